Source: an optimization exercise on an open RTL-to-GDS flow (aim: small area, a short achievable clock period and few clock cycles). Production flows keep margins and buffers that such runs may drop. At most, simulation tests tie the RTL to the original design; equivalence was not proved. Runs are listed by start time; runs that overlapped did not see each other's results, and the first one shown may already differ from the original design. Some runs may be left out. An edit can pass the tests and still lose a function that they never use. No functional check of the RTL was part of runs 2, 4, 5, 7, 13 and 14. Power is estimated from default activity; no workload was simulated.

`flow/config.mk`:
```
export PLATFORM = sky130hd
export DESIGN_NAME = ARM
export DESIGN_NICKNAME = ARM
export VERILOG_FILES = /design/flow/design.v
export SDC_FILE = /design/flow/constraint.sdc
export NUM_CORES = 4
export LEC_CHECK = 0
export CAP_MARGIN = 20
export CORE_MARGIN = 2
export CORE_UTILIZATION = 40
export SLEW_MARGIN = 20
```
`flow/constraint.sdc`:
```
create_clock -name core_clock -period 20.0 [get_ports {clk}]
set_input_delay 4.0000 -clock core_clock [delete_from_list [all_inputs] [get_ports {clk}]]
set_output_delay 4.0000 -clock core_clock [all_outputs]
set_load 0.01 [all_outputs]
```
`flow/design.v`:
```
module Adder #(parameter WIDTH = 32)(a, b, res);
    input [WIDTH-1:0] a, b;
    output [WIDTH-1:0] res;
    assign res = a + b;
endmodule
module Mux2To1 # (parameter WIDTH = 32)(out, in1, in2, sel);
    input [WIDTH - 1:0] in1, in2;
    input sel;
    output [WIDTH - 1:0] out;
    assign out = (sel == 1'b0) ? in1 : in2;
endmodule
module Mux3To1  #(parameter WIDTH=32)(in1, in2, in3, sel, out);
    input [WIDTH - 1 : 0] in1;
    input [WIDTH - 1 : 0] in2;
    input [WIDTH - 1 : 0] in3;
    input [1:0] sel;
    output reg [WIDTH - 1 : 0] out;
    always @(*) begin
        out = {WIDTH{1'b0}};
        if (sel == 2'b00)
            out = in1;
        else if (sel == 2'b01)
            out = in2;
        else if (sel == 2'b10)
            out = in3;
    end
endmodule
module ALU ( val1, val2, cin, EX_command, ALU_out, SR);
    input [32-1:0] val1, val2;
    input cin;
    input [3:0] EX_command;
    output reg [32-1:0] ALU_out;
    output [3:0] SR;
    reg V, C;
    wire N, Z;
    always @(*) begin
        {V, C} = 2'd0;
        case (EX_command)
            4'b0001: begin
                ALU_out = val2;
            end
            4'b1001: begin
                ALU_out = ~val2;
            end
            4'b0010: begin
                {C, ALU_out} = val1 + val2;
                V = ((val1[32 - 1] == val2[32 - 1]) & (ALU_out[32 - 1] != val1[32 - 1]));
            end
            4'b0011: begin
                {C, ALU_out} = val1 + val2 + {31'd0, cin};
                V = ((val1[32 - 1] == val2[32 - 1]) & (ALU_out[32 - 1] != val1[32 - 1]));
            end
            4'b0100: begin
               {C, ALU_out} = val1 - val2;
                V = ((val1[32 - 1] != val2[32 - 1]) & (ALU_out[32 - 1] != val1[32 - 1]));
            end
            4'b0101: begin
               {C, ALU_out} = val1 - val2 - {31'd0, ~cin};
                V = ((val1[32 - 1] != val2[32 - 1]) & (ALU_out[32 - 1] != val1[32 - 1]));
            end
            4'b0110: begin
                ALU_out = val1 & val2;
            end
            4'b0111: begin
                ALU_out = val1 | val2;
            end
            4'b1000: begin
                ALU_out = val1 ^ val2;
            end
            default: ALU_out = {32{1'b0}};
        endcase
    end
    assign SR = {Z, C, N, V};
    assign N = ALU_out[32-1];
    assign Z = |ALU_out ? 1'b0:1'b1;
endmodule
module Val2Generator(val_Rm, shift_operand, immediate, is_mem_cmd, val2_out);
    input [32-1:0] val_Rm;
    input [12-1:0] shift_operand;
    input immediate, is_mem_cmd;
    output reg [32-1:0] val2_out;
    reg [2 * (32) - 1 : 0] tmp;
    always @(val_Rm, shift_operand, immediate, is_mem_cmd) begin
        val2_out = 32'b0;
        tmp = 0;
        if (is_mem_cmd == 1'b0) begin
            if (immediate == 1'b1) begin
                tmp = {24'b0, shift_operand[7 : 0], 24'b0, shift_operand[7 : 0]} >> {shift_operand[11:8], 1'b0};
                val2_out = tmp[32-1:0];
            end 
            else if(immediate == 1'b0 && shift_operand[4] == 0) begin
                case(shift_operand[6:5])
                    2'b00 : begin
                        val2_out = val_Rm << shift_operand[11 : 7];
                    end
                    2'b01 : begin
                        val2_out = val_Rm >> shift_operand[11 : 7];
                    end
                    2'b10 : begin
                        val2_out = $signed(val_Rm) >>> shift_operand[11 : 7];
                    end
                    2'b11 : begin
                        tmp = {val_Rm, val_Rm} >> shift_operand[11 : 7];
                        val2_out = tmp[32-1:0];
                    end
                endcase
            end
        end 
        else  
        begin
            val2_out = { {20{shift_operand[11]}} , shift_operand}; 
        end
    end
endmodule
module Status_Register(clk, rst, ld, in, out);
    input clk;
    input rst;
    input ld;
    input [3:0] in;
    output reg [3:0] out;
    always@(negedge clk, posedge rst) 
	begin
		if (rst) 
            out <= 0;
		else 
        if (ld) 
            out <= in;
	end
endmodule
module Condition_Check(cond, status_register, condition);
    input  [3:0] cond, status_register;
    output condition;
    reg   condition_state;
    wire  Z, C, N, V;
    assign {Z, C, N, V} = status_register;
    parameter [3:0] EQ = 4'b0000,
                    NE = 4'b0001,
                    CS_HS = 4'b0010,
                    CC_LO = 4'b0011,
                    MI = 4'b0100,
                    PL = 4'b0101,
                    VS = 4'b0110,
                    VC = 4'b0111,
                    HI = 4'b1000,
                    LS = 4'b1001,
                    GE = 4'b1010,
                    LT = 4'b1011,
                    GT = 4'b1100,
                    LE = 4'b1101,
                    AL = 4'b1110;
    always @(cond, Z, C, N, V)begin
        case(cond)
            EQ:    condition_state = Z;
            NE:    condition_state = ~Z;
            CS_HS: condition_state = C;
            CC_LO: condition_state = ~C;
            MI:    condition_state = N;
            PL:    condition_state = ~N;
            VS:    condition_state = V;
            VC:    condition_state = ~V;
            HI:    condition_state = C & ~Z;
            LS:    condition_state = ~C | Z;
            GE:    condition_state = (N & V) | (~N & ~V);
            LT:    condition_state = N != V;
            GT:    condition_state = ~Z & ((N & V) | (~N & ~V));
            LE:    condition_state = Z | ((N & ~V) | (~N & V));
            AL:    condition_state = 1'b1;
            default: condition_state = 1'b0;
        endcase
    end
    assign condition = condition_state;
endmodule
module Control_Unit(S, mode, op_code, executeCommand, mem_read, mem_write, WB_Enable, B, status_update);
    input S;
    input [1:0] mode;
    input [3:0] op_code;
    output reg [3:0] executeCommand;
    output reg  mem_read, mem_write, WB_Enable, B;
    output status_update;
    always @(*) begin
        {mem_read, mem_write, WB_Enable, B} = 4'd0;
        executeCommand = 4'd0;
        case (mode)
            2'b10: begin
                B = 1'b1;
            end
            2'b01: begin
                case (S)
                    0: begin
                        executeCommand = 4'b0010;
                        mem_write = 1'b1;
                    end
                    1: begin
                        executeCommand = 4'b0010;
                        mem_read = 1'b1;
                        WB_Enable = 1'b1;
                    end
                endcase
            end
            2'b00: begin
                case (op_code)
                    4'b1101: begin
                        executeCommand = 4'b0001;
                        WB_Enable = 1'b1;
                    end
                    4'b1111: begin
                        executeCommand = 4'b1001;
                        WB_Enable = 1'b1;
                    end
                    4'b0100: begin
                        executeCommand = 4'b0010;
                        WB_Enable = 1'b1;
                    end
                    4'b0101: begin
                        executeCommand = 4'b0011;
                        WB_Enable = 1'b1;
                    end
                    4'b0010: begin
                        executeCommand = 4'b0100;
                        WB_Enable = 1'b1;
                    end
                    4'b0110: begin
                        executeCommand = 4'b0101;
                        WB_Enable = 1'b1;
                    end
                    4'b0000: begin
                        executeCommand = 4'b0110;
                        WB_Enable = 1'b1;
                    end
                    4'b1100: begin
                        executeCommand = 4'b0111;
                        WB_Enable = 1'b1;
                    end
                    4'b0001: begin
                        executeCommand = 4'b1000;
                        WB_Enable = 1'b1;
                    end
                    4'b1010: begin
                        executeCommand = 4'b0100;
                        WB_Enable = 1'b0;
                    end
                    4'b1000: begin
                        executeCommand = 4'b0110;
                        WB_Enable = 1'b0;
                    end
                endcase
            end
        endcase
    end
    assign status_update = S & (mode == 2'b00);
endmodule
module Register_File(reg1, reg2, result_WB, src1, src2, dest_wb, writeBackEn, rst, clk);
    input [32-1:0] result_WB;
    input [4-1:0] src1, src2, dest_wb;
    input clk, rst, writeBackEn;
    output [32-1:0] reg1, reg2;
    reg [32-1:0] registerFile [0:16-2];
    integer i;
    always@(negedge clk, posedge rst)begin
        if(rst)
            for(i = 0; i < 16 - 1; i = i + 1) 
                registerFile[i] <= i;
        else if(writeBackEn)
                registerFile[dest_wb] <= result_WB;
    end
    assign reg1 = registerFile[src1];
    assign reg2 = registerFile[src2];
endmodule
module PCRegister # (parameter WIDTH = 32)(out, in, rst, freeze, clk);
    input [WIDTH - 1:0] in;
    input rst, freeze, clk;
    output reg [WIDTH - 1:0] out;
    always@(posedge clk, posedge rst) begin
        if(rst)
            out <= {WIDTH{1'b0}};
        else if(~freeze)
            out <= in;
    end
endmodule
module IF_Stage(clk, rst, freeze, branch_taken, branchAddr, pc, instruction, inst_addr, inst_data);
    input clk, rst, freeze, branch_taken;
    input [31:0] branchAddr;
    output [31:0] pc, instruction;
    output [31:0] inst_addr;
    input [31:0] inst_data;
    wire [31:0] adderOut;
    wire [31:0] PCout;
    wire [31:0] muxIFout;
    Adder adder(.a(PCout), .b(32'd4), .res(adderOut));
    assign inst_addr = PCout;
    assign instruction = inst_data;
    Mux2To1 muxIF(.out(muxIFout),.in1(adderOut), .in2(branchAddr), .sel(branch_taken));
    PCRegister PCReg(.out(PCout), .in(muxIFout), .rst(rst), .freeze(freeze), .clk(clk));
    assign pc = adderOut;
endmodule
module IF_Stage_Reg #(parameter N = 32)(clk, rst, freeze, flush, pcIn, instructionIn, pcOut, instruction);
    input clk, rst, freeze, flush;
    input [N-1:0] pcIn;
    input [N-1:0] instructionIn;
    output reg [N-1:0] pcOut;
    output reg [N-1:0] instruction;
    always @(posedge clk or posedge rst) begin
        if(rst) begin
            pcOut <= 0;
            instruction <= 0;
        end  
        else if(flush) begin
            pcOut <= 0;
            instruction <= 0;
        end
        else if(~freeze) begin
            pcOut <= pcIn;
            instruction <= instructionIn;
        end    
    end
endmodule
module ID_Stage (clk, rst, freeze, reg_file_enable,  pc_in, instruction_in, reg_file_result_WB, reg_file_dest_wb, status_register,
                                    pcOut, val_Rn, val_Rm, signed_immediate, shifter_operand, reg_file_src1,
                                    reg_file_src2, reg_file_dst, execute_cmd_out, mem_read_out, mem_write_out, WB_en_out, Imm_out, B_out, status_update_out);
    input clk, rst, freeze, reg_file_enable;
    input [32-1:0] pc_in, instruction_in, reg_file_result_WB;
    input [3:0] reg_file_dest_wb, status_register;
    output [32-1:0] pcOut, val_Rn, val_Rm;
    output [24-1:0] signed_immediate;
	output [12-1:0] shifter_operand;
    output [4-1:0] reg_file_src1, reg_file_src2, reg_file_dst, execute_cmd_out;
    output mem_read_out, mem_write_out, WB_en_out, Imm_out, B_out, status_update_out;
    wire [8:0] ctrl_unit_mux_in, ctrl_unit_mux_out;
    wire[3:0] executeCommand;
    wire mem_read, mem_write, WB_Enable, B, status_update, condition_state;
	wire ctrl_unit_mux_enable;
    wire [32-1:0] val_Rn_temp, val_Rm_temp;
    Mux2To1 #(4) muxRegFile(.out(reg_file_src2),.in1(instruction_in[3:0]), .in2(instruction_in[15:12]), .sel(mem_write));
    Register_File regFile(.reg1(val_Rn_temp), .reg2(val_Rm_temp), .result_WB(reg_file_result_WB), .src1(reg_file_src1), .src2(reg_file_src2),
                         .dest_wb(reg_file_dest_wb), .writeBackEn(reg_file_enable), .rst(rst), .clk(clk));
    Mux2To1 #(9) muxCtrlUnit(.out(ctrl_unit_mux_out),.in1(ctrl_unit_mux_in), .in2(9'd0), .sel(ctrl_unit_mux_enable));
    Control_Unit ctrlUnit(.S(instruction_in[20]), .mode(instruction_in[27:26]), .op_code(instruction_in[24:21]), .executeCommand(executeCommand),
                          .mem_read(mem_read), .mem_write(mem_write), .WB_Enable(WB_Enable), .B(B), .status_update(status_update));
    Condition_Check condCheck(.cond(instruction_in[31:28]), .status_register(status_register), .condition(condition_state));
    wire isRn15, isRm15;
    assign isRn15 = &reg_file_src1;
    assign isRm15 = &reg_file_src2;
    Mux2To1 #(32) muxRnVal(.out(val_Rn),.in1(val_Rn_temp), .in2(pc_in), .sel(isRn15));
    Mux2To1 #(32) muxRmVal(.out(val_Rm),.in1(val_Rm_temp), .in2(pc_in), .sel(isRm15));
    assign pcOut = pc_in;
    assign ctrl_unit_mux_in = {status_update, B, executeCommand, mem_write, mem_read, WB_Enable};
    assign {status_update_out, B_out, execute_cmd_out, mem_write_out, mem_read_out, WB_en_out} = ctrl_unit_mux_out;
    assign ctrl_unit_mux_enable = (~condition_state) | freeze;
    assign shifter_operand = instruction_in[11:0];
	assign reg_file_dst = instruction_in[15:12];
	assign reg_file_src1 = instruction_in[19:16];
	assign signed_immediate = instruction_in[23:0];
	assign Imm_out = instruction_in[25];
endmodule
module ID_Stage_Reg #(parameter N = 32)(clk, rst, flush, mem_read_in, mem_write_in, WB_Enable_in, Imm_in, B_in, status_update_in, 
                                        reg_file_dst_in, executeCommand_in, status_register_in, reg_file_src1_in, reg_file_src2_in, 
                                        shifter_operand_in, signed_immediate_in, pc_in, val_Rn_in, val_Rm_in, mem_read_out, 
                                        mem_write_out, WB_Enable_out, Imm_out, B_out, status_update_out, reg_file_dst_out, execute_cmd_out,
                                        status_register_out, reg_file_src1_out, reg_file_src2_out, shifter_operand_out, signed_immediate_out,
                                        pc_out, val_Rn_out, val_Rm_out);
    input clk, rst, flush, mem_read_in, mem_write_in, WB_Enable_in, Imm_in, B_in, status_update_in;
    input [3:0] reg_file_dst_in, executeCommand_in, status_register_in, reg_file_src1_in, reg_file_src2_in;
    input [12-1:0] shifter_operand_in;
    input [24-1:0] signed_immediate_in;
    input [32-1:0] pc_in, val_Rn_in, val_Rm_in;
    output reg mem_read_out, mem_write_out, WB_Enable_out, Imm_out, B_out, status_update_out;
    output reg [3:0] reg_file_dst_out, execute_cmd_out, status_register_out, reg_file_src1_out, reg_file_src2_out;
    output reg [12-1:0] shifter_operand_out;
    output reg [24-1:0] signed_immediate_out;
    output reg [32-1:0] pc_out, val_Rn_out, val_Rm_out;
   always @(posedge clk, posedge rst) begin
    if (rst) 
        begin
            pc_out <= 0;
            reg_file_dst_out <= 0;
            val_Rn_out <= 0;
            val_Rm_out <=0;
            signed_immediate_out <= 0;
            shifter_operand_out <= 0;
            execute_cmd_out <= 0;
            status_register_out <= 0;
            mem_read_out <= 0;
            mem_write_out <= 0;
            WB_Enable_out <= 0;
            Imm_out <= 0;
            B_out <= 0;
            status_update_out <= 0;
            reg_file_src1_out <= 0;
            reg_file_src2_out <= 0;
        end
    else if (flush) 
        begin
            pc_out <= 0;
            reg_file_dst_out <= 0;
            val_Rn_out <= 0;
            val_Rm_out <=0;
            signed_immediate_out <= 0;
            shifter_operand_out <= 0;
            execute_cmd_out <= 0;
            status_register_out <= 0;
            mem_read_out <= 0;
            mem_write_out <= 0;
            WB_Enable_out <= 0;
            Imm_out <= 0;
            B_out <= 0;
            status_update_out <= 0;
            reg_file_src1_out <= 0;
            reg_file_src2_out <= 0;
        end
    else 
        begin
            pc_out <= pc_in;
            reg_file_dst_out <= reg_file_dst_in;
            val_Rn_out <= val_Rn_in;
            val_Rm_out <= val_Rm_in;
            signed_immediate_out <= signed_immediate_in;
            shifter_operand_out <= shifter_operand_in;
            execute_cmd_out <= executeCommand_in;
            status_register_out <= status_register_in;
            mem_read_out <= mem_read_in;
            mem_write_out <= mem_write_in;
            WB_Enable_out <= WB_Enable_in;
            Imm_out <= Imm_in;
            B_out <= B_in;
            status_update_out <= status_update_in;
            reg_file_src1_out <= reg_file_src1_in;
            reg_file_src2_out <= reg_file_src2_in;
        end
  end
endmodule
module Exec_Stage(clk, rst, pc_in, mem_read_in, mem_write_in, S, B, WB_en_in, execute_cmd_in, immediate_in, signed_immediate_24_in, shift_operand_in,
				 val_Rn_in, val_Rm_in, SR_in, dst_in, alu_res_in_MEM, wb_value_WB, alu_mux_src_1_sel, alu_mux_src_2_sel, alu_out, branch_address, 
				 status_reg_out, branch_taken_out, WB_en_out, mem_read_out, mem_write_out, dst_out, val_Rm_out);
	input clk, rst;
	input [32-1: 0] pc_in;
	input mem_read_in, mem_write_in, S, B, WB_en_in;
	input [3:0] execute_cmd_in;
	input immediate_in;
	input [24-1:0] signed_immediate_24_in;
	input [12 - 1 : 0] shift_operand_in;
	input [32 - 1: 0] val_Rn_in, val_Rm_in;
	input [3:0] SR_in; 
	input [4-1:0] dst_in;
	input [32 - 1 : 0] alu_res_in_MEM, wb_value_WB;
	input [1:0] alu_mux_src_1_sel;
	input [1:0] alu_mux_src_2_sel;
	output [32 - 1 : 0] alu_out;
	output [32 - 1 : 0] branch_address;
	output [3:0] status_reg_out;
	output branch_taken_out, WB_en_out, mem_read_out, mem_write_out;
	output [4-1:0] dst_out;
	output [32 - 1 : 0] val_Rm_out;
	wire [3:0] status_bits;
	wire [32 - 1 : 0] val2out;
	wire [32 - 1 : 0] alu_mux_Rn_out, alu_mux_Rm_out;
	ALU alu(.val1(alu_mux_Rn_out), .val2(val2out), .cin(SR_in[2]), .EX_command(execute_cmd_in), .ALU_out(alu_out), .SR(status_bits));
	Mux3To1 #(32) alu_mux_src_1(.in1(val_Rn_in), .in2(alu_res_in_MEM), .in3(wb_value_WB), .sel(alu_mux_src_1_sel), .out(alu_mux_Rn_out)); 
	Mux3To1 #(32) alu_mux_src_2(.in1(val_Rm_in), .in2(alu_res_in_MEM), .in3(wb_value_WB), .sel(alu_mux_src_2_sel), .out(alu_mux_Rm_out));
	wire is_mem_cmd;
	assign is_mem_cmd = mem_read_in | mem_write_in;
	assign dst_out = dst_in;
	assign branch_taken_out = B;
	assign mem_read_out = mem_read_in;
	assign mem_write_out = mem_write_in;
	assign WB_en_out = WB_en_in;
	Status_Register status_ref(.clk(clk), .rst(rst), .ld(S), .in(status_bits), .out(status_reg_out));
	assign val_Rm_out = alu_mux_Rm_out; 
    Val2Generator v2g(.val_Rm(alu_mux_Rm_out), .shift_operand(shift_operand_in), .immediate(immediate_in), .is_mem_cmd(is_mem_cmd), .val2_out(val2out));
	wire [32 - 1 : 0] sign_immediate_extended = { {8{signed_immediate_24_in[23]}}, signed_immediate_24_in}; 
    wire [32 - 1 : 0] sign_immediate_extended_xfour = sign_immediate_extended << 2;
    Adder adderPc(.a(pc_in), .b(sign_immediate_extended_xfour), .res(branch_address));
endmodule 
module Exec_Stage_Reg (clk, rst, dst_in, mem_read_in, mem_write_in, WB_en_in, val_Rm_in, ALU_res_in, dst_out, ALU_res_out, val_Rm_out, mem_read_out, mem_write_out, WB_en_out);
    input clk, rst;
    input  [4-1:0] dst_in;
    input  mem_read_in, mem_write_in, WB_en_in;
    input  [32-1:0] val_Rm_in;
    input [32-1:0] ALU_res_in;
    output reg [4-1:0] dst_out;
    output reg [32-1:0] ALU_res_out;
    output reg [32-1:0] val_Rm_out;
    output reg mem_read_out, mem_write_out, WB_en_out;
    always @(posedge clk, posedge rst) begin
        if(rst) begin
        dst_out <= 0;
        ALU_res_out <= 0;
        val_Rm_out <= 0;
        mem_read_out <= 0;
        mem_write_out <= 0;
        WB_en_out <= 0;
        end
        else begin
        dst_out <= dst_in;
        ALU_res_out <= ALU_res_in;
        val_Rm_out <= val_Rm_in;
        mem_read_out <= mem_read_in;
        mem_write_out <= mem_write_in;
        WB_en_out <= WB_en_in;
        end
    end
endmodule
module Mem_Stage (clk, rst, dst, ALU_res, val_Rm, mem_read, mem_write, WB_en, dst_out, ALU_res_out, mem_out, mem_read_out, WB_en_out,
                  data_addr, data_wdata, data_we, data_re, data_rdata);
    input clk, rst;
    input [4-1:0] dst;
    input [32-1:0] ALU_res;
    input [32-1:0] val_Rm;
    input mem_read, mem_write, WB_en;
    output [4-1:0] dst_out;
    output [32-1:0] ALU_res_out;
    output [32-1:0] mem_out;
    output mem_read_out, WB_en_out;
    output [32-1:0] data_addr, data_wdata;
    output data_we, data_re;
    input [32-1:0] data_rdata;
    assign dst_out = dst;
    assign mem_read_out = mem_read;
    assign WB_en_out = WB_en;
    assign ALU_res_out = ALU_res;
    assign data_addr = ALU_res;
    assign data_wdata = val_Rm;
    assign data_we = mem_write;
    assign data_re = mem_read;
    assign mem_out = data_rdata;
endmodule
module Mem_Stage_Reg (clk, rst, dst, ALU_res, mem_data, mem_read, WB_en, dst_out, ALU_res_out, mem_data_out, mem_read_out, WB_en_out);
    input clk, rst;
    input [4-1:0] dst;
    input [32-1:0] ALU_res;
    input [32-1:0] mem_data;
    input mem_read, WB_en;
    output reg [4-1:0] dst_out;
    output reg [32-1:0] ALU_res_out;
    output reg [32-1:0] mem_data_out;
    output reg mem_read_out, WB_en_out;
    always @(posedge clk, posedge rst) begin
        if(rst) begin
            dst_out <= 0;
            ALU_res_out <= 0;
            mem_data_out <= 0;
            mem_read_out <= 0;
            WB_en_out <= 0;
        end
        else begin
            dst_out <= dst;
            ALU_res_out <= ALU_res;
            mem_data_out <= mem_data;
            mem_read_out <= mem_read;
            WB_en_out <= WB_en;
        end
    end
endmodule
module WB_Stage(clk, rst, dst, ALU_res, mem_data, mem_read, WB_en, WB_dst, WB_en_out, WB_value);
    input clk, rst;
    input [4-1:0] dst;
    input [32-1:0] ALU_res;
    input [32-1:0] mem_data;
    input mem_read, WB_en;
    output [4-1:0] WB_dst;
    output WB_en_out;
    output [32-1:0] WB_value;
    assign WB_dst = dst;
    assign WB_en_out = WB_en;
    Mux2To1 #(32) MUX_2_to_1_Reg_File (.out(WB_value), .in1(ALU_res), .in2(mem_data), .sel(mem_read));
endmodule
module Hazard_Detector (src1, src2, exe_wb_dest, mem_wb_dest, two_src,  exe_wb_enable, mem_wb_enable, forward_en, EXE_mem_read_en, hazard);  
    input [4 - 1:0] src1, src2;
    input [4 - 1:0] exe_wb_dest;
    input [4 - 1:0] mem_wb_dest;
    input two_src, exe_wb_enable, mem_wb_enable;
    input forward_en, EXE_mem_read_en;
    output reg hazard;
    always @(*)
    begin
        if (~forward_en) begin
            if ((src1 == exe_wb_dest) && (exe_wb_enable == 1'b1))
                hazard = 1'b1;
            else
            if ((src1 == mem_wb_dest) && (mem_wb_enable == 1'b1))
                hazard = 1'b1;
            else
            if ((src2 == exe_wb_dest) && (exe_wb_enable == 1'b1) && (two_src == 1'b1))
                hazard = 1'b1;            
            else
            if ((src2 == mem_wb_dest) && (mem_wb_enable == 1'b1) && (two_src == 1'b1))
                hazard = 1'b1;    
            else
                hazard = 1'b0;
        end
        else  begin
            if ((src1 == exe_wb_dest) && EXE_mem_read_en)
                hazard = 1'b1;
            else
            if ((src2 == exe_wb_dest) && (two_src == 1'b1) && EXE_mem_read_en)
                hazard = 1'b1;
            else
                hazard = 1'b0;
        end
    end
endmodule
module Forwarding_Unit (forward_en, WB_wb_en, MEM_wb_en, MEM_dst, WB_dst, src1_in, src2_in, sel_src1, sel_src2);
    input forward_en;
	input WB_wb_en, MEM_wb_en;
    input [4 - 1:0] MEM_dst, WB_dst, src1_in, src2_in;
    output reg [1:0] sel_src1, sel_src2;
	always@(*) begin
		{sel_src1, sel_src2} = 4'd0;
        if (forward_en && WB_wb_en) begin
            if (WB_dst == src1_in) begin
                sel_src1 = 2'b10; 
            end
            if (WB_dst == src2_in) begin
                sel_src2 = 2'b10; 
            end
        end
        if (forward_en && MEM_wb_en) begin
            if (MEM_dst == src1_in) begin
                sel_src1 = 2'b01;
            end
            if (MEM_dst == src2_in) begin
                sel_src2 = 2'b01;
            end
        end
	end
endmodule
module ARM(clk, rst, inst_addr, inst_data, data_addr, data_wdata, data_we, data_re, data_rdata);
    input clk, rst;
    output [32-1:0] inst_addr;
    input  [32-1:0] inst_data;
    output [32-1:0] data_addr, data_wdata;
    output data_we, data_re;
    input  [32-1:0] data_rdata;
    wire forward_en = 1'b1;
    wire freeze, branch_taken;
    wire  [32-1:0] branchAddr, IFStagePcOut, IFRegPcOut, IFStageInstructionOut, IFRegInstructionOut;
    wire  [32-1:0] ID_pc_out, ID_val_Rn, ID_val_Rm;
    wire [24-1:0] ID_signed_immediate;
    wire [12-1:0] ID_shifter_operand;
    wire [4-1:0] ID_regFile_src1, ID_regFile_src2, ID_regFile_dst;
    wire [3:0] ID_execute_cmd_out, status_reg_out;
    wire ID_mem_read_out, ID_mem_write_out, ID_WB_en_out, ID_imm_out, ID_B_out, ID_status_update_out;
    wire IDreg_mem_read_out, IDreg_mem_write_out, IDreg_WB_en_out, IDreg_imm_out, IDreg_B_out, IDreg_S_out;
    wire [4-1:0] IDreg_regFile_dst;
    wire [3:0] IDreg_execute_cmd_out, IDreg_status_reg_out;
    wire [4-1:0] IDreg_regFile_src1, IDreg_regFile_src2;
    wire [12-1:0] IDreg_shifter_operand;
    wire [24-1:0] IDreg_signed_immediate;
    wire [32-1:0] IDreg_pc_out, IDreg_val_Rn, IDreg_val_Rm;
    wire EXE_wb_en_out, EXE_mem_read_out, EXE_mem_write_out;
    wire [32-1:0] EXE_alu_out, EXE_val_Rm_out;
    wire [4-1:0] EXE_dst_out;
    wire EXEreg_wb_en_out, EXEreg_mem_read_out, EXEreg_mem_write_out;
    wire [32-1:0] EXEreg_alu_out, EXEreg_val_Rm_out;
    wire [4-1:0] EXEreg_dst_out;
    wire MEM_wb_en_out, MEM_mem_read_out;
    wire [32-1:0] MEM_alu_out;
    wire [4-1:0] MEM_dst_out;
    wire [32-1:0] mem_out;
    wire MEMreg_wb_en_out, MEMreg_mem_read_out;
    wire [32-1:0] MEMreg_alu_out;
    wire [4-1:0] MEMreg_dst_out;
    wire [32-1:0] MEMreg_mem_out;
    wire WB_WB_en_out;
    wire [32-1:0] WB_value;
    wire [4-1:0] WB_dst_out;
    wire two_src;
    wire [1 : 0] FWD_sel_src1, FWD_sel_src2;
    IF_Stage IF_stage(.clk(clk), .rst(rst), .freeze(freeze), .branch_taken(branch_taken), .branchAddr(branchAddr), .pc(IFStagePcOut),
                      .instruction(IFStageInstructionOut), .inst_addr(inst_addr), .inst_data(inst_data));
    IF_Stage_Reg IF_stage_reg(.clk(clk), .rst(rst), .freeze(freeze), .flush(branch_taken), .pcIn(IFStagePcOut), .instructionIn(IFStageInstructionOut),
                              .pcOut(IFRegPcOut), .instruction(IFRegInstructionOut));
    ID_Stage ID_stage(.clk(clk), .rst(rst), .freeze(freeze), .reg_file_enable(WB_WB_en_out),  .pc_in(IFRegPcOut), .instruction_in(IFRegInstructionOut),
                      .reg_file_result_WB(WB_value), .reg_file_dest_wb(WB_dst_out), .status_register(status_reg_out), .pcOut(ID_pc_out),
                      .val_Rn(ID_val_Rn), .val_Rm(ID_val_Rm), .signed_immediate(ID_signed_immediate), .shifter_operand(ID_shifter_operand), 
                      .reg_file_src1(ID_regFile_src1), .reg_file_src2(ID_regFile_src2), .reg_file_dst(ID_regFile_dst),
                      .execute_cmd_out(ID_execute_cmd_out), .mem_read_out(ID_mem_read_out), .mem_write_out(ID_mem_write_out),
                      .WB_en_out(ID_WB_en_out), .Imm_out(ID_imm_out), .B_out(ID_B_out), .status_update_out(ID_status_update_out));
    ID_Stage_Reg ID_stage_reg(.clk(clk), .rst(rst), .flush(branch_taken), .mem_read_in(ID_mem_read_out), .mem_write_in(ID_mem_write_out),
                              .WB_Enable_in(ID_WB_en_out), .Imm_in(ID_imm_out), .B_in(ID_B_out), .status_update_in(ID_status_update_out), 
                              .reg_file_dst_in(ID_regFile_dst), .executeCommand_in(ID_execute_cmd_out), .status_register_in(status_reg_out),
                              .reg_file_src1_in(ID_regFile_src1), .reg_file_src2_in(ID_regFile_src2), .shifter_operand_in(ID_shifter_operand),
                              .signed_immediate_in(ID_signed_immediate), .pc_in(ID_pc_out), .val_Rn_in(ID_val_Rn), .val_Rm_in(ID_val_Rm),
                              .mem_read_out(IDreg_mem_read_out), .mem_write_out(IDreg_mem_write_out), .WB_Enable_out(IDreg_WB_en_out),
                              .Imm_out(IDreg_imm_out), .B_out(IDreg_B_out), .status_update_out(IDreg_S_out),
                              .reg_file_dst_out(IDreg_regFile_dst), .execute_cmd_out(IDreg_execute_cmd_out), .status_register_out(IDreg_status_reg_out),
                              .reg_file_src1_out(IDreg_regFile_src1), .reg_file_src2_out(IDreg_regFile_src2), .shifter_operand_out(IDreg_shifter_operand),
                              .signed_immediate_out(IDreg_signed_immediate), .pc_out(IDreg_pc_out), 
                              .val_Rn_out(IDreg_val_Rn), .val_Rm_out(IDreg_val_Rm));
    Exec_Stage exec_stage(.clk(clk), .rst(rst), .pc_in(IDreg_pc_out), .mem_read_in(IDreg_mem_read_out), .mem_write_in(IDreg_mem_write_out), .S(IDreg_S_out), .B(IDreg_B_out),
                          .WB_en_in(IDreg_WB_en_out), .execute_cmd_in(IDreg_execute_cmd_out), .immediate_in(IDreg_imm_out), .signed_immediate_24_in(IDreg_signed_immediate),
                          .shift_operand_in(IDreg_shifter_operand), .val_Rn_in(IDreg_val_Rn), .val_Rm_in(IDreg_val_Rm), .SR_in(IDreg_status_reg_out), .dst_in(IDreg_regFile_dst),
                          .alu_res_in_MEM(MEM_alu_out), .wb_value_WB(WB_value), .alu_mux_src_1_sel(FWD_sel_src1), .alu_mux_src_2_sel(FWD_sel_src2),
                          .alu_out(EXE_alu_out), .branch_address(branchAddr), .status_reg_out(status_reg_out), .branch_taken_out(branch_taken), .WB_en_out(EXE_wb_en_out), 
                          .mem_read_out(EXE_mem_read_out), .mem_write_out(EXE_mem_write_out), .dst_out(EXE_dst_out), .val_Rm_out(EXE_val_Rm_out));
    Exec_Stage_Reg Exec_stage_reg(.clk(clk), .rst(rst), .dst_in(EXE_dst_out), .mem_read_in(EXE_mem_read_out), .mem_write_in(EXE_mem_write_out), .WB_en_in(EXE_wb_en_out),
                                  .val_Rm_in(EXE_val_Rm_out), .ALU_res_in(EXE_alu_out), .dst_out(EXEreg_dst_out), .ALU_res_out(EXEreg_alu_out), .val_Rm_out(EXEreg_val_Rm_out),
                                  .mem_read_out(EXEreg_mem_read_out), .mem_write_out(EXEreg_mem_write_out), .WB_en_out(EXEreg_wb_en_out));
    Mem_Stage Mem_stage(.clk(clk), .rst(rst), .dst(EXEreg_dst_out), .ALU_res(EXEreg_alu_out), .val_Rm(EXEreg_val_Rm_out), .mem_read(EXEreg_mem_read_out), .mem_write(EXEreg_mem_write_out),
                        .WB_en(EXEreg_wb_en_out), .dst_out(MEM_dst_out), .ALU_res_out(MEM_alu_out), .mem_out(mem_out), .mem_read_out(MEM_mem_read_out), .WB_en_out(MEM_wb_en_out),
                        .data_addr(data_addr), .data_wdata(data_wdata), .data_we(data_we), .data_re(data_re), .data_rdata(data_rdata));
    Mem_Stage_Reg Mem_stage_reg(.clk(clk), .rst(rst), .dst(MEM_dst_out), .ALU_res(MEM_alu_out), .mem_data(mem_out), .mem_read(MEM_mem_read_out), .WB_en(MEM_wb_en_out),
                                .dst_out(MEMreg_dst_out), .ALU_res_out(MEMreg_alu_out), .mem_data_out(MEMreg_mem_out), .mem_read_out(MEMreg_mem_read_out), .WB_en_out(MEMreg_wb_en_out));
    WB_Stage wb_stage(.clk(clk), .rst(rst), .dst(MEMreg_dst_out), .ALU_res(MEMreg_alu_out), .mem_data(MEMreg_mem_out), .mem_read(MEMreg_mem_read_out), .WB_en(MEMreg_wb_en_out),
                      .WB_dst(WB_dst_out), .WB_en_out(WB_WB_en_out), .WB_value(WB_value));
    wire ID_is_store = (IFRegInstructionOut[27:26] == 2'b01) & ~IFRegInstructionOut[20];
    assign two_src = ID_is_store | ~ID_imm_out;
    Hazard_Detector hazard_detector(.src1(ID_regFile_src1), .src2(ID_regFile_src2), .exe_wb_dest(EXE_dst_out), .mem_wb_dest(MEM_dst_out), .two_src(two_src),  .exe_wb_enable(EXE_wb_en_out),
                                    .mem_wb_enable(MEM_wb_en_out), .forward_en(forward_en), .EXE_mem_read_en(IDreg_mem_read_out), .hazard(freeze));  
    Forwarding_Unit forwarding_unit(.forward_en(forward_en), .WB_wb_en(WB_WB_en_out), .MEM_wb_en(MEM_wb_en_out), .MEM_dst(MEM_dst_out), .WB_dst(WB_dst_out), .src1_in(IDreg_regFile_src1), 
                                    .src2_in(IDreg_regFile_src2), .sel_src1(FWD_sel_src1), .sel_src2(FWD_sel_src2));
endmodule
```
`flow/run.sh`:
```
#!/bin/bash
# synth_recipe.tcl (not shown) runs the flow's synth.tcl, then flattens the netlist and writes it again
# the make line also repeats each setting of config.mk as NAME=value (left out here)
make -C /OpenROAD-flow-scripts/flow DESIGN_CONFIG=/design/flow/config.mk WORK_HOME=/design/flow/orfs CLKGATE_MAP_FILE= SYNTH_SCRIPT=/design/flow/synth_recipe.tcl finish
```
==> results.toml, run 1 <==
[run_status]
status = "finished clean"

[setup_path]
startpoint_type = "flip-flop"
crit_path_start = "Mem_stage_reg.dst_out[1]"
crit_type = "flip-flop to flip-flop"
regToRegSetupSlack_ps = 220
cp_slowest_cell = "nor4_1"
required_ps = 10690
worstRegToRegCells = 28
r2r-end = "exec_stage.status_ref.out[3]"
cp.arrival_ps = 10470
critPathMaxStageDelay_ps = 940
cp_max_fo = 20
reg2reg_from = "Mem_stage_reg.dst_out[1]"
crit_path_end_kind = "flip-flop"

[synth]
synth.yosys.seq_area_share = 0.403
ys_warn_count = 15
synth_cell_types = 111
ys_dominant_reg_cell = "dfrtn_1"
avgSynthCellArea_um2 = 8.43
synth.largest_area_cell = "dfrtn_1"
ys_ff_latch = 856
synth_top_area_frac = 0.214
async_flop_share = 1.00
synth_edf_count = 0
syn_area_um2 = 53300
syn_inst = 6323
netlist_top_cells_area = "dfrtn_1 21%, dfrtp_1 17%, a21oi_1 5.8%"

[cells_and_area]
synthToLayoutAreaGrowth_pct = 16.8
most-common-layout-cells = "773 x nor2_1, 629 x nand2_1, 613 x a21oi_1, 456 x dfrtn_1, 439 x o21ai_0"
area.sequential_um2 = 21500
layout_commonest_cell = "nor2_1"
layout.nets = 6700
fillCellCount = 12900
multi_input_area_um2 = 29800
layout-drive-gt1-share = 0.122

[run]
maxCapViolCount = 0

[route]
drcViolationCount = 0
dr_total_vias = 55600
dr.pass1.iters = 8
antenna_left = 0
wl_per_cell_um = 34.0
routed_wl_um = 284000
drt_iter0_drc = 8176
vias_per_cell = 6.66

[clock_tree]
cts_resized = 0
cts_setup_buffers = 0
tritoncts = "built"
cts_sinks = 856
clock_latency_ps = 750
ctsHoldBuffers = 0
clk_pin_slew_ps = 60
cts_buffer_depth = 3
cts-root-buf = "clkbuf_16"
htreeDepth = 3
cts_buffers = 96

[power]
leakagePower_uw = 0.0261
intPower_uw = 5790
power_density_nw_per_um2 = 188
combPwrFrac = 0.585
pwr-share-seq = 0.249
swShare = 0.504
p_sw_uw = 5880
vdd_drop_max_v = 0.0000913
p_clk_frac = 0.166
p_total_uw = 11700

[global_route]
grt_pass1_wl_um = 401000
grt-ovfl-total = 0
antenna_found_initial = 19
grt_max_degree = 155
grt_pass1_vias = 52800
grtUsageTotal = 0.408

[floorplanning]
die_w_um = 369
dieArea_um2 = 136000
ios = 164
fp.dieH_um = 369
row_count = 133
core_um2 = 132000
start_util = 0.404

[timing]
setup_viol = 0
fin_tns_setup_ps = 0
slew_headroom = 0.117
whs_ps = 414
rsz0062_at_grt = "no"
finalHoldViolations = 0
tightest_slew_ps = 1310
final_max_slew_viol_count = 0
clock_skew_ps = 86.4

[worst_hold_path]
holdPathStages = 0
min_to = "Exec_stage_reg.WB_en_out"
worstHoldStart = "ID_stage_reg.WB_Enable_out"
hp-class = "flip-flop to flip-flop"

[placed_design]
place_congestion = 1.08
hpwl_um = 197000
io_buffers = 163
-- flip-flops by register name, summed over array words and instances (netlist names), 4 cells and up --
register	cells
IF_stage_reg.instruction	32
Exec_stage_reg.ALU_res_out	32
Mem_stage_reg.mem_data_out	32
Exec_stage_reg.val_Rm_out	32
ID_stage_reg.val_Rm_out	32
ID_stage_reg.val_Rn_out	32
ID_stage_reg.execute_cmd_out	4
Mem_stage_reg.ALU_res_out	32
exec_stage.status_ref.out	4
IF_stage_reg.pcOut	32
ID_stage.regFile.registerFile	480
ID_stage_reg.pc_out	32
IF_stage.PCReg.out	32
Mem_stage_reg.dst_out	4
ID_stage_reg.reg_file_src2_out	4
Exec_stage_reg.dst_out	4
ID_stage_reg.signed_immediate_out	24
-- layout make-up --
class,count,share of cell area
diodes,6,0.000241
clock buffers,151,0.0481
clock inverters,59,0.00853
inverters,166,0.0101
multi-input cells,4801,0.479
flip-flops and latches,856,0.345
well taps,1755,0.0353
repair buffers,547,0.0742
-- synth_stat cells, types with 39 or more instances --
master,count
nor2_1,811
nand2_1,630
a21oi_1,614
dfrtn_1,456
o21ai_0,448
clkbuf_1,425
dfrtp_1,372
a22oi_1,274
nand3_1,192
inv_1,152
ha_1,135
o22ai_1,122
xnor2_1,109
nor3_1,107
nand4_1,99
mux2i_1,91
nor2b_1,78
a221oi_1,73
xor2_1,66
and3_1,63
a211oi_1,60
a222oi_1,58
a22o_1,50
o211ai_1,50
a31oi_1,39
-- power by group through the flow --
stage          Sequential (µW)  Clock (µW)  Combinational, µW
3_3_place_gp              2900        8.86               6550
6_report                  2910        1930               6830
4_1_cts                   2890        1950               6580
5_1_grt                   2970        2030               7140
3_5_place_dp              2910        8.86               6540
2_1_floorplan             2710        8.86               3810
-- metrics by stage --
step	instances	worst slack [ps]	cell area (µm²)	utilization
floorplan	6323	-5410	53300	-
global placement	8124	653	58600	0.445
detailed placement	8125	562	58700	0.445
CTS	8334	481	62200	0.472
global route	8335	23.9	62200	0.472
finish	8341	217	62200	0.472
-- worst max path at each step --
| stage | cells after the start | end |
|---|---|---|
| 3_5_place_dp | 30 | exec_stage.status_ref.out[3] |
| 6_report | 28 | exec_stage.status_ref.out[3] |
| 5_1_grt | 30 | exec_stage.status_ref.out[3] |
| 3_3_place_gp | 30 | exec_stage.status_ref.out[3] |
| 4_1_cts | 30 | exec_stage.status_ref.out[3] |
| 2_1_floorplan | 1 | ID_stage.regFile.registerFile[0][0] |
-- critical path: cells and delay by family, from the launching register on --
family,cells,cell delay [ps]
simple gates,12,4840
xor+xnor,2,350
flops,1,530
buf+inv,3,670
fa+ha+maj,1,310
compound gates,10,3020
-- cell families (layout without fill, tap and decap cells) --
group | Yosys count | after routing | synth area share
compound gates | 2152 | 2152 | 0.265
buf+inv | 666 | 923 | 0.0486
fa+ha+maj | 138 | 138 | 0.0328
xor+xnor | 176 | 176 | 0.0291
flops | 856 | 856 | 0.403
mux | 141 | 141 | 0.0353
other cells | 0 | 6 | 0
simple gates | 2194 | 2194 | 0.187
-- routing by layer --
metal / vias up / part of all wire / GRT usage
met3: 1139 / 0.11 / 0.119
li1: 23500 / - / -
met4: 26 / 0.089 / 0.291
met2: 3766 / 0.42 / 0.602
met1: 27100 / 0.37 / 0.509
met5: - / 0.00061 / 0
Testbench counts, summed over its fixed seeds: cycles 99,171.
==> run 2: changes to the inputs <==
==> flow/design.v (replaced) <==
module ARM(clk, rst, inst_addr, inst_data, data_addr, data_wdata, data_we, data_re, data_rdata);
    input clk, rst;
    output [31:0] inst_addr;
    input  [31:0] inst_data;
    output [31:0] data_addr, data_wdata;
    output data_we, data_re;
    input  [31:0] data_rdata;
    reg [31:0] pc;
    reg [31:0] ir;
    reg [3:0]  ra2;               
    reg        e_v;
    reg        fZ, fC, fN, fV;
    reg [31:0] m_res, m_wd;
    reg [3:0]  m_dst;
    reg        m_wb, m_ld, m_st;
    wire [31:0] rf_q [0:15];
    wire [31:0] wb_val = m_ld ? data_rdata : m_res;
    genvar gi;
    generate
        for (gi = 0; gi < 15; gi = gi + 1) begin : g_rf
            reg [31:0] r;
            always @(posedge clk or posedge rst)
                if (rst) r <= gi;
                else if (m_wb && m_dst == gi) r <= wb_val;
            assign rf_q[gi] = r;
        end
    endgenerate
    assign rf_q[15] = pc;
    wire [3:0] cond = ir[31:28];
    wire is_dp  = ir[27:26] == 2'b00;
    wire is_mem = ir[27:26] == 2'b01;
    wire is_br  = ir[27:26] == 2'b10;
    wire I      = ir[25];
    wire [3:0] opc = ir[24:21];
    wire S      = ir[20];
    wire [3:0] rn = ir[19:16];
    wire [3:0] rd = ir[15:12];
    wire is_ld  = is_mem & ir[20];
    wire is_st  = is_mem & ~ir[20];
    wire op_and = opc == 4'b0000, op_eor = opc == 4'b0001, op_sub = opc == 4'b0010,
         op_add = opc == 4'b0100, op_adc = opc == 4'b0101, op_sbc = opc == 4'b0110,
         op_tst = opc == 4'b1000, op_cmp = opc == 4'b1010, op_orr = opc == 4'b1100,
         op_mov = opc == 4'b1101, op_mvn = opc == 4'b1111;
    wire dp_wb   = is_dp & (op_and | op_eor | op_sub | op_add | op_adc | op_sbc | op_orr | op_mov | op_mvn);
    wire uses_rn = is_mem | (is_dp & ~op_mov & ~op_mvn);
    wire uses_rm = is_dp & ~I & ~ir[4];
    reg cond_ok;
    always @(*) begin
        case (cond)
            4'd0:  cond_ok = fZ;
            4'd1:  cond_ok = ~fZ;
            4'd2:  cond_ok = fC;
            4'd3:  cond_ok = ~fC;
            4'd4:  cond_ok = fN;
            4'd5:  cond_ok = ~fN;
            4'd6:  cond_ok = fV;
            4'd7:  cond_ok = ~fV;
            4'd8:  cond_ok = fC & ~fZ;
            4'd9:  cond_ok = ~fC | fZ;
            4'd10: cond_ok = fN == fV;
            4'd11: cond_ok = fN != fV;
            4'd12: cond_ok = ~fZ & (fN == fV);
            4'd13: cond_ok = fZ | (fN != fV);
            4'd14: cond_ok = 1'b1;
            default: cond_ok = 1'b0;
        endcase
    end
    wire stall = e_v & m_ld & ((uses_rn & (rn == m_dst)) | (uses_rm & (ra2 == m_dst)));
    wire fwd_a = m_wb & (m_dst == rn);
    wire fwd_b = m_wb & (m_dst == ra2);
    wire [31:0] val_a = fwd_a ? m_res : rf_q[rn];
    wire [31:0] val_b = fwd_b ? m_res : rf_q[ra2];
    wire [31:0] st_data = (m_ld & (m_dst == ra2)) ? data_rdata : val_b;
    wire [4:0] sh   = ir[11:7];
    wire [1:0] styp = ir[6:5];
    wire [4:0] ramt = I ? {ir[11:8], 1'b0} : ((styp == 2'b00) ? (5'd0 - sh) : sh);
    wire [31:0] rin = I ? {24'd0, ir[7:0]} : val_b;
    wire [63:0] rdbl = {rin, rin} >> ramt;
    wire [31:0] rot = rdbl[31:0];
    wire [31:0] ones = 32'hFFFFFFFF;
    wire [31:0] hi_m = ~(ones >> sh);           
    wire [31:0] lo_m = ~(ones << sh);           
    wire [31:0] shifted =
        (I | styp == 2'b11) ? rot :
        (styp == 2'b00) ? (rot & ~lo_m) :
        (styp == 2'b01) ? (rot & ~hi_m) :
                          ((rot & ~hi_m) | (hi_m & {32{val_b[31]}}));
    wire [31:0] op2 = is_mem ? {{20{ir[11]}}, ir[11:0]} :
                      (~I & ir[4]) ? 32'd0 : shifted;
    wire sub  = is_dp & (op_sub | op_sbc | op_cmp);
    wire arith = is_mem | (is_dp & (op_sub | op_sbc | op_cmp | op_add | op_adc));
    wire cin  = (is_dp & (op_adc | op_sbc)) ? fC : sub;
    wire [31:0] bx = op2 ^ {32{sub}};
    wire [32:0] sum = {1'b0, val_a} + {1'b0, bx} + {32'd0, cin};
    reg [31:0] logic_res;
    always @(*) begin
        case (opc)
            4'b0000, 4'b1000: logic_res = val_a & op2;
            4'b0001:          logic_res = val_a ^ op2;
            4'b1100:          logic_res = val_a | op2;
            4'b1101:          logic_res = op2;
            4'b1111:          logic_res = ~op2;
            default:          logic_res = 32'd0;
        endcase
    end
    wire [31:0] res = arith ? sum[31:0] : logic_res;
    wire nC = arith & (sum[32] ^ sub);
    wire nV = arith & (val_a[31] == bx[31]) & (sum[31] != val_a[31]);
    wire nN = res[31];
    wire nZ = ~|res;
    wire exec  = e_v & cond_ok & ~stall;
    wire br_tk = e_v & cond_ok & is_br;
    wire [31:0] br_target = pc + {{6{ir[23]}}, ir[23:0], 2'b00};
    assign inst_addr  = pc;
    assign data_addr  = m_res;
    assign data_wdata = m_wd;
    assign data_we    = m_st;
    assign data_re    = m_ld;
    always @(posedge clk or posedge rst) begin
        if (rst) begin
            pc <= 32'd0;
            e_v <= 1'b0;
            fZ <= 1'b0; fC <= 1'b0; fN <= 1'b0; fV <= 1'b0;
            m_wb <= 1'b0; m_ld <= 1'b0; m_st <= 1'b0;
        end else begin
            if (br_tk) begin
                pc <= br_target;
                e_v <= 1'b0;
            end else if (!stall) begin
                pc <= pc + 32'd4;
                e_v <= 1'b1;
            end
            if (exec & is_dp & S) begin
                fZ <= nZ; fC <= nC; fN <= nN; fV <= nV;
            end
            m_wb <= exec & (dp_wb | is_ld);
            m_ld <= exec & is_ld;
            m_st <= exec & is_st;
        end
    end
    always @(posedge clk) begin
        if (!stall) begin
            ir  <= inst_data;
            ra2 <= (inst_data[27:26] == 2'b01 && !inst_data[20]) ? inst_data[15:12] : inst_data[3:0];
        end
        m_res <= res;
        m_wd  <= st_data;
        m_dst <= rd;
    end
endmodule
==> results.toml, run 2 <==
[timing]
fin_tns_setup_ps = 0
final_max_slew_viol_count = 0
setup_viol = 0
fin_crit_ps = 10300
rsz0062_at_grt = "no"
slew_headroom = 0.173
clock_skew_ps = 37.4
fmax_ghz = 0.0971
finalHoldViolations = 0
tightest_slew_ps = 1240
period_share = 0.515

[clock_tree]
cts_resized = 0
clk_pin_slew_ps = 60
tritoncts = "built"
clock_latency_ps = 680
cts-root-buf = "clkbuf_16"
cts_sinks = 622
ctsHoldBuffers = 0
cts_setup_buffers = 0
htreeDepth = 3
cts_buffers = 74
cts_buffer_depth = 3

[global_route]
antenna_found_initial = 20
grt-ovfl-total = 0
grt_pass1_vias = 39600
grtUsageTotal = 0.406
grt_pass1_wl_um = 304000
grt_max_degree = 125

[synth]
synth.yosys.seq_area_share = 0.377
syn_area_um2 = 41000
syn_inst = 4849
ys_ff_latch = 622
synth_cell_types = 110
yosysMostFrequentCell = "nor2_1"
avgSynthCellArea_um2 = 8.45
synth.largest_area_cell = "dfrtp_1"
ys_warn_count = 1
netlist_top_cells_area = "dfrtp_1 30%, a21oi_1 6.4%, nor2_1 4.9%"
async_flop_share = 0.833
synth_edf_count = 36
synth_top_area_frac = 0.299
ys_dominant_reg_cell = "dfrtp_1"
yosys-top-cells-count = "530 x nor2_1, 527 x a21oi_1, 490 x dfrtp_1"

[cells_and_area]
largest_reg_flops = 480
layout.nets = 5049
most-common-layout-cells = "525 x a21oi_1, 511 x nor2_1, 489 x dfrtp_1, 411 x nand2_1, 346 x o21ai_0"
layout_commonest_cell = "a21oi_1"
largest-register = "g_rf.r"
final_area_um2 = 46700
layout-drive-gt1-share = 0.109
final_core_util = 0.459
fillCellCount = 9949
synthToLayoutAreaGrowth_pct = 14.0

[setup_path]
critPathMaxStageDelay_ps = 1000
required_ps = 20570
crit_path_end_kind = "flip-flop"
crit_top_cell = "o21ai_0"
startpoint_type = "flip-flop"
cp_max_fo = 67
cp_slowest_cell = "nor2b_1"
cp.arrival_ps = 10860
crit_type = "flip-flop to flip-flop"
regToRegSetupSlack_ps = 9700

[route]
drt_iter0_drc = 6503
antenna_left = 0
routed_wl_um = 218000
drcViolationCount = 0
dr_total_vias = 43200
dr.pass1.iters = 9
wl_per_cell_um = 34.6
vias_per_cell = 6.87

[floorplanning]
core_um2 = 102000
dieArea_um2 = 105000
fp.dieH_um = 324
row_count = 117
die_w_um = 324
start_util = 0.403
ios = 164

[run_status]
status = "finished clean"

[run]
maxCapViolCount = 0

[power]
p_total_uw = 5540
vdd_drop_max_v = 0.0000692
power_density_nw_per_um2 = 119
leakagePower_uw = 0.0188

[placed_design]
hpwl_um = 151000
place_congestion = 1.07
io_buffers = 161
place_area_um2 = 44200

[worst_hold_path]
hp-class = "flip-flop to flip-flop"
-- run 2: worst paths after layout --
path,start,endpoint,depth (start not counted)
setup / recovery,ra2[1],fZ,31
hold / removal,ir[15],m_dst[3],0
setup reg to reg,ra2[1],fZ,31
hold reg to reg,ir[15],m_dst[3],0
max in group asynchronous,rst,m_ld,4
min in group asynchronous,rst,g_rf[3].r[6],2
-- run 2: worst max-delay path: cells and delay by family (launching register included) --
| kind | cells | cell delay (ps) |
|---|---|---|
| xor+xnor | 2 | 250 |
| buf+inv | 2 | 1500 |
| fa+ha+maj | 1 | 370 |
| simple gates | 11 | 2660 |
| flops | 1 | 810 |
| mux | 1 | 290 |
| compound gates | 14 | 4240 |
-- run 2: final cells by class --
cell class              count  area, µm²  area share
multi-input cells        3705      23700       0.507
clock buffers             107       2190      0.0469
flip-flops and latches    622      15400       0.331
well taps                1368       1710      0.0366
clock inverters            27        248     0.00530
diodes                      7       17.5    0.000375
inverters                 112        428     0.00916
repair buffers            337       2980      0.0637
-- run 2: routing by layer --
metal,up-vias,share of wire,routed length [µm],GRT usage
li1,17900,-,-,-
met1,21000,0.38,83000,0.529
met2,3371,0.40,86600,0.556
met3,847,0.15,32100,0.170
met4,20,0.072,15800,0.239
met5,-,0.0010,218,0
-- run 2: through the flow --
stage	cells	hold slack (ps)	setup slack [ps]
after floorplan	4850	339	1580
final	6285	372	9700
after detailed placement	6141	360	10160
after global placement	6140	361	10220
after global routing	6279	388	9220
after CTS	6275	374	10140
-- run 2: report_power, final --
| group | internal (µW) | switching (µW) | total [µW] |
|---|---|---|---|
| combinational | 767 | 1260 | 2030 |
| sequential | 1630 | 485 | 2110 |
| clock | 791 | 600 | 1390 |
| total | 3190 | 2350 | 5540 |
-- run 2: kinds of logic after synthesis --
family,after synthesis,share of synthesized area
other,1,0.0000915
adder cells (fa/ha/maj),131,0.0405
multiplexers,175,0.0470
buffers and inverters,523,0.0544
XOR/XNOR,94,0.0201
AND/OR/NAND/NOR,1531,0.177
flip-flops,622,0.377
AO/OA/AOI/OAI,1772,0.284
==> run 3: changes to the inputs <==
==> flow/design.v (replaced) <==
module ARM(clk, rst, inst_addr, inst_data, data_addr, data_wdata, data_we, data_re, data_rdata);
    input clk, rst;
    output [31:0] inst_addr;
    input  [31:0] inst_data;
    output [31:0] data_addr, data_wdata;
    output data_we, data_re;
    input  [31:0] data_rdata;
    reg [31:0] pc, alt_pc;
    reg [31:0] ir;
    reg        e_v, e_pred;
    reg [3:0]  ra2;               
    reg [14:0] sa_rf, sb_rf;      
    reg        sa_pc, sb_pc;      
    reg        sa_fw, sb_fw;      
    reg        sa_k, sb_k;        
    reg [4:0]  ramt;              
    reg        fZr, zsel, fC, fN, fV;
    reg [31:0] m_res, m_wd;
    reg [3:0]  m_dst;
    reg        m_wb, m_ld, m_st;
    reg [14:0] rv;                
    wire [31:0] wb_val = m_ld ? data_rdata : m_res;
    wire [14:0] we;
    wire [31:0] rf_q [0:14];
    genvar gi;
    generate
        for (gi = 0; gi < 15; gi = gi + 1) begin : g_rf
            reg [31:0] r;
            assign we[gi] = m_wb & (m_dst == gi);
            always @(posedge clk)
                if (we[gi]) r <= wb_val;
            assign rf_q[gi] = r;
        end
    endgenerate
    function [31:0] rd_port;
        input [14:0] s;
        input spc, sfw, sk;
        input [3:0] idx;
        input [31:0] pcv, fwv;
        integer k;
        begin
            rd_port = ({32{spc}} & pcv) | ({32{sfw}} & fwv) | {28'd0, {4{sk}} & idx};
            for (k = 0; k < 15; k = k + 1)
                rd_port = rd_port | ({32{s[k]}} & rf_q[k]);
        end
    endfunction
    wire [3:0] cond = ir[31:28];
    wire is_dp  = ir[27:26] == 2'b00;
    wire is_mem = ir[27:26] == 2'b01;
    wire is_br  = ir[27:26] == 2'b10;
    wire I      = ir[25];
    wire [3:0] opc = ir[24:21];
    wire S      = ir[20];
    wire [3:0] rn = ir[19:16];
    wire [3:0] rd = ir[15:12];
    wire is_ld  = is_mem & ir[20];
    wire is_st  = is_mem & ~ir[20];
    wire op_and = opc == 4'b0000, op_eor = opc == 4'b0001, op_sub = opc == 4'b0010,
         op_add = opc == 4'b0100, op_adc = opc == 4'b0101, op_sbc = opc == 4'b0110,
         op_tst = opc == 4'b1000, op_cmp = opc == 4'b1010, op_orr = opc == 4'b1100,
         op_mov = opc == 4'b1101, op_mvn = opc == 4'b1111;
    wire dp_wb   = is_dp & (op_and | op_eor | op_sub | op_add | op_adc | op_sbc | op_orr | op_mov | op_mvn);
    wire uses_rn = is_mem | (is_dp & ~op_mov & ~op_mvn);
    wire uses_rm = is_dp & ~I & ~ir[4];
    wire fZ = zsel ? ~|m_res : fZr;
    function cond_pass;
        input [3:0] c;
        input z, cy, n, v;
        begin
            case (c)
                4'd0:  cond_pass = z;
                4'd1:  cond_pass = ~z;
                4'd2:  cond_pass = cy;
                4'd3:  cond_pass = ~cy;
                4'd4:  cond_pass = n;
                4'd5:  cond_pass = ~n;
                4'd6:  cond_pass = v;
                4'd7:  cond_pass = ~v;
                4'd8:  cond_pass = cy & ~z;
                4'd9:  cond_pass = ~cy | z;
                4'd10: cond_pass = n == v;
                4'd11: cond_pass = n != v;
                4'd12: cond_pass = ~z & (n == v);
                4'd13: cond_pass = z | (n != v);
                4'd14: cond_pass = 1'b1;
                default: cond_pass = 1'b0;
            endcase
        end
    endfunction
    wire cond_ok = cond_pass(cond, fZ, fC, fN, fV);
    wire stall = e_v & m_ld & ((uses_rn & (rn == m_dst)) | (uses_rm & (ra2 == m_dst)));
    wire [31:0] val_a = rd_port(sa_rf, sa_pc, sa_fw, sa_k, rn,  pc, m_res);
    wire [31:0] val_b = rd_port(sb_rf, sb_pc, sb_fw, sb_k, ra2, pc, m_res);
    wire [31:0] st_data = (m_ld & (m_dst == ra2)) ? data_rdata : val_b;
    wire [4:0] sh   = ir[11:7];
    wire [1:0] styp = ir[6:5];
    wire [31:0] rin = I ? {24'd0, ir[7:0]} : val_b;
    wire [63:0] rdbl = {rin, rin} >> ramt;
    wire [31:0] rot = rdbl[31:0];
    wire [31:0] ones = 32'hFFFFFFFF;
    wire [31:0] hi_m = ~(ones >> sh);           
    wire [31:0] lo_m = ~(ones << sh);           
    wire [31:0] keep = (I | styp == 2'b11) ? ones : (styp == 2'b00) ? ~lo_m : ~hi_m;
    wire [31:0] fill = (~I & styp == 2'b10) ? hi_m : 32'd0;
    wire [31:0] shifted = (rot & keep) | (fill & {32{val_b[31]}});
    wire [31:0] op2 = is_mem ? {{20{ir[11]}}, ir[11:0]} :
                      (~I & ir[4]) ? 32'd0 : shifted;
    wire sub  = is_dp & (op_sub | op_sbc | op_cmp);
    wire arith = is_mem | (is_dp & (op_sub | op_sbc | op_cmp | op_add | op_adc));
    wire cin  = (is_dp & (op_adc | op_sbc)) ? fC : sub;
    wire [31:0] bx = op2 ^ {32{sub}};
    wire [32:0] sum = {1'b0, val_a} + {1'b0, bx} + {32'd0, cin};
    reg [31:0] logic_res;
    always @(*) begin
        case (opc)
            4'b0000, 4'b1000: logic_res = val_a & op2;
            4'b0001:          logic_res = val_a ^ op2;
            4'b1100:          logic_res = val_a | op2;
            4'b1101:          logic_res = op2;
            4'b1111:          logic_res = ~op2;
            default:          logic_res = 32'd0;
        endcase
    end
    wire [31:0] res = arith ? sum[31:0] : logic_res;
    wire nC = arith & (sum[32] ^ sub);
    wire nV = arith & (val_a[31] == bx[31]) & (sum[31] != val_a[31]);
    wire nN = res[31];
    wire exec    = e_v & cond_ok & ~stall;
    wire setf    = exec & is_dp & S;
    wire e_wr    = exec & (dp_wb | is_ld);
    wire mispred = e_v & is_br & (cond_ok != e_pred);
    wire [31:0] nx = stall ? ir : inst_data;
    wire nx_st = nx[27:26] == 2'b01 && !nx[20];
    wire [3:0] nx_a = nx[19:16];
    wire [3:0] nx_b = nx_st ? nx[15:12] : nx[3:0];
    wire [14:0] rv_n = rv | we;
    wire [15:0] rv16 = {1'b1, rv_n};
    wire fw_a = e_wr & (rd == nx_a);
    wire fw_b = e_wr & (rd == nx_b);
    wire [4:0] nx_sh = nx[11:7];
    wire [4:0] nx_ramt = nx[25] ? {nx[11:8], 1'b0} : (nx[6:5] == 2'b00) ? (5'd0 - nx_sh) : nx_sh;
    wire f_br = inst_data[27:26] == 2'b10;
    wire [3:0] f_cond = inst_data[31:28];
    wire f_pend = e_v & is_dp & S & cond_ok;
    wire f_static = (f_cond == 4'd14) | ((f_cond != 4'd15) & inst_data[23]);
    wire f_taken = f_br & (f_pend ? f_static : cond_pass(f_cond, fZ, fC, fN, fV));
    wire [31:0] seq = pc + 32'd4;
    wire [29:0] tgt_w = pc[31:2] + {{6{inst_data[23]}}, inst_data[23:0]} + 30'd1;
    wire [31:0] tgt = {tgt_w, 2'b00};
    assign inst_addr  = pc;
    assign data_addr  = m_res;
    assign data_wdata = m_wd;
    assign data_we    = m_st;
    assign data_re    = m_ld;
    integer k;
    always @(posedge clk or posedge rst) begin
        if (rst) begin
            pc <= 32'd0;
            e_v <= 1'b0;
            fZr <= 1'b0; zsel <= 1'b0; fC <= 1'b0; fN <= 1'b0; fV <= 1'b0;
            m_wb <= 1'b0; m_ld <= 1'b0; m_st <= 1'b0;
            rv <= 15'd0;
        end else begin
            if (mispred) begin
                pc <= alt_pc;
                e_v <= 1'b0;
            end else if (!stall) begin
                pc <= f_taken ? tgt : seq;
                e_v <= 1'b1;
            end
            if (setf) begin
                zsel <= 1'b1; fC <= nC; fN <= nN; fV <= nV;
            end else if (zsel) begin
                zsel <= 1'b0; fZr <= ~|m_res;
            end
            m_wb <= e_wr;
            m_ld <= exec & is_ld;
            m_st <= exec & is_st;
            rv <= rv_n;
        end
    end
    always @(posedge clk) begin
        if (!stall) begin
            ir  <= inst_data;
            e_pred <= f_taken;
            alt_pc <= f_taken ? seq : tgt;
        end
        ra2 <= nx_b;
        ramt <= nx_ramt;
        for (k = 0; k < 15; k = k + 1) begin
            sa_rf[k] <= (nx_a == k) & rv_n[k] & ~fw_a;
            sb_rf[k] <= (nx_b == k) & rv_n[k] & ~fw_b;
        end
        sa_pc <= nx_a == 4'd15;
        sb_pc <= nx_b == 4'd15;
        sa_fw <= fw_a & (nx_a != 4'd15);
        sb_fw <= fw_b & (nx_b != 4'd15);
        sa_k  <= ~rv16[nx_a] & ~fw_a;
        sb_k  <= ~rv16[nx_b] & ~fw_b;
        m_res <= res;
        m_wd  <= st_data;
        m_dst <= rd;
    end
endmodule
==> flow/flow/run.sh (new file) <==
#!/bin/bash
set -euo pipefail
MARGIN=$(cat flow/margin.txt)
bash standard.sh SETUP_SLACK_MARGIN=$MARGIN finish > standard_flow.log 2>&1
==> flow/flow/margin.txt (new file) <==
14
==> flow/standard.sh (new file) <==
#!/bin/bash
# synth_recipe.tcl (not shown) runs the flow's synth.tcl, then flattens the netlist and writes it again
# the make line also repeats each setting of config.mk as NAME=value (left out here)
make -C /OpenROAD-flow-scripts/flow DESIGN_CONFIG=/design/flow/config.mk WORK_HOME=/design/flow/orfs CLKGATE_MAP_FILE= SYNTH_SCRIPT=/design/flow/synth_recipe.tcl "${@:-finish}"
removed: flow/run.sh
==> results.toml, run 3 <==
[timing]
fin_crit_ps = 6430
finalHoldViolations = 0
tightest_slew_ps = 1190
slew_headroom = 0.196
fin_tns_setup_ps = 0
fmax_ghz = 0.155
worst_slack_ps = 13570
period_share = 0.322
rsz0062_at_grt = "yes"
setup_viol = 0
final_max_slew_viol_count = 0
clock_skew_ps = 29.0

[floorplanning]
core_um2 = 98400
fp.dieH_um = 319
ios = 164
row_count = 115
die_w_um = 319
dieArea_um2 = 102000
start_util = 0.403

[route]
wl_met2_um = 75300
route.met3.wl_um = 29600
drcViolationCount = 0
dr_total_vias = 37300
wl_per_cell_um = 34.8
vias_per_cell = 6.94
dr.pass1.iters = 10
wl_met1_um = 68800
top_layer_used = "met5"
routed_wl_um = 187000
antenna_left = 0
drt_iter0_drc = 6393

[synth]
yosys-top-cells-count = "522 x edfxtp_1, 296 x nand2_1, 294 x a22oi_1"
synth-compound-area-share = 0.235
synth_cell_types = 86
synthMuxAreaShare = 0.0397
ys_dominant_reg_cell = "edfxtp_1"
syn_area_um2 = 39700
synthAdderAreaFrac = 0.0412
syn_inst = 3763
yosysMostFrequentCell = "edfxtp_1"
netlist_top_cells_area = "edfxtp_1 39%, dfxtp_1 6.9%, a22oi_1 5.6%"
synth-xor-area-share = 0.0313
async_flop_share = 0.0784
ys_ff_latch = 714
ys_warn_count = 1
synth_top_area_frac = 0.395
synth_top_family_by_area = "compound AO/OA/AOI/OAI gates"
yosys.area_share.simple = 0.112
synth.largest_area_cell = "edfxtp_1"
synth.yosys.seq_area_share = 0.499
synth_edf_count = 522
avgSynthCellArea_um2 = 10.6

[power]
p_clk_frac = 0.313
swShare = 0.349
leakagePower_uw = 0.0176
vdd_drop_max_v = 0.0000617
p_sw_uw = 1860
pwr-share-seq = 0.353
intPower_uw = 3470
power_density_nw_per_um2 = 109
combPwrFrac = 0.334

[global_route]
grt_pass1_vias = 35100
grt_pass1_wl_um = 258000
antenna_found_initial = 6
grt-ovfl-total = 0
grt_max_degree = 64
grtUsageTotal = 0.351

[placed_design]
place_ws_ps = 12240
io_buffers = 163
place_congestion = 1.02
hpwl_um = 113000

[run]
maxCapViolCount = 0

[run_status]
status = "finished clean"

[worst_hold_path]
hp-class = "flip-flop to flip-flop"
worstHoldStart = "ir[13]"

[clock_tree]
tritoncts = "built"
clock_latency_ps = 670
ctsHoldBuffers = 0
clk_pin_slew_ps = 60
cts-root-buf = "clkbuf_16"
htreeDepth = 3
cts_sinks = 714
cts_buffers = 80
cts_buffer_depth = 3

[setup_path]
crit_path_end_kind = "flip-flop"
cp_max_fo = 3
required_ps = 20400
crit_type = "input pin to flip-flop"
reg2reg_from = "sb_fw"
crit_path_start = "inst_data[0]"
startpoint_type = "input pin"
cp.arrival_ps = 6830

[cells_and_area]
largest-register = "g_rf.r"
most-common-layout-cells = "522 x edfxtp_1, 294 x a22oi_1, 285 x nand2_1, 211 x a21oi_1"
layout_commonest_cell = "edfxtp_1"
fillCellCount = 8758
largest_reg_flops = 480
synthToLayoutAreaGrowth_pct = 23.3
layout-drive-gt1-share = 0.191
layout.nets = 4203
run 3: cell type report:
| type | count | area, µm² | area share |
|---|---|---|---|
| multi-input cells | 2661 | 20000 | 0.409 |
| flip-flops and latches | 714 | 19900 | 0.406 |
| clock inverters | 55 | 817 | 0.0167 |
| inverters | 134 | 528 | 0.0108 |
| well taps | 1287 | 1610 | 0.0329 |
| clock buffers | 95 | 2150 | 0.0440 |
| repair buffers | 417 | 3950 | 0.0807 |
| diodes | 3 | 7.51 | 0.000153 |
run 3: power groups by stage:
stage	combinational, µW	sequential (µW)	clock, µW
5_1_grt	1880	1890	1730
4_1_cts	1630	1880	1670
3_3_place_gp	1500	1900	0
6_report	1780	1880	1670
3_5_place_dp	1510	1900	0
2_1_floorplan	832	1910	0
run 3: cells by family after synthesis:
group,Yosys count
muxes,142
AOI/OAI and AO/OA,1319
and+or+nand+nor,929
xor gates and xnor gates,142
adders and majority gates,129
DFF,714
buffers and inverters,388
run 3: timing repair:
action                                 CTS  global route
setup endpoints to repair              136            87
setup buffers                           61            41
gates cloned                             4             5
endpoints found under the hold margin    0             0
resized for setup                      291           179
pin swaps                               47            74
run 3: worst max-delay path, stage by stage:
cell and delay (ps):
buf_12 110, inv_12 40, ha_4 120, inv_2 40, fa_2 350, a211oi_2 250
o211ai_1 260, a311oi_2 360, nand2_1 100, a221o_1 370, a221oi_2 320, nand2b_1 110
a21oi_2 130, xor2_1 180, mux2i_1 90
run 3: routing by layer:
| metal | up-vias | global-route usage |
|---|---|---|
| li1 | 15300 | - |
| met1 | 18100 | 0.465 |
| met2 | 3114 | 0.495 |
| met3 | 734 | 0.127 |
| met4 | 6 | 0.193 |
| met5 | - | 0 |
run 3: path summary, 6_finish.rpt:
kind,endpoint,slack (ps),cells past startpoint
worst min register to register,m_dst[1],450,0
min in group asynchronous,rv[7],3920,3
worst min-delay path,m_dst[1],450,0
max in group asynchronous,pc[4],15390,3
worst max register to register,fN,14060,25
worst max-delay path,alt_pc[28],13570,15
run 3: per-stage QoR:
step / area (µm²) / hold slack, ps / total power, µW / util / cells
after global placement: 43100 / 434 / 3400 / 0.438 / 5102
after floorplan: 39800 / 394 / 2740 / - / 3763
after global routing: 48900 / 462 / 5500 / 0.497 / 5363
after detailed placement: 43100 / 441 / 3410 / 0.438 / 5102
after CTS: 47800 / 453 / 5180 / 0.486 / 5317
final: 48900 / 446 / 5330 / 0.497 / 5366
Testbench counts for the RTL of run 3, summed over its fixed seeds: cycles 81,880.
==> run 4: changes to the inputs <==
--- a/flow/design.v
+++ b/flow/design.v
@@ -129,6 +129,17 @@
     wire setf    = exec & is_dp & S;
     wire e_wr    = exec & (dp_wb | is_ld);
     wire mispred = e_v & is_br & (cond_ok != e_pred);
+    wire [31:0] e_tgt = alt_pc + {{6{ir[23]}}, ir[23:0], 2'b00};
+    wire [21:0] pc_hi    = pc[31:10];
+    wire [21:0] pc_hi_p1 = pc_hi + 22'd1;
+    wire [21:0] pc_hi_m1 = pc_hi - 22'd1;
+    wire [8:0]  lo_inc   = {1'b0, pc[9:2]} + 9'd1;
+    wire [31:0] seq      = {lo_inc[8] ? pc_hi_p1 : pc_hi, lo_inc[7:0], 2'b00};
+    wire [8:0]  lo_tgt   = {1'b0, pc[9:2]} + {1'b0, inst_data[7:0]} + 9'd1;
+    wire f_off_pos = ~|inst_data[23:8];
+    wire f_off_neg = &inst_data[23:8];
+    wire [21:0] hi_tgt = f_off_neg ? (lo_tgt[8] ? pc_hi : pc_hi_m1) : (lo_tgt[8] ? pc_hi_p1 : pc_hi);
+    wire [31:0] tgt = {hi_tgt, lo_tgt[7:0], 2'b00};
     wire [31:0] nx = stall ? ir : inst_data;
     wire nx_st = nx[27:26] == 2'b01 && !nx[20];
     wire [3:0] nx_a = nx[19:16];
@@ -143,10 +154,7 @@
     wire [3:0] f_cond = inst_data[31:28];
     wire f_pend = e_v & is_dp & S & cond_ok;
     wire f_static = (f_cond == 4'd14) | ((f_cond != 4'd15) & inst_data[23]);
-    wire f_taken = f_br & (f_pend ? f_static : cond_pass(f_cond, fZ, fC, fN, fV));
-    wire [31:0] seq = pc + 32'd4;
-    wire [29:0] tgt_w = pc[31:2] + {{6{inst_data[23]}}, inst_data[23:0]} + 30'd1;
-    wire [31:0] tgt = {tgt_w, 2'b00};
+    wire f_taken = f_br & (f_off_pos | f_off_neg) & (f_pend ? f_static : cond_pass(f_cond, fZ, fC, fN, fV));
     assign inst_addr  = pc;
     assign data_addr  = m_res;
     assign data_wdata = m_wd;
@@ -162,7 +170,7 @@
             rv <= 15'd0;
         end else begin
             if (mispred) begin
-                pc <= alt_pc;
+                pc <= e_pred ? alt_pc : e_tgt;
                 e_v <= 1'b0;
             end else if (!stall) begin
                 pc <= f_taken ? tgt : seq;
@@ -183,7 +191,7 @@
         if (!stall) begin
             ir  <= inst_data;
             e_pred <= f_taken;
-            alt_pc <= f_taken ? seq : tgt;
+            alt_pc <= seq;
         end
         ra2 <= nx_b;
         ramt <= nx_ramt;
==> flow/flow/run.sh (replaced) <==
#!/bin/bash
set -euo pipefail
KNOBS=$(grep -v '^#' flow/knobs.txt | tr '\n' ' ')
bash standard.sh $KNOBS finish > standard_flow.log 2>&1
==> flow/flow/knobs.txt (new file) <==
SETUP_SLACK_MARGIN=14
removed: flow/flow/margin.txt
==> results.toml, run 4 <==
[run_status]
status = "finished clean"

[power]
p_sw_uw = 1850
p_clk_frac = 0.302
swShare = 0.361
pwr-share-seq = 0.363
intPower_uw = 3280
vdd_drop_max_v = 0.0000600
combPwrFrac = 0.335
power_density_nw_per_um2 = 99.1
leakagePower_uw = 0.0189

[timing]
slew_headroom = 0.241
period_share = 0.311
final_max_slew_viol_count = 0
setup_viol = 0
whs_ps = 512
fmax_ghz = 0.161
finalHoldViolations = 0
rsz0062_at_grt = "yes"
fin_crit_ps = 6220
clock_skew_ps = 57.6
tightest_slew_ps = 1120
fin_tns_setup_ps = 0

[cells_and_area]
fin_cells = 5703
layout_commonest_cell = "edfxtp_1"
multi_input_area_um2 = 21300
largest_reg_flops = 480
most-common-layout-cells = "520 x edfxtp_1, 295 x buf_4, 286 x a22oi_1, 253 x nand2_1, 219 x nor2_1"
fillCellCount = 9065
final_area_um2 = 51800
layout-drive-gt1-share = 0.212
area.sequential_um2 = 19800
largest-register = "g_rf.r"
layout.nets = 4467
synthToLayoutAreaGrowth_pct = 26.2

[setup_path]
path_delay_family = "compound AO/OA/AOI/OAI gates"
crit_type = "input pin to flip-flop"
critPathMaxStageDelay_ps = 450
cp_slowest_cell = "a2111o_1"
startpoint_type = "input pin"
regToRegSetupSlack_ps = 13790
cp_max_fo = 6
cp_num_buf_inv = 4
path_cells = "buf_12 -> inv_12 -> ha_4 -> inv_2 -> fa_2 -> a21o_1 -> a21oi_2 -> o21bai_2 -> a21oi_2 -> o21ai_4 -> xor2_4 -> a2111o_1 -> o21ai_4 -> buf_6 -> a21oi_2 -> o22a_1"
crit_path_end_kind = "flip-flop"
crit_top_cell = "a21oi_2"
required_ps = 20540
cp.arrival_ps = 6760

[floorplanning]
core_um2 = 102000
die_w_um = 324
fp.dieH_um = 324
dieArea_um2 = 105000
start_util = 0.404
ios = 164
row_count = 117

[synth]
syn_area_um2 = 41100
yosysMostFrequentCell = "edfxtp_1"
ys_warn_count = 1
synth_cell_types = 95
avgSynthCellArea_um2 = 10.5
yosys-top-cells-count = "520 x edfxtp_1, 287 x a22oi_1, 269 x nand2_1"
ys_dominant_reg_cell = "edfxtp_1"
ys_ff_latch = 710
synth.yosys.seq_area_share = 0.479
async_flop_share = 0.0761
synth_top_area_frac = 0.380
synth_edf_count = 520
syn_inst = 3904
synth.largest_area_cell = "edfxtp_1"
netlist_top_cells_area = "edfxtp_1 38%, dfxtp_1 6.6%, a22oi_1 5.2%"

[global_route]
grt_max_degree = 65
antenna_found_initial = 6
grtUsageTotal = 0.366
grt-ovfl-total = 0
grt_pass1_vias = 37500
grt_pass1_wl_um = 278000

[clock_tree]
cts-root-buf = "clkbuf_16"
clk_pin_slew_ps = 60
htreeDepth = 3
cts_buffer_depth = 3
cts_buffers = 81
tritoncts = "built"
clock_latency_ps = 700
cts_sinks = 710

[route]
antenna_left = 0
dr_total_vias = 40000
drcViolationCount = 0
drt_iter0_drc = 6675
routed_wl_um = 202000
vias_per_cell = 7.02
wl_per_cell_um = 35.4
dr.pass1.iters = 9

[worst_hold_path]
hp-class = "flip-flop to flip-flop"

[placed_design]
dpl.cell_count = 5316
place_area_um2 = 44600
hpwl_um = 119000
io_buffers = 161
place_congestion = 1.01

[run]
maxCapViolCount = 0
==> run 4: power groups by stage <==
stage,Combinational [µW],Clock [µW],Sequential [µW]
floorplan,833,0,1860
global placement,1470,0,1880
detailed placement,1480,0,1880
CTS,1590,1550,1860
global route,1800,1600,1870
finish,1720,1550,1870
==> run 4: cells by family after synthesis <==
| family | synth area share |
|---|---|
| AOI/OAI and AO/OA | 0.246 |
| xor gates and xnor gates | 0.0296 |
| adders and majority gates | 0.0434 |
| buffers and inverters | 0.0430 |
| DFF | 0.479 |
| muxes | 0.0430 |
| other | 0.0000913 |
| and+or+nand+nor | 0.116 |
==> run 4: through the flow <==
step	util	worst slack [ps]	total power [µW]
2_1_floorplan	-	13480	2700
3_3_place_gp	0.439	11500	3350
3_5_place_dp	0.439	11390	3360
4_1_cts	0.496	13880	5000
5_1_grt	0.509	13690	5270
6_report	0.509	13780	5130
==> run 4: cell type report <==
type                    count  share of cell area
clock inverters            39             0.00862
flip-flops and latches    710               0.382
diodes                      7            0.000338
repair buffers            546               0.109
multi-input cells        2769               0.412
well taps                1368              0.0330
repair inverters            3            0.000386
clock buffers             111              0.0438
inverters                 150              0.0116
==> run 4: what timing repair did <==
action | in CTS | in global routing
gates resized for setup | 353 | 163
setup endpoints to repair | 94 | 72
gates cloned | 21 | 7
endpoints found under the hold margin | 0 | 0
hold buffers | 0 | 0
buffers inserted | 141 | 61
pin swaps | 77 | 95
==> run 4: worst min-delay path, delay by kind of cell, from the launching register on <==
family                 cells  cell delay, ps
DFF                        1             320
buffers and inverters      1              80
and+or+nand+nor            1              80
==> run 4: final timing paths <==
path / from / to / cells past startpoint
max: inst_data[0] / pc[25] / 16
min: rv[4] / rv[4] / 2
max reg2reg: sb_rf[3] / fC / 25
min reg2reg: rv[4] / rv[4] / 2
max in group asynchronous: rst / pc[3] / 3
min in group asynchronous: rst / pc[17] / 3
==> run 4: layer usage <==
metal / vias to the layer above / global-route usage / wire, µm
met4: 0 / 0.253 / 16300
li1: 16200 / - / -
met5: - / 0 / 0
met3: 880 / 0.144 / 30700
met1: 19500 / 0.462 / 73400
met2: 3453 / 0.512 / 81700
==> run 5: changes to the inputs <==
--- a/flow/design.v
+++ b/flow/design.v
@@ -5,7 +5,7 @@
     output [31:0] data_addr, data_wdata;
     output data_we, data_re;
     input  [31:0] data_rdata;
-    reg [31:0] pc, alt_pc;
+    reg [31:0] pc;
     reg [31:0] ir;
     reg        e_v, e_pred;
     reg [3:0]  ra2;               
@@ -13,6 +13,7 @@
     reg        sa_pc, sb_pc;      
     reg        sa_fw, sb_fw;      
     reg        sa_k, sb_k;        
+    reg        sb_im;             
     reg [4:0]  ramt;              
     reg        fZr, zsel, fC, fN, fV;
     reg [31:0] m_res, m_wd;
@@ -90,11 +91,11 @@
     wire cond_ok = cond_pass(cond, fZ, fC, fN, fV);
     wire stall = e_v & m_ld & ((uses_rn & (rn == m_dst)) | (uses_rm & (ra2 == m_dst)));
     wire [31:0] val_a = rd_port(sa_rf, sa_pc, sa_fw, sa_k, rn,  pc, m_res);
-    wire [31:0] val_b = rd_port(sb_rf, sb_pc, sb_fw, sb_k, ra2, pc, m_res);
+    wire [31:0] val_b = rd_port(sb_rf, sb_pc, sb_fw, sb_k, ra2, pc, m_res) | {24'd0, {8{sb_im}} & ir[7:0]};
     wire [31:0] st_data = (m_ld & (m_dst == ra2)) ? data_rdata : val_b;
     wire [4:0] sh   = ir[11:7];
     wire [1:0] styp = ir[6:5];
-    wire [31:0] rin = I ? {24'd0, ir[7:0]} : val_b;
+    wire [31:0] rin = val_b;
     wire [63:0] rdbl = {rin, rin} >> ramt;
     wire [31:0] rot = rdbl[31:0];
     wire [31:0] ones = 32'hFFFFFFFF;
@@ -129,7 +130,8 @@
     wire setf    = exec & is_dp & S;
     wire e_wr    = exec & (dp_wb | is_ld);
     wire mispred = e_v & is_br & (cond_ok != e_pred);
-    wire [31:0] e_tgt = alt_pc + {{6{ir[23]}}, ir[23:0], 2'b00};
+    wire [31:0] e_off = {{6{ir[23]}}, ir[23:0], 2'b00};
+    wire [31:0] e_fix = pc + (e_off ^ {32{e_pred}}) + {31'd0, e_pred};
     wire [21:0] pc_hi    = pc[31:10];
     wire [21:0] pc_hi_p1 = pc_hi + 22'd1;
     wire [21:0] pc_hi_m1 = pc_hi - 22'd1;
@@ -147,7 +149,8 @@
     wire [14:0] rv_n = rv | we;
     wire [15:0] rv16 = {1'b1, rv_n};
     wire fw_a = e_wr & (rd == nx_a);
-    wire fw_b = e_wr & (rd == nx_b);
+    wire nx_imm = nx[27:26] == 2'b00 && nx[25];
+    wire fw_b = e_wr & (rd == nx_b) & ~nx_imm;
     wire [4:0] nx_sh = nx[11:7];
     wire [4:0] nx_ramt = nx[25] ? {nx[11:8], 1'b0} : (nx[6:5] == 2'b00) ? (5'd0 - nx_sh) : nx_sh;
     wire f_br = inst_data[27:26] == 2'b10;
@@ -170,7 +173,7 @@
             rv <= 15'd0;
         end else begin
             if (mispred) begin
-                pc <= e_pred ? alt_pc : e_tgt;
+                pc <= e_fix;
                 e_v <= 1'b0;
             end else if (!stall) begin
                 pc <= f_taken ? tgt : seq;
@@ -191,20 +194,20 @@
         if (!stall) begin
             ir  <= inst_data;
             e_pred <= f_taken;
-            alt_pc <= seq;
         end
         ra2 <= nx_b;
         ramt <= nx_ramt;
         for (k = 0; k < 15; k = k + 1) begin
             sa_rf[k] <= (nx_a == k) & rv_n[k] & ~fw_a;
-            sb_rf[k] <= (nx_b == k) & rv_n[k] & ~fw_b;
+            sb_rf[k] <= (nx_b == k) & rv_n[k] & ~fw_b & ~nx_imm;
         end
         sa_pc <= nx_a == 4'd15;
-        sb_pc <= nx_b == 4'd15;
+        sb_pc <= (nx_b == 4'd15) & ~nx_imm;
+        sb_im <= nx_imm;
         sa_fw <= fw_a & (nx_a != 4'd15);
         sb_fw <= fw_b & (nx_b != 4'd15);
         sa_k  <= ~rv16[nx_a] & ~fw_a;
-        sb_k  <= ~rv16[nx_b] & ~fw_b;
+        sb_k  <= ~rv16[nx_b] & ~fw_b & ~nx_imm;
         m_res <= res;
         m_wd  <= st_data;
         m_dst <= rd;
==> results.toml, run 5 <==
[timing]
finalHoldViolations = 0
period_share = 0.318
tightest_slew_ps = 1110
fin_crit_ps = 6360
rsz0062_at_grt = "yes"
fin_tns_setup_ps = 0
clock_skew_ps = 50.3
setup_viol = 0
final_max_slew_viol_count = 0
slew_headroom = 0.254
fmax_ghz = 0.157
worst_slack_ps = 13640

[worst_hold_path]
min_to = "fZr"
hp-class = "flip-flop to flip-flop"
holdPathStages = 2
worstHoldStart = "fZr"

[cells_and_area]
most-common-layout-cells = "490 x edfxtp_1, 371 x a22oi_1, 207 x nand2_1, 200 x buf_4, 167 x nor2_1"
largest_reg_flops = 480
synthToLayoutAreaGrowth_pct = 22.2
layout.nets = 3990
layout-drive-gt1-share = 0.207
largest-register = "g_rf.r"
fillCellCount = 8515
fin_cells = 5128
layout_commonest_cell = "edfxtp_1"

[synth]
syn_inst = 3536
yosys-top-cells-count = "490 x edfxtp_1, 372 x a22oi_1, 212 x nand2_1"
ys_ff_latch = 683
async_flop_share = 0.0820
yosysMostFrequentCell = "edfxtp_1"
synth_top_area_frac = 0.375
synth.largest_area_cell = "edfxtp_1"
ys_warn_count = 1
netlist_top_cells_area = "edfxtp_1 37%, a22oi_1 7.1%, dfxtp_1 7.0%"
avgSynthCellArea_um2 = 11.1
synth.yosys.seq_area_share = 0.480
synth_edf_count = 490
ys_dominant_reg_cell = "edfxtp_1"
synth_cell_types = 97
syn_area_um2 = 39300

[power]
combPwrFrac = 0.339
power_density_nw_per_um2 = 107
p_clk_frac = 0.312
intPower_uw = 3300
swShare = 0.358
vdd_drop_max_v = 0.0000677
p_sw_uw = 1840
leakagePower_uw = 0.0176
pwr-share-seq = 0.349
p_total_uw = 5140

[setup_path]
r2r-end = "fC"
cp_max_fo = 15
cp.arrival_ps = 6890
reg2reg_from = "sb_rf[1]"
regToRegSetupSlack_ps = 14020
crit_path_end_kind = "flip-flop"
required_ps = 20530
crit_type = "input pin to flip-flop"
worstRegToRegCells = 26
startpoint_type = "input pin"

[placed_design]
place_ws_ps = 11970
dpl.cell_count = 4861
hpwl_um = 108000
place_congestion = 1.04
io_buffers = 163

[clock_tree]
ctsHoldBuffers = 0
tritoncts = "built"
cts_buffers = 79
clk_pin_slew_ps = 60
cts_sinks = 683
htreeDepth = 3
cts_buffer_depth = 3
clock_latency_ps = 680
cts-root-buf = "clkbuf_16"

[floorplanning]
row_count = 114
ios = 164
fp.dieH_um = 317
die_w_um = 317
dieArea_um2 = 101000
core_um2 = 97000
start_util = 0.405

[route]
dr.pass1.iters = 13
routed_wl_um = 179000
antenna_left = 0
wl_per_cell_um = 34.9
drcViolationCount = 0
vias_per_cell = 6.87
dr_total_vias = 35200
wl_met1_um = 63200
drt_iter0_drc = 6194
route.met3.wl_um = 27500
wl_met2_um = 74100
top_layer_used = "met5"

[global_route]
grtUsageTotal = 0.346
grt-ovfl-total = 0
grt_pass1_vias = 33400
grt_max_degree = 58
grt_pass1_wl_um = 247000
antenna_found_initial = 10

[run]
maxCapViolCount = 0

[run_status]
status = "finished clean"
## run 5: area by class of cell
class	instances	area, µm²	area share
diodes	4	10.0	0.000209
multi-input cells	2463	20100	0.418
clock inverters	61	830	0.0173
flip-flops and latches	683	18900	0.394
inverters	142	554	0.0115
well taps	1276	1600	0.0333
clock buffers	87	2040	0.0424
repair buffers	412	3980	0.0830
## run 5: layer usage
layer | vias up | GRT usage
met5 | - | 0
met4 | 2 | 0.227
met3 | 764 | 0.131
met2 | 3092 | 0.500
met1 | 16900 | 0.431
li1 | 14500 | -
## run 5: how the worst max path moves through the flow
stage	start	end	depth (start not counted)
final	inst_data[0]	pc[19]	17
after global routing	inst_data[0]	pc[19]	17
after CTS	inst_data[0]	pc[23]	17
after detailed placement	inst_data[0]	pc[11]	16
after global placement	inst_data[0]	pc[11]	16
after floorplan	inst_data[0]	pc[19]	16
## run 5: what timing repair did
| item | 4_1_cts | 5_1_grt |
|---|---|---|
| endpoints found under the hold margin | 0 | 0 |
| buffers inserted | 79 | 29 |
| gates cloned | 6 | 1 |
| pin swaps | 66 | 58 |
| gates resized for setup | 225 | 101 |
| setup endpoints to repair | 92 | 57 |
## run 5: logic make-up (layout without fill, tap and decap cells)
family          after synthesis  after routing  share of synthesized area
fa+ha+maj                   143            143                     0.0463
xor+xnor                    172            172                     0.0384
buf+inv                     391            702                     0.0401
mux                         240            240                     0.0871
flops                       683            683                      0.480
other cells                   0              4                          0
compound gates             1093           1093                      0.206
simple gates                814            815                      0.102
## run 5: critical path: stages
cell	delay (ps)
buf_12	110
inv_12	40
ha_4	110
inv_2	40
fa_2	360
a21o_1	180
a21oi_2	200
o21ai_2	90
o41ai_2	240
xor2_1	240
nor2_2	70
and4_1	160
a41o_4	280
o31ai_4	260
buf_12	200
o21ba_1	150
o22a_1	150
## run 5: through the flow
stage               hold slack [ps]  utilization  area (µm²)
finish                          498        0.495       48000
CTS                             499        0.487       47300
floorplan                       329            -       39400
global placement                466        0.440       42700
detailed placement              485        0.440       42700
global route                    532        0.495       48000
## run 5: power groups by stage
stage                     Combinational [µW]  Clock (µW)  Sequential (µW)
after global routing                    1820        1660             1790
final                                   1740        1600             1790
after detailed placement                1550           0             1810
after floorplan                          876           0             1790
after global placement                  1540           0             1810
after CTS                               1640        1610             1780
==> run 6: changes to the inputs <==
==> flow/design.v: back to that of run 3 <==
==> flow/flow/run.sh (replaced) <==
#!/bin/bash
set -euo pipefail
KNOBS=()
while IFS= read -r line; do
  [[ -z "$line" || "$line" == \#* ]] && continue
  KNOBS+=("$line")
done < flow/knobs.txt
bash standard.sh "${KNOBS[@]}" finish > standard_flow.log 2>&1
==> results.toml, run 6 <==
[run_status]
status = "finished clean"

[floorplanning]
dieArea_um2 = 102000
die_w_um = 319
start_util = 0.403
ios = 164
fp.dieH_um = 319
row_count = 115
core_um2 = 98400

[timing]
rsz0062_at_grt = "yes"
tightest_slew_ps = 1190
fin_crit_ps = 6430
clock_skew_ps = 29.0
finalHoldViolations = 0
fmax_ghz = 0.155
final_max_slew_viol_count = 0
setup_viol = 0
fin_tns_setup_ps = 0
slew_headroom = 0.196
period_share = 0.322

[cells_and_area]
final_area_um2 = 48900
most-common-layout-cells = "522 x edfxtp_1, 294 x a22oi_1, 285 x nand2_1, 211 x a21oi_1"
synthToLayoutAreaGrowth_pct = 23.3
fillCellCount = 8758
layout-drive-gt1-share = 0.191
largest-register = "g_rf.r"
largest_reg_flops = 480
layout_commonest_cell = "edfxtp_1"
layout.nets = 4203

[route]
wl_per_cell_um = 34.8
drcViolationCount = 0
routed_wl_um = 187000
drt_iter0_drc = 6393
vias_per_cell = 6.94
dr.pass1.iters = 10
antenna_left = 0
dr_total_vias = 37300

[clock_tree]
tritoncts = "built"
cts_sinks = 714
clk_pin_slew_ps = 60
cts-root-buf = "clkbuf_16"
cts_buffer_depth = 3
cts_buffers = 80
htreeDepth = 3
clock_latency_ps = 670

[synth]
syn_inst = 3763
ys_dominant_reg_cell = "edfxtp_1"
yosysMostFrequentCell = "edfxtp_1"
ys_ff_latch = 714
synth_edf_count = 522
ys_warn_count = 1
yosys-top-cells-count = "522 x edfxtp_1, 296 x nand2_1, 294 x a22oi_1"
async_flop_share = 0.0784
avgSynthCellArea_um2 = 10.6
synth.largest_area_cell = "edfxtp_1"
synth_top_area_frac = 0.395
netlist_top_cells_area = "edfxtp_1 39%, dfxtp_1 6.9%, a22oi_1 5.6%"
syn_area_um2 = 39700
synth.yosys.seq_area_share = 0.499
synth_cell_types = 86

[power]
power_density_nw_per_um2 = 109
p_total_uw = 5330
vdd_drop_max_v = 0.0000617
leakagePower_uw = 0.0176

[setup_path]
path_cells = "buf_12 -> inv_12 -> ha_4 -> inv_2 -> fa_2 -> a211oi_2 -> o211ai_1 -> a311oi_2 -> nand2_1 -> a221o_1 -> a221oi_2 -> nand2b_1 -> a21oi_2 -> xor2_1 -> mux2i_1"
crit_type = "input pin to flip-flop"
cp_max_fo = 3
critPathMaxStageDelay_ps = 370
worstRegToRegCells = 25
required_ps = 20400
cp.arrival_ps = 6830
crit_path_end_kind = "flip-flop"
startpoint_type = "input pin"
cp_slowest_cell = "a221o_1"

[global_route]
grt_pass1_vias = 35100
grt_max_degree = 64
grt-ovfl-total = 0
grtUsageTotal = 0.351
antenna_found_initial = 6
grt_pass1_wl_um = 258000

[worst_hold_path]
holdPathStages = 0
hp-class = "flip-flop to flip-flop"

[placed_design]
hpwl_um = 113000
place_congestion = 1.02
place_area_um2 = 43100
io_buffers = 163

[run]
maxCapViolCount = 0
run 6: cell count changes in the layout (fill, tap and decap cells not counted), moves of 29 or more:
cell | before | now
a21oi_1 | 98 | 211
a221oi_1 | 68 | 125
a22o_1 | 63 | 109
a22oi_1 | 371 | 294
a31oi_1 | 16 | 48
edfxtp_1 | 490 | 522
ha_1 | 133 | 101
mux2_2 | 79 | 50
mux4_2 | 70 | 5
nand2_1 | 207 | 285
nor2_1 | 167 | 210
o21ai_0 | 109 | 184
run 6: final timing paths:
path	start	end	slack, ps
setup / recovery	inst_data[0]	alt_pc[28]	13570
hold / removal	ir[13]	m_dst[1]	450
setup reg to reg	sb_fw	fN	14060
hold reg to reg	ir[13]	m_dst[1]	450
max in group asynchronous	rst	pc[4]	15390
min in group asynchronous	rst	rv[7]	3920
run 6: through the flow:
step	util	std cells	hold WS (ps)	setup WS [ps]
2_1_floorplan	-	3763	394	13360
3_3_place_gp	0.438	5102	434	12300
3_5_place_dp	0.438	5102	441	12240
4_1_cts	0.486	5317	453	13650
5_1_grt	0.497	5363	462	13430
6_report	0.497	5366	446	13570
run 6: cell families (layout without fill, tap and decap cells):
kind of cell	Yosys count	after routing	synth area share
AOI/OAI and AO/OA	1319	1319	0.235
muxes	142	142	0.0397
xor gates and xnor gates	142	142	0.0313
and+or+nand+nor	929	929	0.112
DFF	714	714	0.499
other	0	3	0
buffers and inverters	388	701	0.0416
adders and majority gates	129	129	0.0412
run 6: repair_timing:
| item | in CTS | in global routing |
|---|---|---|
| hold buffers | 0 | 0 |
| pin swaps | 47 | 74 |
| endpoints found under the setup margin | 136 | 87 |
| endpoints found under the hold margin | 0 | 0 |
| setup buffers | 61 | 41 |
| cloned | 4 | 5 |
| resized for setup | 291 | 179 |
run 6: routing by layer:
layer  part of all wire  global-route usage  up-vias
li1                   -                   -    15300
met1               0.37               0.465    18100
met2               0.40               0.495     3114
met3               0.16               0.127      734
met4              0.069               0.193        6
met5            0.00051                   0        -
run 6: final cells by class:
type	count	area [µm²]	share of cell area
inverters	134	528	0.0108
multi-input cells	2661	20000	0.409
repair buffers	417	3950	0.0807
clock buffers	95	2150	0.0440
flip-flops and latches	714	19900	0.406
clock inverters	55	817	0.0167
well taps	1287	1610	0.0329
diodes	3	7.51	0.000153
run 6: report_power, final:
part / total [µW] / switching, µW / internal, µW
sequential: 1880 / 111 / 1770
combinational: 1780 / 1100 / 686
clock: 1670 / 654 / 1010
run 6: worst max-delay path, delay by kind of cell:
kind            cells  cell delay (ps)
buf+inv             3              190
fa+ha+maj           2              470
mux                 1               90
simple gates        2              210
xor+xnor            1              180
compound gates      6             1690
Testbench counts for the RTL of run 6, summed over its fixed seeds: cycles 81,880.
==> run 7: changes to the inputs <==
--- a/flow/design.v
+++ b/flow/design.v
@@ -1,3 +1,24 @@
+module add32(a, b, ci, s, co);
+    input  [31:0] a, b;
+    input  ci;
+    output [31:0] s;
+    output co;
+    assign {co, s} = {1'b0, a} + {1'b0, b} + {32'd0, ci};
+endmodule
+module add8p1(a, b, s, co);
+    input  [7:0] a, b;
+    output [7:0] s;
+    output co;
+    assign {co, s} = {1'b0, a} + {1'b0, b} + 9'd1;
+endmodule
+module pick_taken(ok_f, ok_b, cond, back, br, near, taken);
+    input  [15:0] ok_f, ok_b;
+    input  [3:0] cond;
+    input  back, br, near;
+    output taken;
+    wire [15:0] ok = back ? ok_b : ok_f;
+    assign taken = br & near & ok[cond];
+endmodule
 module ARM(clk, rst, inst_addr, inst_data, data_addr, data_wdata, data_we, data_re, data_rdata);
     input clk, rst;
     output [31:0] inst_addr;
@@ -5,7 +26,7 @@
     output [31:0] data_addr, data_wdata;
     output data_we, data_re;
     input  [31:0] data_rdata;
-    reg [31:0] pc, alt_pc;
+    reg [31:0] pc;
     reg [31:0] ir;
     reg        e_v, e_pred;
     reg [3:0]  ra2;               
@@ -13,6 +34,7 @@
     reg        sa_pc, sb_pc;      
     reg        sa_fw, sb_fw;      
     reg        sa_k, sb_k;        
+    reg        sb_im;             
     reg [4:0]  ramt;              
     reg        fZr, zsel, fC, fN, fV;
     reg [31:0] m_res, m_wd;
@@ -90,11 +112,11 @@
     wire cond_ok = cond_pass(cond, fZ, fC, fN, fV);
     wire stall = e_v & m_ld & ((uses_rn & (rn == m_dst)) | (uses_rm & (ra2 == m_dst)));
     wire [31:0] val_a = rd_port(sa_rf, sa_pc, sa_fw, sa_k, rn,  pc, m_res);
-    wire [31:0] val_b = rd_port(sb_rf, sb_pc, sb_fw, sb_k, ra2, pc, m_res);
+    wire [31:0] val_b = rd_port(sb_rf, sb_pc, sb_fw, sb_k, ra2, pc, m_res) | {24'd0, {8{sb_im}} & ir[7:0]};
     wire [31:0] st_data = (m_ld & (m_dst == ra2)) ? data_rdata : val_b;
     wire [4:0] sh   = ir[11:7];
     wire [1:0] styp = ir[6:5];
-    wire [31:0] rin = I ? {24'd0, ir[7:0]} : val_b;
+    wire [31:0] rin = val_b;
     wire [63:0] rdbl = {rin, rin} >> ramt;
     wire [31:0] rot = rdbl[31:0];
     wire [31:0] ones = 32'hFFFFFFFF;
@@ -109,7 +131,8 @@
     wire arith = is_mem | (is_dp & (op_sub | op_sbc | op_cmp | op_add | op_adc));
     wire cin  = (is_dp & (op_adc | op_sbc)) ? fC : sub;
     wire [31:0] bx = op2 ^ {32{sub}};
-    wire [32:0] sum = {1'b0, val_a} + {1'b0, bx} + {32'd0, cin};
+    wire [32:0] sum;
+    add32 alu_add(.a(val_a), .b(bx), .ci(cin), .s(sum[31:0]), .co(sum[32]));
     reg [31:0] logic_res;
     always @(*) begin
         case (opc)
@@ -129,6 +152,19 @@
     wire setf    = exec & is_dp & S;
     wire e_wr    = exec & (dp_wb | is_ld);
     wire mispred = e_v & is_br & (cond_ok != e_pred);
+    wire [31:0] e_off = {{6{ir[23]}}, ir[23:0], 2'b00};
+    wire [31:0] e_fix = pc + (e_off ^ {32{e_pred}}) + {31'd0, e_pred};
+    wire [21:0] pc_hi    = pc[31:10];
+    wire [21:0] pc_hi_p1 = pc_hi + 22'd1;
+    wire [21:0] pc_hi_m1 = pc_hi - 22'd1;
+    wire [8:0]  lo_inc   = {1'b0, pc[9:2]} + 9'd1;
+    wire [31:0] seq      = {lo_inc[8] ? pc_hi_p1 : pc_hi, lo_inc[7:0], 2'b00};
+    wire [8:0]  lo_tgt;
+    add8p1 tgt_add(.a(pc[9:2]), .b(inst_data[7:0]), .s(lo_tgt[7:0]), .co(lo_tgt[8]));
+    wire f_off_pos = ~|inst_data[23:8];
+    wire f_off_neg = &inst_data[23:8];
+    wire [21:0] hi_tgt = f_off_neg ? (lo_tgt[8] ? pc_hi : pc_hi_m1) : (lo_tgt[8] ? pc_hi_p1 : pc_hi);
+    wire [31:0] tgt = {hi_tgt, lo_tgt[7:0], 2'b00};
     wire [31:0] nx = stall ? ir : inst_data;
     wire nx_st = nx[27:26] == 2'b01 && !nx[20];
     wire [3:0] nx_a = nx[19:16];
@@ -136,17 +172,25 @@
     wire [14:0] rv_n = rv | we;
     wire [15:0] rv16 = {1'b1, rv_n};
     wire fw_a = e_wr & (rd == nx_a);
-    wire fw_b = e_wr & (rd == nx_b);
+    wire nx_imm = nx[27:26] == 2'b00 && nx[25];
+    wire fw_b = e_wr & (rd == nx_b) & ~nx_imm;
     wire [4:0] nx_sh = nx[11:7];
     wire [4:0] nx_ramt = nx[25] ? {nx[11:8], 1'b0} : (nx[6:5] == 2'b00) ? (5'd0 - nx_sh) : nx_sh;
     wire f_br = inst_data[27:26] == 2'b10;
     wire [3:0] f_cond = inst_data[31:28];
     wire f_pend = e_v & is_dp & S & cond_ok;
-    wire f_static = (f_cond == 4'd14) | ((f_cond != 4'd15) & inst_data[23]);
-    wire f_taken = f_br & (f_pend ? f_static : cond_pass(f_cond, fZ, fC, fN, fV));
-    wire [31:0] seq = pc + 32'd4;
-    wire [29:0] tgt_w = pc[31:2] + {{6{inst_data[23]}}, inst_data[23:0]} + 30'd1;
-    wire [31:0] tgt = {tgt_w, 2'b00};
+    reg [15:0] ok_f, ok_b;
+    integer c;
+    always @(*)
+        for (c = 0; c < 16; c = c + 1) begin
+            ok_f[c] = f_pend ? (c == 14) : cond_pass(c, fZ, fC, fN, fV);
+            ok_b[c] = f_pend ? (c != 15) : cond_pass(c, fZ, fC, fN, fV);
+        end
+    wire f_taken;
+    pick_taken pt(.ok_f(ok_f), .ok_b(ok_b), .cond(f_cond), .back(inst_data[23]), .br(f_br),
+                  .near(f_off_pos | f_off_neg), .taken(f_taken));
+    wire [31:0] pc_other = mispred ? e_fix : stall ? pc : seq;
+    wire f_follow = f_taken & ~mispred & ~stall;
     assign inst_addr  = pc;
     assign data_addr  = m_res;
     assign data_wdata = m_wd;
@@ -161,13 +205,9 @@
             m_wb <= 1'b0; m_ld <= 1'b0; m_st <= 1'b0;
             rv <= 15'd0;
         end else begin
-            if (mispred) begin
-                pc <= alt_pc;
-                e_v <= 1'b0;
-            end else if (!stall) begin
-                pc <= f_taken ? tgt : seq;
-                e_v <= 1'b1;
-            end
+            pc <= f_follow ? tgt : pc_other;
+            if (mispred) e_v <= 1'b0;
+            else if (!stall) e_v <= 1'b1;
             if (setf) begin
                 zsel <= 1'b1; fC <= nC; fN <= nN; fV <= nV;
             end else if (zsel) begin
@@ -183,20 +223,20 @@
         if (!stall) begin
             ir  <= inst_data;
             e_pred <= f_taken;
-            alt_pc <= f_taken ? seq : tgt;
         end
         ra2 <= nx_b;
         ramt <= nx_ramt;
         for (k = 0; k < 15; k = k + 1) begin
             sa_rf[k] <= (nx_a == k) & rv_n[k] & ~fw_a;
-            sb_rf[k] <= (nx_b == k) & rv_n[k] & ~fw_b;
+            sb_rf[k] <= (nx_b == k) & rv_n[k] & ~fw_b & ~nx_imm;
         end
         sa_pc <= nx_a == 4'd15;
-        sb_pc <= nx_b == 4'd15;
+        sb_pc <= (nx_b == 4'd15) & ~nx_imm;
+        sb_im <= nx_imm;
         sa_fw <= fw_a & (nx_a != 4'd15);
         sb_fw <= fw_b & (nx_b != 4'd15);
         sa_k  <= ~rv16[nx_a] & ~fw_a;
-        sb_k  <= ~rv16[nx_b] & ~fw_b;
+        sb_k  <= ~rv16[nx_b] & ~fw_b & ~nx_imm;
         m_res <= res;
         m_wd  <= st_data;
         m_dst <= rd;
--- a/flow/config.mk
+++ b/flow/config.mk
@@ -9,3 +9,4 @@
 export CORE_MARGIN = 2
 export CORE_UTILIZATION = 40
 export SLEW_MARGIN = 20
+export SYNTH_HIERARCHICAL = 1
==> results.toml, run 7 <==
[route]
vias_per_cell = 6.99
drcViolationCount = 0
antenna_left = 0
routed_wl_um = 194000
drt_iter0_drc = 7049
dr_total_vias = 38400
wl_per_cell_um = 35.4
dr.pass1.iters = 8

[power]
p_clk_frac = 0.301
power_density_nw_per_um2 = 104
pwr-share-seq = 0.347
swShare = 0.372
vdd_drop_max_v = 0.0000698
p_total_uw = 5130
leakagePower_uw = 0.0183
combPwrFrac = 0.352
intPower_uw = 3220
p_sw_uw = 1910

[floorplanning]
die_w_um = 322
start_util = 0.404
ios = 164
row_count = 116
fp.dieH_um = 322
dieArea_um2 = 103000
core_um2 = 100000

[placed_design]
place_congestion = 1.05
io_buffers = 163
dpl.cell_count = 5174
hpwl_um = 119000

[synth]
netlist_top_cells_area = "edfxtp_1 36%, dfxtp_1 6.8%, a22oi_1 6.4%"
syn_area_um2 = 40400
synth_cell_types = 102
async_flop_share = 0.0820
synth.yosys.seq_area_share = 0.467
synth_top_area_frac = 0.364
ys_ff_latch = 683
synth.largest_area_cell = "edfxtp_1"
syn_inst = 3846
yosys-top-cells-count = "490 x edfxtp_1, 342 x a22oi_1, 331 x nand2_1"
avgSynthCellArea_um2 = 10.5
ys_warn_count = 7
ys_dominant_reg_cell = "edfxtp_1"
synth_edf_count = 490
yosysMostFrequentCell = "edfxtp_1"

[timing]
finalHoldViolations = 0
tightest_slew_ps = 1130
fin_tns_setup_ps = 0
clock_skew_ps = 63.9
rsz0062_at_grt = "yes"
fmax_ghz = 0.164
slew_headroom = 0.227
period_share = 0.305
setup_viol = 0
fin_crit_ps = 6090
final_max_slew_viol_count = 0

[global_route]
antenna_found_initial = 7
grt_pass1_wl_um = 260000
grt-ovfl-total = 0
grtUsageTotal = 0.353
grt_max_degree = 65
grt_pass1_vias = 35100

[clock_tree]
clk_pin_slew_ps = 50
cts_buffer_depth = 3
htreeDepth = 3
tritoncts = "built"
cts-root-buf = "clkbuf_16"
cts_sinks = 683
clock_latency_ps = 700
cts_buffers = 80

[cells_and_area]
layout.nets = 4330
fin_cells = 5492
layout_commonest_cell = "edfxtp_1"
largest-register = "g_rf.r"
synthToLayoutAreaGrowth_pct = 22.3
most-common-layout-cells = "490 x edfxtp_1, 340 x a22oi_1, 322 x nand2_1, 222 x buf_4, 221 x nor2_1"
largest_reg_flops = 480
layout-drive-gt1-share = 0.196

[setup_path]
cp_slowest_cell = "or4_4"
path_delay_family = "simple AND/OR/NAND/NOR gates"
cp_max_fo = 6
critPathMaxStageDelay_ps = 560
cp.arrival_ps = 6660
required_ps = 20570
crit_top_cell = "buf_12"
crit_path_end_kind = "flip-flop"
startpoint_type = "input pin"
cp_num_buf_inv = 4
crit_type = "input pin to flip-flop"
path_cells = "buf_12 -> nand4_1 -> or4_4 -> nand2_4 -> o311ai_4 -> a211oi_2 -> buf_6 -> and2_4 -> nand2_8 -> buf_12 -> buf_8 -> nor3_4 -> a41oi_2 -> a211o_1 -> a21oi_2"

[run_status]
status = "finished clean"

[worst_hold_path]
hp-class = "flip-flop to flip-flop"

[run]
maxCapViolCount = 0
[run 7: cell types whose count changed after synthesis, moves of 24 or more]
cell	before	now
a21oi_1	235	178
a221oi_1	145	107
a22oi_1	294	342
and3_1	27	51
clkbuf_1	175	201
edfxtp_1	522	490
mux4_2	5	49
nand2_1	296	331
nand3_1	77	108
o211ai_1	12	37
o21ai_0	212	146
xor2_1	58	84
[run 7: repair_timing]
action | CTS | global route
resized for setup | 240 | 195
buffers inserted | 63 | 81
gates cloned | 5 | 15
pin swaps | 26 | 64
setup endpoints to repair | 96 | 53
hold buffers | 0 | 0
[run 7: final cells by class]
class,instances,area (µm²)
Timing Repair Buffer,458,4610
Fill cell,8834,50600
Tap cell,1298,1620
Clock inverter,50,631
Sequential cell,683,18900
Clock buffer,100,2160
Multi-Input combinational cell,2747,20800
Antenna cell,4,10.0
Inverter,152,571
[run 7: path summary, 6_finish.rpt]
kind / start / end / slack [ps] / cells after the start
setup / recovery: inst_data[23] / pc[26] / 13910 / 15
hold / removal: fZr / fZr / 500 / 1
setup reg to reg: sb_rf[2] / m_res[29] / 14000 / 20
hold reg to reg: fZr / fZr / 500 / 1
max in group asynchronous: rst / m_ld / 15440 / 3
min in group asynchronous: rst / rv[13] / 3910 / 3
[run 7: kinds of logic after synthesis]
logic type,count (synthesis),share of synthesized area
AOI/OAI and AO/OA,1207,0.219
and+or+nand+nor,1060,0.127
DFF,683,0.467
buffers and inverters,422,0.0438
muxes,174,0.0644
xor gates and xnor gates,156,0.0340
adders and majority gates,142,0.0446
other,2,0.000186
[run 7: worst reg2reg max path, stage by stage (launching register included)]
cell	delay, ps
dfxtp_2	480
buf_12	260
a22o_1	180
a221oi_1	50
and4_2	290
and2_2	270
mux4_2	540
mux4_2	530
and2_0	260
o31a_1	390
xor2_1	200
ha_1	330
a21o_1	140
nand4_1	220
a211oi_2	510
o21ai_0	260
a31oi_1	330
nor4b_1	90
a311oi_1	430
nand2_1	90
o21ai_0	90
[run 7: per-layer routing]
metal	track usage	vias up	share of wire
met1	0.449	18700	0.36
met3	0.142	783	0.16
li1	-	15600	-
met4	0.184	6	0.071
met5	0	-	0.00053
met2	0.512	3304	0.41
[run 7: power by group through the flow]
stage          Clock, µW  Combinational, µW  Sequential, µW
6_report            1550               1810            1780
5_1_grt             1610               1890            1780
4_1_cts             1550               1670            1770
3_5_place_dp           0               1620            1800
3_3_place_gp           0               1620            1800
2_1_floorplan          0                926            1780
[run 7: metrics by stage]
stage               cell area [µm²]  hold WS (ps)  worst slack, ps  utilization
finish                        49400           505            13910        0.494
global route                  49400           524            13840        0.494
CTS                           47700           509            13890        0.477
detailed placement            43700           497            11860        0.437
global placement              43700           492            11930        0.437
floorplan                     40500           329            13390            -
[run 7: per-module statistics from Yosys (local to each module, per instance)]
module | flip-flops and latches | cells inside | area (µm²) | times used
add8p1 | 0 | 43 | 347 | 1
ARM | 683 | 3547 | 38000 | 1
add32 | 0 | 237 | 1750 | 1
pick_taken | 0 | 19 | 300 | 1
==> run 8: changes to the inputs <==
--- a/flow/design.v
+++ b/flow/design.v
@@ -156,15 +156,13 @@
     wire [31:0] e_fix = pc + (e_off ^ {32{e_pred}}) + {31'd0, e_pred};
     wire [21:0] pc_hi    = pc[31:10];
     wire [21:0] pc_hi_p1 = pc_hi + 22'd1;
-    wire [21:0] pc_hi_m1 = pc_hi - 22'd1;
     wire [8:0]  lo_inc   = {1'b0, pc[9:2]} + 9'd1;
     wire [31:0] seq      = {lo_inc[8] ? pc_hi_p1 : pc_hi, lo_inc[7:0], 2'b00};
     wire [8:0]  lo_tgt;
     add8p1 tgt_add(.a(pc[9:2]), .b(inst_data[7:0]), .s(lo_tgt[7:0]), .co(lo_tgt[8]));
     wire f_off_pos = ~|inst_data[23:8];
     wire f_off_neg = &inst_data[23:8];
-    wire [21:0] hi_tgt = f_off_neg ? (lo_tgt[8] ? pc_hi : pc_hi_m1) : (lo_tgt[8] ? pc_hi_p1 : pc_hi);
-    wire [31:0] tgt = {hi_tgt, lo_tgt[7:0], 2'b00};
+    wire f_near = ~lo_inc[8] & ((f_off_pos & ~lo_tgt[8]) | (f_off_neg & lo_tgt[8]));
     wire [31:0] nx = stall ? ir : inst_data;
     wire nx_st = nx[27:26] == 2'b01 && !nx[20];
     wire [3:0] nx_a = nx[19:16];
@@ -188,7 +186,7 @@
         end
     wire f_taken;
     pick_taken pt(.ok_f(ok_f), .ok_b(ok_b), .cond(f_cond), .back(inst_data[23]), .br(f_br),
-                  .near(f_off_pos | f_off_neg), .taken(f_taken));
+                  .near(f_near), .taken(f_taken));
     wire [31:0] pc_other = mispred ? e_fix : stall ? pc : seq;
     wire f_follow = f_taken & ~mispred & ~stall;
     assign inst_addr  = pc;
@@ -205,7 +203,8 @@
             m_wb <= 1'b0; m_ld <= 1'b0; m_st <= 1'b0;
             rv <= 15'd0;
         end else begin
-            pc <= f_follow ? tgt : pc_other;
+            pc[31:10] <= pc_other[31:10];
+            pc[9:0]   <= f_follow ? {lo_tgt[7:0], 2'b00} : pc_other[9:0];
             if (mispred) e_v <= 1'b0;
             else if (!stall) e_v <= 1'b1;
             if (setf) begin
==> results.toml, run 8 <==
[setup_path]
cp_num_buf_inv = 4
path_delay_family = "multiplexers"
crit_top_cell = "a21oi_1"
path_cells = "clkdlybuf4s15_1 -> mux4_1 -> mux2_2 -> o311ai_4 -> a211oi_4 -> buf_4 -> buf_6 -> buf_6 -> a21oi_1 -> nor2_1 -> a21oi_1 -> a21oi_1"
cp_max_fo = 9
r2r-end = "fV"
crit_path_start = "inst_data[23]"
cp_num_cells = 12
cp.arrival_ps = 6550
worstRegToRegCells = 24
required_ps = 20520
critPathMaxStageDelay_ps = 630
cp_slowest_cell = "mux4_1"
setup.worst_path.end = "pc[6]"
startpoint_type = "input pin"
reg2reg_from = "sb_rf[5]"
crit_path_end_kind = "flip-flop"
regToRegSetupSlack_ps = 14060
crit_type = "input pin to flip-flop"

[route]
drt_iter0_drc = 7268
vias_per_cell = 6.92
routed_wl_um = 195000
dr.pass1.iters = 10
drcViolationCount = 0
dr_total_vias = 38100
antenna_left = 0
wl_per_cell_um = 35.4

[timing]
fin_crit_ps = 6030
slew_headroom = 0.312
tightest_slew_ps = 1030
whs_ps = 510
rsz0062_at_grt = "yes"
fmax_ghz = 0.166
fin_tns_setup_ps = 0
setup_viol = 0
clock_skew_ps = 50.0
finalHoldViolations = 0
period_share = 0.301
final_max_slew_viol_count = 0

[clock_tree]
clock_latency_ps = 690
cts-root-buf = "clkbuf_16"
tritoncts = "built"
cts_sinks = 683
cts_buffer_depth = 3
clk_pin_slew_ps = 60
cts_buffers = 79
htreeDepth = 3
ctsHoldBuffers = 0

[global_route]
grtUsageTotal = 0.362
grt-ovfl-total = 0
antenna_found_initial = 9
grt_pass1_wl_um = 266000
grt_max_degree = 63
grt_pass1_vias = 35300

[power]
swShare = 0.377
power_density_nw_per_um2 = 105
intPower_uw = 3140
combPwrFrac = 0.355
vdd_drop_max_v = 0.0000694
p_sw_uw = 1900
leakagePower_uw = 0.0177
p_clk_frac = 0.288
pwr-share-seq = 0.357

[synth]
ys_warn_count = 7
yosysMostFrequentCell = "edfxtp_1"
synth.yosys.seq_area_share = 0.469
async_flop_share = 0.0820
synth_cell_types = 106
synth_edf_count = 490
synth.largest_area_cell = "edfxtp_1"
ys_dominant_reg_cell = "edfxtp_1"
avgSynthCellArea_um2 = 10.3
syn_inst = 3920
syn_area_um2 = 40200
netlist_top_cells_area = "edfxtp_1 37%, dfxtp_1 6.8%, a22oi_1 6.6%"
ys_ff_latch = 683
yosys-top-cells-count = "490 x edfxtp_1, 370 x nand2_1, 353 x a22oi_1"
synth_top_area_frac = 0.366

[cells_and_area]
area.sequential_um2 = 18900
largest_reg_flops = 480
layout.nets = 4338
layout-drive-gt1-share = 0.159
largest-register = "g_rf.r"
final_core_util = 0.481
fillCellCount = 9170
multi_input_area_um2 = 20500
most-common-layout-cells = "490 x edfxtp_1, 362 x nand2_1, 349 x a22oi_1, 239 x nor2_1, 168 x buf_4"
synthToLayoutAreaGrowth_pct = 19.4
layout_commonest_cell = "edfxtp_1"

[floorplanning]
die_w_um = 321
fp.dieH_um = 321
dieArea_um2 = 103000
row_count = 116
ios = 164
core_um2 = 99900
start_util = 0.402

[run]
maxCapViolCount = 0

[placed_design]
place_congestion = 1.04
hpwl_um = 123000
io_buffers = 163

[run_status]
status = "finished clean"

[worst_hold_path]
hp-class = "flip-flop to flip-flop"
run 8: cell type report:
class,instances,share of cell area
well taps,1298,0.0338
repair buffers,382,0.0783
flip-flops and latches,683,0.395
diodes,5,0.000261
clock buffers,105,0.0458
inverters,157,0.0126
multi-input cells,2828,0.427
clock inverters,43,0.00780
run 8: routing by layer:
| layer | up-vias | global-route usage | part of all wire |
|---|---|---|---|
| met5 | - | 0 | 0.00024 |
| met3 | 727 | 0.128 | 0.15 |
| met2 | 3263 | 0.520 | 0.41 |
| li1 | 15700 | - | - |
| met1 | 18400 | 0.465 | 0.36 |
| met4 | 6 | 0.222 | 0.077 |
run 8: cell families after synthesis:
logic type,Yosys count,synth area share
XOR/XNOR,169,0.0374
AO/OA/AOI/OAI,1256,0.228
other,2,0.000187
multiplexers,132,0.0440
buffers and inverters,411,0.0429
flip-flops,683,0.469
adder cells (fa/ha/maj),141,0.0445
AND/OR/NAND/NOR,1126,0.134
run 8: how the worst min path moves through the flow:
stage                     startpoint       end  slack (ps)  depth (start not counted)
after floorplan               ir[12]  m_dst[0]         330                          0
after global placement         rv[8]     rv[8]         480                          2
after detailed placement       rv[8]     rv[8]         500                          2
after CTS                      rv[8]     rv[8]         510                          2
after global routing           rv[8]     rv[8]         530                          2
final                          rv[8]     rv[8]         510                          2
run 8: tightest hold or removal path, cell delays in order, from the launching register on:
cell	delay (ps)
dfrtp_1	320
nor2_1	90
inv_1	60
run 8: metrics by stage:
stage | total power (µW) | cells | setup slack [ps] | cell area (µm²)
2_1_floorplan | 2700 | 3922 | 13460 | 40200
3_3_place_gp | 3420 | 5268 | 12230 | 43600
3_5_place_dp | 3430 | 5269 | 12240 | 43600
4_1_cts | 4890 | 5433 | 13870 | 46700
5_1_grt | 5190 | 5496 | 13850 | 48000
6_report | 5030 | 5501 | 13970 | 48000
run 8: repair_timing:
action	CTS	global route
cloned	2	6
setup buffers	14	57
setup endpoints to repair	61	39
gates resized for setup	137	138
pin swaps	14	35
run 8: Yosys stat by module, one instance, submodules excluded:
module,flip-flops and latches,cell area [µm²]
add32,0,1750
pick_taken,0,300
add8p1,0,347
ARM,683,37800
run 8: power by group through the flow:
stage | logic, µW | registers [µW] | clock network (µW)
after detailed placement | 1610 | 1820 | 0
after global routing | 1870 | 1800 | 1520
final | 1790 | 1800 | 1450
after CTS | 1650 | 1790 | 1450
after floorplan | 911 | 1790 | 0
after global placement | 1610 | 1820 | 0
Testbench counts for the RTL of run 8, summed over its fixed seeds: cycles 81,948.
==> run 9: changes to the inputs <==
==> flow/flow/knobs.txt (replaced) <==
SETUP_SLACK_MARGIN=14
BUFFER_PORTS_ARGS=-buffer_cell sky130_fd_sc_hd__buf_2
--- a/flow/config.mk
+++ b/flow/config.mk
@@ -7,6 +7,7 @@
 export LEC_CHECK = 0
 export CAP_MARGIN = 20
 export CORE_MARGIN = 2
-export CORE_UTILIZATION = 40
+export CORE_UTILIZATION = 50
+export CTS_BUF_LIST = sky130_fd_sc_hd__clkbuf_4
 export SLEW_MARGIN = 20
 export SYNTH_HIERARCHICAL = 1
==> results.toml, run 9 <==
[run_status]
status = "finished clean"

[clock_tree]
clk_pin_slew_ps = 70
cts_buffer_depth = 3
ctsHoldBuffers = 0
clock_latency_ps = 1150
cts_sinks = 683
tritoncts = "built"
htreeDepth = 4
cts_buffers = 180
cts-root-buf = "clkbuf_4"

[timing]
setup_viol = 0
rsz0062_at_grt = "yes"
slew_headroom = 0.238
final_max_slew_viol_count = 0
period_share = 0.304
fmax_ghz = 0.164
finalHoldViolations = 0
whs_ps = 527
clock_skew_ps = 93.9
fin_crit_ps = 6080
tightest_slew_ps = 1140
fin_tns_setup_ps = 0
worst_slack_ps = 13920

[floorplanning]
start_util = 0.507
die_w_um = 287
dieArea_um2 = 82700
core_um2 = 79300
ios = 164
row_count = 103
fp.dieH_um = 287

[worst_hold_path]
holdPathStages = 0
worstHoldStart = "ir[13]"
hp-class = "flip-flop to flip-flop"
min_to = "m_dst[1]"

[power]
power_density_nw_per_um2 = 103
vdd_drop_max_v = 0.0000895
swShare = 0.397
pwr-share-seq = 0.372
leakagePower_uw = 0.0177
p_clk_frac = 0.269
combPwrFrac = 0.359
p_sw_uw = 1890
intPower_uw = 2870

[setup_path]
cp_max_fo = 5
cp.arrival_ps = 2080
crit_path_end_kind = "output port"
r2r-end = "fV"
reg2reg_from = "sb_rf[2]"
regToRegSetupSlack_ps = 13920
required_ps = 16000
crit_type = "flip-flop to output port"
startpoint_type = "flip-flop"
worstRegToRegCells = 24

[synth]
ys_ff_latch = 683
synth_edf_count = 490
avgSynthCellArea_um2 = 10.3
syn_inst = 3920
yosysMostFrequentCell = "edfxtp_1"
synth_top_area_frac = 0.366
synth.yosys.seq_area_share = 0.469
ys_warn_count = 7
synth.largest_area_cell = "edfxtp_1"
ys_dominant_reg_cell = "edfxtp_1"
syn_area_um2 = 40200
yosys-top-cells-count = "490 x edfxtp_1, 370 x nand2_1, 353 x a22oi_1"
synth_cell_types = 106
netlist_top_cells_area = "edfxtp_1 37%, dfxtp_1 6.8%, a22oi_1 6.6%"
async_flop_share = 0.0820

[route]
drt_iter0_drc = 6890
routed_wl_um = 194000
dr.pass1.iters = 9
antenna_left = 0
vias_per_cell = 7.24
dr_total_vias = 39100
wl_per_cell_um = 35.9
drcViolationCount = 0

[placed_design]
place_ws_ps = 12770
place_area_um2 = 42400
io_buffers = 163
place_congestion = 1.03
hpwl_um = 124000

[global_route]
grt-ovfl-total = 0
grt_max_degree = 63
grt_pass1_wl_um = 268000
antenna_found_initial = 9
grt_pass1_vias = 36300
grtUsageTotal = 0.457

[run]
maxCapViolCount = 0

[cells_and_area]
synthToLayoutAreaGrowth_pct = 14.7
largest_reg_flops = 480
fillCellCount = 6951
final_core_util = 0.581
most-common-layout-cells = "490 x edfxtp_1, 362 x nand2_1, 352 x a22oi_1, 259 x clkbuf_4, 242 x nor2_1"
final_area_um2 = 46100
layout_commonest_cell = "edfxtp_1"
layout-drive-gt1-share = 0.213
largest-register = "g_rf.r"
layout.nets = 4402
## run 9: worst max path at each step
stage | slack [ps] | from | depth (start not counted) | endpoint
after global routing | 13770 | sb_rf[0] | 24 | fV
after global placement | 12780 | inst_data[0] | 19 | pc[8]
after CTS | 13920 | sb_rf[6] | 25 | fV
after detailed placement | 12770 | inst_data[0] | 19 | pc[8]
final | 13920 | m_res[10] | 2 | data_addr[10]
after floorplan | 13460 | inst_data[0] | 18 | pc[3]
## run 9: timing repair
item / in CTS / in global routing
resized for setup: 100 / 90
gates cloned: 1 / 6
setup endpoints to repair: 47 / 28
pin swaps: 10 / 18
buffers inserted: 18 / 20
## run 9: kinds of logic after synthesis
family | after synthesis | synth area share
compound gates | 1256 | 0.228
buf+inv | 411 | 0.0429
mux | 132 | 0.0440
other cells | 2 | 0.000187
simple gates | 1126 | 0.134
xor+xnor | 169 | 0.0374
flops | 683 | 0.469
fa+ha+maj | 141 | 0.0445
## run 9: power groups by stage
stage | Clock (µW) | Sequential (µW) | Combinational, µW
global route | 1360 | 1770 | 1790
detailed placement | 0 | 1800 | 1550
finish | 1280 | 1770 | 1710
global placement | 0 | 1800 | 1560
CTS | 1280 | 1770 | 1610
floorplan | 0 | 1790 | 911
## run 9: metrics by stage
step	cells	power (µW)
floorplan	3922	2700
global placement	5018	3360
detailed placement	5018	3360
CTS	5373	4660
global route	5406	4930
finish	5410	4760
## run 9: final cells by class
type,instances,area (µm²),share of cell area
Inverter,157,606,0.0131
Timing Repair inverter,1,5.00,0.000109
Antenna cell,11,27.5,0.000597
Tap cell,1050,1310,0.0285
Clock buffer,259,1940,0.0422
Sequential cell,683,18900,0.411
Clock inverter,77,439,0.00953
Timing Repair Buffer,344,2560,0.0556
Multi-Input combinational cell,2828,20200,0.439
## run 9: per-layer routing
metal / track usage / part of all wire / vias to the layer above
met2: 0.639 / 0.40 / 3569
li1: - / - / 15900
met1: 0.593 / 0.36 / 18800
met5: 0.0180 / 0.00010 / -
met3: 0.180 / 0.16 / 856
met4: 0.273 / 0.074 / 4
## run 9: worst max-delay path: stages, from the launching register on
cell	delay (ps)
dfxtp_2	530
buf_6	290
buf_2	180
## run 9: modules after synthesis (local to each module, per instance)
| module | flops+latches | times used |
|---|---|---|
| ARM | 683 | 1 |
| add8p1 | 0 | 1 |
| add32 | 0 | 1 |
| pick_taken | 0 | 1 |
==> run 10: changes to the inputs <==
--- a/flow/config.mk
+++ b/flow/config.mk
@@ -7,7 +7,7 @@
 export LEC_CHECK = 0
 export CAP_MARGIN = 20
 export CORE_MARGIN = 2
-export CORE_UTILIZATION = 50
-export CTS_BUF_LIST = sky130_fd_sc_hd__clkbuf_4
+export CORE_UTILIZATION = 40
+export CTS_BUF_LIST = sky130_fd_sc_hd__clkbuf_8
 export SLEW_MARGIN = 20
 export SYNTH_HIERARCHICAL = 1
==> results.toml, run 10 <==
[global_route]
grt_pass1_vias = 35500
antenna_found_initial = 6
grt_max_degree = 63
grt_pass1_wl_um = 264000
grtUsageTotal = 0.358
grt-ovfl-total = 0

[cells_and_area]
fillCellCount = 9290
layout_commonest_cell = "edfxtp_1"
largest-register = "g_rf.r"
area.sequential_um2 = 18900
synthToLayoutAreaGrowth_pct = 16.2
layout.nets = 4344
multi_input_area_um2 = 20300
largest_reg_flops = 480
most-common-layout-cells = "490 x edfxtp_1, 364 x nand2_1, 353 x a22oi_1, 241 x nor2_1, 184 x inv_1"
layout-drive-gt1-share = 0.192
fin_cells = 5554
final_core_util = 0.468

[route]
antenna_left = 0
drt_iter0_drc = 6789
dr.pass1.iters = 12
wl_met1_um = 70800
drcViolationCount = 0
vias_per_cell = 6.91
routed_wl_um = 194000
route.met3.wl_um = 29300
wl_met2_um = 78600
wl_per_cell_um = 34.9
top_layer_used = "met5"
dr_total_vias = 38400

[clock_tree]
clock_latency_ps = 830
cts_sinks = 683
tritoncts = "built"
htreeDepth = 3
cts_buffers = 116
cts_buffer_depth = 3
cts-root-buf = "clkbuf_8"
clk_pin_slew_ps = 60

[setup_path]
cp.arrival_ps = 2070
crit_type = "flip-flop to output port"
required_ps = 16000
crit_path_start = "pc[22]"
cp_max_fo = 8
reg2reg_from = "sb_fw"
crit_path_end_kind = "output port"
startpoint_type = "flip-flop"

[timing]
rsz0062_at_grt = "yes"
clock_skew_ps = 56.1
period_share = 0.304
setup_viol = 0
finalHoldViolations = 0
whs_ps = 515
fmax_ghz = 0.165
slew_headroom = 0.299
fin_crit_ps = 6070
fin_tns_setup_ps = 0
tightest_slew_ps = 1020
final_max_slew_viol_count = 0

[placed_design]
place_congestion = 1.06
dpl.cell_count = 5261
hpwl_um = 121000
io_buffers = 163

[worst_hold_path]
worstHoldStart = "rv[8]"
hp-class = "flip-flop to flip-flop"

[power]
leakagePower_uw = 0.0178
vdd_drop_max_v = 0.0000614
power_density_nw_per_um2 = 103

[synth]
synth-xor-area-share = 0.0374
synth_top_family_by_area = "compound AO/OA/AOI/OAI gates"
yosysMostFrequentCell = "edfxtp_1"
yosys-top-cells-count = "490 x edfxtp_1, 370 x nand2_1, 353 x a22oi_1"
synth_top_area_frac = 0.366
synthAdderAreaFrac = 0.0445
syn_inst = 3920
synthMuxAreaShare = 0.0440
ys_ff_latch = 683
avgSynthCellArea_um2 = 10.3
netlist_top_cells_area = "edfxtp_1 37%, dfxtp_1 6.8%, a22oi_1 6.6%"
syn_area_um2 = 40200
yosys.area_share.simple = 0.134
ys_dominant_reg_cell = "edfxtp_1"
synth.largest_area_cell = "edfxtp_1"
synth-compound-area-share = 0.228
synth_cell_types = 106
ys_warn_count = 7
async_flop_share = 0.0820
synth.yosys.seq_area_share = 0.469
synth_edf_count = 490

[floorplanning]
dieArea_um2 = 103000
core_um2 = 99900
die_w_um = 321
fp.dieH_um = 321
ios = 164
row_count = 116
start_util = 0.402

[run_status]
status = "finished clean"

[run]
maxCapViolCount = 0
[run 10: cell count changes in the layout (fill, tap and decap cells not counted), moves of 7 or more]
cell	change
inv_1	+36
clkinv_1	-35
clkinv_2	+7
clkbuf_8	+134
buf_6	-11
clkbuf_4	-259
dfrtp_1	+10
dfrtp_2	-10
buf_12	+10
dfxtp_2	-7
buf_4	+8
[run 10: worst paths after layout]
check,endpoint,slack [ps],depth (start not counted)
min in group asynchronous,fZr,3400,3
min reg2reg,rv[8],520,2
max in group asynchronous,pc[14],15920,3
max reg2reg,fV,14010,23
max,inst_addr[22],13930,2
min,rv[8],520,2
[run 10: stage by stage]
stage                     cell area [µm²]  setup slack, ps  power (µW)
after detailed placement            42700            12740        3350
after global placement              42700            12750        3350
after global routing                46600            13820        4960
after CTS                           45600            13880        4690
after floorplan                     40200            13460        2700
final                               46700            13930        4810
[run 10: per-module statistics from Yosys (local to each module, per instance)]
module      flip-flops and latches  cell area, µm²  cells inside  copies in the design
ARM                            683           37800          3621                     1
add32                            0            1750           237                     1
add8p1                           0             347            43                     1
pick_taken                       0             300            19                     1
[run 10: layer usage]
layer  up-vias  track usage
li1      15800            -
met1     18500        0.452
met2      3241        0.510
met3       834        0.140
met4         6        0.225
met5         -            0
[run 10: cell type report]
class,instances,area share
timing repair inverter,1,0.000107
clock buffer,134,0.0395
timing repair buffer,350,0.0579
sequential,683,0.405
clock inverter,88,0.0128
inverter,157,0.0131
multi-input combinational,2828,0.436
antenna,15,0.000804
tap,1298,0.0348
[run 10: power by group]
group	internal (µW)	switching (µW)
combinational	578	1100
sequential	1650	143
clock	697	634
[run 10: cells by family (layout without fill, tap and decap cells)]
kind of cell               count (synthesis)  count (layout)
AOI/OAI and AO/OA                       1256            1256
xor gates and xnor gates                 169             169
adders and majority gates                141             141
buffers and inverters                    411             730
DFF                                      683             683
muxes                                    132             132
other                                      2              19
and+or+nand+nor                         1126            1126
[run 10: what timing repair did]
item | in CTS | in global routing
pin swaps | 10 | 28
resized for setup | 76 | 122
gates cloned | 2 | 9
endpoints found under the hold margin | 0 | 0
endpoints found under the setup margin | 36 | 27
hold buffers | 0 | 0
buffers inserted | 9 | 36
[run 10: worst max-delay path, stage by stage (launching register included)]
cell and delay [ps]:
dfrtp_1 730, buf_4 370, buf_2 180
==> run 11: changes to the inputs <==
--- a/flow/design.v
+++ b/flow/design.v
@@ -153,7 +153,8 @@
     wire e_wr    = exec & (dp_wb | is_ld);
     wire mispred = e_v & is_br & (cond_ok != e_pred);
     wire [31:0] e_off = {{6{ir[23]}}, ir[23:0], 2'b00};
-    wire [31:0] e_fix = pc + (e_off ^ {32{e_pred}}) + {31'd0, e_pred};
+    wire [31:0] e_fix = pc + (stall ? 32'hFFFFFFFC : (e_off ^ {32{e_pred}})) + {31'd0, e_pred & ~stall};
+    wire redirect = mispred | stall;
     wire [21:0] pc_hi    = pc[31:10];
     wire [21:0] pc_hi_p1 = pc_hi + 22'd1;
     wire [8:0]  lo_inc   = {1'b0, pc[9:2]} + 9'd1;
@@ -163,7 +164,7 @@
     wire f_off_pos = ~|inst_data[23:8];
     wire f_off_neg = &inst_data[23:8];
     wire f_near = ~lo_inc[8] & ((f_off_pos & ~lo_tgt[8]) | (f_off_neg & lo_tgt[8]));
-    wire [31:0] nx = stall ? ir : inst_data;
+    wire [31:0] nx = inst_data;
     wire nx_st = nx[27:26] == 2'b01 && !nx[20];
     wire [3:0] nx_a = nx[19:16];
     wire [3:0] nx_b = nx_st ? nx[15:12] : nx[3:0];
@@ -187,8 +188,8 @@
     wire f_taken;
     pick_taken pt(.ok_f(ok_f), .ok_b(ok_b), .cond(f_cond), .back(inst_data[23]), .br(f_br),
                   .near(f_near), .taken(f_taken));
-    wire [31:0] pc_other = mispred ? e_fix : stall ? pc : seq;
-    wire f_follow = f_taken & ~mispred & ~stall;
+    wire [31:0] pc_other = redirect ? e_fix : seq;
+    wire f_follow = f_taken & ~redirect;
     assign inst_addr  = pc;
     assign data_addr  = m_res;
     assign data_wdata = m_wd;
@@ -205,8 +206,7 @@
         end else begin
             pc[31:10] <= pc_other[31:10];
             pc[9:0]   <= f_follow ? {lo_tgt[7:0], 2'b00} : pc_other[9:0];
-            if (mispred) e_v <= 1'b0;
-            else if (!stall) e_v <= 1'b1;
+            e_v <= ~redirect;
             if (setf) begin
                 zsel <= 1'b1; fC <= nC; fN <= nN; fV <= nV;
             end else if (zsel) begin
@@ -219,10 +219,8 @@
         end
     end
     always @(posedge clk) begin
-        if (!stall) begin
-            ir  <= inst_data;
-            e_pred <= f_taken;
-        end
+        ir  <= inst_data;
+        e_pred <= f_taken;
         ra2 <= nx_b;
         ramt <= nx_ramt;
         for (k = 0; k < 15; k = k + 1) begin
--- a/flow/config.mk
+++ b/flow/config.mk
@@ -11,3 +11,4 @@
 export CTS_BUF_LIST = sky130_fd_sc_hd__clkbuf_8
 export SLEW_MARGIN = 20
 export SYNTH_HIERARCHICAL = 1
+export TNS_END_PERCENT = 10
==> results.toml, run 11 <==
[run_status]
status = "finished clean"

[synth]
netlist_top_cells_area = "edfxtp_1 38%, dfxtp_1 7.7%, a22oi_1 6.0%"
ys_warn_count = 7
syn_area_um2 = 38200
synth.largest_area_cell = "edfxtp_1"
synth_top_area_frac = 0.377
synth.yosys.seq_area_share = 0.491
syn_inst = 3438
async_flop_share = 0.0820
avgSynthCellArea_um2 = 11.1
synth_cell_types = 95
ys_dominant_reg_cell = "edfxtp_1"
yosys-top-cells-count = "480 x edfxtp_1, 303 x a22oi_1, 286 x nand2_1"
yosysMostFrequentCell = "edfxtp_1"
synth_edf_count = 480
ys_ff_latch = 683

[floorplanning]
die_w_um = 313
fp.dieH_um = 313
row_count = 113
dieArea_um2 = 98000
start_util = 0.403
core_um2 = 94900
ios = 164

[route]
routed_wl_um = 171000
wl_per_cell_um = 34.2
wl_met1_um = 61400
vias_per_cell = 6.80
dr_total_vias = 34000
drcViolationCount = 0
route.met3.wl_um = 25400
top_layer_used = "met5"
antenna_left = 0
dr.pass1.iters = 9
wl_met2_um = 71800
drt_iter0_drc = 5493

[setup_path]
reg2reg_from = "sb_rf[10]"
required_ps = 20680
critPathMaxStageDelay_ps = 620
crit_type = "flip-flop to flip-flop"
r2r-end = "fC"
worstRegToRegCells = 21
crit_path_start = "sb_rf[10]"
cp_slowest_cell = "mux4_2"
cp_max_fo = 32
cp.arrival_ps = 6780
setup.worst_path.end = "fC"
path_cells = "buf_4 -> a22o_1 -> a221oi_1 -> and4_1 -> nand2_1 -> mux4_2 -> mux4_2 -> and3_1 -> a211o_1 -> xnor2_1 -> ha_1 -> nand3_1 -> nor3_1 -> o21ai_1 -> o2111ai_2 -> o21ai_2 -> o21a_4 -> o21ai_2 -> xnor2_1 -> nand3_1 -> o21ai_0"
regToRegSetupSlack_ps = 13900
crit_path_end_kind = "flip-flop"
startpoint_type = "flip-flop"

[global_route]
grt_pass1_vias = 31800
grt_max_degree = 63
grtUsageTotal = 0.338
grt_pass1_wl_um = 237000
antenna_found_initial = 14
grt-ovfl-total = 0

[clock_tree]
cts-root-buf = "clkbuf_8"
clk_pin_slew_ps = 70
htreeDepth = 3
tritoncts = "built"
cts_buffer_depth = 3
cts_sinks = 683
clock_latency_ps = 840
cts_buffers = 115
ctsHoldBuffers = 0

[placed_design]
io_buffers = 163
place_congestion = 1.00
place_area_um2 = 40700
place_ws_ps = 12950
hpwl_um = 105000

[timing]
setup_viol = 0
tightest_slew_ps = 1010
worst_slack_ps = 13900
fin_crit_ps = 6100
final_max_slew_viol_count = 0
slew_headroom = 0.324
period_share = 0.305
fin_tns_setup_ps = 0
clock_skew_ps = 77.8
rsz0062_at_grt = "yes"
finalHoldViolations = 0
fmax_ghz = 0.164

[cells_and_area]
area.sequential_um2 = 18800
layout-drive-gt1-share = 0.197
largest_reg_flops = 480
final_core_util = 0.460
most-common-layout-cells = "480 x edfxtp_1, 303 x a22oi_1, 283 x nand2_1, 192 x nor2_1, 180 x inv_1"
fillCellCount = 8718
multi_input_area_um2 = 18300
layout_commonest_cell = "edfxtp_1"
layout.nets = 3833
synthToLayoutAreaGrowth_pct = 14.2
largest-register = "g_rf.r"
final_area_um2 = 43700

[worst_hold_path]
worstHoldStart = "ir[13]"
hp-class = "flip-flop to flip-flop"

[power]
vdd_drop_max_v = 0.0000571
leakagePower_uw = 0.0165
power_density_nw_per_um2 = 104

[run]
maxCapViolCount = 0
run 11: cell count changes after synthesis, moves of 22 or more:
cell	delta
o22ai_1	-27
nand2_1	-84
nor4_1	-22
o21ai_0	-44
a31oi_1	-27
and2_1	-28
a22oi_1	-50
a22o_1	+32
mux4_2	+35
a21oi_1	-67
nor2_1	-52
run 11: modules after synthesis (local to each module, per instance):
module	cells inside	flops+latches
add8p1	43	0
pick_taken	19	0
add32	237	0
ARM	3139	683
run 11: per-stage QoR:
stage | hold WS (ps) | power [µW] | instances
2_1_floorplan | 397 | 2550 | 3440
3_3_place_gp | 479 | 3120 | 4769
3_5_place_dp | 481 | 3130 | 4769
4_1_cts | 500 | 4480 | 4990
5_1_grt | 493 | 4680 | 4996
6_report | 492 | 4540 | 5001
run 11: routing by layer:
metal  up-vias  global-route usage
met5         -             0.00290
met1     16600               0.428
li1      13900                   -
met2      2813               0.498
met3       667               0.118
met4         6               0.202
run 11: kinds of logic (layout without fill, tap and decap cells):
kind of cell             after synthesis  in the layout  share of synthesized area
AO/OA/AOI/OAI                       1050           1050                      0.209
AND/OR/NAND/NOR                      864            864                      0.107
flip-flops                           683            683                      0.491
buffers and inverters                369            657                     0.0418
XOR/XNOR                             168            168                     0.0387
multiplexers                         163            163                     0.0663
adder cells (fa/ha/maj)              139            139                     0.0463
other                                  2             12                   0.000197
run 11: worst max-delay path: cells and delay by family, from the launching register on:
kind / cells / cell delay, ps
simple gates: 6 / 1400
compound gates: 9 / 2030
mux: 2 / 1160
xor+xnor: 2 / 320
fa+ha+maj: 1 / 380
buf+inv: 1 / 330
flops: 1 / 310
run 11: layout make-up:
cell class | count | area share
sequential | 683 | 0.431
antenna | 8 | 0.000459
inverter | 144 | 0.0127
clock inverter | 71 | 0.0114
clock buffer | 146 | 0.0460
tap | 1265 | 0.0363
multi-input combinational | 2388 | 0.419
timing repair buffer | 296 | 0.0441
run 11: worst min path at each step:
stage,endpoint,cells past startpoint
2_1_floorplan,m_dst[3],0
3_3_place_gp,m_dst[0],0
3_5_place_dp,m_dst[2],0
5_1_grt,m_dst[1],0
4_1_cts,m_dst[1],0
6_report,m_dst[1],0
run 11: repair_timing:
| action | in CTS | in global routing |
|---|---|---|
| pin swaps | 5 | 8 |
| setup endpoints to repair | 34 | 39 |
| resized for setup | 51 | 26 |
| buffers inserted | 4 | 2 |
| cloned | 0 | 1 |
run 11: power by group:
group	switching (µW)	total, µW	internal, µW	leakage [µW]
combinational	931	1440	506	0.00872
clock	621	1360	735	0.00143
sequential	109	1740	1630	0.00633
Testbench counts for the RTL of run 11, summed over its fixed seeds: cycles 82,314.
==> run 12: changes to the inputs <==
--- a/flow/config.mk
+++ b/flow/config.mk
@@ -11,4 +11,3 @@
 export CTS_BUF_LIST = sky130_fd_sc_hd__clkbuf_8
 export SLEW_MARGIN = 20
 export SYNTH_HIERARCHICAL = 1
-export TNS_END_PERCENT = 10
==> results.toml, run 12 <==
[floorplanning]
dieArea_um2 = 98000
ios = 164
row_count = 113
fp.dieH_um = 313
start_util = 0.403
die_w_um = 313
core_um2 = 94900

[cells_and_area]
most-common-layout-cells = "480 x edfxtp_1, 303 x a22oi_1, 277 x nand2_1, 192 x nor2_1, 171 x inv_1"
largest-register = "g_rf.r"
fillCellCount = 8631
layout-drive-gt1-share = 0.222
multi_input_area_um2 = 18800
layout_commonest_cell = "edfxtp_1"
fin_cells = 5038
area.sequential_um2 = 18800
largest_reg_flops = 480
synthToLayoutAreaGrowth_pct = 16.7
final_core_util = 0.470
layout.nets = 3875

[global_route]
grt-ovfl-total = 0
grt_pass1_wl_um = 236000
grt_max_degree = 63
antenna_found_initial = 8
grt_pass1_vias = 31900
grtUsageTotal = 0.335

[run_status]
status = "finished clean"

[synth]
async_flop_share = 0.0820
syn_inst = 3438
yosysMostFrequentCell = "edfxtp_1"
netlist_top_cells_area = "edfxtp_1 38%, dfxtp_1 7.7%, a22oi_1 6.0%"
synth_cell_types = 95
yosys-top-cells-count = "480 x edfxtp_1, 303 x a22oi_1, 286 x nand2_1"
avgSynthCellArea_um2 = 11.1
ys_warn_count = 7
synth.largest_area_cell = "edfxtp_1"
synth_edf_count = 480
synth_top_area_frac = 0.377
ys_ff_latch = 683
syn_area_um2 = 38200
synth.yosys.seq_area_share = 0.491
ys_dominant_reg_cell = "edfxtp_1"

[setup_path]
cp.arrival_ps = 2010
cp_num_buf_inv = 2
cp_slowest_cell = "dfrtp_1"
reg2reg_from = "sb_rf[1]"
crit_type = "flip-flop to output port"
path_cells = "buf_4 -> buf_2"
startpoint_type = "flip-flop"
required_ps = 16000
worstRegToRegCells = 19
crit_path_end_kind = "output port"
critPathMaxStageDelay_ps = 710
cp_num_cells = 2
path_delay_family = "flip-flops"
cp_max_fo = 8
crit_path_start = "pc[16]"

[clock_tree]
cts-root-buf = "clkbuf_8"
htreeDepth = 3
cts_buffers = 114
clk_pin_slew_ps = 70
cts_sinks = 683
ctsHoldBuffers = 0
cts_buffer_depth = 3
clock_latency_ps = 780
tritoncts = "built"

[placed_design]
hpwl_um = 106000
dpl.cell_count = 4765
place_ws_ps = 12930
place_congestion = 1.01
io_buffers = 163

[route]
vias_per_cell = 6.77
drt_iter0_drc = 5456
dr.pass1.iters = 10
routed_wl_um = 171000
dr_total_vias = 34100
wl_per_cell_um = 34.0
antenna_left = 0
drcViolationCount = 0

[run]
maxCapViolCount = 0

[worst_hold_path]
worstHoldStart = "ir[13]"
holdPathStages = 0
hp-class = "flip-flop to flip-flop"

[timing]
fin_crit_ps = 6010
slew_headroom = 0.266
setup_viol = 0
fmax_ghz = 0.166
finalHoldViolations = 0
rsz0062_at_grt = "yes"
clock_skew_ps = 39.7
fin_tns_setup_ps = 0
worst_slack_ps = 13990
tightest_slew_ps = 1090
period_share = 0.301
final_max_slew_viol_count = 0

[power]
vdd_drop_max_v = 0.0000517
power_density_nw_per_um2 = 102
leakagePower_uw = 0.0169
==> run 12: modules after synthesis (local to each module, per instance) <==
| module | cell area, µm² | cells inside |
|---|---|---|
| ARM | 35800 | 3139 |
| add32 | 1750 | 237 |
| pick_taken | 300 | 19 |
| add8p1 | 347 | 43 |
==> run 12: final timing paths <==
| check | to | slack, ps |
|---|---|---|
| min in group asynchronous | pc[30] | 3460 |
| setup / recovery | inst_addr[16] | 13990 |
| max in group asynchronous | m_ld | 15840 |
| setup reg to reg | fN | 14020 |
| hold / removal | m_dst[1] | 500 |
| hold reg to reg | m_dst[1] | 500 |
==> run 12: final cells by class <==
| cell class | instances | share of cell area |
|---|---|---|
| tap | 1265 | 0.0355 |
| clock buffer | 129 | 0.0398 |
| clock inverter | 87 | 0.0150 |
| sequential | 683 | 0.422 |
| timing repair inverter | 1 | 0.000112 |
| timing repair buffer | 338 | 0.0543 |
| multi-input combinational | 2388 | 0.421 |
| inverter | 144 | 0.0125 |
| antenna | 3 | 0.000168 |
==> run 12: where the power goes <==
part           internal [µW]  switching [µW]  leakage, µW  total, µW
clock network            724             619      0.00136       1340
registers               1630             117      0.00633       1750
logic                    532             941      0.00916       1470
==> run 12: cells by family after synthesis <==
| kind of cell | share of synthesized area |
|---|---|
| AOI/OAI and AO/OA | 0.209 |
| and+or+nand+nor | 0.107 |
| DFF | 0.491 |
| buffers and inverters | 0.0418 |
| xor gates and xnor gates | 0.0387 |
| muxes | 0.0663 |
| adders and majority gates | 0.0463 |
| other | 0.000197 |
==> run 12: what timing repair did <==
item,4_1_cts,5_1_grt
cloned,0,5
pin swaps,4,49
setup endpoints to repair,20,28
buffers inserted,6,43
endpoints found under the hold margin,0,0
resized for setup,47,172
==> run 12: routing by layer <==
metal  wire length, µm  up-vias  GRT usage
li1                  -    14000          -
met1             61800    16700      0.421
met2             72000     2751      0.494
met3             25700      634      0.128
met4             11800        4      0.185
met5                28        -    0.00193
==> run 12: metrics by stage <==
stage / total power, µW / area (µm²) / hold slack, ps
floorplan: 2550 / 38300 / 397
global placement: 3120 / 40700 / 505
detailed placement: 3130 / 40700 / 502
CTS: 4460 / 43400 / 504
global route: 4710 / 44600 / 510
finish: 4570 / 44600 / 500
==> run 13: changes to the inputs <==
--- a/flow/design.v
+++ b/flow/design.v
@@ -36,7 +36,8 @@
     reg        sa_k, sb_k;        
     reg        sb_im;             
     reg [4:0]  ramt;              
-    reg        fZr, zsel, fC, fN, fV;
+    reg        fZr, fCr, fNr, fVr, zsel;
+    reg        m_c, m_v;          
     reg [31:0] m_res, m_wd;
     reg [3:0]  m_dst;
     reg        m_wb, m_ld, m_st;
@@ -85,6 +86,9 @@
     wire uses_rn = is_mem | (is_dp & ~op_mov & ~op_mvn);
     wire uses_rm = is_dp & ~I & ~ir[4];
     wire fZ = zsel ? ~|m_res : fZr;
+    wire fN = zsel ? m_res[31] : fNr;
+    wire fC = zsel ? m_c : fCr;
+    wire fV = zsel ? m_v : fVr;
     function cond_pass;
         input [3:0] c;
         input z, cy, n, v;
@@ -200,7 +204,7 @@
         if (rst) begin
             pc <= 32'd0;
             e_v <= 1'b0;
-            fZr <= 1'b0; zsel <= 1'b0; fC <= 1'b0; fN <= 1'b0; fV <= 1'b0;
+            fZr <= 1'b0; zsel <= 1'b0; fCr <= 1'b0; fNr <= 1'b0; fVr <= 1'b0;
             m_wb <= 1'b0; m_ld <= 1'b0; m_st <= 1'b0;
             rv <= 15'd0;
         end else begin
@@ -208,9 +212,9 @@
             pc[9:0]   <= f_follow ? {lo_tgt[7:0], 2'b00} : pc_other[9:0];
             e_v <= ~redirect;
             if (setf) begin
-                zsel <= 1'b1; fC <= nC; fN <= nN; fV <= nV;
+                zsel <= 1'b1;
             end else if (zsel) begin
-                zsel <= 1'b0; fZr <= ~|m_res;
+                zsel <= 1'b0; fZr <= ~|m_res; fNr <= m_res[31]; fCr <= m_c; fVr <= m_v;
             end
             m_wb <= e_wr;
             m_ld <= exec & is_ld;
@@ -237,5 +241,7 @@
         m_res <= res;
         m_wd  <= st_data;
         m_dst <= rd;
+        m_c   <= nC;
+        m_v   <= nV;
     end
 endmodule
==> results.toml, run 13 <==
[clock_tree]
ctsHoldBuffers = 0
clk_pin_slew_ps = 60
tritoncts = "built"
cts_buffer_depth = 3
cts_buffers = 116
cts-root-buf = "clkbuf_8"
cts_sinks = 685
htreeDepth = 3
clock_latency_ps = 810

[run_status]
status = "finished clean"

[timing]
finalHoldViolations = 0
period_share = 0.300
rsz0062_at_grt = "yes"
clock_skew_ps = 62.6
fin_tns_setup_ps = 0
final_max_slew_viol_count = 0
fin_crit_ps = 6000
setup_viol = 0
tightest_slew_ps = 1150
fmax_ghz = 0.167
slew_headroom = 0.232

[synth]
ys_ff_latch = 685
synth_top_area_frac = 0.373
async_flop_share = 0.0818
synth_cell_types = 92
avgSynthCellArea_um2 = 11.0
syn_inst = 3522
yosysMostFrequentCell = "edfxtp_1"
syn_area_um2 = 38600
netlist_top_cells_area = "edfxtp_1 37%, dfxtp_1 7.7%, a22oi_1 6.7%"
synth_edf_count = 480
yosys-top-cells-count = "480 x edfxtp_1, 342 x a22oi_1, 309 x nand2_1"
ys_dominant_reg_cell = "edfxtp_1"
synth.largest_area_cell = "edfxtp_1"
synth.yosys.seq_area_share = 0.487
ys_warn_count = 7

[cells_and_area]
final_core_util = 0.466
layout_commonest_cell = "edfxtp_1"
layout-drive-gt1-share = 0.209
most-common-layout-cells = "480 x edfxtp_1, 339 x a22oi_1, 307 x nand2_1, 197 x nor2_1, 175 x inv_1"
largest_reg_flops = 480
synthToLayoutAreaGrowth_pct = 15.0
layout.nets = 3925
fillCellCount = 8821
largest-register = "g_rf.r"

[route]
dr_total_vias = 34100
routed_wl_um = 169000
dr.pass1.iters = 9
vias_per_cell = 6.71
wl_per_cell_um = 33.3
antenna_left = 0
drt_iter0_drc = 5563
drcViolationCount = 0

[global_route]
grt_pass1_vias = 32400
grt_max_degree = 57
grtUsageTotal = 0.333
grt_pass1_wl_um = 236000
grt-ovfl-total = 0
antenna_found_initial = 7

[floorplanning]
start_util = 0.405
core_um2 = 95300
die_w_um = 315
fp.dieH_um = 315
dieArea_um2 = 99000
ios = 164
row_count = 113

[setup_path]
worstRegToRegCells = 23
cp_slowest_cell = "or4_1"
reg2reg_from = "sb_rf[9]"
crit_type = "flip-flop to flip-flop"
required_ps = 20720
path_cells = "buf_6 -> a22o_1 -> a221oi_1 -> and3_1 -> nand3_1 -> mux2i_2 -> mux4_2 -> nand2_1 -> o21ai_0 -> o21ai_0 -> a22oi_2 -> nor2_1 -> mux2i_1 -> ha_1 -> a21oi_2 -> and2_1 -> a21oi_2 -> a21boi_4 -> o21bai_2 -> a221oi_2 -> xnor2_2 -> or4_1 -> mux2i_1"
crit_path_end_kind = "flip-flop"
cp_num_buf_inv = 1
crit_path_start = "sb_rf[9]"
startpoint_type = "flip-flop"
path_delay_family = "compound AO/OA/AOI/OAI gates"
regToRegSetupSlack_ps = 14000
r2r-end = "m_v"
critPathMaxStageDelay_ps = 540
cp.arrival_ps = 6720
cp_max_fo = 32

[worst_hold_path]
min_to = "m_ld"
holdPathStages = 2
worstHoldStart = "ir[20]"
hp-class = "flip-flop to flip-flop"

[power]
vdd_drop_max_v = 0.0000550
leakagePower_uw = 0.0169
power_density_nw_per_um2 = 105

[placed_design]
io_buffers = 163
place_congestion = 1.01
hpwl_um = 105000

[run]
maxCapViolCount = 0
-- run 13: metrics by stage --
step           instance area, µm²  total power, µW  std cells  setup WS [ps]  hold WS, ps
5_1_grt                     44400             4820       5086          13870          522
4_1_cts                     43800             4580       5063          14000          505
3_5_place_dp                41100             3280       4836          12960          505
2_1_floorplan               38700             2670       3524          13720          397
6_report                    44400             4660       5090          14000          511
3_3_place_gp                41100             3270       4836          12960          500
-- run 13: worst max path at each step --
stage                 end  slack, ps  cells past startpoint
floorplan           pc[2]      13720                     16
global placement    pc[2]      12960                     16
detailed placement  pc[4]      12960                     16
CTS                   m_v      14000                     23
global route          m_v      13870                     23
finish                m_v      14000                     23
-- run 13: layer usage --
layer  vias up  routed length, µm  GRT usage
li1      14200                  -          -
met1     16600              60300      0.409
met2      2726              70900      0.486
met3       674              24800      0.127
met4         0              13400      0.218
met5         -                  0          0
-- run 13: power breakdown --
group          internal [µW]  switching (µW)  total, µW  leakage [µW]
Sequential              1670             131       1800       0.00635
Combinational            563            1000       1560       0.00918
Clock                    680             619       1300       0.00135
-- run 13: per-module statistics from Yosys, one instance, submodules excluded --
| module | times used | flip-flops and latches | cell area (µm²) |
|---|---|---|---|
| pick_taken | 1 | 0 | 300 |
| add8p1 | 1 | 0 | 347 |
| ARM | 1 | 685 | 36200 |
| add32 | 1 | 0 | 1750 |
-- run 13: kinds of logic (layout without fill, tap and decap cells) --
family	Yosys count	after routing	synth area share
fa+ha+maj	139	139	0.0458
compound gates	1035	1035	0.199
buf+inv	368	663	0.0398
xor+xnor	150	150	0.0342
flops	685	685	0.487
other cells	2	10	0.000195
simple gates	899	899	0.110
mux	244	244	0.0838
-- run 13: area by class of cell --
| type | instances | area [µm²] | share of cell area |
|---|---|---|---|
| timing repair inverter | 1 | 7.51 | 0.000169 |
| inverter | 136 | 524 | 0.0118 |
| clock inverter | 93 | 647 | 0.0146 |
| clock buffer | 124 | 1710 | 0.0384 |
| multi-input combinational | 2471 | 19000 | 0.428 |
| sequential | 685 | 18800 | 0.424 |
| antenna | 6 | 15.0 | 0.000338 |
| tap | 1265 | 1580 | 0.0356 |
| timing repair buffer | 309 | 2050 | 0.0462 |
-- run 13: worst min-delay path: stages, from the launching register on --
cell and delay, ps:
dfxtp_1 380, nand2_1 90, nor2_1 40
-- run 13: what timing repair did --
action,in CTS,in global routing
buffers inserted,9,21
cloned,1,0
setup endpoints to repair,27,27
pin swaps,4,27
gates resized for setup,61,94
==> run 14: changes to the inputs <==
--- a/flow/config.mk
+++ b/flow/config.mk
@@ -7,7 +7,7 @@
 export LEC_CHECK = 0
 export CAP_MARGIN = 20
 export CORE_MARGIN = 2
-export CORE_UTILIZATION = 40
+export CORE_UTILIZATION = 50
 export CTS_BUF_LIST = sky130_fd_sc_hd__clkbuf_8
 export SLEW_MARGIN = 20
 export SYNTH_HIERARCHICAL = 1
==> results.toml, run 14 <==
[run_status]
status = "finished clean"

[cells_and_area]
fillCellCount = 6465
multi_input_area_um2 = 19200
layout-drive-gt1-share = 0.214
layout.nets = 3937
largest_reg_flops = 480
synthToLayoutAreaGrowth_pct = 15.1
area.sequential_um2 = 18800
most-common-layout-cells = "480 x edfxtp_1, 340 x a22oi_1, 306 x nand2_1, 198 x nor2_1, 162 x buf_2"
layout_commonest_cell = "edfxtp_1"
largest-register = "g_rf.r"

[synth]
ys_dominant_reg_cell = "edfxtp_1"
synth_top_area_frac = 0.373
yosys-top-cells-count = "480 x edfxtp_1, 342 x a22oi_1, 309 x nand2_1"
avgSynthCellArea_um2 = 11.0
synth.largest_area_cell = "edfxtp_1"
yosysMostFrequentCell = "edfxtp_1"
netlist_top_cells_area = "edfxtp_1 37%, dfxtp_1 7.7%, a22oi_1 6.7%"
synth_edf_count = 480
syn_area_um2 = 38600
async_flop_share = 0.0818
ys_warn_count = 7
ys_ff_latch = 685
synth_cell_types = 92
syn_inst = 3522
synth.yosys.seq_area_share = 0.487

[route]
wl_per_cell_um = 35.6
dr_total_vias = 35000
routed_wl_um = 173000
drt_iter0_drc = 5678
drcViolationCount = 0
vias_per_cell = 7.19
dr.pass1.iters = 10
antenna_left = 0

[global_route]
grt.met1_usage = 0.536
grt_util_met3 = 0.155
busiest_layer = "met2"
grt_use_met2 = 0.621
grt_pass1_wl_um = 240000
antenna_found_initial = 10
grt-ovfl-total = 0
grtUsageTotal = 0.425
grt_max_degree = 57
grt_pass1_vias = 33200

[setup_path]
regToRegSetupSlack_ps = 13960
crit_path_end_kind = "flip-flop"
critPathMaxStageDelay_ps = 570
crit_path_start = "sb_pc"
r2r-end = "m_v"
reg2reg_from = "sb_pc"
cp_slowest_cell = "mux4_2"
crit_type = "flip-flop to flip-flop"
startpoint_type = "flip-flop"
required_ps = 20690
path_cells = "buf_12 -> a22o_1 -> a221oi_1 -> and3_1 -> nand4_1 -> mux4_2 -> mux4_2 -> nor2_1 -> o31a_1 -> o21ai_2 -> xnor2_2 -> ha_4 -> a211oi_2 -> nor4_1 -> a2111oi_2 -> o21ai_1 -> o21bai_1 -> a221oi_2 -> xnor2_2 -> or4_1 -> mux2i_1"
setup.worst_path.end = "m_v"
cp.arrival_ps = 6740
path_delay_family = "compound AO/OA/AOI/OAI gates"
worstRegToRegCells = 21
cp_num_cells = 21
cp_num_buf_inv = 1
cp_max_fo = 32

[timing]
period_share = 0.302
finalHoldViolations = 0
setup_viol = 0
fin_tns_setup_ps = 0
slew_headroom = 0.222
clock_skew_ps = 49.4
tightest_slew_ps = 1160
fmax_ghz = 0.166
worst_slack_ps = 13960
rsz0062_at_grt = "yes"
fin_crit_ps = 6040
final_max_slew_viol_count = 0

[power]
power_density_nw_per_um2 = 105
leakagePower_uw = 0.0170
vdd_drop_max_v = 0.0000679
p_total_uw = 4680

[floorplanning]
row_count = 101
core_um2 = 76200
start_util = 0.507
ios = 164
die_w_um = 282
dieArea_um2 = 79400
fp.dieH_um = 282

[clock_tree]
htreeDepth = 3
cts_buffers = 113
clk_pin_slew_ps = 70
cts-root-buf = "clkbuf_8"
tritoncts = "built"
cts_sinks = 685
ctsHoldBuffers = 0
cts_buffer_depth = 3
clock_latency_ps = 770

[placed_design]
place_ws_ps = 13030
io_buffers = 163
hpwl_um = 106000
place_congestion = 1.06

[run]
maxCapViolCount = 0

[worst_hold_path]
hp-class = "flip-flop to flip-flop"
run 14: cell counts after synthesis:
Identical to the previous run, type by type.
run 14: worst min-delay path by stage:
| stage | start | endpoint | slack [ps] | depth (start not counted) |
|---|---|---|---|---|
| global route | ir[15] | m_dst[3] | 510 | 0 |
| detailed placement | ir[15] | m_dst[3] | 480 | 0 |
| floorplan | ir[12] | m_dst[0] | 400 | 0 |
| global placement | ir[14] | m_dst[2] | 480 | 0 |
| finish | ir[15] | m_dst[3] | 500 | 0 |
| CTS | ir[15] | m_dst[3] | 490 | 0 |
run 14: Yosys stat by module, one instance, submodules excluded:
module      flops+latches  cell area, µm²
pick_taken              0             300
add8p1                  0             347
ARM                   685           36200
add32                   0            1750
run 14: layer usage:
metal	part of all wire	wire length, µm	vias up
met4	0.076	13200	8
met5	0.00044	77	-
met1	0.35	61000	16900
met2	0.42	72000	3089
met3	0.16	26900	806
li1	-	-	14200
run 14: per-stage QoR:
step,instance area [µm²],std cells,hold slack [ps],util
3_3_place_gp,40800,4599,483,0.535
5_1_grt,44400,4863,511,0.583
2_1_floorplan,38700,3524,397,-
3_5_place_dp,40800,4599,478,0.535
4_1_cts,43500,4821,485,0.571
6_report,44400,4869,503,0.583
run 14: logic make-up after synthesis:
| family | count (synthesis) | synth area share |
|---|---|---|
| AO/OA/AOI/OAI | 1035 | 0.199 |
| AND/OR/NAND/NOR | 899 | 0.110 |
| flip-flops | 685 | 0.487 |
| buffers and inverters | 368 | 0.0398 |
| multiplexers | 244 | 0.0838 |
| XOR/XNOR | 150 | 0.0342 |
| adder cells (fa/ha/maj) | 139 | 0.0458 |
| other | 2 | 0.000195 |
run 14: report_power, final:
part / switching [µW] / leakage [µW] / internal (µW)
Clock: 612 / 0.00134 / 685
Combinational: 1020 / 0.00932 / 576
Sequential: 122 / 0.00634 / 1670
run 14: layout make-up:
class                           count  share of cell area
Clock inverter                     90              0.0144
Antenna cell                        7            0.000394
Clock buffer                      125              0.0387
Inverter                          136              0.0118
Timing Repair Buffer              325              0.0509
Sequential cell                   685               0.423
Tap cell                         1030              0.0290
Multi-Input combinational cell   2471               0.431
run 14: what timing repair did:
| action | in CTS | in global routing |
|---|---|---|
| gates resized for setup | 64 | 128 |
| setup endpoints to repair | 33 | 36 |
| buffers inserted | 7 | 39 |
| cloned | 0 | 2 |
| pin swaps | 6 | 38 |
==> run 15: changes to the inputs <==
--- a/flow/design.v
+++ b/flow/design.v
@@ -36,8 +36,7 @@
     reg        sa_k, sb_k;        
     reg        sb_im;             
     reg [4:0]  ramt;              
-    reg        fZr, fCr, fNr, fVr, zsel;
-    reg        m_c, m_v;          
+    reg        fZr, zsel, fC, fN, fV;
     reg [31:0] m_res, m_wd;
     reg [3:0]  m_dst;
     reg        m_wb, m_ld, m_st;
@@ -86,9 +85,6 @@
     wire uses_rn = is_mem | (is_dp & ~op_mov & ~op_mvn);
     wire uses_rm = is_dp & ~I & ~ir[4];
     wire fZ = zsel ? ~|m_res : fZr;
-    wire fN = zsel ? m_res[31] : fNr;
-    wire fC = zsel ? m_c : fCr;
-    wire fV = zsel ? m_v : fVr;
     function cond_pass;
         input [3:0] c;
         input z, cy, n, v;
@@ -204,7 +200,7 @@
         if (rst) begin
             pc <= 32'd0;
             e_v <= 1'b0;
-            fZr <= 1'b0; zsel <= 1'b0; fCr <= 1'b0; fNr <= 1'b0; fVr <= 1'b0;
+            fZr <= 1'b0; zsel <= 1'b0; fC <= 1'b0; fN <= 1'b0; fV <= 1'b0;
             m_wb <= 1'b0; m_ld <= 1'b0; m_st <= 1'b0;
             rv <= 15'd0;
         end else begin
@@ -212,9 +208,9 @@
             pc[9:0]   <= f_follow ? {lo_tgt[7:0], 2'b00} : pc_other[9:0];
             e_v <= ~redirect;
             if (setf) begin
-                zsel <= 1'b1;
+                zsel <= 1'b1; fC <= nC; fN <= nN; fV <= nV;
             end else if (zsel) begin
-                zsel <= 1'b0; fZr <= ~|m_res; fNr <= m_res[31]; fCr <= m_c; fVr <= m_v;
+                zsel <= 1'b0; fZr <= ~|m_res;
             end
             m_wb <= e_wr;
             m_ld <= exec & is_ld;
@@ -241,7 +237,5 @@
         m_res <= res;
         m_wd  <= st_data;
         m_dst <= rd;
-        m_c   <= nC;
-        m_v   <= nV;
     end
 endmodule
==> flow/flow/knobs.txt (replaced) <==
SETUP_SLACK_MARGIN=13.7
BUFFER_PORTS_ARGS=-buffer_cell sky130_fd_sc_hd__buf_2
--- a/flow/config.mk
+++ b/flow/config.mk
@@ -7,7 +7,7 @@
 export LEC_CHECK = 0
 export CAP_MARGIN = 20
 export CORE_MARGIN = 2
-export CORE_UTILIZATION = 50
+export CORE_UTILIZATION = 40
 export CTS_BUF_LIST = sky130_fd_sc_hd__clkbuf_8
 export SLEW_MARGIN = 20
 export SYNTH_HIERARCHICAL = 1
==> results.toml, run 15 <==
[synth]
synth.yosys.seq_area_share = 0.491
yosys-top-cells-count = "480 x edfxtp_1, 303 x a22oi_1, 286 x nand2_1"
synth.largest_area_cell = "edfxtp_1"
synth-xor-area-share = 0.0387
syn_inst = 3438
syn_area_um2 = 38200
async_flop_share = 0.0820
yosys.area_share.simple = 0.107
synth_top_family_by_area = "compound AO/OA/AOI/OAI gates"
synth_edf_count = 480
synth_cell_types = 95
ys_dominant_reg_cell = "edfxtp_1"
synthMuxAreaShare = 0.0663
synth_top_area_frac = 0.377
synth-compound-area-share = 0.209
ys_warn_count = 7
synthAdderAreaFrac = 0.0463
ys_ff_latch = 683
netlist_top_cells_area = "edfxtp_1 38%, dfxtp_1 7.7%, a22oi_1 6.0%"
yosysMostFrequentCell = "edfxtp_1"
avgSynthCellArea_um2 = 11.1

[floorplanning]
start_util = 0.403
fp.dieH_um = 313
row_count = 113
dieArea_um2 = 98000
die_w_um = 313
core_um2 = 94900
ios = 164

[route]
vias_per_cell = 6.81
dr_total_vias = 34000
drcViolationCount = 0
antenna_left = 0
dr.pass1.iters = 10
wl_per_cell_um = 34.2
drt_iter0_drc = 5505
route.met3.wl_um = 25700
routed_wl_um = 171000
wl_met2_um = 71600
wl_met1_um = 61300
top_layer_used = "met5"

[setup_path]
required_ps = 20680
setup.worst_path.end = "fV"
reg2reg_from = "sb_rf[12]"
r2r-end = "fV"
path_delay_family = "compound AO/OA/AOI/OAI gates"
crit_top_cell = "mux4_2"
critPathMaxStageDelay_ps = 600
cp_slowest_cell = "mux4_2"
path_cells = "buf_6 -> a22oi_1 -> nand2_1 -> a221oi_1 -> nand3_2 -> mux4_2 -> mux4_2 -> a211oi_2 -> xor2_1 -> ha_1 -> a21oi_1 -> o21ai_1 -> a31oi_1 -> a21boi_2 -> o21bai_1 -> a221oi_4 -> xnor2_2 -> and2_1 -> mux2i_1 -> o31ai_1"
cp.arrival_ps = 6840
regToRegSetupSlack_ps = 13840
cp_num_cells = 20
worstRegToRegCells = 20
cp_num_buf_inv = 1
cp_max_fo = 17
startpoint_type = "flip-flop"
crit_type = "flip-flop to flip-flop"
crit_path_end_kind = "flip-flop"
crit_path_start = "sb_rf[12]"

[placed_design]
place_congestion = 1.00
io_buffers = 163
hpwl_um = 105000

[global_route]
grt_pass1_vias = 31700
grt_max_degree = 63
grt_pass1_wl_um = 237000
grt-ovfl-total = 0
grtUsageTotal = 0.337
antenna_found_initial = 12

[timing]
whs_ps = 484
setup_viol = 0
rsz0062_at_grt = "yes"
period_share = 0.308
fin_tns_setup_ps = 0
final_max_slew_viol_count = 0
fin_crit_ps = 6160
fmax_ghz = 0.162
clock_skew_ps = 76.9
finalHoldViolations = 0
tightest_slew_ps = 1240
slew_headroom = 0.167

[clock_tree]
clock_latency_ps = 850
cts-root-buf = "clkbuf_8"
cts_buffers = 115
htreeDepth = 3
clk_pin_slew_ps = 70
tritoncts = "built"
cts_sinks = 683
ctsHoldBuffers = 0
cts_buffer_depth = 3

[cells_and_area]
layout_commonest_cell = "edfxtp_1"
largest_reg_flops = 480
multi_input_area_um2 = 18200
fillCellCount = 8728
most-common-layout-cells = "480 x edfxtp_1, 303 x a22oi_1, 283 x nand2_1, 192 x nor2_1, 180 x inv_1"
layout-drive-gt1-share = 0.193
largest-register = "g_rf.r"
layout.nets = 3828
area.sequential_um2 = 18800
synthToLayoutAreaGrowth_pct = 13.9

[run_status]
status = "finished clean"

[power]
swShare = 0.366
power_density_nw_per_um2 = 104
combPwrFrac = 0.315
p_sw_uw = 1650
intPower_uw = 2870
vdd_drop_max_v = 0.0000568
pwr-share-seq = 0.385
p_clk_frac = 0.300
leakagePower_uw = 0.0164

[run]
maxCapViolCount = 0

[worst_hold_path]
hp-class = "flip-flop to flip-flop"
==> run 15: cell count changes after synthesis, sizes merged, moves of 10 or more <==
cell | before | now
mux2 | 78 | 60
a31oi | 15 | 29
xor2 | 44 | 56
mux4 | 53 | 65
a221oi | 114 | 135
o21ai | 127 | 117
a22oi | 343 | 305
nand2 | 309 | 286
o32ai | 12 | 2
a21oi | 138 | 115
nand3 | 97 | 86
o211ai | 17 | 34
mux2i | 113 | 38
a22o | 79 | 109
==> run 15: worst min-delay path by stage <==
stage                      start       end  cells after the start
after CTS                 ir[13]  m_dst[1]                      0
after detailed placement  ir[14]  m_dst[2]                      0
after global placement    ir[12]  m_dst[0]                      0
after global routing      ir[13]  m_dst[1]                      0
final                     ir[13]  m_dst[1]                      0
after floorplan           ir[15]  m_dst[3]                      0
==> run 15: metal layers <==
layer / GRT usage / vias to the layer above
met5: 0 / -
met1: 0.426 / 16700
met3: 0.118 / 648
li1: - / 13900
met2: 0.500 / 2784
met4: 0.195 / 8
==> run 15: kinds of logic after synthesis <==
family / after synthesis
AO/OA/AOI/OAI: 1050
XOR/XNOR: 168
adder cells (fa/ha/maj): 139
buffers and inverters: 369
flip-flops: 683
multiplexers: 163
other: 2
AND/OR/NAND/NOR: 864
==> run 15: power groups by stage <==
| stage | registers (µW) | logic [µW] | clock network [µW] |
|---|---|---|---|
| after floorplan | 1760 | 788 | 0 |
| after global placement | 1760 | 1350 | 0 |
| after detailed placement | 1760 | 1360 | 0 |
| after CTS | 1730 | 1370 | 1360 |
| after global routing | 1740 | 1500 | 1420 |
| final | 1740 | 1420 | 1360 |
==> run 15: per-stage QoR <==
stage,std cells,total power (µW),worst slack (ps),instance area [µm²],utilization
after floorplan,3440,2550,13690,38300,-
after CTS,4986,4470,13710,43300,0.456
after detailed placement,4769,3130,12950,40700,0.429
final,4993,4520,13840,43500,0.459
after global placement,4769,3120,12950,40700,0.429
after global routing,4991,4670,13640,43500,0.459
==> run 15: layout make-up <==
class                      instances  area share
clock buffer                     146      0.0462
multi-input combinational       2388       0.419
timing repair buffer             291      0.0423
clock inverter                    71      0.0114
tap                             1265      0.0364
sequential                       683       0.432
inverter                         144      0.0127
antenna                            5    0.000288
==> run 15: what timing repair did <==
| action | CTS | global route |
|---|---|---|
| endpoints found under the setup margin | 9 | 26 |
| setup buffers | 0 | 2 |
| pin swaps | 0 | 5 |
| gates resized for setup | 9 | 47 |
==> run 15: per-module statistics from Yosys (local to each module, per instance) <==
module	times used	flip-flops and latches	area, µm²	cells inside
ARM	1	683	35800	3139
add32	1	0	1750	237
add8p1	1	0	347	43
pick_taken	1	0	300	19
Testbench counts for the RTL of run 15, summed over its fixed seeds: cycles 82,314.
==> run 16: changes to the inputs <==
==> flow/flow/knobs.txt (replaced) <==
SETUP_SLACK_MARGIN=14
BUFFER_PORTS_ARGS=-buffer_cell sky130_fd_sc_hd__buf_2
--- a/flow/config.mk
+++ b/flow/config.mk
@@ -9,5 +9,6 @@
 export CORE_MARGIN = 2
 export CORE_UTILIZATION = 40
 export CTS_BUF_LIST = sky130_fd_sc_hd__clkbuf_8
+export GPL_TIMING_DRIVEN = 1
 export SLEW_MARGIN = 20
 export SYNTH_HIERARCHICAL = 1
==> results.toml, run 16 <==
[setup_path]
crit_path_end_kind = "output port"
cp_num_buf_inv = 2
required_ps = 16000
startpoint_type = "flip-flop"
critPathMaxStageDelay_ps = 710
cp.arrival_ps = 2010
cp_max_fo = 8
path_delay_family = "flip-flops"
cp_slowest_cell = "dfrtp_1"
crit_type = "flip-flop to output port"
path_cells = "buf_4 -> buf_2"

[synth]
netlist_top_cells_area = "edfxtp_1 38%, dfxtp_1 7.7%, a22oi_1 6.0%"
synth_top_area_frac = 0.377
ys_ff_latch = 683
syn_area_um2 = 38200
avgSynthCellArea_um2 = 11.1
syn_inst = 3438
synth.yosys.seq_area_share = 0.491
async_flop_share = 0.0820
ys_warn_count = 7
yosys-top-cells-count = "480 x edfxtp_1, 303 x a22oi_1, 286 x nand2_1"
ys_dominant_reg_cell = "edfxtp_1"
yosysMostFrequentCell = "edfxtp_1"
synth_cell_types = 95
synth_edf_count = 480
synth.largest_area_cell = "edfxtp_1"

[worst_hold_path]
hp-class = "flip-flop to flip-flop"

[global_route]
antenna_found_initial = 8
grt_pass1_vias = 31900
grtUsageTotal = 0.335
grt_max_degree = 63
busiest_layer = "met2"
grt.met1_usage = 0.421
grt-ovfl-total = 0
grt_use_met2 = 0.494
grt_pass1_wl_um = 236000
grt_util_met3 = 0.128

[clock_tree]
tritoncts = "built"
cts-root-buf = "clkbuf_8"
ctsHoldBuffers = 0
cts_buffers = 114
clk_pin_slew_ps = 70
clock_latency_ps = 780
htreeDepth = 3
cts_sinks = 683
cts_buffer_depth = 3

[power]
swShare = 0.367
combPwrFrac = 0.323
intPower_uw = 2890
vdd_drop_max_v = 0.0000517
pwr-share-seq = 0.383
p_total_uw = 4570
p_sw_uw = 1680
p_clk_frac = 0.294
power_density_nw_per_um2 = 102
leakagePower_uw = 0.0169

[cells_and_area]
fin_cells = 5038
layout-drive-gt1-share = 0.222
layout.nets = 3875
synthToLayoutAreaGrowth_pct = 16.7
layout_commonest_cell = "edfxtp_1"
largest_reg_flops = 480
largest-register = "g_rf.r"
most-common-layout-cells = "480 x edfxtp_1, 303 x a22oi_1, 277 x nand2_1, 192 x nor2_1, 171 x inv_1"
fillCellCount = 8631

[floorplanning]
core_um2 = 94900
die_w_um = 313
dieArea_um2 = 98000
ios = 164
fp.dieH_um = 313
start_util = 0.403
row_count = 113

[placed_design]
hpwl_um = 106000
io_buffers = 163
place_congestion = 1.01
dpl.cell_count = 4765
place_ws_ps = 12930

[route]
antenna_left = 0
drt_iter0_drc = 5456
vias_per_cell = 6.77
wl_per_cell_um = 34.0
routed_wl_um = 171000
drcViolationCount = 0
dr.pass1.iters = 10
dr_total_vias = 34100

[timing]
final_max_slew_viol_count = 0
fin_crit_ps = 6010
fin_tns_setup_ps = 0
finalHoldViolations = 0
fmax_ghz = 0.166
rsz0062_at_grt = "yes"
worst_slack_ps = 13990
period_share = 0.301
clock_skew_ps = 39.7
setup_viol = 0
slew_headroom = 0.266
tightest_slew_ps = 1090

[run]
maxCapViolCount = 0

[run_status]
status = "finished clean"
run 16: path summary, 6_finish.rpt:
kind | start | end | slack (ps) | cells after the start
setup / recovery | pc[16] | inst_addr[16] | 13990 | 2
hold / removal | ir[13] | m_dst[1] | 500 | 0
setup reg to reg | sb_rf[1] | fN | 14020 | 19
hold reg to reg | ir[13] | m_dst[1] | 500 | 0
max in group asynchronous | rst | m_ld | 15840 | 3
min in group asynchronous | rst | pc[30] | 3460 | 3
run 16: modules after synthesis, one instance, submodules excluded:
module      cell area, µm²  flip-flops and latches  copies in the design
ARM                  35800                     683                     1
add32                 1750                       0                     1
add8p1                 347                       0                     1
pick_taken             300                       0                     1
run 16: power groups by stage:
stage          registers [µW]  clock network, µW  logic, µW
6_report                 1750               1340       1470
4_1_cts                  1740               1350       1370
3_5_place_dp             1770                  0       1360
5_1_grt                  1750               1410       1550
3_3_place_gp             1770                  0       1350
2_1_floorplan            1760                  0        788
run 16: per-stage QoR:
step | util | hold WS (ps) | instance area (µm²)
floorplan | - | 397 | 38300
global route | 0.470 | 510 | 44600
global placement | 0.429 | 505 | 40700
finish | 0.470 | 500 | 44600
detailed placement | 0.429 | 502 | 40700
CTS | 0.457 | 504 | 43400
run 16: timing repair:
action	in CTS	in global routing
gates cloned	0	5
setup endpoints to repair	20	28
gates resized for setup	47	172
buffers inserted	6	43
pin swaps	4	49
run 16: layout make-up:
cell class / count / area (µm²) / share of cell area
well taps: 1265 / 1580 / 0.0355
repair inverters: 1 / 5.00 / 0.000112
inverters: 144 / 557 / 0.0125
clock inverters: 87 / 669 / 0.0150
flip-flops and latches: 683 / 18800 / 0.422
repair buffers: 338 / 2420 / 0.0543
multi-input cells: 2388 / 18800 / 0.421
diodes: 3 / 7.51 / 0.000168
clock buffers: 129 / 1780 / 0.0398
run 16: routing by layer:
metal | up-vias | share of wire
met3 | 634 | 0.15
met2 | 2751 | 0.42
li1 | 14000 | -
met4 | 4 | 0.069
met1 | 16700 | 0.36
met5 | - | 0.00016
run 16: kinds of logic (layout without fill, tap and decap cells):
| group | after synthesis | in the layout | synth area share |
|---|---|---|---|
| buffers and inverters | 369 | 699 | 0.0418 |
| flip-flops | 683 | 683 | 0.491 |
| XOR/XNOR | 168 | 168 | 0.0387 |
| adder cells (fa/ha/maj) | 139 | 139 | 0.0463 |
| multiplexers | 163 | 163 | 0.0663 |
| AND/OR/NAND/NOR | 864 | 864 | 0.107 |
| AO/OA/AOI/OAI | 1050 | 1050 | 0.209 |
| other | 2 | 7 | 0.000197 |
==> run 17: changes to the inputs <==
--- a/flow/config.mk
+++ b/flow/config.mk
@@ -9,6 +9,7 @@
 export CORE_MARGIN = 2
 export CORE_UTILIZATION = 40
 export CTS_BUF_LIST = sky130_fd_sc_hd__clkbuf_8
-export GPL_TIMING_DRIVEN = 1
+export CTS_CLUSTER_DIAMETER = 45
+export CTS_CLUSTER_SIZE = 30
 export SLEW_MARGIN = 20
 export SYNTH_HIERARCHICAL = 1
==> results.toml, run 17 <==
[synth]
synth_cell_types = 95
synth.yosys.seq_area_share = 0.491
synth_top_area_frac = 0.377
yosys-top-cells-count = "480 x edfxtp_1, 303 x a22oi_1, 286 x nand2_1"
synth.largest_area_cell = "edfxtp_1"
ys_ff_latch = 683
syn_area_um2 = 38200
netlist_top_cells_area = "edfxtp_1 38%, dfxtp_1 7.7%, a22oi_1 6.0%"
ys_dominant_reg_cell = "edfxtp_1"
synth-compound-area-share = 0.209
ys_warn_count = 7
yosys.area_share.simple = 0.107
synth_edf_count = 480
synthAdderAreaFrac = 0.0463
synthMuxAreaShare = 0.0663
avgSynthCellArea_um2 = 11.1
syn_inst = 3438
synth_top_family_by_area = "compound AO/OA/AOI/OAI gates"
synth-xor-area-share = 0.0387
yosysMostFrequentCell = "edfxtp_1"
async_flop_share = 0.0820

[floorplanning]
dieArea_um2 = 98000
die_w_um = 313
row_count = 113
fp.dieH_um = 313
ios = 164
core_um2 = 94900
start_util = 0.403

[global_route]
grt_pass1_vias = 31800
antenna_found_initial = 8
busiest_layer = "met2"
grt_max_degree = 63
grt.met1_usage = 0.420
grtUsageTotal = 0.334
grt-ovfl-total = 0
grt_util_met3 = 0.130
grt_pass1_wl_um = 235000
grt_use_met2 = 0.487

[cells_and_area]
synthToLayoutAreaGrowth_pct = 16.7
most-common-layout-cells = "480 x edfxtp_1, 302 x a22oi_1, 276 x nand2_1, 192 x nor2_1, 162 x buf_2"
final_core_util = 0.470
layout.nets = 3861
largest-register = "g_rf.r"
layout-drive-gt1-share = 0.228
layout_commonest_cell = "edfxtp_1"
fin_cells = 5012
largest_reg_flops = 480

[route]
dr_total_vias = 34200
dr.pass1.iters = 14
routed_wl_um = 171000
drt_iter0_drc = 5524
vias_per_cell = 6.82
wl_per_cell_um = 34.2
antenna_left = 0
drcViolationCount = 0

[placed_design]
hpwl_um = 106000
io_buffers = 163
place_congestion = 1.01
dpl.cell_count = 4765

[timing]
period_share = 0.302
fmax_ghz = 0.166
slew_headroom = 0.255
rsz0062_at_grt = "yes"
clock_skew_ps = 78.9
setup_viol = 0
finalHoldViolations = 0
tightest_slew_ps = 1110
final_max_slew_viol_count = 0
fin_crit_ps = 6030
fin_tns_setup_ps = 0

[setup_path]
cp.arrival_ps = 2030
cp_max_fo = 6
crit_path_end_kind = "output port"
startpoint_type = "flip-flop"
required_ps = 16000
crit_type = "flip-flop to output port"

[clock_tree]
cts_buffer_depth = 3
tritoncts = "built"
cts_buffers = 94
cts_sinks = 683
clk_pin_slew_ps = 80
clock_latency_ps = 820
cts-root-buf = "clkbuf_8"
ctsHoldBuffers = 0
htreeDepth = 3

[run]
maxCapViolCount = 0

[power]
power_density_nw_per_um2 = 102
vdd_drop_max_v = 0.0000620
leakagePower_uw = 0.0167

[worst_hold_path]
hp-class = "flip-flop to flip-flop"

[run_status]
status = "finished clean"
## run 17: cell count changes in the layout (fill, tap and decap cells not counted), sizes merged
cell    before  now
clkbuf     133  103
clkinv      36   23
inv        179  189
diode        3    9
buf        334  338
bufinv      10    7
## run 17: path summary, 6_finish.rpt
kind                               start  depth (start not counted)  slack (ps)            end
max in group asynchronous            rst                          3       15870           m_ld
worst min-delay path              ir[13]                          0         490       m_dst[1]
worst max-delay path              pc[23]                          2       13970  inst_addr[23]
min in group asynchronous            rst                          3        3460         pc[30]
worst min register to register    ir[13]                          0         490       m_dst[1]
worst max register to register  sb_rf[1]                         19       13990             fV
## run 17: Yosys stat by module, one instance, submodules excluded
module	copies in the design	cell area (µm²)
ARM	1	35800
add32	1	1750
add8p1	1	347
pick_taken	1	300
## run 17: through the flow
stage                     setup slack (ps)  instance area [µm²]  total power (µW)  hold WS, ps
final                                13970                44600              4540          491
after global routing                 13930                44600              4680          507
after detailed placement             12930                40700              3130          502
after floorplan                      13690                38300              2550          397
after global placement               12950                40700              3120          505
after CTS                            13980                43200              4430          500
## run 17: critical path, cell delays in order (launching register included)
cell	delay (ps)
dfrtp_1	710
buf_4	360
buf_2	180
## run 17: logic make-up (layout without fill, tap and decap cells)
logic type               count (synthesis)  after routing
AO/OA/AOI/OAI                         1050           1050
XOR/XNOR                               168            168
adder cells (fa/ha/maj)                139            139
buffers and inverters                  369            667
flip-flops                             683            683
multiplexers                           163            163
other                                    2             13
AND/OR/NAND/NOR                        864            864
## run 17: report_power, final
group	internal [µW]	switching, µW
combinational	535	945
clock	607	702
sequential	1630	117
## run 17: routing by layer
metal / vias up / routed length, µm
met3: 688 / 26100
li1: 14000 / -
met2: 2851 / 71500
met1: 16700 / 61000
met5: - / 56
met4: 6 / 12700
## run 17: area by class of cell
cell class,instances,area (µm²)
Antenna cell,9,22.5
Clock buffer,97,1340
Clock inverter,81,941
Fill cell,8617,50300
Inverter,144,557
Multi-Input combinational cell,2388,18800
Sequential cell,683,18800
Tap cell,1265,1580
Timing Repair Buffer,344,2520
Timing Repair inverter,1,5.00
## run 17: timing repair
item / CTS / global route
gates cloned: 0 / 8
pin swaps: 4 / 49
endpoints found under the hold margin: 0 / 0
resized for setup: 48 / 172
setup buffers: 7 / 45
setup endpoints to repair: 20 / 29
==> run 18: changes to the inputs <==
==> flow/flow/knobs.txt (replaced) <==
SETUP_SLACK_MARGIN=14.25
BUFFER_PORTS_ARGS=-buffer_cell sky130_fd_sc_hd__buf_2
--- a/flow/config.mk
+++ b/flow/config.mk
@@ -9,7 +9,5 @@
 export CORE_MARGIN = 2
 export CORE_UTILIZATION = 40
 export CTS_BUF_LIST = sky130_fd_sc_hd__clkbuf_8
-export CTS_CLUSTER_DIAMETER = 45
-export CTS_CLUSTER_SIZE = 30
 export SLEW_MARGIN = 20
 export SYNTH_HIERARCHICAL = 1
==> results.toml, run 18 <==
[run_status]
status = "finished clean"

[setup_path]
reg2reg_from = "sb_rf[5]"
cp_max_fo = 8
r2r-end = "fV"
crit_path_end_kind = "flip-flop"
worstRegToRegCells = 21
crit_path_start = "sb_rf[5]"
startpoint_type = "flip-flop"
required_ps = 20680
crit_type = "flip-flop to flip-flop"
setup.worst_path.end = "fV"
regToRegSetupSlack_ps = 14070
cp.arrival_ps = 6610

[floorplanning]
core_um2 = 94900
fp.dieH_um = 313
dieArea_um2 = 98000
start_util = 0.403
ios = 164
row_count = 113
die_w_um = 313

[route]
vias_per_cell = 6.78
wl_met2_um = 73300
wl_met1_um = 61800
wl_per_cell_um = 34.7
routed_wl_um = 176000
antenna_left = 0
drcViolationCount = 0
dr.pass1.iters = 10
dr_total_vias = 34500
drt_iter0_drc = 5710
top_layer_used = "met5"
route.met3.wl_um = 27200

[power]
leakagePower_uw = 0.0171
p_sw_uw = 1730
combPwrFrac = 0.331
vdd_drop_max_v = 0.0000593
swShare = 0.374
p_clk_frac = 0.287
power_density_nw_per_um2 = 102
pwr-share-seq = 0.382
intPower_uw = 2900

[global_route]
grt_pass1_wl_um = 242000
antenna_found_initial = 7
grt_pass1_vias = 32600
grt_max_degree = 63
grt-ovfl-total = 0
grtUsageTotal = 0.345

[clock_tree]
cts_sinks = 683
ctsHoldBuffers = 0
clk_pin_slew_ps = 70
cts_buffers = 114
tritoncts = "built"
cts-root-buf = "clkbuf_8"
clock_latency_ps = 810
cts_buffer_depth = 3
htreeDepth = 3

[cells_and_area]
largest-register = "g_rf.r"
layout-drive-gt1-share = 0.246
synthToLayoutAreaGrowth_pct = 18.6
most-common-layout-cells = "480 x edfxtp_1, 302 x a22oi_1, 272 x nand2_1, 187 x nor2_1, 176 x buf_4"
largest_reg_flops = 480
layout.nets = 3915
final_core_util = 0.478
layout_commonest_cell = "edfxtp_1"

[timing]
whs_ps = 503
fin_tns_setup_ps = 0
slew_headroom = 0.277
fin_crit_ps = 5930
final_max_slew_viol_count = 0
finalHoldViolations = 0
tightest_slew_ps = 1070
period_share = 0.296
clock_skew_ps = 63.4
fmax_ghz = 0.169
setup_viol = 0
rsz0062_at_grt = "yes"
worst_slack_ps = 14070

[synth]
yosysMostFrequentCell = "edfxtp_1"
yosys-top-cells-count = "480 x edfxtp_1, 303 x a22oi_1, 286 x nand2_1"
synth_cell_types = 95
synth_top_area_frac = 0.377
netlist_top_cells_area = "edfxtp_1 38%, dfxtp_1 7.7%, a22oi_1 6.0%"
avgSynthCellArea_um2 = 11.1
synth_edf_count = 480
synth.largest_area_cell = "edfxtp_1"
syn_inst = 3438
ys_dominant_reg_cell = "edfxtp_1"
syn_area_um2 = 38200
async_flop_share = 0.0820
synth.yosys.seq_area_share = 0.491
ys_warn_count = 7
ys_ff_latch = 683

[run]
maxCapViolCount = 0

[placed_design]
place_congestion = 1.00
place_ws_ps = 12890
io_buffers = 163
hpwl_um = 109000

[worst_hold_path]
worstHoldStart = "ir[12]"
hp-class = "flip-flop to flip-flop"
run 18: layer usage:
metal  GRT usage  vias up
met4       0.224        4
met1       0.428    16700
met2       0.504     2929
met3       0.129      712
met5           0        -
li1            -    14100
run 18: worst min-delay path by stage:
stage / to / slack (ps) / depth (start not counted)
after floorplan: m_dst[3] / 400 / 0
after global placement: rv[7] / 510 / 2
after detailed placement: m_dst[0] / 500 / 0
after CTS: m_dst[0] / 500 / 0
after global routing: m_dst[0] / 510 / 0
final: m_dst[0] / 500 / 0
run 18: through the flow:
| stage | cells | instance area [µm²] | total power, µW |
|---|---|---|---|
| 3_5_place_dp | 4765 | 40700 | 3150 |
| 5_1_grt | 5080 | 45300 | 4770 |
| 2_1_floorplan | 3440 | 38300 | 2550 |
| 3_3_place_gp | 4765 | 40700 | 3150 |
| 4_1_cts | 5024 | 44100 | 4510 |
| 6_report | 5084 | 45300 | 4620 |
run 18: logic make-up after synthesis:
group                      count (synthesis)  synth area share
and+or+nand+nor                          864             0.107
AOI/OAI and AO/OA                       1050             0.209
DFF                                      683             0.491
other                                      2          0.000197
muxes                                    163            0.0663
adders and majority gates                139            0.0463
buffers and inverters                    369            0.0418
xor gates and xnor gates                 168            0.0387
run 18: modules after synthesis, one instance, submodules excluded:
module,area [µm²],times used,cells,flops+latches
add8p1,347,1,43,0
ARM,35800,1,3139,683
pick_taken,300,1,19,0
add32,1750,1,237,0
run 18: power by group through the flow:
stage	combinational (µW)	sequential, µW	clock (µW)
6_report	1530	1770	1330
5_1_grt	1610	1760	1390
4_1_cts	1420	1750	1330
3_5_place_dp	1370	1780	0
3_3_place_gp	1370	1780	0
2_1_floorplan	789	1760	0
run 18: cell type report:
cell class	instances	area [µm²]
fill	8612	49600
clock buffer	132	1820
clock inverter	86	604
inverter	144	557
sequential	683	18800
timing repair buffer	378	2890
timing repair inverter	1	5.00
tap	1265	1580
multi-input combinational	2388	19000
antenna	7	17.5
run 18: timing repair:
action	4_1_cts	5_1_grt
pin swaps	26	70
endpoints found under the setup margin	62	42
resized for setup	140	147
buffers inserted	39	47
gates cloned	2	6
run 18: worst max-delay path, cell delays in order, from the launching register on:
cell	delay [ps]
dfxtp_4	400
clkbuf_16	210
a22o_1	220
a221oi_1	220
and4_1	300
nand2_4	130
mux4_2	560
mux2_4	300
mux4_2	520
a221o_2	480
xnor2_2	230
ha_4	260
nand4_1	140
nor3_2	70
a2111oi_2	340
o21ai_1	120
o21bai_4	190
a221oi_4	400
xnor2_2	200
and2_4	170
mux2i_1	80
o31ai_1	250

re-timing with driven ports:
The flow's constraints put no driver on any port. The routed layouts listed below were extracted and timed again, unchanged, in two steps.
Step 1, drivers: a clkbuf_16 drives clk and a buf_2 each remaining input, both assumed.
Step 2 also shifts input and output timing later by t, the mid clock arrival at the registers, as if the neighbouring blocks saw the same clock.
Three values: no drivers, after step 1, after step 2; two values: the first two.
run | shift t [ns] | setup WS [ns] | latest minus earliest clock arrival (ns) | pins driven straight from the clock port
run 2 | 0.736 | 9.703 / 9.703 / 9.703 | 0.039 / 0.039 | 1
run 3 | 0.724 | 13.569 / 13.590 / 12.866 | 0.029 / 0.029 | 1
run 4 | 0.744 | 13.782 / 13.788 / 13.065 | 0.060 / 0.060 | 1
run 5 | 0.720 | 13.639 / 13.658 / 12.938 | 0.051 / 0.051 | 1
run 6 | 0.724 | 13.569 / 13.590 / 12.866 | 0.029 / 0.029 | 1
run 7 | 0.740 | 13.908 / 13.904 / 13.164 | 0.064 / 0.064 | 1
run 8 | 0.732 | 13.971 / 13.934 / 13.283 | 0.054 / 0.054 | 1
run 9 | 1.174 | 13.917 / 13.849 / 13.104 | 0.093 / 0.094 | 1
run 10 | 0.871 | 13.929 / 13.864 / 13.256 | 0.065 / 0.065 | 1
run 11 | 0.868 | 13.900 / 13.900 / 13.232 | 0.078 / 0.078 | 1
run 12 | 0.833 | 13.988 / 13.920 / 13.390 | 0.050 / 0.050 | 1
run 13 | 0.843 | 14.000 / 13.959 / 13.342 | 0.067 / 0.067 | 1
run 14 | 0.817 | 13.958 / 13.958 / 13.305 | 0.049 / 0.049 | 1
run 15 | 0.879 | 13.839 / 13.827 / 13.239 | 0.081 / 0.081 | 1
run 16 | 0.833 | 13.988 / 13.920 / 13.390 | 0.050 / 0.050 | 1
run 17 | 0.861 | 13.967 / 13.890 / 13.326 | 0.080 / 0.081 | 1
run 18 | 0.849 | 14.075 / 14.075 / 13.421 | 0.067 / 0.067 | 1
After both steps setup and hold are still met in every run listed. The setup slack of run 9, which loses most, moves by -0.068 ns with the drivers and by -0.813 ns with both steps.
